This is an optimization exercise on Yosys and OpenROAD, whose aim is small area, a short achievable clock period and few clock cycles, not a production implementation.
At most, simulation tests tie the RTL to the original design; equivalence was not proved.
The runs stand in the order in which they began. Some may have run side by side, so a run need not build on the results above it, and the first need not be the original design.
Not every run is shown, and edits may drop behaviour that the tests do not exercise.
Only the layout flow was run in run 1; the RTL was not checked for function there.

## flow/config.mk

```make
export PLATFORM = sky130hd
export DESIGN_NAME = sun
export DESIGN_NICKNAME = sun
export VERILOG_FILES = /design/flow/design.v
export SDC_FILE = /design/flow/constraint.sdc
export NUM_CORES = 4
export LEC_CHECK = 0
export CAP_MARGIN = 20
export CORE_MARGIN = 2
export CORE_UTILIZATION = 40
export PLACE_DENSITY = 0.6
export SLEW_MARGIN = 20
```

## flow/constraint.sdc

```tcl
create_clock -name core_clock -period 80.0 [get_ports {pclk}]
set_input_delay 16.0000 -clock core_clock [delete_from_list [all_inputs] [get_ports {pclk}]]
set_output_delay 16.0000 -clock core_clock [all_outputs]
set_load 0.01 [all_outputs]
```

## flow/design.v

```verilog
module sun(
    pclk,
    presetn,
    psels,
    penables,
    pwrites,
    paddrs,
    pwdatas,
    prdatas,
    preadys
);
input pclk;
input presetn;
input psels;
input penables;
input pwrites;
input [31:0] paddrs;
input [31:0] pwdatas;
output [31:0] prdatas;
output preadys;
reg pready_temp;
reg [7:0] control;
reg [7:0] status;
reg [7:0] threshold;
reg [15:0] xmax;
reg [15:0] ymax;
reg [15:0] xcount;
reg [15:0] ycount;
reg [7:0] access_state;
reg [7:0] calc_state;
reg [31:0] op_temp;
reg[31:0] sum_accum_x;
reg[31:0] sum_accum_y;
reg[31:0] I_Data;
reg[31:0] I_Data_temp;
reg[31:0] I_total;
reg[31:0] ans;
reg[31:0] h;
reg[31:0] k;
always @(posedge pclk) begin
    if(psels == 1'b1) begin
        if(penables == 1'b1) begin
            if(access_state == 8'h02) begin
                if(paddrs[7:0] == 8'h00) begin
                    control <= pwdatas[7:0];
                    access_state <= 8'h61;
                    calc_state <= 8'h01;
                end
                else if(paddrs[7:0] == 8'h01) begin
                    threshold <= pwdatas[7:0];
                    access_state <= 8'h61;
                end
                else if(paddrs[7:0] == 8'h02) begin
                    xmax <= pwdatas[7:0];
                    access_state <= 8'h61;
                end
                else if(paddrs[7:0] == 8'h03) begin
                    ymax <= pwdatas[7:0];
                    access_state <= 8'h61;
                end
                else if(paddrs[7:0] == 8'h04) begin
                    I_Data_temp <= pwdatas[7:0];
                    access_state <= 8'h61;
                    calc_state <= 8'h04;
                    status <= 8'h03;
                end 
                else begin
                    access_state <= 8'h01;
                end
            end
            else if(access_state == 8'h03) begin
                if(paddrs[7:0] == 8'h05) begin
                    op_temp[7:0] <= status;
                end
                else if(paddrs[7:0] == 8'h06) begin
                    op_temp <= sum_accum_x;
                end
                else if(paddrs[7:0] == 8'h07) begin
                    op_temp <= sum_accum_y;
                end
                else if(paddrs[7:0] == 8'h08) begin
                    op_temp <= h;
                end
                else if(paddrs[7:0] == 8'h09) begin
                    op_temp <= k;
                end
                else if(paddrs[7:0] == 8'h01) begin
                    op_temp[7:0] <= threshold;
                end
                access_state <= 8'h01;
            end
        end
        else begin
            if(access_state == 8'h02)
                access_state <= 8'h01;
            else if(access_state == 8'h03)
                access_state <= 8'h01;
        end
        if(access_state == 8'h01) begin 
            if(psels == 1'b1) begin
                if(pwrites == 1'b1) begin
                    access_state <= 8'h02;
                end
                else begin
                    access_state <= 8'h03;
                end
            end
        end
    end
        if(access_state == 8'h61) begin
            pready_temp <= 1'b1;
            access_state <= 8'h62;
        end
        else if(access_state == 8'h62) begin
            pready_temp <= 1'b0;
            access_state <= 8'h01;
        end
        if(calc_state == 8'h01) begin
            if(control == 8'h01) begin
                sum_accum_x <= 32'h00000000;
                sum_accum_y <= 32'h00000000;
                xcount <= 16'h0000;
                ycount <= 16'h0000;
                status <= 8'h01;
                I_total <= 32'h00000000;
                calc_state <= 8'h00;
            end
        end
        else if(calc_state == 8'h04) begin
            I_Data <= (I_Data_temp > threshold) ? I_Data_temp: 8'h00;
            calc_state <= 8'h05;
        end
        else if(calc_state == 8'h05) begin
            sum_accum_x <= sum_accum_x + I_Data * (xcount+1);
            sum_accum_y <= sum_accum_y + I_Data * (ycount+1);
            I_total <= I_total + I_Data;
            calc_state <= 8'h06;
        end
        else if(calc_state == 8'h06) begin
            xcount <= xcount + 16'h0001;
            calc_state <= 8'h07;
        end
        else if(calc_state == 8'h07) begin
            if(xcount == xmax) begin
                calc_state <= 8'h03;
            end
            else begin
                status <= 8'h02;
                calc_state <= 8'h00;
            end
        end
        else if(calc_state == 8'h03) begin
            ycount <= ycount + 1;
            xcount <= 0;
            calc_state <= 8'h09;
        end
        else if(calc_state == 8'h09) begin
            if(ycount == ymax) begin
                calc_state <= 8'h08;
            end
            else begin
                status <= 8'h02;
                calc_state <= 8'h00;
            end
        end
        else if(calc_state == 8'h08) begin
            h <= (I_total == 32'h00000000) ? 32'h00000000 : sum_accum_x / I_total;
            k <= (I_total == 32'h00000000) ? 32'h00000000 : sum_accum_y / I_total;
            status <= 8'h48;
            calc_state <= 8'h00;
        end
        if(presetn == 1'b0) begin
            pready_temp <= 1'b0;
            control <= 8'h00;
            access_state <= 8'h01;
            calc_state <= 8'h00;
        end
end
assign prdatas = op_temp;
assign preadys = pready_temp;
endmodule
```

## flow/run.sh

```bash
#!/bin/bash
# synth_recipe.tcl (not shown) runs the flow's synth.tcl, then flattens the netlist and writes it again
# the make line also repeats each setting of config.mk as NAME=value (left out here)
make -C /OpenROAD-flow-scripts/flow DESIGN_CONFIG=/design/flow/config.mk WORK_HOME=/design/flow/orfs CLKGATE_MAP_FILE= SYNTH_SCRIPT=/design/flow/synth_recipe.tcl finish
```

==> results of run 1 <==
-- repair_timing --
item                                    CTS  global route
endpoints found under the setup margin    0             4
resized for setup                         0           140
setup buffers                             0            10
hold endpoints to repair                  0             0
-- critical path: cells and delay by family (launching register included) --
kind                     cells  cell delay, ns
flip-flops                   1            0.45
AND/OR/NAND/NOR             81           16.13
multiplexers                 8            2.70
buffers and inverters       52            8.99
AO/OA/AOI/OAI              166           38.02
adder cells (fa/ha/maj)     31            9.48
-- worst max path at each step --
stage,from,endpoint,cells past startpoint
final,I_total[27],k[0],338
after global routing,I_total[21],k[0],340
after CTS,I_total[24],h[0],326
after detailed placement,I_total[24],h[0],325
after global placement,I_total[24],h[0],325
after floorplan,I_total[0],h[0],328
-- per-stage QoR --
step	utilization	area [sq um]	setup slack, ns
3_3_place_gp	0.511	99800	1.47
5_1_grt	0.521	102000	-0.0794
3_5_place_dp	0.511	99800	1.13
6_report	0.521	102000	3.73
4_1_cts	0.518	101000	0.657
2_1_floorplan	-	78700	7.37
-- cell type report --
type	instances	area [sq um]
tap	2624	3280
clock buffer	48	1030
antenna	2	5.00
fill	18800	93400
inverter	576	2170
sequential	297	8590
timing repair buffer	2484	19000
multi-input combinational	9218	67500
clock inverter	20	221
-- logic make-up (layout without fill, tap and decap cells) --
| group | after synthesis | in the layout |
|---|---|---|
| other | 0 | 2 |
| AO/OA/AOI/OAI | 3010 | 3010 |
| multiplexers | 228 | 228 |
| adder cells (fa/ha/maj) | 1403 | 1403 |
| buffers and inverters | 918 | 3128 |
| flip-flops | 297 | 297 |
| XOR/XNOR | 765 | 765 |
| AND/OR/NAND/NOR | 3812 | 3812 |
-- layer usage --
| metal | GRT usage | vias to the layer above | routed length [um] |
|---|---|---|---|
| met2 | 0.510 | 2818 | 144000 |
| li1 | - | 42600 | - |
| met5 | 0 | - | 27 |
| met1 | 0.413 | 42900 | 142000 |
| met3 | 0.0326 | 548 | 20800 |
| met4 | 0.0954 | 4 | 10900 |
-- Yosys cell counts, types with 264 or more instances --
library cell	count	area [sq um]
clkbuf_1	309	1160
edfxtp_1	264	7930
a21o_1	320	2400
a21oi_1	732	3660
nand3_1	284	1420
nor3_1	302	1510
nand2_1	1068	4010
o21ai_0	527	2640
xnor2_1	503	4410
inv_1	576	2160
ha_1	1176	14700
nor2_1	1043	3920
-- state kept, by name, summed over array words and instances (netlist names), 16 cells and up --
signal,count
I_total,32
h,32
sum_accum_y,32
k,32
ycount,16
xcount,16
sum_accum_x,32
op_temp,32
-- cell usage in the layout, fill, tap and decap left out, drive strengths merged, types with 264 or more instances in the layout --
cell type,netlist,layout
nand3,284,284
inv,576,573
ha,1176,1176
buf,33,2432
a21oi,732,732
edfxtp,264,264
nand2,1068,1068
xnor2,503,503
nor3,306,306
nor2,1043,1043
o21ai,558,558
a21o,320,320
==> summary.txt, run 1 <==
Outcome:
- The run finished with no timing, DRC or antenna violations.

STA:
- Based on the critical path, the design can be clocked at up to between 0.01 and 0.015 GHz.
- The final critical path time including I/O delays and setup is 76.27 ns.
- The number of pins exceeding their max-slew limit in the final report came to 0.
- Hold timing on the final database bottoms out at a slack of roughly 0.44 ns.
- The final-report hold violation count came to 0.
- The clock skew after layout is 0.0179 ns.
- The setup TNS is 0 ns.
- The worst pin sits at a relative slew slack of 0.257.
- For the pin with the worst max-slew slack, the measured transition is roughly 1.1 ns.
- Setup violations remaining at the end of the flow were counted as 0.
- The part of the cycle the worst path needs is 0.953.

Clock network:
- For the worst-skew pair, the clock arrives at the later sink with an insertion delay of approximately 0.60 ns.
- In this run, post-CTS hold repair placed 0 buffers.
- CTS built an H-tree with a depth of 2.
- The clock transition time at the flip-flop clock pins of the worst setup and hold paths is ~0.060 ns.
- The clock passes through at most 3 buffers.
- In this run, CTS created clock tree buffers numbering 38.
- The cell sitting at the root of the clock tree is a clkbuf_16.
- The TritonCTS clock tree is yes.
- Clock tree synthesis found a total of between 200 and 300 sinks.

GRT:
- The number of antenna violations at the first check in global routing is 15.
- The global router's overall resource usage is 0.306.
- Entering global routing, the biggest net connects 73 pins.
- Summed over all layers, the global routing overflow is 0.
- The number of global-route vias before repair is 86600.
- The first global-routing pass estimated around 480000 um of wire.

Cells and area:
- Of the cells placed in the final design, the portion with a size suffix greater than 1 is 0.236.
- The final cell count without fillers is ~15000.
- The total number of nets in the final design is about 14000.
- From synthesis to final layout, the design area changed by 29.4%.

Worst setup path:
- The critical path in this run is classified as reg -> reg.
- The worst register-to-register path ends at k[0].
- The required time reported for the critical path endpoint is 80.33 ns.
- In this run the worst path has a maximum fanout of 23.
- The nature of the critical path startpoint is a flip-flop.
- The slack of the worst reg-to-reg path is around 3.7 ns.
- At the worst endpoint, the arrival time is around 77 ns.
- Among the stages of the critical path, the cell type that occurs most often is buf_4.
- On the critical path, the stage with the largest delay is an instance of or4_1.
- The maximum cell stage delay along the critical path is around 0.55 ns.
- The depth of the worst register-to-register path is around 340.
- The launch point of the worst reg-to-reg path is I_total[27].
- STA classifies the critical path endpoint as a flip-flop.

Synth:
- The count of warnings emitted by yosys is 1.
- Each instance of the synthesized netlist takes up on average 7.54 sq um.
- Of the post-synthesis cell area, the part taken by muxes is 0.0321.
- The count of different cell masters after synthesis is between 90 and 100.
- The register bit total from synthesis is 297.
- The post-synthesis share of cell area spent on full adders, half adders and majority gates is 0.245.
- The most used flip-flop cell after synthesis is edfxtp_1.
- After synthesis, the largest family of logic cells by area is compound AO/OA/AOI/OAI gates.
- The post-synthesis net count is ~12000.
- The compound-cell area share of the yosys netlist is 0.254.
- The simple-gate portion of the synthesized area is 0.230.
- The synthesized design contains 264 enable-type register cells.
- The cell area after synthesis is ~79000 sq um.
- The area share of xor/xnor cells in the synthesized design is 0.0852.
- For this run, the register share of the synthesized area comes to 0.109.
- The share of synthesized registers carrying an async set or reset is 0.
- Synthesis handed over a netlist of between 10000 and 15000 instances.

Floorplanning:
- The chip width is approximately 450 um.
- For this configuration, the core starts out at a cell density of 0.403.
- The overall die area is approximately 200000 sq um.
- The area inside the core boundary is around 200000 sq um.
- The initialized floorplan defines between 150 and 200 standard-cell rows.
- approximately 100 I/O pins were placed.
- The vertical extent of the die is 447 um.

Hold path:
- The worst hold path begins at calc_state[7].
- The worst hold path passes through 2 cells.
- The worst hold-check path type is reg -> reg.
- The sink of the worst hold path is calc_state[7].

Placement:
- The placed cell count is ~15000.
- Input and output buffers added on the ports amount to 53.
- The weighted congestion reported at the end of routability-driven placement is between 0.9 and 1.
- The HPWL after detailed placement is 260000 um.

Drt:
- The starting DRC count in detailed routing is 7044.
- The number of DRC violations after detailed routing is 0.
- The total routed wirelength is between 300000 and 400000 um.
- The count of TritonRoute iterations in the first routing pass is 6.
- The average wire per cell in the routed design is between 20 and 25 um.
- Dividing the detail-routed via count by the number of cells gives roughly 5.8.
- The routed layout has between 80000 and 90000 vias.
- The count of nets left with antenna violations once routing finished came out at 0.

Flow run:
- The number of maximum-capacitance violations is 0.
Power of run 1 is not shown: the default activity estimate is doubtful for this run.
==> run 2: changes to the inputs <==
==> flow/design.v (replaced) <==
module sun(
    pclk,
    presetn,
    psels,
    penables,
    pwrites,
    paddrs,
    pwdatas,
    prdatas,
    preadys
);
input pclk;
input presetn;
input psels;
input penables;
input pwrites;
input [31:0] paddrs;
input [31:0] pwdatas;
output [31:0] prdatas;
output preadys;
reg        pr0;           
reg        prd;           
reg  [7:0] thr;
reg  [7:0] xmax;
reg  [7:0] ymax;
reg  [7:0] x;
reg  [7:0] y;
reg  [7:0] p;             
reg [30:0] sx;            
reg [30:0] sy;            
reg [23:0] it;            
reg [23:0] rem;           
reg  [1:0] st;            
reg        go;            
reg        dv;            
reg  [3:0] dc;            
reg [30:0] rd;            
wire       acc  = psels & penables;
wire [7:0] a    = paddrs[7:0];
wire       wacc = acc & pwrites;
wire       racc = acc & ~pwrites;
wire [7:0] I    = (p > thr) ? p : 8'd0;
wire       xend = (x == xmax);
wire       yend = (y == ymax);
wire        dk    = dc[3];
wire        first = (dc[2:0] == 3'd0);
wire [23:0] ps    = first ? (dk ? {1'b0, sy[30:8]} : {1'b0, sx[30:8]}) : rem;
wire  [7:0] qs    = first ? (dk ? sy[7:0] : sx[7:0]) : (dk ? y : x);
wire [24:0] t     = {ps, qs[7]} - {1'b0, it};
wire        qb    = ~t[24] & (it != 24'd0);
wire [23:0] rn    = qb ? t[23:0] : {ps[22:0], qs[7]};
wire  [7:0] qn    = {qs[6:0], qb};
wire  [7:0] stb   = {1'b0, st == 2'b00, 2'b00, st == 2'b00, 1'b0, st};
always @(posedge pclk) begin
    go <= 1'b0;
    if (wacc) begin
        case (a)
            8'h00: if (pwdatas[7:0] == 8'h01) begin
                sx <= 31'd0;
                sy <= 31'd0;
                it <= 24'd0;
                x  <= 8'd1;
                y  <= 8'd1;
                st <= 2'b01;
            end
            8'h01: thr  <= pwdatas[7:0];
            8'h02: xmax <= pwdatas[7:0];
            8'h03: ymax <= pwdatas[7:0];
            8'h04: begin
                p  <= pwdatas[7:0];
                go <= 1'b1;
                st <= 2'b11;
            end
            default: ;
        endcase
    end
    if (racc) begin
        case (a)
            8'h01: rd[7:0] <= thr;
            8'h05: rd[7:0] <= stb;
            8'h06: rd <= sx;
            8'h07: rd <= sy;
            8'h08: rd <= {23'd0, x};
            8'h09: rd <= {23'd0, y};
            default: ;
        endcase
    end
    if (go) begin
        sx <= sx + I * x;
        sy <= sy + I * y;
        it <= it + I;
        if (xend) begin
            x <= 8'd1;
            if (yend) begin
                dv <= 1'b1;
                dc <= 4'd0;
            end else begin
                y  <= y + 8'd1;
                st <= 2'b10;
            end
        end else begin
            x  <= x + 8'd1;
            st <= 2'b10;
        end
    end
    if (dv) begin
        rem <= rn;
        if (dk) y <= qn; else x <= qn;
        dc <= dc + 4'd1;
        if (dc == 4'd15) begin
            dv <= 1'b0;
            st <= 2'b00;
        end
    end
    pr0 <= wacc & (a <= 8'h04);
    prd <= pr0;
    if (!presetn) begin
        pr0 <= 1'b0;
        prd <= 1'b0;
        go  <= 1'b0;
        dv  <= 1'b0;
    end
end
assign prdatas = {1'b0, rd};
assign preadys = prd;
endmodule
==> run 2 against run 1 <==
  * Still clean
  * Maximum frequency rose to 4.0 times the previous value
  * Clock skew fell by 0.0066 ns
  * Non-clock buffer count fell by 2418
  * Worst setup slack improved by 57 ns
  * Synthesized cell count fell by 83%
  * Register-to-register slack improved by 68 ns
==> summary.txt, run 2 <==
Outcome:
- Status: no timing/DRC/antenna violations (unchanged).

Cells and area:
- The final cell area excluding filler cells is 18400 sq um (was 102000 sq um).
- In the final layout, the registers with the most flip-flops are rd: 31 flops, sx: 31 flops, sy: 31 flops.
- The antenna cell count was 0 (was 2).
- The total number of nets in the final design is 2044 (was 14100).
- The number of fill cells was 4055 (was 18800).
- Commonest cells after routing, fill and taps aside: inv_1, edfxtp_1, nand2_1 (was buf_4, ha_1, nand2_1).
- The ratio of cells with drive above 1 in the final layout is 0.0466 (was 0.236).
- The area overhead of the layout relative to synthesis is 9.65% (was 29.4%).
- The most frequent standard cell in the layout excluding fill and tap cells was inv_1 (was buf_4).

GRT:
- The routing usage on met2 was 0.353 (was 0.510).
- The met1 track demand over resource in global routing was 0.270 (was 0.413).
- The met3 demand-to-capacity share in global routing is 0.0353 (was 0.0326).
- The overall overflow remaining after global route was 0 (unchanged).
- The global router's overall resource usage was 0.207 (was 0.306).
- The pin count of the biggest net entering global routing came to 78 (was 73).
- The global routing's busiest layer was met2 (unchanged).
- The number of global-route vias before repair is 12900 (was 86600).
- The global-route wire length before repair came to 70700 um (was 485000 um).
- The number of antenna violations at the first check in global routing was 1 (was 15).

Synth:
- The area share of xor/xnor cells in the synthesized design is 0.0527 (was 0.0852).
- The sequential element share of the synthesized area was 0.343 (was 0.109).
- The most common cell in the synthesized netlist is inv_1 (was ha_1).
- The compound-cell area share of the yosys netlist is 0.120 (was 0.254).
- The register bit total from synthesis is 199 (was 297).
- The library cell with the largest summed area after synthesis is edfxtp_1 (was ha_1).
- The cell count after synthesis came to 1743 (was 10400).
- The fraction of synthesized cell area taken by the top area cell type was 0.317 (was 0.187).
- The post-synthesis share of cell area spent on full adders, half adders and majority gates came to 0.216 (was 0.245).
- The combinational family with the most area after synthesis is adder cells (was compound AO/OA/AOI/OAI gates).
- The post-synthesis net count is 2040 (was 11900).
- The count of warnings emitted by yosys is 1 (unchanged).
- The portion of netlist area occupied by mux cells came to 0.0375 (was 0.0321).
- Leading cell types by count after synthesis: inv_1, edfxtp_1, nand2_1 (was ha_1, nand2_1, nor2_1).
- The post-synthesis area per instance is 9.62 sq um (was 7.54 sq um).
- The simple-gate portion of the synthesized area was 0.155 (was 0.230).
- The count of different cell masters after synthesis is 69 (was 96).
- The flip-flop cell with the highest count after synthesis was edfxtp_1 (unchanged).
- The number of enable-type register cells in the synthesized netlist is 177 (was 264).
- The cell area after synthesis is 16800 sq um (was 78700 sq um).
- The share of synthesized registers carrying an async set or reset is 0 (unchanged).
- Leading cell types by total area after synthesis: edfxtp_1, fa_1, ha_1 (was ha_1, edfxtp_1, fa_1).

Worst setup path:
- The category of the critical setup timing path was in -> reg (was reg -> reg).
- The dominant delay contributor by cell family on the critical path is simple AND/OR/NAND/NOR gates (was compound AO/OA/AOI/OAI gates).
- The maximum fanout along the worst path is 77 (was 23).
- The number of buffers and inverters on the critical path is 2 (was 52).
- The data arrival time of the critical path was 19.43 ns (was 76.60 ns).
- The nature of the critical path startpoint is an input port (was flip-flop).
- The element type at the critical path end is a flip-flop (unchanged).
- The required time reported for the critical path endpoint came to 80.41 ns (was 80.33 ns).
- Walking the worst path, the cells encountered are clkdlybuf4s50_1, or4_1, or4_1, or2_1, nand2_4, buf_6, nor2_1, a21oi_1, nor2_1, a21oi_1.
- The cell with the biggest individual delay on the critical path is buf_6 (was or4_1).
- The maximum cell stage delay along the critical path is 0.65 ns (was 0.55 ns).

STA:
- The count of endpoints failing setup in the final report is 0 (unchanged).
- The final critical path time including I/O delays and setup is 19.02 ns (was 76.27 ns).
- The maximum clock rate is 0.0526 GHz (was 0.0131 GHz).
- The setup TNS is 0 ns (unchanged).
- The actual slew at the worst max-slew pin is 1.06 ns (was 1.11 ns).
- The tightest slew margin relative to the limit came to 0.294 (was 0.257).
- The clock skew after layout is 0.0113 ns (was 0.0179 ns).
- The part of the cycle the worst path needs is 0.238 (was 0.953).
- The final-report hold violation count is 0 (unchanged).
- Setup repair after global routing left no endpoint under its margin.
- The tightest hold margin was 0.436 ns (was 0.441 ns).
- The number of pins exceeding their max-slew limit in the final report is 0 (unchanged).

Clock network:
- The maximum buffer depth of the clock tree is 2 (was 3).
- The TritonCTS clock tree is yes (unchanged).
- The number of cells upsized or downsized after cts is 0 (unchanged).
- The root cell of the clock tree is clkbuf_16 (unchanged).
- The number of sinks on the clock net is 199 (was 297).
- The count of hold-fix buffers inserted at cts is 0 (unchanged).
- The number of buffers added by the clock tree synthesis step is 17 (was 38).
- The H-tree depth came to 4 (was 2).
- The post-CTS setup buffer count is 0 (unchanged).
- The clock latency at the later pin of the worst-skew pair is 0.47 ns (was 0.60 ns).
- The clock transition time at the flip-flop clock pins of the worst setup and hold paths is 0.08 ns (was 0.06 ns).

Placement:
- The placed cell area is 17800 sq um (was 99800 sq um).
- The HPWL after detailed placement is 31000 um (was 260000 um).
- The weighted congestion reported at the end of routability-driven placement is 0.867 (was 0.979).
- The quantity of I/O buffers inserted on ports is 52 (was 53).

Drt:
- The number of DRC violations after detailed routing is 0 (unchanged).
- The total routed wirelength is 43000 um (was 317000 um).
- The starting DRC count in detailed routing is 1043 (was 7044).
- The average vias per placed instance is 5.49 (was 5.82).
- The average wire per cell in the routed design is 18.7 um (was 20.8 um).
- The remaining antenna violation count after routing is 0 (unchanged).
- The via total after detailed routing came to 12600 (was 88800).
- The count of TritonRoute iterations in the first routing pass came to 5 (was 6).

Floorplanning:
- The overall die area came to 43600 sq um (was 200000 sq um).
- The area inside the core boundary is 41700 sq um (was 195000 sq um).
- The number of placement rows is 75 (was 162).
- The I/O pin total is 102 (unchanged).
- The vertical extent of the die came to 209 um (was 447 um).
- The chip width is 209 um (was 447 um).
- The starting density of the core is 0.402 (was 0.403).

Flow run:
- The number of maximum-capacitance violations came to 0 (unchanged).

Hold path:
- The worst hold-check path type was reg -> reg (unchanged).
[run 2: cell families (layout without fill, tap and decap cells)]
logic type | Yosys count | after routing
simple gates | 533 | 533
buf+inv | 331 | 348
compound gates | 299 | 299
fa+ha+maj | 228 | 228
flops | 199 | 199
xor+xnor | 100 | 100
mux | 52 | 52
other cells | 1 | 1
[run 2: per-layer routing]
metal	wire length (um)	vias to the layer above
met2	20900	323
met5	0	-
met4	1010	0
met3	2050	56
met1	19100	6238
li1	-	6014
[run 2: worst reg2reg max path: cells and delay by family (launching register included)]
family | cells | cell delay (ns)
buffers and inverters | 4 | 0.62
AND/OR/NAND/NOR | 7 | 1.42
adder cells (fa/ha/maj) | 6 | 2.91
XOR/XNOR | 1 | 0.18
AO/OA/AOI/OAI | 8 | 1.79
flip-flops | 1 | 0.66
[run 2: path summary, 6_finish.rpt]
kind | cells past startpoint | endpoint | slack (ns) | start
setup / recovery | 10 | x[0] | 60.98 | paddrs[4]
hold / removal | 1 | prd | 0.44 | pr0
setup reg to reg | 26 | sy[24] | 72.13 | p[1]
hold reg to reg | 1 | prd | 0.44 | pr0
[run 2: area by class of cell]
| cell class | instances | area (sq um) | area share |
|---|---|---|---|
| Clock buffer | 19 | 433 | 0.0235 |
| Clock inverter | 13 | 148 | 0.00803 |
| Inverter | 250 | 938 | 0.0510 |
| Multi-Input combinational cell | 1213 | 9790 | 0.532 |
| Sequential cell | 199 | 5760 | 0.313 |
| Tap cell | 539 | 674 | 0.0367 |
| Timing Repair Buffer | 66 | 649 | 0.0353 |
[run 2: per-stage QoR]
stage           util  cells  worst slack, ns
2_1_floorplan      -   1743            59.73
5_1_grt        0.441   2299            60.73
6_report       0.441   2299            60.98
3_5_place_dp   0.427   2267            60.17
3_3_place_gp   0.426   2266            60.21
4_1_cts        0.441   2299            60.67
Testbench counts for the RTL of run 2, summed over its fixed seeds: cycles 19,824.
Power of run 2 is not shown: the default activity estimate is doubtful for this run.
==> run 3: changes to the inputs <==
==> flow/design.v (replaced) <==
module sun(
    pclk,
    presetn,
    psels,
    penables,
    pwrites,
    paddrs,
    pwdatas,
    prdatas,
    preadys
);
input pclk;
input presetn;
input psels;
input penables;
input pwrites;
input [31:0] paddrs;
input [31:0] pwdatas;
output [31:0] prdatas;
output preadys;
reg        sq;            
reg        wq;            
reg        zq;            
reg  [3:0] aq;            
reg        pr0;           
reg        prd;           
reg  [7:0] thr;
reg  [7:0] xmax;
reg  [7:0] ymax;
reg  [7:0] x;             
reg  [7:0] y;             
reg  [7:0] p;             
reg [30:0] r0;            
reg [30:0] r1;            
reg [23:0] it;            
reg [15:0] hk;            
reg  [1:0] st;            
reg        ac;            
reg        dv;            
reg        cl;            
reg  [3:0] c;             
reg [30:0] rd;            
wire       acc  = sq & zq;            
wire       wa   = acc & wq;
wire       ra   = acc & ~wq;
wire       a0   = (aq == 4'd0);
wire       a1   = (aq == 4'd1);
wire       a2   = (aq == 4'd2);
wire       a3   = (aq == 4'd3);
wire       a4   = (aq == 4'd4);
wire       pix  = wa & a4;
wire       ctl  = wa & a0 & (p == 8'h01);
wire       busy = ac | dv;
wire [8:0] gb;
assign gb[0] = 1'b0;
genvar i;
generate for (i = 0; i < 8; i = i + 1) begin : g_cmp
    assign gb[i+1] = (p[i] & ~thr[i]) | (~(p[i] ^ thr[i]) & gb[i]);
end endgenerate
wire [7:0] I    = p & {8{gb[8]}};
wire       xend = (x == xmax);
wire       yend = (y == ymax);
reg  [3:0] dig;
always @(*) begin
    case (c[1:0])
        2'd0: dig = y[3:0];
        2'd1: dig = x[3:0];
        2'd2: dig = y[7:4];
        default: dig = x[7:4];
    endcase
end
wire [7:0] pp0 = I & {8{dig[0]}};
wire [7:0] pp1 = I & {8{dig[1]}};
wire [7:0] pp2 = I & {8{dig[2]}};
wire [7:0] pp3 = I & {8{dig[3]}};
wire [8:0] m1c, m2c, m3c;
wire [7:0] m1s, m2s, m3s;
assign m1c[0] = 1'b0;
assign m2c[0] = 1'b0;
assign m3c[0] = 1'b0;
generate for (i = 0; i < 8; i = i + 1) begin : g_mul
    wire a1b = (i < 7) ? pp0[i+1] : 1'b0;
    assign m1s[i]   = a1b ^ pp1[i] ^ m1c[i];
    assign m1c[i+1] = (a1b & pp1[i]) | (m1c[i] & (a1b ^ pp1[i]));
    wire a2b = (i < 7) ? m1s[i+1] : m1c[8];
    assign m2s[i]   = a2b ^ pp2[i] ^ m2c[i];
    assign m2c[i+1] = (a2b & pp2[i]) | (m2c[i] & (a2b ^ pp2[i]));
    wire a3b = (i < 7) ? m2s[i+1] : m2c[8];
    assign m3s[i]   = a3b ^ pp3[i] ^ m3c[i];
    assign m3c[i+1] = (a3b & pp3[i]) | (m3c[i] & (a3b ^ pp3[i]));
end endgenerate
wire [11:0] pr   = {m3c[8], m3s, m2s[0], m1s[0], pp0[0]};
wire        stp  = pix | ac;
wire [15:0] addv = stp ? (c[1] ? {pr, 4'd0} : {4'd0, pr}) : 16'd0;
wire        ren  = ctl | cl | stp | (dv & (c[2:0] == 3'd7));
wire [30:0] ra_in = (ctl | cl) ? 31'd0 : r1;
wire [31:0] rc;
wire [30:0] rsum;
assign rc[0] = 1'b0;
generate for (i = 0; i < 31; i = i + 1) begin : g_ring
    wire b = (i < 16) ? addv[i] : 1'b0;
    assign rsum[i] = ra_in[i] ^ b ^ rc[i];
    assign rc[i+1] = (ra_in[i] & b) | (rc[i] & (ra_in[i] ^ b));
end endgenerate
wire [24:0] tc;
wire [23:0] itn;
assign tc[0] = 1'b0;
generate for (i = 0; i < 24; i = i + 1) begin : g_it
    wire b = (i < 8) ? I[i] : 1'b0;
    assign itn[i]  = it[i] ^ b ^ tc[i];
    assign tc[i+1] = (it[i] & b) | (tc[i] & (it[i] ^ b));
end endgenerate
wire [8:0] xc, yc;
wire [7:0] xn, yn;
assign xc[0] = 1'b1;
assign yc[0] = 1'b1;
generate for (i = 0; i < 8; i = i + 1) begin : g_inc
    assign xn[i]   = x[i] ^ xc[i];
    assign xc[i+1] = x[i] & xc[i];
    assign yn[i]   = y[i] ^ yc[i];
    assign yc[i+1] = y[i] & yc[i];
end endgenerate
wire [23:0] rem   = {x, y, p};
wire        first = (c[2:0] == 3'd0);
wire [23:0] ps    = first ? {1'b0, r0[30:8]} : rem;
wire        nb    = r0[~c[2:0]];
wire [24:0] da    = {ps, nb};
wire [24:0] db    = {1'b1, ~it};
wire [25:0] dcy;
wire [24:0] t;
assign dcy[0] = 1'b1;
generate for (i = 0; i < 25; i = i + 1) begin : g_div
    assign t[i]     = da[i] ^ db[i] ^ dcy[i];
    assign dcy[i+1] = (da[i] & db[i]) | (dcy[i] & (da[i] ^ db[i]));
end endgenerate
wire        qb    = dcy[25] & (it != 24'd0);
wire [23:0] rn    = qb ? t[23:0] : {ps[22:0], nb};
wire  [7:0] stb   = {1'b0, st == 2'b00, 2'b00, st == 2'b00, 1'b0, st};
always @(posedge pclk) begin
    sq <= psels & ~penables;
    wq <= pwrites;
    zq <= (paddrs[7:4] == 4'd0);
    aq <= paddrs[3:0];
    if (!busy)
        p <= pwdatas[7:0];
    if (wa & a1) thr  <= pwdatas[7:0];
    if (wa & a2) xmax <= pwdatas[7:0];
    if (wa & a3) ymax <= pwdatas[7:0];
    if (ctl) begin
        it <= 24'd0;
        x  <= 8'd1;
        y  <= 8'd1;
        st <= 2'b01;
        cl <= 1'b1;
    end
    if (ren) begin
        r0 <= rsum;
        r1 <= r0;
    end
    if (cl)
        cl <= 1'b0;
    if (ra) begin
        case (aq)
            4'h1: rd[7:0] <= thr;
            4'h5: rd[7:0] <= stb;
            4'h6: rd <= r0;
            4'h7: rd <= r1;
            4'h8: rd <= {23'd0, hk[15:8]};
            4'h9: rd <= {23'd0, hk[7:0]};
            default: ;
        endcase
    end
    if (stp) begin
        ac <= 1'b1;
        c  <= c + 4'd1;
        if (c[1:0] == 2'd0)
            it <= itn;
        if (c[1:0] == 2'd3) begin
            ac <= 1'b0;
            c  <= 4'd0;
            if (xend) begin
                x <= 8'd1;
                if (yend) begin
                    st <= 2'b11;
                    dv <= 1'b1;
                end else begin
                    y  <= yn;
                    st <= 2'b10;
                end
            end else begin
                x  <= xn;
                st <= 2'b10;
            end
        end
    end
    if (dv) begin
        {x, y, p} <= rn;
        hk <= {hk[14:0], qb};
        c  <= c + 4'd1;
        if (c == 4'd15) begin
            dv <= 1'b0;
            st <= 2'b00;
        end
    end
    pr0 <= wa & (aq <= 4'd4);
    prd <= pr0;
    if (!presetn) begin
        pr0 <= 1'b0;
        prd <= 1'b0;
        ac  <= 1'b0;
        dv  <= 1'b0;
        cl  <= 1'b0;
        c   <= 4'd0;
    end
end
assign prdatas = {1'b0, rd};
assign preadys = prd;
endmodule
==> run 3 against run 2 <==
  * Routed wire length down 42%
  * Hold slack better by 0.00072 ns
  * Non-clock buffer count fell by 4
  * Maximum frequency is 9.8% higher
  * Synthesized area down 35%
  * Largest cell class is now flip-flops and latches
  * Highest routed layer unchanged
==> summary.txt, run 3 <==
Drt:
- The remaining antenna violation count after routing was 0 (unchanged).
- The count of TritonRoute iterations in the first routing pass came to 5 (unchanged).
- The number of DRC violations after detailed routing is 0 (unchanged).
- The average wire per cell in the routed design is 19.3 um (was 18.7 um).
- The total routed wirelength is 25000 um (was 43000 um).
- The starting DRC count in detailed routing is 677 (was 1043).
- The via total after detailed routing is 6961 (was 12600).
- The average vias per placed instance is 5.36 (was 5.49).

GRT:
- The number of antenna violations at the first check in global routing was 0 (was 1).
- The overall overflow remaining after global route is 0 (unchanged).
- The met1 track demand over resource in global routing came to 0.271 (was 0.270).
- The met3 demand-to-capacity share in global routing was 0.0296 (was 0.0353).
- The global-route wire length before repair is 39500 um (was 70700 um).
- The global router's overall resource usage came to 0.180 (was 0.207).
- The pin count of the biggest net entering global routing came to 52 (was 78).
- The global routing's busiest layer is met2 (unchanged).
- The routing usage on met2 is 0.272 (was 0.353).
- The number of global-route vias before repair was 6880 (was 12900).

Worst setup path:
- The nature of the critical path startpoint is a flip-flop (was input port).
- The dominant delay contributor by cell family on the critical path is buffers and inverters (was simple AND/OR/NAND/NOR gates).
- The data arrival time of the critical path is 1.32 ns (was 19.43 ns).
- Cell-by-cell trace of the critical path: clkdlybuf4s50_1 (was clkdlybuf4s50_1, or4_1, or4_1, or2_1, nand2_4, buf_6, nor2_1, a21oi_1, nor2_1, a21oi_1).
- The launch point of the worst reg-to-reg path was c[1] (was p[1]).
- The maximum fanout along the worst path is 1 (was 77).
- The required time reported for the critical path endpoint is 64.00 ns (was 80.41 ns).
- The category of the critical setup timing path is reg -> out (was in -> reg).
- The element type at the critical path end is a primary output (was flip-flop).
- The cell with the biggest individual delay on the critical path is clkdlybuf4s50_1 (was buf_6).
- The maximum cell stage delay along the critical path is 0.55 ns (was 0.65 ns).
- The launching element of the worst setup path is rd[22] (was paddrs[4]).
- The number of buffers and inverters on the critical path was 1 (was 2).

Cells and area:
- The total number of nets in the final design is 1139 (was 2044).
- Registers with the most flip-flops: r0: 31 flops, r1: 31 flops, rd: 31 flops (was rd: 31 flops, sx: 31 flops, sy: 31 flops).
- The final cell area excluding filler cells is 12400 sq um (was 18400 sq um).
- The most frequent standard cell in the layout excluding fill and tap cells is edfxtp_1 (was inv_1).
- The ratio of cells with drive above 1 in the final layout is 0.0920 (was 0.0466).
- The antenna cell count was 0 (unchanged).
- The area overhead of the layout relative to synthesis is 13.6% (was 9.65%).
- Commonest cells after routing, fill and taps aside: edfxtp_1, nand2_1, fa_1 (was inv_1, edfxtp_1, nand2_1).
- The number of fill cells is 2420 (was 4055).

Clock network:
- The H-tree depth is 4 (unchanged).
- The number of sinks on the clock net is 199 (unchanged).
- The clock latency at the later pin of the worst-skew pair is 0.44 ns (was 0.47 ns).
- The number of buffers added by the clock tree synthesis step is 17 (unchanged).
- The root cell of the clock tree is clkbuf_16 (unchanged).
- The count of hold-fix buffers inserted at cts is 0 (unchanged).
- The post-CTS setup buffer count came to 0 (unchanged).
- The clock transition time at the flip-flop clock pins of the worst setup and hold paths is 0.08 ns (about the same).
- The TritonCTS clock tree is yes (unchanged).
- The maximum buffer depth of the clock tree is 2 (unchanged).
- The number of cells upsized or downsized after cts was 0 (unchanged).

Synth:
- The number of enable-type register cells in the synthesized netlist is 141 (was 177).
- The register bit total from synthesis was 199 (unchanged).
- The post-synthesis area per instance is 12.1 sq um (was 9.62 sq um).
- Leading cell types by count after synthesis: edfxtp_1, nand2_1, fa_1 (was inv_1, edfxtp_1, nand2_1).
- Leading cell types by total area after synthesis: edfxtp_1, fa_1, dfxtp_1 (was edfxtp_1, fa_1, ha_1).
- The library cell with the largest summed area after synthesis is edfxtp_1 (unchanged).
- The compound-cell area share of the yosys netlist is 0.0782 (was 0.120).
- The portion of netlist area occupied by mux cells came to 0.0743 (was 0.0375).
- The fraction of synthesized cell area taken by the top area cell type is 0.388 (was 0.317).
- The cell count after synthesis came to 901 (was 1743).
- The share of synthesized registers carrying an async set or reset is 0 (unchanged).
- The post-synthesis share of cell area spent on full adders, half adders and majority gates is 0.189 (was 0.216).
- The post-synthesis net count came to 1096 (was 2040).
- The area share of xor/xnor cells in the synthesized design is 0.0160 (was 0.0527).
- The count of warnings emitted by yosys is 1 (unchanged).
- The simple-gate portion of the synthesized area is 0.115 (was 0.155).
- The count of different cell masters after synthesis is 59 (was 69).
- The most common cell in the synthesized netlist is edfxtp_1 (was inv_1).
- The combinational family with the most area after synthesis is adder cells (unchanged).
- The flip-flop cell with the highest count after synthesis is edfxtp_1 (unchanged).
- The sequential element share of the synthesized area is 0.494 (was 0.343).
- The cell area after synthesis was 10900 sq um (was 16800 sq um).

STA:
- The tightest hold margin came to 0.437 ns (was 0.436 ns).
- The maximum clock rate was 0.0577 GHz (was 0.0526 GHz).
- The number of pins exceeding their max-slew limit in the final report was 0 (unchanged).
- The actual slew at the worst max-slew pin is 0.975 ns (was 1.06 ns).
- The setup slack after layout is 62.68 ns (was 60.98 ns).
- The part of the cycle the worst path needs came to 0.217 (was 0.238).
- The clock skew after layout is 0.0171 ns (was 0.0113 ns).
- Unrepaired setup endpoints after global routing: false (unchanged).
- The final critical path time including I/O delays and setup came to 17.32 ns (was 19.02 ns).
- The count of endpoints failing setup in the final report was 0 (unchanged).
- The setup TNS is 0 ns (unchanged).
- The tightest slew margin relative to the limit is 0.349 (was 0.294).
- The final-report hold violation count was 0 (unchanged).

Floorplanning:
- The overall die area is 28600 sq um (was 43600 sq um).
- The number of placement rows is 60 (was 75).
- The vertical extent of the die was 169 um (was 209 um).
- The area inside the core boundary is 26900 sq um (was 41700 sq um).
- The I/O pin total is 102 (unchanged).
- The chip width came to 169 um (was 209 um).
- The starting density of the core came to 0.406 (was 0.402).

Placement:
- The worst slack at placement is 62.87 ns (was 60.17 ns).
- The quantity of I/O buffers inserted on ports is 52 (unchanged).
- The HPWL after detailed placement is 18800 um (was 31000 um).
- The weighted congestion reported at the end of routability-driven placement is 0.852 (was 0.867).
- The placed cell area is 11800 sq um (was 17800 sq um).

Hold path:
- The worst hold path startpoint was pr0 (unchanged).
- The worst hold-check path type is reg -> reg (unchanged).

Flow run:
- The number of maximum-capacitance violations was 0 (unchanged).

Outcome:
- Status: no timing/DRC/antenna violations (unchanged).
## run 3: final timing paths
| path | to | slack [ns] | cells after the start |
|---|---|---|---|
| worst max-delay path | prdatas[22] | 62.68 | 1 |
| worst max register to register | r0[30] | 67.13 | 44 |
| worst min register to register | prd | 0.44 | 1 |
| worst min-delay path | prd | 0.44 | 1 |
## run 3: kinds of logic (layout without fill, tap and decap cells)
logic type                 count (synthesis)  count (layout)
other                                      1               1
xor gates and xnor gates                  20              20
buffers and inverters                     83             139
and+or+nand+nor                          274             274
AOI/OAI and AO/OA                        123             123
adders and majority gates                126             126
muxes                                     75              75
DFF                                      199             199
## run 3: final cells by class
class / count / area [sq um] / share of cell area
Clock buffer: 17 / 425 / 0.0343
Clock inverter: 15 / 170 / 0.0137
Inverter: 45 / 169 / 0.0136
Multi-Input combinational cell: 619 / 5190 / 0.419
Sequential cell: 199 / 5400 / 0.435
Tap cell: 341 / 427 / 0.0344
Timing Repair Buffer: 62 / 616 / 0.0496
## run 3: stage by stage
step / cells / utilization
floorplan: 901 / -
global placement: 1265 / 0.438
detailed placement: 1265 / 0.438
CTS: 1297 / 0.460
global route: 1298 / 0.461
finish: 1298 / 0.461
## run 3: routing by layer
metal,up-vias,wire (um)
met1,3450,12400
met4,0,380
met3,21,1290
li1,3294,-
met2,196,10900
met5,-,0
Testbench counts for the RTL of run 3, summed over its fixed seeds: cycles 19,920.
Power of run 3 is not shown: the default activity estimate is doubtful for this run.
==> run 4: changes to the inputs <==
--- a/flow/config.mk
+++ b/flow/config.mk
@@ -5,6 +5,7 @@
 export SDC_FILE = /design/flow/constraint.sdc
 export NUM_CORES = 4
 export LEC_CHECK = 0
+export ABC_AREA = 1
 export CAP_MARGIN = 20
 export CORE_MARGIN = 2
 export CORE_UTILIZATION = 40
==> run 4 against run 3 <==
  * Still clean on timing, DRC and antenna
  * Die area about the same
  * Cell count increased by 11%
  * Sequential share of layout area increased by 0.31 points
  * Sequential cell count unchanged
  * Clock-buffer cell count unchanged
  * Critical endpoint is now prdatas[14]
  * Largest cell class unchanged
==> summary.txt, run 4 <==
Outcome:
- Status: no timing/DRC/antenna violations (unchanged).

Placement:
- The weighted congestion reported at the end of routability-driven placement was 0.876 (was 0.852).
- The placed cell area is 11700 sq um (was 11800 sq um).
- The HPWL after detailed placement is 19800 um (was 18800 um).
- The worst slack at placement was 62.69 ns (was 62.87 ns).
- The quantity of I/O buffers inserted on ports is 52 (unchanged).

Worst setup path:
- The dominant delay contributor by cell family on the critical path is buffers and inverters (unchanged).
- The number of buffers and inverters on the critical path is 1 (unchanged).
- The maximum cell stage delay along the critical path is 0.55 ns (about the same).
- Cell-by-cell trace of the critical path: clkdlybuf4s50_1 (unchanged).
- The data arrival time of the critical path is 1.32 ns (about the same).
- The launch point of the worst reg-to-reg path is c[0] (was c[1]).
- The nature of the critical path startpoint is a flip-flop (unchanged).
- The element type at the critical path end is a primary output (unchanged).
- The cell with the biggest individual delay on the critical path was clkdlybuf4s50_1 (unchanged).
- The depth of the worst register-to-register path is 36 (was 44).
- The required time reported for the critical path endpoint was 64.00 ns (about the same).
- The maximum fanout along the worst path is 1 (unchanged).
- The category of the critical setup timing path was reg -> out (unchanged).
- The endpoint of the worst-slack reg-to-reg timing path is p[6] (was r0[30]).
- The slack of the worst reg-to-reg path is 66.47 ns (was 67.13 ns).

Synth:
- The cell count after synthesis is 1038 (was 901).
- Leading cell types by total area after synthesis: edfxtp_1, fa_1, dfxtp_1 (unchanged).
- The sequential element share of the synthesized area came to 0.494 (about the same).
- The share of synthesized registers carrying an async set or reset is 0 (unchanged).
- The register bit total from synthesis is 199 (unchanged).
- The post-synthesis area per instance was 10.5 sq um (was 12.1 sq um).
- The library cell with the largest summed area after synthesis is edfxtp_1 (unchanged).
- The post-synthesis net count is 1233 (was 1096).
- The cell area after synthesis is 10900 sq um (about the same).
- The fraction of synthesized cell area taken by the top area cell type is 0.388 (about the same).
- The most common cell in the synthesized netlist is nand2_1 (was edfxtp_1).
- The count of different cell masters after synthesis is 46 (was 59).
- The count of warnings emitted by yosys is 1 (unchanged).
- Leading cell types by count after synthesis: nand2_1, edfxtp_1, inv_1 (was edfxtp_1, nand2_1, fa_1).
- The number of enable-type register cells in the synthesized netlist is 141 (unchanged).
- The flip-flop cell with the highest count after synthesis is edfxtp_1 (unchanged).

Floorplanning:
- The area inside the core boundary is 26900 sq um (unchanged).
- The overall die area is 28600 sq um (about the same).
- The starting density of the core was 0.406 (about the same).
- The chip width came to 169 um (about the same).
- The number of placement rows was 60 (unchanged).
- The vertical extent of the die is 169 um (about the same).
- The I/O pin total is 102 (unchanged).

Drt:
- The via total after detailed routing is 7594 (was 6961).
- The number of DRC violations after detailed routing is 0 (unchanged).
- The total routed wirelength is 26300 um (was 25000 um).
- The remaining antenna violation count after routing is 0 (unchanged).
- The starting DRC count in detailed routing is 551 (was 677).
- The count of TritonRoute iterations in the first routing pass is 5 (unchanged).
- The average vias per placed instance is 5.29 (was 5.36).
- The average wire per cell in the routed design is 18.4 um (was 19.3 um).

Clock network:
- The clock latency at the later pin of the worst-skew pair is 0.44 ns (about the same).
- The number of buffers added by the clock tree synthesis step was 17 (unchanged).
- The TritonCTS clock tree is yes (unchanged).
- The H-tree depth is 4 (unchanged).
- The post-CTS setup buffer count is 0 (unchanged).
- The root cell of the clock tree is clkbuf_16 (unchanged).
- The number of sinks on the clock net is 199 (unchanged).
- The clock transition time at the flip-flop clock pins of the worst setup and hold paths is 0.08 ns (about the same).
- The count of hold-fix buffers inserted at cts came to 0 (unchanged).
- The maximum buffer depth of the clock tree was 2 (unchanged).
- The number of cells upsized or downsized after cts is 0 (unchanged).

STA:
- The final critical path time including I/O delays and setup was 17.32 ns (about the same).
- The final-report hold violation count is 0 (unchanged).
- The clock skew after layout is 0.0147 ns (was 0.0171 ns).
- The part of the cycle the worst path needs is 0.216 (was 0.217).
- The count of endpoints failing setup in the final report is 0 (unchanged).
- Unrepaired setup endpoints after global routing: false (unchanged).
- The number of pins exceeding their max-slew limit in the final report is 0 (unchanged).
- The tightest slew margin relative to the limit is 0.400 (was 0.349).
- The maximum clock rate came to 0.0577 GHz (about the same).
- The setup slack after layout is 62.68 ns (about the same).
- The actual slew at the worst max-slew pin came to 0.899 ns (was 0.975 ns).
- The setup TNS is 0 ns (unchanged).

Cells and area:
- Registers with the most flip-flops: r0: 31 flops, r1: 31 flops, rd: 31 flops (unchanged).
- The share of the core filled with cells is 0.458 (was 0.461).
- Commonest cells after routing, fill and taps aside: nand2_1, edfxtp_1, inv_1 (was edfxtp_1, nand2_1, fa_1).
- The area overhead of the layout relative to synthesis is 12.7% (was 13.6%).
- The number of fill cells is 2527 (was 2420).
- The most frequent standard cell in the layout excluding fill and tap cells is nand2_1 (was edfxtp_1).
- The ratio of cells with drive above 1 in the final layout is 0.0622 (was 0.0920).
- The antenna cell count is 0 (unchanged).
- The total number of nets in the final design was 1277 (was 1139).
- The final cell area excluding filler cells is 12300 sq um (was 12400 sq um).

Hold path:
- The worst hold-check path type is reg -> reg (unchanged).
- The worst hold path startpoint is pr0 (unchanged).
- The sink of the worst hold path was prd (unchanged).
- The count of cells along the worst hold path is 2 (was 1).

GRT:
- The number of global-route vias before repair is 7256 (was 6880).
- The global router's overall resource usage is 0.189 (was 0.180).
- The global-route wire length before repair is 40800 um (was 39500 um).
- The pin count of the biggest net entering global routing came to 63 (was 52).
- The overall overflow remaining after global route is 0 (unchanged).
- The number of antenna violations at the first check in global routing came to 0 (unchanged).

Flow run:
- The number of maximum-capacitance violations was 0 (unchanged).
run 4: cell types whose count changed in the layout (fill, tap and decap cells not counted), sizes merged, moves of 22 or more:
cell / delta
inv: +91
nor2: +53
mux2i: -40
nand3: +35
a21oi: +29
mux2: -28
o21ai: +27
nand2: +22
run 4: metrics by stage:
step / hold WS, ns / std cells
floorplan: 0.390 / 1038
global placement: 0.409 / 1404
detailed placement: 0.409 / 1404
CTS: 0.426 / 1435
global route: 0.440 / 1435
finish: 0.423 / 1435
run 4: layout make-up:
class | instances | area, sq um | area share
clock buffer | 17 | 425 | 0.0346
tap | 341 | 427 | 0.0347
sequential | 199 | 5400 | 0.438
inverter | 137 | 519 | 0.0422
timing repair buffer | 55 | 543 | 0.0441
clock inverter | 14 | 140 | 0.0114
multi-input combinational | 672 | 4860 | 0.395
run 4: cells by family (layout without fill, tap and decap cells):
kind of cell    count (synthesis)  after routing  share of synthesized area
mux                             5              5                    0.00458
buf+inv                       167            223                     0.0617
flops                         199            199                      0.494
xor+xnor                       13             13                     0.0104
simple gates                  348            348                      0.140
compound gates                179            179                      0.100
fa+ha+maj                     126            126                      0.189
other cells                     1              1                   0.000343
run 4: worst max-delay path by stage:
stage / from / to / slack, ns / depth (start not counted)
after global placement: presetn / pr0 / 62.72 / 3
after detailed placement: presetn / pr0 / 62.69 / 3
after global routing: rd[14] / prdatas[14] / 62.63 / 1
final: rd[14] / prdatas[14] / 62.68 / 1
after CTS: rd[14] / prdatas[14] / 62.66 / 1
after floorplan: pwdatas[0] / p[0] / 63.58 / 1
run 4: metal layers:
| metal | wire [um] | vias to the layer above | GRT usage | part of all wire |
|---|---|---|---|---|
| met2 | 11800 | 237 | 0.291 | 0.45 |
| li1 | - | 3614 | - | - |
| met4 | 354 | 0 | 0.0442 | 0.013 |
| met1 | 12800 | 3719 | 0.273 | 0.49 |
| met3 | 1380 | 24 | 0.0406 | 0.052 |
| met5 | 0 | - | 0 | 0 |
Power of run 4 is not shown: the default activity estimate is doubtful for this run.
==> run 5: changes to the inputs <==
--- a/flow/config.mk
+++ b/flow/config.mk
@@ -9,5 +9,6 @@
 export CAP_MARGIN = 20
 export CORE_MARGIN = 2
 export CORE_UTILIZATION = 40
+export CTS_BUF_LIST = sky130_fd_sc_hd__clkbuf_8
 export PLACE_DENSITY = 0.6
 export SLEW_MARGIN = 20
==> run 5 against run 4 <==
  * Still clean on timing, DRC and antenna
  * Utilization decreased by 0.71 points
  * Die area did not move
  * Clock-buffer cell count did not move
  * Via count up 0.37%
  * Maximum frequency fell by 0.37%
  * Register-to-register slack gained 0.05 ns
  * Synthesized area unchanged
  * Sequential share of layout area grew 0.69 points
  * Clock skew is 0.0056 ns higher
  * Synthesized cell count is the same
  * Routed wire length decreased by 0.72%
==> summary.txt, run 5 <==
Synth:
- The post-synthesis share of cell area spent on full adders, half adders and majority gates is 0.189 (unchanged).
- The most common cell in the synthesized netlist is nand2_1 (unchanged).
- The post-synthesis area per instance is 10.5 sq um (unchanged).
- The sequential element share of the synthesized area is 0.494 (unchanged).
- The count of different cell masters after synthesis came to 46 (unchanged).
- The flip-flop cell with the highest count after synthesis was edfxtp_1 (unchanged).
- The share of synthesized registers carrying an async set or reset is 0 (unchanged).
- The cell area after synthesis came to 10900 sq um (unchanged).
- The post-synthesis net count came to 1233 (unchanged).
- The fraction of synthesized cell area taken by the top area cell type is 0.388 (unchanged).
- The compound-cell area share of the yosys netlist was 0.100 (unchanged).
- The portion of netlist area occupied by mux cells was 0.00458 (unchanged).
- The simple-gate portion of the synthesized area is 0.140 (unchanged).
- The cell count after synthesis is 1038 (unchanged).
- The area share of xor/xnor cells in the synthesized design was 0.0104 (unchanged).
- Leading cell types by count after synthesis: nand2_1, edfxtp_1, inv_1 (unchanged).
- The combinational family with the most area after synthesis is adder cells (unchanged).
- The count of warnings emitted by yosys is 1 (unchanged).
- The library cell with the largest summed area after synthesis is edfxtp_1 (unchanged).
- Leading cell types by total area after synthesis: edfxtp_1, fa_1, dfxtp_1 (unchanged).
- The number of enable-type register cells in the synthesized netlist came to 141 (unchanged).
- The register bit total from synthesis is 199 (unchanged).

Placement:
- The quantity of I/O buffers inserted on ports was 52 (unchanged).
- The HPWL after detailed placement came to 19800 um (unchanged).
- The weighted congestion reported at the end of routability-driven placement is 0.876 (unchanged).
- The placed cell count came to 1404 (unchanged).
- The placed cell area is 11700 sq um (unchanged).

Worst setup path:
- Cell-by-cell trace of the critical path: clkdlybuf4s50_1 (unchanged).
- The element type at the critical path end is a primary output (unchanged).
- The slack of the worst reg-to-reg path is 66.52 ns (was 66.47 ns).
- The maximum cell stage delay along the critical path is 0.54 ns (was 0.55 ns).
- The maximum fanout along the worst path is 1 (unchanged).
- The depth of the worst register-to-register path came to 36 (unchanged).
- The required time reported for the critical path endpoint is 64.00 ns (about the same).
- The number of buffers and inverters on the critical path came to 1 (unchanged).
- The nature of the critical path startpoint is a flip-flop (unchanged).
- The dominant delay contributor by cell family on the critical path was buffers and inverters (unchanged).
- The data arrival time of the critical path is 1.38 ns (was 1.32 ns).
- The cell depth of the worst setup path is 1 (unchanged).
- The category of the critical setup timing path is reg -> out (unchanged).
- The cell with the biggest individual delay on the critical path is clkdlybuf4s50_1 (unchanged).

STA:
- Unrepaired setup endpoints after global routing: false (unchanged).
- The final-report hold violation count was 0 (unchanged).
- The actual slew at the worst max-slew pin is 0.901 ns (was 0.899 ns).
- The number of pins exceeding their max-slew limit in the final report came to 0 (unchanged).
- The count of endpoints failing setup in the final report is 0 (unchanged).
- The setup TNS is 0 ns (unchanged).
- The final critical path time including I/O delays and setup was 17.38 ns (was 17.32 ns).
- The tightest slew margin relative to the limit is 0.399 (was 0.400).
- The maximum clock rate was 0.0575 GHz (was 0.0577 GHz).
- The clock skew after layout was 0.0202 ns (was 0.0147 ns).
- The part of the cycle the worst path needs is 0.217 (was 0.216).

Drt:
- The via total after detailed routing is 7622 (was 7594).
- The count of TritonRoute iterations in the first routing pass is 5 (unchanged).
- The total routed wirelength is 26200 um (was 26300 um).
- The starting DRC count in detailed routing is 561 (was 551).
- The remaining antenna violation count after routing is 0 (unchanged).
- The average wire per cell in the routed design is 18.2 um (was 18.4 um).
- The average vias per placed instance came to 5.31 (was 5.29).
- The number of DRC violations after detailed routing is 0 (unchanged).

Clock network:
- The post-CTS setup buffer count is 0 (unchanged).
- The maximum buffer depth of the clock tree is 2 (unchanged).
- The number of sinks on the clock net was 199 (unchanged).
- The root cell of the clock tree is clkbuf_8 (was clkbuf_16).
- The clock latency at the later pin of the worst-skew pair is 0.49 ns (was 0.44 ns).
- The TritonCTS clock tree is yes (unchanged).
- The number of cells upsized or downsized after cts is 0 (unchanged).
- The H-tree depth was 4 (unchanged).
- The number of buffers added by the clock tree synthesis step is 17 (unchanged).
- The clock transition time at the flip-flop clock pins of the worst setup and hold paths came to 0.12 ns (was 0.08 ns).
- The count of hold-fix buffers inserted at cts is 0 (unchanged).

Floorplanning:
- The vertical extent of the die came to 169 um (unchanged).
- The I/O pin total came to 102 (unchanged).
- The chip width is 169 um (unchanged).
- The starting density of the core came to 0.406 (unchanged).
- The overall die area is 28600 sq um (unchanged).
- The number of placement rows was 60 (unchanged).
- The area inside the core boundary is 26900 sq um (unchanged).

Cells and area:
- The antenna cell count is 0 (unchanged).
- The final cell area excluding filler cells is 12100 sq um (was 12300 sq um).
- The ratio of cells with drive above 1 in the final layout came to 0.0622 (unchanged).
- The number of fill cells came to 2549 (was 2527).
- The total number of nets in the final design is 1277 (unchanged).
- The most frequent standard cell in the layout excluding fill and tap cells is nand2_1 (unchanged).
- Commonest cells after routing, fill and taps aside: nand2_1, edfxtp_1, inv_1 (unchanged).
- Registers with the most flip-flops: r0: 31 flops, r1: 31 flops, rd: 31 flops (unchanged).
- The final cell count without fillers is 1435 (unchanged).
- The area overhead of the layout relative to synthesis is 10.9% (was 12.7%).

GRT:
- The global router's overall resource usage is 0.189 (about the same).
- The number of global-route vias before repair came to 7244 (was 7256).
- The overall overflow remaining after global route is 0 (unchanged).
- The global-route wire length before repair is 40800 um (about the same).
- The pin count of the biggest net entering global routing is 63 (unchanged).
- The number of antenna violations at the first check in global routing is 0 (unchanged).

Flow run:
- The number of maximum-capacitance violations is 0 (unchanged).

Hold path:
- The worst hold-check path type was reg -> reg (unchanged).
- The count of cells along the worst hold path is 2 (unchanged).

Outcome:
- Status: no timing/DRC/antenna violations (unchanged).
run 5: final cells by class:
cell class                      instances  area, sq um  share of cell area
Clock inverter                         14          140              0.0116
Tap cell                              341          427              0.0352
Multi-Input combinational cell        672         4860               0.401
Inverter                              137          519              0.0429
Sequential cell                       199         5400               0.445
Clock buffer                           17          234              0.0193
Timing Repair Buffer                   55          543              0.0448
run 5: path summary, 6_finish.rpt:
check | endpoint | startpoint
hold reg to reg | prd | pr0
setup reg to reg | p[6] | c[0]
setup / recovery | prdatas[20] | rd[20]
hold / removal | prd | pr0
run 5: kinds of logic after synthesis:
family,after synthesis
DFF,199
other,1
xor gates and xnor gates,13
and+or+nand+nor,348
muxes,5
AOI/OAI and AO/OA,179
adders and majority gates,126
buffers and inverters,167
run 5: worst register-to-register path, delay by kind of cell, from the launching register on:
| family | cells | cell delay, ns |
|---|---|---|
| compound gates | 3 | 0.47 |
| simple gates | 4 | 1.08 |
| buf+inv | 5 | 1.29 |
| fa+ha+maj | 24 | 9.99 |
| flops | 1 | 0.44 |
run 5: layer usage:
metal / up-vias / wire length, um / share of wire / global-route usage
met3: 31 / 1610 / 0.062 / 0.0420
li1: 3615 / - / - / -
met4: 0 / 322 / 0.012 / 0.0431
met2: 260 / 11700 / 0.45 / 0.290
met1: 3716 / 12500 / 0.48 / 0.274
met5: - / 0 / 0 / 0
run 5: stage by stage:
stage               utilization  worst slack (ns)  hold slack, ns
floorplan                     -             63.58           0.390
global placement          0.437             62.72           0.409
detailed placement        0.437             62.69           0.409
CTS                       0.451             62.60           0.431
global route              0.451             62.56           0.445
finish                    0.451             62.62           0.427
Power of run 5 is not shown: the default activity estimate is doubtful for this run.
==> run 6: changes to the inputs <==
==> flow/flow/run.sh (new file) <==
#!/bin/bash
# Own layout flow: the standard flow (standard.sh) with two changes in how the
# layout is made:
#  - synthesis maps the logic with an area-oriented ABC script (flow/abc_area.script)
#    instead of ORFS's delay-oriented one; everything else in synthesis is unchanged,
#    so the registers (names, count, cells) are the standard synthesis's;
#  - the port buffers are sky130_fd_sc_hd__buf_2 cells.
# Each make run writes its full output to a log file in the work folder.
set -euo pipefail
W=$(pwd)
S="$W/scripts_area"
rm -rf "$S"
cp -r "$FLOW_HOME/scripts" "$S"
cp "$W/flow/abc_area.script" "$S/abc_speed.script"
bash standard.sh SCRIPTS_DIR="$S" synth > "$W/make_synth.log" 2>&1
bash standard.sh BUFFER_PORTS_ARGS="-buffer_cell sky130_fd_sc_hd__buf_2" finish > "$W/make_finish.log" 2>&1
==> flow/flow/abc_area.script (new file) <==
strash
dch -f
map -a
==> flow/standard.sh (new file) <==
#!/bin/bash
# synth_recipe.tcl (not shown) runs the flow's synth.tcl, then flattens the netlist and writes it again
# the make line also repeats each setting of config.mk as NAME=value (left out here)
make -C /OpenROAD-flow-scripts/flow DESIGN_CONFIG=/design/flow/config.mk WORK_HOME=/design/flow/orfs CLKGATE_MAP_FILE= SYNTH_SCRIPT=/design/flow/synth_recipe.tcl "${@:-finish}"
==> flow/config.mk (replaced) <==
export PLATFORM = sky130hd
export DESIGN_NAME = sun
export DESIGN_NICKNAME = sun
export VERILOG_FILES = /design/flow/design.v
export SDC_FILE = /design/flow/constraint.sdc
export NUM_CORES = 4
export LEC_CHECK = 0
export CAP_MARGIN = 20
export CORE_MARGIN = 2
export CORE_UTILIZATION = 40
export CTS_CLUSTER_DIAMETER = 100
export CTS_CLUSTER_SIZE = 50
export PLACE_DENSITY = 0.6
export SLEW_MARGIN = 20
removed: flow/run.sh
==> run 6 against run 5 <==
  * Routed wire length down 2.8%
  * Critical path depth is the same
  * Synthesized area decreased by 3.3%
  * Non-clock buffer count increased by 10
  * Largest cell class unchanged
  * Still clean
==> summary.txt, run 6 <==
Drt:
- The number of DRC violations after detailed routing is 0 (unchanged).
- The remaining antenna violation count after routing came to 0 (unchanged).
- The starting DRC count in detailed routing is 712 (was 561).
- The count of TritonRoute iterations in the first routing pass is 5 (unchanged).
- The via total after detailed routing came to 7416 (was 7622).
- The total routed wirelength is 25400 um (was 26200 um).
- The average wire per cell in the routed design came to 18.1 um (was 18.2 um).
- The average vias per placed instance is 5.29 (was 5.31).

Cells and area:
- The most frequent standard cell in the layout excluding fill and tap cells is nand2_1 (unchanged).
- The register area came to 5400 sq um (about the same).
- The ratio of cells with drive above 1 in the final layout is 0.108 (was 0.0622).
- The multi-input gate area in the final layout was 4670 sq um (was 4860 sq um).
- The number of fill cells is 2435 (was 2549).
- The area overhead of the layout relative to synthesis is 13.2% (was 10.9%).
- Commonest cells after routing, fill and taps aside: nand2_1, edfxtp_1, clkinv_1 (was nand2_1, edfxtp_1, inv_1).
- The total number of nets in the final design is 1249 (was 1277).
- Registers with the most flip-flops: r0: 31 flops, r1: 31 flops, rd: 31 flops (unchanged).

Hold path:
- The worst hold-check path type is reg -> reg (unchanged).
- The worst hold path startpoint is cl (was pr0).
- The sink of the worst hold path was cl (was prd).
- The count of cells along the worst hold path was 1 (was 2).

Clock network:
- The root cell of the clock tree is clkbuf_16 (was clkbuf_8).
- The maximum buffer depth of the clock tree is 2 (unchanged).
- The clock latency at the later pin of the worst-skew pair was 0.45 ns (was 0.49 ns).
- The count of hold-fix buffers inserted at cts is 0 (unchanged).
- The number of sinks on the clock net is 199 (unchanged).
- The H-tree depth is 4 (unchanged).
- The clock transition time at the flip-flop clock pins of the worst setup and hold paths came to 0.07 ns (was 0.12 ns).
- The number of cells upsized or downsized after cts was 0 (unchanged).
- The TritonCTS clock tree is yes (unchanged).
- The number of buffers added by the clock tree synthesis step is 17 (unchanged).
- The post-CTS setup buffer count was 0 (unchanged).

GRT:
- The number of global-route vias before repair is 7243 (was 7244).
- The number of antenna violations at the first check in global routing is 0 (unchanged).
- The pin count of the biggest net entering global routing is 63 (unchanged).
- The overall overflow remaining after global route is 0 (unchanged).
- The global-route wire length before repair is 40800 um (about the same).
- The global router's overall resource usage is 0.191 (was 0.189).

STA:
- The maximum clock rate is 0.0587 GHz (was 0.0575 GHz).
- The setup TNS is 0 ns (unchanged).
- The tightest slew margin relative to the limit is 0.238 (was 0.399).
- The final-report hold violation count is 0 (unchanged).
- Unrepaired setup endpoints after global routing: false (unchanged).
- The final critical path time including I/O delays and setup is 17.04 ns (was 17.38 ns).
- The count of endpoints failing setup in the final report came to 0 (unchanged).
- The number of pins exceeding their max-slew limit in the final report came to 0 (unchanged).
- The part of the cycle the worst path needs is 0.213 (was 0.217).
- The clock skew after layout came to 0.0142 ns (was 0.0202 ns).
- The actual slew at the worst max-slew pin is 1.14 ns (was 0.901 ns).

Synth:
- The post-synthesis area per instance was 10.9 sq um (was 10.5 sq um).
- The library cell with the largest summed area after synthesis is edfxtp_1 (unchanged).
- Leading cell types by count after synthesis: nand2_1, edfxtp_1, clkinv_1 (was nand2_1, edfxtp_1, inv_1).
- The fraction of synthesized cell area taken by the top area cell type is 0.401 (was 0.388).
- The number of enable-type register cells in the synthesized netlist came to 141 (unchanged).
- The cell area after synthesis is 10600 sq um (was 10900 sq um).
- The sequential element share of the synthesized area is 0.511 (was 0.494).
- The most common cell in the synthesized netlist is nand2_1 (unchanged).
- Leading cell types by total area after synthesis: edfxtp_1, fa_1, dfxtp_1 (unchanged).
- The count of warnings emitted by yosys is 1 (unchanged).
- The flip-flop cell with the highest count after synthesis is edfxtp_1 (unchanged).
- The cell count after synthesis was 971 (was 1038).
- The post-synthesis net count is 1166 (was 1233).
- The register bit total from synthesis is 199 (unchanged).
- The share of synthesized registers carrying an async set or reset came to 0 (unchanged).
- The count of different cell masters after synthesis came to 34 (was 46).

Worst setup path:
- The number of buffers and inverters on the critical path is 1 (unchanged).
- The nature of the critical path startpoint is a flip-flop (unchanged).
- The maximum cell stage delay along the critical path is 0.43 ns (was 0.54 ns).
- The dominant delay contributor by cell family on the critical path is flip-flops (was buffers and inverters).
- The slack of the worst reg-to-reg path was 66.45 ns (was 66.52 ns).
- The element type at the critical path end is a primary output (unchanged).
- The launch point of the worst reg-to-reg path is c[0] (unchanged).
- The required time reported for the critical path endpoint is 64.00 ns (about the same).
- The data arrival time of the critical path is 1.04 ns (was 1.38 ns).
- The endpoint of the worst-slack reg-to-reg timing path is p[1] (was p[6]).
- Cell-by-cell trace of the critical path: buf_2 (was clkdlybuf4s50_1).
- The cell with the biggest individual delay on the critical path is edfxtp_1 (was clkdlybuf4s50_1).
- The cell depth of the worst setup path was 1 (unchanged).
- The category of the critical setup timing path is reg -> out (unchanged).
- The depth of the worst register-to-register path is 37 (was 36).
- The maximum fanout along the worst path came to 1 (unchanged).

Floorplanning:
- The I/O pin total is 102 (unchanged).
- The starting density of the core is 0.406 (about the same).
- The area inside the core boundary is 26000 sq um (was 26900 sq um).
- The number of placement rows was 59 (was 60).
- The overall die area came to 27700 sq um (was 28600 sq um).
- The chip width is 166 um (was 169 um).
- The vertical extent of the die is 166 um (was 169 um).

Placement:
- The weighted congestion reported at the end of routability-driven placement is 0.873 (was 0.876).
- The HPWL after detailed placement is 19000 um (was 19800 um).
- The quantity of I/O buffers inserted on ports is 52 (unchanged).

Outcome:
- Status: no timing/DRC/antenna violations (unchanged).

Flow run:
- The number of maximum-capacitance violations is 0 (unchanged).
## run 6: cell count changes after synthesis, moves of 8 or more
cell / delta
o21ai_0: +9
inv_1: -128
nand3_1: -36
a21oi_1: +8
o22a_1: -8
clkinv_1: +131
buf_2: -16
a32oi_1: +10
nor2_1: -17
clkbuf_1: -10
a22o_2: +10
a22oi_1: +15
## run 6: cell families (layout without fill, tap and decap cells)
group | Yosys count | count (layout) | share of synthesized area
XOR/XNOR | 16 | 16 | 0.0133
adder cells (fa/ha/maj) | 126 | 126 | 0.196
AO/OA/AOI/OAI | 214 | 214 | 0.125
other | 1 | 2 | 0.000355
AND/OR/NAND/NOR | 282 | 282 | 0.108
flip-flops | 199 | 199 | 0.511
buffers and inverters | 133 | 229 | 0.0476
## run 6: per-stage QoR
stage	utilization	setup slack [ns]	instances	hold WS (ns)	area (sq um)
2_1_floorplan	-	63.52	971	0.383	10600
3_3_place_gp	0.436	63.19	1370	0.409	11300
3_5_place_dp	0.436	63.20	1370	0.420	11300
4_1_cts	0.460	62.96	1402	0.430	11900
5_1_grt	0.460	62.95	1402	0.462	11900
6_report	0.460	62.96	1403	0.429	12000
## run 6: layout make-up
cell class                 instances  share of cell area
antenna                            1            0.000209
clock buffer                      17              0.0356
timing repair buffer              65              0.0299
inverter                         132              0.0415
clock inverter                    15              0.0152
tap                              335              0.0351
multi-input combinational        639               0.391
sequential                       199               0.451
## run 6: worst max-delay path by stage
stage	to	slack [ns]	startpoint
4_1_cts	prdatas[0]	62.96	rd[0]
6_report	prdatas[0]	62.96	rd[0]
2_1_floorplan	p[0]	63.52	pwdatas[0]
5_1_grt	prdatas[0]	62.95	rd[0]
3_3_place_gp	pr0	63.19	presetn
3_5_place_dp	pr0	63.20	presetn
## run 6: per-layer routing
layer	share of wire	up-vias	GRT usage
li1	-	3570	-
met1	0.47	3618	0.283
met2	0.45	199	0.291
met3	0.058	29	0.0304
met4	0.018	0	0.0588
met5	0	-	0
Power of run 6 is not shown: the default activity estimate is doubtful for this run.
==> run 7: changes to the inputs <==
--- a/flow/config.mk
+++ b/flow/config.mk
@@ -7,8 +7,6 @@
 export LEC_CHECK = 0
 export CAP_MARGIN = 20
 export CORE_MARGIN = 2
-export CORE_UTILIZATION = 40
-export CTS_CLUSTER_DIAMETER = 100
-export CTS_CLUSTER_SIZE = 50
-export PLACE_DENSITY = 0.6
+export CORE_UTILIZATION = 65
+export PLACE_DENSITY = 0.8
 export SLEW_MARGIN = 20
==> run 7 against run 6 <==
  * Maximum frequency rose by 0.39%
  * Hold slack got worse by 0.031 ns
  * Sequential cell count did not move
  * Worst setup slack improved by 0.066 ns
  * Via count rose by 5.7%
  * Clock-buffer cell count rose by 3
  * Critical endpoint is now prdatas[1]
  * Highest routed layer unchanged
==> summary.txt, run 7 <==
GRT:
- The overall overflow remaining after global route is 0 (unchanged).
- The number of global-route vias before repair is 7516 (was 7243).
- The pin count of the biggest net entering global routing is 63 (unchanged).
- The number of antenna violations at the first check in global routing was 0 (unchanged).
- The global router's overall resource usage came to 0.300 (was 0.191).
- The global-route wire length before repair is 39900 um (was 40800 um).

Worst setup path:
- The category of the critical setup timing path is reg -> out (unchanged).
- The cell with the biggest individual delay on the critical path is edfxtp_1 (unchanged).
- The element type at the critical path end is a primary output (unchanged).
- The number of buffers and inverters on the critical path is 1 (unchanged).
- The maximum cell stage delay along the critical path came to 0.38 ns (was 0.43 ns).
- The launch point of the worst reg-to-reg path is p[1] (was c[0]).
- The slack of the worst reg-to-reg path is 66.90 ns (was 66.45 ns).
- The cell depth of the worst setup path is 1 (unchanged).
- The dominant delay contributor by cell family on the critical path is flip-flops (unchanged).
- Cell-by-cell trace of the critical path: buf_2 (unchanged).
- The data arrival time of the critical path was 0.97 ns (was 1.04 ns).
- The required time reported for the critical path endpoint is 64.00 ns (about the same).
- The nature of the critical path startpoint is a flip-flop (unchanged).
- The depth of the worst register-to-register path is 50 (was 37).
- The maximum fanout along the worst path came to 1 (unchanged).
- The endpoint of the worst-slack reg-to-reg timing path is r0[29] (was p[1]).

Synth:
- The flip-flop cell with the highest count after synthesis is edfxtp_1 (unchanged).
- The post-synthesis area per instance is 10.9 sq um (unchanged).
- The cell count after synthesis is 971 (unchanged).
- The number of enable-type register cells in the synthesized netlist is 141 (unchanged).
- The most common cell in the synthesized netlist is nand2_1 (unchanged).
- The fraction of synthesized cell area taken by the top area cell type was 0.401 (unchanged).
- The post-synthesis net count is 1166 (unchanged).
- The register bit total from synthesis is 199 (unchanged).
- The count of different cell masters after synthesis is 34 (unchanged).
- The count of warnings emitted by yosys is 1 (unchanged).
- The library cell with the largest summed area after synthesis was edfxtp_1 (unchanged).
- The cell area after synthesis was 10600 sq um (unchanged).
- The sequential element share of the synthesized area is 0.511 (unchanged).
- Leading cell types by count after synthesis: nand2_1, edfxtp_1, clkinv_1 (unchanged).
- Leading cell types by total area after synthesis: edfxtp_1, fa_1, dfxtp_1 (unchanged).
- The share of synthesized registers carrying an async set or reset is 0 (unchanged).

Clock network:
- The number of buffers added by the clock tree synthesis step was 17 (unchanged).
- The post-CTS setup buffer count is 0 (unchanged).
- The number of sinks on the clock net is 199 (unchanged).
- The TritonCTS clock tree was yes (unchanged).
- The maximum buffer depth of the clock tree came to 2 (unchanged).
- The root cell of the clock tree is clkbuf_16 (unchanged).
- The number of cells upsized or downsized after cts was 0 (unchanged).
- The clock latency at the later pin of the worst-skew pair is 0.44 ns (was 0.45 ns).
- The clock transition time at the flip-flop clock pins of the worst setup and hold paths is 0.07 ns (about the same).
- The H-tree depth is 4 (unchanged).
- The count of hold-fix buffers inserted at cts came to 0 (unchanged).

Drt:
- The average vias per placed instance was 6.11 (was 5.29).
- The starting DRC count in detailed routing is 937 (was 712).
- The count of TritonRoute iterations in the first routing pass came to 5 (unchanged).
- The total routed wirelength is 24800 um (was 25400 um).
- The number of DRC violations after detailed routing is 0 (unchanged).
- The average wire per cell in the routed design is 19.4 um (was 18.1 um).
- The via total after detailed routing came to 7838 (was 7416).
- The remaining antenna violation count after routing was 0 (unchanged).

Outcome:
- Status: no timing/DRC/antenna violations (unchanged).

STA:
- Unrepaired setup endpoints after global routing: false (unchanged).
- The final critical path time including I/O delays and setup came to 16.97 ns (was 17.04 ns).
- The clock skew after layout is 0.00753 ns (was 0.0142 ns).
- The number of pins exceeding their max-slew limit in the final report is 0 (unchanged).
- The actual slew at the worst max-slew pin came to 1.14 ns (about the same).
- The part of the cycle the worst path needs came to 0.212 (was 0.213).
- The tightest slew margin relative to the limit is 0.238 (about the same).
- The tightest hold margin is 0.399 ns (was 0.429 ns).
- The final-report hold violation count came to 0 (unchanged).
- The setup TNS is 0 ns (unchanged).
- The maximum clock rate is 0.0589 GHz (was 0.0587 GHz).
- The count of endpoints failing setup in the final report is 0 (unchanged).

Cells and area:
- The area overhead of the layout relative to synthesis is 12.0% (was 13.2%).
- Registers with the most flip-flops: r0: 31 flops, r1: 31 flops, rd: 31 flops (unchanged).
- The total number of nets in the final design is 1249 (unchanged).
- The antenna cell count is 0 (was 1).
- Commonest cells after routing, fill and taps aside: nand2_1, edfxtp_1, clkinv_1 (unchanged).
- The share of the core filled with cells was 0.745 (was 0.460).
- The final cell area excluding filler cells came to 11800 sq um (was 12000 sq um).
- The ratio of cells with drive above 1 in the final layout is 0.107 (was 0.108).
- The most frequent standard cell in the layout excluding fill and tap cells was nand2_1 (unchanged).

Placement:
- The weighted congestion reported at the end of routability-driven placement is 0.941 (was 0.873).
- The quantity of I/O buffers inserted on ports came to 52 (unchanged).
- The HPWL after detailed placement is 17900 um (was 19000 um).
- The placed cell area came to 11200 sq um (was 11300 sq um).

Hold path:
- The worst hold path startpoint is pr0 (was cl).
- The worst hold-check path type is reg -> reg (unchanged).
- The sink of the worst hold path is prd (was cl).
- The count of cells along the worst hold path came to 2 (was 1).

Floorplanning:
- The area inside the core boundary came to 15900 sq um (was 26000 sq um).
- The overall die area is 17300 sq um (was 27700 sq um).
- The chip width is 131 um (was 166 um).
- The I/O pin total is 102 (unchanged).
- The vertical extent of the die is 131 um (was 166 um).
- The number of placement rows came to 46 (was 59).
- The starting density of the core was 0.665 (was 0.406).

Flow run:
- The number of maximum-capacitance violations was 0 (unchanged).
-- run 7: cell counts after synthesis --
No cell type changed its count.
-- run 7: worst max-delay path by stage --
stage | startpoint | to | slack (ns)
after floorplan | pwdatas[0] | p[0] | 63.52
after global placement | presetn | pr0 | 63.26
after detailed placement | presetn | pr0 | 63.26
after CTS | rd[1] | prdatas[1] | 63.02
after global routing | rd[1] | prdatas[1] | 63.00
final | rd[1] | prdatas[1] | 63.03
-- run 7: cells by family (layout without fill, tap and decap cells) --
family / count (synthesis) / count (layout) / share of synthesized area
simple gates: 282 / 282 / 0.108
compound gates: 214 / 214 / 0.125
flops: 199 / 199 / 0.511
buf+inv: 133 / 229 / 0.0476
fa+ha+maj: 126 / 126 / 0.196
xor+xnor: 16 / 16 / 0.0133
other cells: 1 / 1 / 0.000355
-- run 7: area by class of cell --
| type | instances | area (sq um) |
|---|---|---|
| Sequential cell | 199 | 5400 |
| Multi-Input combinational cell | 639 | 4670 |
| Fill cell | 1094 | 4060 |
| Inverter | 132 | 495 |
| Clock buffer | 20 | 447 |
| Timing Repair Buffer | 65 | 358 |
| Tap cell | 216 | 270 |
| Clock inverter | 12 | 189 |
-- run 7: per-stage QoR --
step,setup slack [ns],std cells
after global routing,63.00,1283
after floorplan,63.52,971
after CTS,63.02,1283
final,63.03,1283
after detailed placement,63.26,1251
after global placement,63.26,1251
-- run 7: metal layers --
metal | vias to the layer above | GRT usage | part of all wire
met5 | - | 0 | 0
met4 | 0 | 0.102 | 0.024
met3 | 48 | 0.0694 | 0.11
met2 | 446 | 0.457 | 0.45
met1 | 3777 | 0.430 | 0.42
li1 | 3567 | - | -
Power of run 7 is not shown: the default activity estimate is doubtful for this run.
==> run 8: changes to the inputs <==
--- a/flow/config.mk
+++ b/flow/config.mk
@@ -7,6 +7,6 @@
 export LEC_CHECK = 0
 export CAP_MARGIN = 20
 export CORE_MARGIN = 2
-export CORE_UTILIZATION = 65
-export PLACE_DENSITY = 0.8
+export CORE_UTILIZATION = 40
+export PLACE_DENSITY = 0.6
 export SLEW_MARGIN = 20
==> run 8 against run 7 <==
  * Cell area is 1.0% higher
  * Synthesized cell count is the same
  * Still clean on timing, DRC and antenna
  * Highest routed layer unchanged
  * Global-route usage down 11 points
  * Critical endpoint is now prdatas[0]
  * Clock skew increased by 0.0067 ns
  * Non-clock buffer count stayed put
==> summary.txt, run 8 <==
Clock network:
- The maximum buffer depth of the clock tree came to 2 (unchanged).
- The clock latency at the later pin of the worst-skew pair came to 0.45 ns (was 0.44 ns).
- The number of cells upsized or downsized after cts is 0 (unchanged).
- The H-tree depth is 4 (unchanged).
- The TritonCTS clock tree is yes (unchanged).
- The clock transition time at the flip-flop clock pins of the worst setup and hold paths is 0.07 ns (about the same).
- The number of buffers added by the clock tree synthesis step is 17 (unchanged).
- The number of sinks on the clock net is 199 (unchanged).
- The count of hold-fix buffers inserted at cts was 0 (unchanged).
- The root cell of the clock tree is clkbuf_16 (unchanged).
- The post-CTS setup buffer count is 0 (unchanged).

Synth:
- The share of synthesized registers carrying an async set or reset is 0 (unchanged).
- The most common cell in the synthesized netlist is nand2_1 (unchanged).
- The post-synthesis net count is 1166 (unchanged).
- Leading cell types by count after synthesis: nand2_1, edfxtp_1, clkinv_1 (unchanged).
- The count of warnings emitted by yosys is 1 (unchanged).
- The fraction of synthesized cell area taken by the top area cell type is 0.401 (unchanged).
- The sequential element share of the synthesized area was 0.511 (unchanged).
- The flip-flop cell with the highest count after synthesis is edfxtp_1 (unchanged).
- The post-synthesis area per instance is 10.9 sq um (unchanged).
- The library cell with the largest summed area after synthesis is edfxtp_1 (unchanged).
- The count of different cell masters after synthesis was 34 (unchanged).
- Leading cell types by total area after synthesis: edfxtp_1, fa_1, dfxtp_1 (unchanged).
- The number of enable-type register cells in the synthesized netlist was 141 (unchanged).
- The cell area after synthesis is 10600 sq um (unchanged).
- The register bit total from synthesis is 199 (unchanged).
- The cell count after synthesis is 971 (unchanged).

Worst setup path:
- The maximum cell stage delay along the critical path was 0.43 ns (was 0.38 ns).
- The element type at the critical path end is a primary output (unchanged).
- The category of the critical setup timing path is reg -> out (unchanged).
- The slack of the worst reg-to-reg path came to 66.45 ns (was 66.90 ns).
- The data arrival time of the critical path is 1.04 ns (was 0.97 ns).
- The cell with the biggest individual delay on the critical path is edfxtp_1 (unchanged).
- Cell-by-cell trace of the critical path: buf_2 (unchanged).
- The maximum fanout along the worst path is 1 (unchanged).
- The dominant delay contributor by cell family on the critical path is flip-flops (unchanged).
- The nature of the critical path startpoint is a flip-flop (unchanged).
- The number of buffers and inverters on the critical path is 1 (unchanged).
- The required time reported for the critical path endpoint is 64.00 ns (about the same).

STA:
- Unrepaired setup endpoints after global routing: false (unchanged).
- The setup TNS was 0 ns (unchanged).
- The clock skew after layout came to 0.0142 ns (was 0.00753 ns).
- The tightest slew margin relative to the limit came to 0.238 (about the same).
- The number of pins exceeding their max-slew limit in the final report is 0 (unchanged).
- The count of endpoints failing setup in the final report came to 0 (unchanged).
- The actual slew at the worst max-slew pin is 1.14 ns (about the same).
- The final critical path time including I/O delays and setup is 17.04 ns (was 16.97 ns).
- The final-report hold violation count is 0 (unchanged).
- The part of the cycle the worst path needs was 0.213 (was 0.212).
- The maximum clock rate is 0.0587 GHz (was 0.0589 GHz).

Placement:
- The HPWL after detailed placement came to 19000 um (was 17900 um).
- The quantity of I/O buffers inserted on ports came to 52 (unchanged).
- The weighted congestion reported at the end of routability-driven placement is 0.873 (was 0.941).

Cells and area:
- Commonest cells after routing, fill and taps aside: nand2_1, edfxtp_1, clkinv_1 (unchanged).
- The number of fill cells is 2435 (was 1094).
- The most frequent standard cell in the layout excluding fill and tap cells is nand2_1 (unchanged).
- The ratio of cells with drive above 1 in the final layout is 0.108 (was 0.107).
- Registers with the most flip-flops: r0: 31 flops, r1: 31 flops, rd: 31 flops (unchanged).
- The total number of nets in the final design is 1249 (unchanged).
- The share of the core filled with cells is 0.460 (was 0.745).
- The area overhead of the layout relative to synthesis is 13.2% (was 12.0%).

Drt:
- The remaining antenna violation count after routing is 0 (unchanged).
- The average vias per placed instance is 5.29 (was 6.11).
- The total routed wirelength is 25400 um (was 24800 um).
- The via total after detailed routing is 7416 (was 7838).
- The number of DRC violations after detailed routing was 0 (unchanged).
- The starting DRC count in detailed routing is 712 (was 937).
- The average wire per cell in the routed design is 18.1 um (was 19.4 um).
- The count of TritonRoute iterations in the first routing pass came to 5 (unchanged).

GRT:
- The pin count of the biggest net entering global routing was 63 (unchanged).
- The number of global-route vias before repair is 7243 (was 7516).
- The global-route wire length before repair is 40800 um (was 39900 um).
- The number of antenna violations at the first check in global routing is 0 (unchanged).
- The global router's overall resource usage was 0.191 (was 0.300).
- The overall overflow remaining after global route was 0 (unchanged).

Floorplanning:
- The area inside the core boundary is 26000 sq um (was 15900 sq um).
- The I/O pin total is 102 (unchanged).
- The number of placement rows is 59 (was 46).
- The overall die area came to 27700 sq um (was 17300 sq um).
- The chip width is 166 um (was 131 um).
- The starting density of the core is 0.406 (was 0.665).
- The vertical extent of the die is 166 um (was 131 um).

Outcome:
- Status: no timing/DRC/antenna violations (unchanged).

Flow run:
- The number of maximum-capacitance violations is 0 (unchanged).

Hold path:
- The worst hold-check path type was reg -> reg (unchanged).
==> run 8: kinds of logic after synthesis <==
family | synth area share
compound gates | 0.125
simple gates | 0.108
other cells | 0.000355
fa+ha+maj | 0.196
buf+inv | 0.0476
flops | 0.511
xor+xnor | 0.0133
==> run 8: stage by stage <==
| stage | hold WS, ns | cell area, sq um | instances | setup slack (ns) |
|---|---|---|---|---|
| after CTS | 0.430 | 11900 | 1402 | 62.96 |
| final | 0.429 | 12000 | 1403 | 62.96 |
| after global placement | 0.409 | 11300 | 1370 | 63.19 |
| after global routing | 0.462 | 11900 | 1402 | 62.95 |
| after floorplan | 0.383 | 10600 | 971 | 63.52 |
| after detailed placement | 0.420 | 11300 | 1370 | 63.20 |
==> run 8: final timing paths <==
path | depth (start not counted) | to | start
worst max-delay path | 1 | prdatas[0] | rd[0]
worst min-delay path | 1 | cl | cl
worst max register to register | 37 | p[1] | c[0]
worst min register to register | 1 | cl | cl
==> run 8: layout make-up <==
class / count / area [sq um] / share of cell area
diodes: 1 / 2.50 / 0.000209
inverters: 132 / 495 / 0.0415
repair buffers: 65 / 358 / 0.0299
multi-input cells: 639 / 4670 / 0.391
well taps: 335 / 419 / 0.0351
clock inverters: 15 / 181 / 0.0152
flip-flops and latches: 199 / 5400 / 0.451
clock buffers: 17 / 425 / 0.0356
==> run 8: layer usage <==
layer,up-vias,GRT usage,share of wire
li1,3570,-,-
met1,3618,0.283,0.47
met2,199,0.291,0.45
met3,29,0.0304,0.058
met4,0,0.0588,0.018
met5,-,0,0
Power of run 8 is not shown: the default activity estimate is doubtful for this run.
==> run 9: changes to the inputs <==
==> flow/design.v (replaced) <==
module sun(
    pclk,
    presetn,
    psels,
    penables,
    pwrites,
    paddrs,
    pwdatas,
    prdatas,
    preadys
);
input pclk;
input presetn;
input psels;
input penables;
input pwrites;
input [31:0] paddrs;
input [31:0] pwdatas;
output [31:0] prdatas;
output preadys;
reg        ws;            
reg        rs;            
reg  [3:0] aq;            
reg        pr0;           
reg        prd;           
reg  [7:0] thr;
reg  [7:0] xmax;
reg  [7:0] ymax;
reg  [7:0] x;             
reg  [7:0] y;             
reg  [7:0] p;             
reg [30:0] r0;            
reg [30:0] r1;
reg        ph;            
reg [23:0] nit;           
reg  [7:0] hq;            
reg  [7:0] kq;            
reg  [1:0] st;            
reg        ac;            
reg        dv;            
reg        cl;            
reg  [4:0] c;             
reg [30:0] rd;            
wire       wa   = ws;                 
wire       ra   = rs;                 
wire       a0   = (aq == 4'd0);
wire       a1   = (aq == 4'd1);
wire       a2   = (aq == 4'd2);
wire       a3   = (aq == 4'd3);
wire       a4   = (aq == 4'd4);
wire       pix  = wa & a4;
wire       ctl  = wa & a0 & (p == 8'h01);
wire       busy = ac | dv;
wire [8:0] gb;
assign gb[0] = 1'b0;
genvar i;
generate for (i = 0; i < 8; i = i + 1) begin : g_cmp
    assign gb[i+1] = (p[i] & ~thr[i]) | (~(p[i] ^ thr[i]) & gb[i]);
end endgenerate
wire [7:0] I    = p & {8{gb[8]}};
wire       xend = (x == xmax);
wire       yend = (y == ymax);
reg  [3:0] dig;
always @(*) begin
    case ({ph, c[1]})
        2'b00: dig = y[3:0];
        2'b01: dig = y[7:4];
        2'b10: dig = x[3:0];
        default: dig = x[7:4];
    endcase
end
wire [7:0] pp0 = I & {8{dig[0]}};
wire [7:0] pp1 = I & {8{dig[1]}};
wire [7:0] pp2 = I & {8{dig[2]}};
wire [7:0] pp3 = I & {8{dig[3]}};
wire [8:0] m1c, m2c, m3c;
wire [7:0] m1s, m2s, m3s;
assign m1c[0] = 1'b0;
assign m2c[0] = 1'b0;
assign m3c[0] = 1'b0;
generate for (i = 0; i < 8; i = i + 1) begin : g_mul
    wire a1b = (i < 7) ? pp0[i+1] : 1'b0;
    assign m1s[i]   = a1b ^ pp1[i] ^ m1c[i];
    assign m1c[i+1] = (a1b & pp1[i]) | (m1c[i] & (a1b ^ pp1[i]));
    wire a2b = (i < 7) ? m1s[i+1] : m1c[8];
    assign m2s[i]   = a2b ^ pp2[i] ^ m2c[i];
    assign m2c[i+1] = (a2b & pp2[i]) | (m2c[i] & (a2b ^ pp2[i]));
    wire a3b = (i < 7) ? m2s[i+1] : m2c[8];
    assign m3s[i]   = a3b ^ pp3[i] ^ m3c[i];
    assign m3c[i+1] = (a3b & pp3[i]) | (m3c[i] & (a3b ^ pp3[i]));
end endgenerate
wire [11:0] pr   = {m3c[8], m3s, m2s[0], m1s[0], pp0[0]};
wire        stp  = pix | ac;
wire [15:0] addv = stp ? (c[1] ? {pr, 4'd0} : {4'd0, pr}) : 16'd0;
wire [30:0] ra_in = (ctl | cl) ? 31'd0 : r1;
wire [31:0] rc;
wire [30:0] rsum;
assign rc[0] = 1'b0;
generate for (i = 0; i < 31; i = i + 1) begin : g_ring
    wire b = (i < 16) ? addv[i] : 1'b0;
    assign rsum[i] = ra_in[i] ^ b ^ rc[i];
    assign rc[i+1] = (ra_in[i] & b) | (rc[i] & (ra_in[i] ^ b));
end endgenerate
wire [23:0] rem   = {x, y, p};
wire        first = dv & ((c == 5'd0) | (c == 5'd9));
wire [23:0] ps    = first ? {1'b0, r0[30:8]} : rem;
wire        nb    = first ? r0[7] : kq[7];
wire [24:0] da    = dv ? {ps, nb} : {17'h1ffff, ~I};
wire [24:0] db    = {1'b1, nit};
wire [25:0] dcy;
wire [24:0] t;
assign dcy[0] = 1'b1;
generate for (i = 0; i < 25; i = i + 1) begin : g_div
    assign t[i]     = da[i] ^ db[i] ^ dcy[i];
    assign dcy[i+1] = (da[i] & db[i]) | (dcy[i] & (da[i] ^ db[i]));
end endgenerate
wire        qb    = dcy[25] & ~(&nit);
wire [23:0] rn    = qb ? t[23:0] : {ps[22:0], nb};
wire        dstep = dv & (c != 5'd8) & ((c != 5'd0) | ~ph);
wire  [7:0] stb   = {1'b0, st == 2'b00, 2'b00, st == 2'b00, 1'b0, st};
always @(posedge pclk) begin
    ws <= psels & ~penables & pwrites & (paddrs[7:4] == 4'd0);
    rs <= psels & ~penables & ~pwrites & (paddrs[7:4] == 4'd0);
    aq <= paddrs[3:0];
    if (!busy)
        p <= pwdatas[7:0];
    if (wa & a1) thr  <= pwdatas[7:0];
    if (wa & a2) xmax <= pwdatas[7:0];
    if (wa & a3) ymax <= pwdatas[7:0];
    r0 <= rsum;
    r1 <= r0;
    ph <= ~ph;
    if (ctl) begin
        nit <= 24'hffffff;
        x   <= 8'd1;
        y   <= 8'd1;
        st  <= 2'b01;
        cl  <= 1'b1;
    end
    if (cl)
        cl <= 1'b0;
    if (ra) begin
        case (aq)
            4'h1: rd[7:0] <= thr;
            4'h5: rd[7:0] <= stb;
            4'h6, 4'h7: rd <= (r0 & {31{aq[0] ^ ~ph}}) | (r1 & {31{aq[0] ^ ph}});
            4'h8: rd <= {23'd0, hq};
            4'h9: rd <= {23'd0, kq};
            default: ;
        endcase
    end
    if (stp) begin
        ac <= 1'b1;
        c  <= c + 5'd1;
        if (c[1:0] == 2'd0)
            nit <= t[23:0];
        if (c[1:0] == 2'd3) begin
            ac <= 1'b0;
            c  <= 5'd0;
            if (xend) begin
                x <= 8'd1;
                if (yend) begin
                    st <= 2'b11;
                    dv <= 1'b1;
                end else begin
                    y  <= y + 8'd1;
                    st <= 2'b10;
                end
            end else begin
                x  <= x + 8'd1;
                st <= 2'b10;
            end
        end
    end
    if (dv) begin
        if ((c != 5'd0) | ~ph)
            c <= c + 5'd1;
        if (dstep) begin
            {x, y, p} <= rn;
            kq <= first ? {r0[6:0], qb} : {kq[6:0], qb};
        end
        if (c == 5'd8)
            hq <= kq;
        if (c == 5'd16) begin
            dv <= 1'b0;
            c  <= 5'd0;
            st <= 2'b00;
        end
    end
    pr0 <= wa & (aq <= 4'd4);
    prd <= pr0;
    if (!presetn) begin
        pr0 <= 1'b0;
        prd <= 1'b0;
        ac  <= 1'b0;
        dv  <= 1'b0;
        cl  <= 1'b0;
        c   <= 5'd0;
        ph  <= 1'b0;
    end
end
assign prdatas = {1'b0, rd};
assign preadys = prd;
endmodule
==> flow/flow/abc_area.script (replaced) <==
strash
dch -f
amap
--- a/flow/config.mk
+++ b/flow/config.mk
@@ -5,8 +5,8 @@
 export SDC_FILE = /design/flow/constraint.sdc
 export NUM_CORES = 4
 export LEC_CHECK = 0
-export CAP_MARGIN = 20
+export CAP_MARGIN = 0
 export CORE_MARGIN = 2
 export CORE_UTILIZATION = 40
 export PLACE_DENSITY = 0.6
-export SLEW_MARGIN = 20
+export SLEW_MARGIN = 0
==> run 9 against run 8 <==
  * Clock-buffer cell count unchanged
  * Register-to-register slack worse by 0.29 ns
  * Worst setup slack better by 0.072 ns
  * Non-clock buffer count up 5
  * Global-route usage up 1.2 points
==> summary.txt, run 9 <==
Outcome:
- Status: no timing/DRC/antenna violations (unchanged).

STA:
- The final critical path time including I/O delays and setup came to 16.96 ns (was 17.04 ns).
- The actual slew at the worst max-slew pin is 1.03 ns (was 1.14 ns).
- The number of pins exceeding their max-slew limit in the final report is 0 (unchanged).
- The part of the cycle the worst path needs came to 0.212 (was 0.213).
- The maximum clock rate is 0.0589 GHz (was 0.0587 GHz).
- The final-report hold violation count is 0 (unchanged).
- The tightest slew margin relative to the limit is 0.305 (was 0.238).
- The clock skew after layout is 0.0138 ns (was 0.0142 ns).
- Unrepaired setup endpoints after global routing: false (unchanged).
- The count of endpoints failing setup in the final report came to 0 (unchanged).
- The setup TNS came to 0 ns (unchanged).

Worst setup path:
- The element type at the critical path end was a primary output (unchanged).
- The required time reported for the critical path endpoint came to 64.00 ns (about the same).
- The depth of the worst register-to-register path was 46 (was 37).
- The maximum fanout along the worst path is 1 (unchanged).
- The cell with the biggest individual delay on the critical path is edfxtp_1 (unchanged).
- The nature of the critical path startpoint was a flip-flop (unchanged).
- The dominant delay contributor by cell family on the critical path is flip-flops (unchanged).
- Cell-by-cell trace of the critical path: buf_2 (unchanged).
- The data arrival time of the critical path is 0.96 ns (was 1.04 ns).
- The maximum cell stage delay along the critical path is 0.38 ns (was 0.43 ns).
- The number of buffers and inverters on the critical path is 1 (unchanged).
- The slack of the worst reg-to-reg path was 66.16 ns (was 66.45 ns).
- The cell depth of the worst setup path is 1 (unchanged).
- The category of the critical setup timing path is reg -> out (unchanged).

Synth:
- The count of different cell masters after synthesis is 46 (was 34).
- The fraction of synthesized cell area taken by the top area cell type is 0.261 (was 0.401).
- The post-synthesis net count is 1118 (was 1166).
- The cell area after synthesis was 9900 sq um (was 10600 sq um).
- The library cell with the largest summed area after synthesis is dfxtp_1 (was edfxtp_1).
- The most common cell in the synthesized netlist is dfxtp_1 (was nand2_1).
- Leading cell types by count after synthesis: dfxtp_1, clkinv_1, nor2_1 (was nand2_1, edfxtp_1, clkinv_1).
- The cell count after synthesis is 958 (was 971).
- Leading cell types by total area after synthesis: dfxtp_1, edfxtp_1, fa_1 (was edfxtp_1, fa_1, dfxtp_1).
- The sequential element share of the synthesized area came to 0.476 (was 0.511).
- The register bit total from synthesis came to 200 (was 199).
- The flip-flop cell with the highest count after synthesis is dfxtp_1 (was edfxtp_1).
- The post-synthesis area per instance came to 10.3 sq um (was 10.9 sq um).
- The share of synthesized registers carrying an async set or reset was 0 (unchanged).
- The number of enable-type register cells in the synthesized netlist is 71 (was 141).
- The count of warnings emitted by yosys came to 1 (unchanged).

GRT:
- The global-route wire length before repair is 41100 um (was 40800 um).
- The overall overflow remaining after global route is 0 (unchanged).
- The number of antenna violations at the first check in global routing is 0 (unchanged).
- The pin count of the biggest net entering global routing is 35 (was 63).
- The number of global-route vias before repair is 7419 (was 7243).
- The global router's overall resource usage is 0.203 (was 0.191).

Clock network:
- The clock transition time at the flip-flop clock pins of the worst setup and hold paths was 0.08 ns (was 0.07 ns).
- The count of hold-fix buffers inserted at cts is 0 (unchanged).
- The post-CTS setup buffer count is 0 (unchanged).
- The TritonCTS clock tree is yes (unchanged).
- The clock latency at the later pin of the worst-skew pair is 0.44 ns (was 0.45 ns).
- The number of buffers added by the clock tree synthesis step is 17 (unchanged).
- The number of cells upsized or downsized after cts was 0 (unchanged).
- The H-tree depth was 4 (unchanged).
- The number of sinks on the clock net is 200 (was 199).
- The root cell of the clock tree is clkbuf_16 (unchanged).
- The maximum buffer depth of the clock tree came to 2 (unchanged).

Cells and area:
- Commonest cells after routing, fill and taps aside: dfxtp_1, clkinv_1, nor2_1 (was nand2_1, edfxtp_1, clkinv_1).
- The most frequent standard cell in the layout excluding fill and tap cells is dfxtp_1 (was nand2_1).
- The antenna cell count was 0 (was 1).
- Registers with the most flip-flops: r0: 31 flops, r1: 31 flops, rd: 31 flops (unchanged).
- The area overhead of the layout relative to synthesis came to 13.9% (was 13.2%).
- The total number of nets in the final design is 1206 (was 1249).
- The ratio of cells with drive above 1 in the final layout is 0.100 (was 0.108).

Floorplanning:
- The vertical extent of the die came to 161 um (was 166 um).
- The I/O pin total is 102 (unchanged).
- The overall die area is 26000 sq um (was 27700 sq um).
- The starting density of the core is 0.407 (was 0.406).
- The number of placement rows came to 57 (was 59).
- The chip width is 161 um (was 166 um).
- The area inside the core boundary is 24300 sq um (was 26000 sq um).

Drt:
- The average vias per placed instance was 5.49 (was 5.29).
- The average wire per cell in the routed design is 18.4 um (was 18.1 um).
- The number of DRC violations after detailed routing is 0 (unchanged).
- The via total after detailed routing is 7595 (was 7416).
- The remaining antenna violation count after routing was 0 (unchanged).
- The total routed wirelength is 25400 um (about the same).
- The count of TritonRoute iterations in the first routing pass was 5 (unchanged).
- The starting DRC count in detailed routing is 672 (was 712).

Placement:
- The weighted congestion reported at the end of routability-driven placement came to 0.880 (was 0.873).
- The quantity of I/O buffers inserted on ports is 52 (unchanged).
- The HPWL after detailed placement is 18800 um (was 19000 um).

Hold path:
- The count of cells along the worst hold path is 0 (was 1).
- The worst hold-check path type is reg -> reg (unchanged).

Flow run:
- The number of maximum-capacitance violations is 0 (unchanged).
==> run 9: metrics by stage <==
| step | utilization | setup WS (ns) | hold slack (ns) | instance area [sq um] | std cells |
|---|---|---|---|---|---|
| 2_1_floorplan | - | 63.22 | 0.338 | 9900 | 958 |
| 4_1_cts | 0.463 | 63.02 | 0.359 | 11300 | 1383 |
| 5_1_grt | 0.463 | 62.99 | 0.366 | 11300 | 1383 |
| 3_3_place_gp | 0.441 | 63.08 | 0.342 | 10700 | 1351 |
| 6_report | 0.463 | 63.04 | 0.359 | 11300 | 1383 |
| 3_5_place_dp | 0.441 | 63.10 | 0.347 | 10700 | 1351 |
==> run 9: final timing paths <==
kind              startpoint           to
setup / recovery      rd[10]  prdatas[10]
hold / removal         r0[2]        r1[2]
setup reg to reg        c[1]         p[6]
hold reg to reg        r0[2]        r1[2]
==> run 9: kinds of logic (layout without fill, tap and decap cells) <==
family	after synthesis	after routing	share of synthesized area
xor gates and xnor gates	1	1	0.000885
AOI/OAI and AO/OA	254	254	0.182
DFF	200	200	0.476
other	1	1	0.000379
and+or+nand+nor	286	286	0.134
adders and majority gates	91	91	0.159
buffers and inverters	125	226	0.0478
==> run 9: cell type report <==
cell class | instances | area, sq um
clock buffers | 17 | 425
clock inverters | 15 | 131
fillers | 2273 | 13000
inverters | 124 | 465
multi-input cells | 633 | 4730
flip-flops and latches | 200 | 4710
well taps | 324 | 405
repair buffers | 70 | 395
==> run 9: per-layer routing <==
metal | track usage | vias to the layer above | share of wire
li1 | - | 3645 | -
met1 | 0.302 | 3702 | 0.49
met2 | 0.309 | 228 | 0.45
met3 | 0.0293 | 20 | 0.048
met4 | 0.0556 | 0 | 0.015
met5 | 0 | - | 0
Testbench counts for the RTL of run 9, summed over its fixed seeds: cycles 20,016.
Power of run 9 is not shown: the default activity estimate is doubtful for this run.
==> run 10: changes to the inputs <==
--- a/flow/config.mk
+++ b/flow/config.mk
@@ -5,8 +5,8 @@
 export SDC_FILE = /design/flow/constraint.sdc
 export NUM_CORES = 4
 export LEC_CHECK = 0
-export CAP_MARGIN = 0
+export CAP_MARGIN = 20
 export CORE_MARGIN = 2
 export CORE_UTILIZATION = 40
 export PLACE_DENSITY = 0.6
-export SLEW_MARGIN = 0
+export SLEW_MARGIN = 20
==> run 10 against run 9 <==
  * Still clean
  * Cell count unchanged
  * First-iteration DRC count is 6.1% lower
  * Sequential share of layout area about the same
  * Via count up 0.39%
  * Largest cell class unchanged
  * Highest routed layer unchanged
==> summary.txt, run 10 <==
Cells and area:
- The ratio of cells with drive above 1 in the final layout is 0.101 (was 0.100).
- The total number of nets in the final design is 1206 (unchanged).
- The antenna cell count was 0 (unchanged).
- The most frequent standard cell in the layout excluding fill and tap cells was dfxtp_1 (unchanged).
- The number of fill cells was 2272 (was 2273).
- The area overhead of the layout relative to synthesis is 13.9% (about the same).
- The final cell count without fillers is 1383 (unchanged).
- The final cell area excluding filler cells is 11300 sq um (about the same).
- Commonest cells after routing, fill and taps aside: dfxtp_1, clkinv_1, nor2_1 (unchanged).
- Registers with the most flip-flops: r0: 31 flops, r1: 31 flops, rd: 31 flops (unchanged).

Floorplanning:
- The vertical extent of the die came to 161 um (unchanged).
- The area inside the core boundary is 24300 sq um (unchanged).
- The I/O pin total is 102 (unchanged).
- The starting density of the core is 0.407 (unchanged).
- The chip width came to 161 um (unchanged).
- The number of placement rows was 57 (unchanged).
- The overall die area is 26000 sq um (unchanged).

Flow run:
- The number of maximum-capacitance violations is 0 (unchanged).

Synth:
- The most common cell in the synthesized netlist was dfxtp_1 (unchanged).
- The number of enable-type register cells in the synthesized netlist is 71 (unchanged).
- The share of synthesized registers carrying an async set or reset was 0 (unchanged).
- The count of different cell masters after synthesis is 46 (unchanged).
- The post-synthesis net count is 1118 (unchanged).
- The post-synthesis area per instance is 10.3 sq um (unchanged).
- Leading cell types by total area after synthesis: dfxtp_1, edfxtp_1, fa_1 (unchanged).
- The cell area after synthesis is 9900 sq um (unchanged).
- The flip-flop cell with the highest count after synthesis is dfxtp_1 (unchanged).
- The register bit total from synthesis is 200 (unchanged).
- The fraction of synthesized cell area taken by the top area cell type is 0.261 (unchanged).
- The library cell with the largest summed area after synthesis is dfxtp_1 (unchanged).
- The sequential element share of the synthesized area came to 0.476 (unchanged).
- The cell count after synthesis was 958 (unchanged).
- The count of warnings emitted by yosys is 1 (unchanged).
- Leading cell types by count after synthesis: dfxtp_1, clkinv_1, nor2_1 (unchanged).

Clock network:
- The number of sinks on the clock net came to 200 (unchanged).
- The clock latency at the later pin of the worst-skew pair was 0.44 ns (about the same).
- The H-tree depth is 4 (unchanged).
- The clock transition time at the flip-flop clock pins of the worst setup and hold paths is 0.08 ns (about the same).
- The number of cells upsized or downsized after cts is 0 (unchanged).
- The maximum buffer depth of the clock tree is 2 (unchanged).
- The post-CTS setup buffer count is 0 (unchanged).
- The number of buffers added by the clock tree synthesis step was 17 (unchanged).
- The count of hold-fix buffers inserted at cts is 0 (unchanged).
- The TritonCTS clock tree is yes (unchanged).
- The root cell of the clock tree is clkbuf_16 (unchanged).

Drt:
- The total routed wirelength is 25400 um (about the same).
- The average wire per cell in the routed design is 18.4 um (about the same).
- The average vias per placed instance came to 5.51 (was 5.49).
- The starting DRC count in detailed routing is 631 (was 672).
- The remaining antenna violation count after routing came to 0 (unchanged).
- The number of DRC violations after detailed routing is 0 (unchanged).
- The count of TritonRoute iterations in the first routing pass came to 6 (was 5).
- The via total after detailed routing is 7625 (was 7595).

Worst setup path:
- The element type at the critical path end is a primary output (unchanged).
- The number of buffers and inverters on the critical path came to 1 (unchanged).
- The nature of the critical path startpoint was a flip-flop (unchanged).
- Cell-by-cell trace of the critical path: buf_2 (unchanged).
- The required time reported for the critical path endpoint is 64.00 ns (about the same).
- The category of the critical setup timing path is reg -> out (unchanged).
- The cell with the biggest individual delay on the critical path is edfxtp_1 (unchanged).
- The maximum cell stage delay along the critical path is 0.38 ns (about the same).
- The maximum fanout along the worst path is 1 (unchanged).
- The dominant delay contributor by cell family on the critical path is flip-flops (unchanged).
- The data arrival time of the critical path is 0.96 ns (about the same).

GRT:
- The pin count of the biggest net entering global routing is 35 (unchanged).
- The number of antenna violations at the first check in global routing is 0 (unchanged).
- The number of global-route vias before repair is 7419 (unchanged).
- The global router's overall resource usage is 0.203 (unchanged).
- The global-route wire length before repair is 41100 um (unchanged).
- The overall overflow remaining after global route was 0 (unchanged).

STA:
- The number of pins exceeding their max-slew limit in the final report is 0 (unchanged).
- The actual slew at the worst max-slew pin is 0.977 ns (was 1.03 ns).
- The count of endpoints failing setup in the final report is 0 (unchanged).
- The part of the cycle the worst path needs came to 0.212 (about the same).
- The setup TNS came to 0 ns (unchanged).
- The maximum clock rate is 0.0589 GHz (about the same).
- The final-report hold violation count was 0 (unchanged).
- The tightest slew margin relative to the limit came to 0.345 (was 0.305).
- The final critical path time including I/O delays and setup came to 16.96 ns (about the same).
- Unrepaired setup endpoints after global routing: false (unchanged).
- The clock skew after layout was 0.0139 ns (was 0.0138 ns).

Placement:
- The placed cell area is 10700 sq um (unchanged).
- The quantity of I/O buffers inserted on ports is 52 (unchanged).
- The placed cell count is 1351 (unchanged).
- The HPWL after detailed placement is 18800 um (unchanged).
- The weighted congestion reported at the end of routability-driven placement came to 0.880 (unchanged).

Hold path:
- The worst hold-check path type is reg -> reg (unchanged).

Outcome:
- Status: no timing/DRC/antenna violations (unchanged).
run 10: cell counts after synthesis:
Identical to the previous run, type by type.
run 10: layer usage:
layer / part of all wire / GRT usage / routed length, um
met1: 0.48 / 0.302 / 12300
met2: 0.45 / 0.309 / 11300
met4: 0.016 / 0.0556 / 398
met3: 0.055 / 0.0293 / 1400
met5: 0 / 0 / 0
run 10: layout make-up:
type,count,area [sq um],share of cell area
timing repair buffer,70,395,0.0351
multi-input combinational,633,4740,0.420
inverter,124,465,0.0413
clock inverter,15,131,0.0117
clock buffer,17,425,0.0377
tap,324,405,0.0360
sequential,200,4710,0.418
run 10: metrics by stage:
step	utilization	worst slack (ns)	hold slack [ns]
4_1_cts	0.463	63.02	0.359
3_3_place_gp	0.441	63.08	0.342
3_5_place_dp	0.441	63.10	0.347
5_1_grt	0.464	62.99	0.366
6_report	0.464	63.04	0.358
2_1_floorplan	-	63.22	0.338
run 10: cells by family (layout without fill, tap and decap cells):
| logic type | Yosys count | in the layout | share of synthesized area |
|---|---|---|---|
| compound gates | 254 | 254 | 0.182 |
| buf+inv | 125 | 226 | 0.0478 |
| other cells | 1 | 1 | 0.000379 |
| simple gates | 286 | 286 | 0.134 |
| fa+ha+maj | 91 | 91 | 0.159 |
| xor+xnor | 1 | 1 | 0.000885 |
| flops | 200 | 200 | 0.476 |
run 10: final timing paths:
kind | startpoint | depth (start not counted) | slack [ns] | end
setup / recovery | rd[10] | 1 | 63.04 | prdatas[10]
hold / removal | r0[2] | 0 | 0.36 | r1[2]
setup reg to reg | c[1] | 46 | 66.13 | p[6]
hold reg to reg | r0[2] | 0 | 0.36 | r1[2]
Power of run 10 is not shown: the default activity estimate is doubtful for this run.
==> run 11: changes to the inputs <==
==> flow/flow/run.sh (replaced) <==
#!/bin/bash
# Own layout flow: the standard flow (standard.sh) with two changes in how the
# layout is made:
#  - synthesis maps the logic with an area-oriented ABC script (flow/abc_area.script)
#    instead of ORFS's delay-oriented one; everything else in synthesis is unchanged,
#    so the registers (names, count, cells) are the standard synthesis's;
#  - the port buffers are sky130_fd_sc_hd__buf_2 cells;
#  - clock tree synthesis adds no dummy loads (same tree otherwise).
# Each make run writes its full output to a log file in the work folder.
set -euo pipefail
W=$(pwd)
S="$W/scripts_area"
rm -rf "$S"
cp -r "$FLOW_HOME/scripts" "$S"
cp "$W/flow/abc_area.script" "$S/abc_speed.script"
bash standard.sh SCRIPTS_DIR="$S" synth > "$W/make_synth.log" 2>&1
bash standard.sh BUFFER_PORTS_ARGS="-buffer_cell sky130_fd_sc_hd__buf_2" \
    CTS_ARGS="-sink_clustering_enable -repair_clock_nets -dont_use_dummy_load" finish > "$W/make_finish.log" 2>&1
==> run 11 against run 10 <==
  * Maximum frequency hardly changed
  * Routed wire length is 0.20% lower
  * Synthesized area stayed put
  * Critical path depth stayed put
  * Critical endpoint is now prdatas[5]
==> summary.txt, run 11 <==
Outcome:
- Status: no timing/DRC/antenna violations (unchanged).

Worst setup path:
- Cell-by-cell trace of the critical path: buf_2 (unchanged).
- The launch point of the worst reg-to-reg path is c[1] (unchanged).
- The required time reported for the critical path endpoint is 64.00 ns (about the same).
- The data arrival time of the critical path is 0.95 ns (was 0.96 ns).
- The element type at the critical path end is a primary output (unchanged).
- The category of the critical setup timing path is reg -> out (unchanged).
- The number of buffers and inverters on the critical path is 1 (unchanged).
- The dominant delay contributor by cell family on the critical path is flip-flops (unchanged).
- The nature of the critical path startpoint is a flip-flop (unchanged).
- The endpoint of the worst-slack reg-to-reg timing path is p[6] (unchanged).
- The depth of the worst register-to-register path came to 46 (unchanged).
- The cell with the biggest individual delay on the critical path is edfxtp_1 (unchanged).
- The maximum cell stage delay along the critical path was 0.36 ns (was 0.38 ns).
- The maximum fanout along the worst path was 1 (unchanged).
- The slack of the worst reg-to-reg path is 66.14 ns (was 66.13 ns).

Cells and area:
- Registers with the most flip-flops: r0: 31 flops, r1: 31 flops, rd: 31 flops (unchanged).
- The most frequent standard cell in the layout excluding fill and tap cells is dfxtp_1 (unchanged).
- The share of the core filled with cells is 0.458 (was 0.464).
- The ratio of cells with drive above 1 in the final layout is 0.0881 (was 0.101).
- The final cell count without fillers is 1368 (was 1383).
- The total number of nets in the final design was 1206 (unchanged).
- The area overhead of the layout relative to synthesis is 12.6% (was 13.9%).
- The antenna cell count was 0 (unchanged).
- Commonest cells after routing, fill and taps aside: dfxtp_1, clkinv_1, nor2_1 (unchanged).
- The final cell area excluding filler cells is 11100 sq um (was 11300 sq um).

Clock network:
- The number of buffers added by the clock tree synthesis step is 17 (unchanged).
- The clock latency at the later pin of the worst-skew pair is 0.45 ns (was 0.44 ns).
- The H-tree depth was 4 (unchanged).
- The maximum buffer depth of the clock tree is 2 (unchanged).
- The root cell of the clock tree is clkbuf_16 (unchanged).
- The clock transition time at the flip-flop clock pins of the worst setup and hold paths is 0.07 ns (was 0.08 ns).
- The count of hold-fix buffers inserted at cts is 0 (unchanged).
- The post-CTS setup buffer count is 0 (unchanged).
- The number of sinks on the clock net is 200 (unchanged).
- The TritonCTS clock tree is yes (unchanged).
- The number of cells upsized or downsized after cts is 0 (unchanged).

Synth:
- The cell count after synthesis is 958 (unchanged).
- The cell area after synthesis is 9900 sq um (unchanged).
- The share of synthesized registers carrying an async set or reset is 0 (unchanged).
- The flip-flop cell with the highest count after synthesis is dfxtp_1 (unchanged).
- The number of enable-type register cells in the synthesized netlist came to 71 (unchanged).
- Leading cell types by count after synthesis: dfxtp_1, clkinv_1, nor2_1 (unchanged).
- The register bit total from synthesis was 200 (unchanged).
- The count of different cell masters after synthesis is 46 (unchanged).
- The library cell with the largest summed area after synthesis was dfxtp_1 (unchanged).
- The most common cell in the synthesized netlist is dfxtp_1 (unchanged).
- The post-synthesis area per instance was 10.3 sq um (unchanged).
- Leading cell types by total area after synthesis: dfxtp_1, edfxtp_1, fa_1 (unchanged).
- The sequential element share of the synthesized area is 0.476 (unchanged).
- The fraction of synthesized cell area taken by the top area cell type is 0.261 (unchanged).
- The post-synthesis net count is 1118 (unchanged).
- The count of warnings emitted by yosys is 1 (unchanged).

Drt:
- The starting DRC count in detailed routing is 585 (was 631).
- The via total after detailed routing is 7555 (was 7625).
- The average vias per placed instance came to 5.52 (was 5.51).
- The total routed wirelength is 25400 um (about the same).
- The number of DRC violations after detailed routing is 0 (unchanged).
- The remaining antenna violation count after routing is 0 (unchanged).
- The average wire per cell in the routed design is 18.6 um (was 18.4 um).
- The count of TritonRoute iterations in the first routing pass was 5 (was 6).

Floorplanning:
- The number of placement rows was 57 (unchanged).
- The vertical extent of the die is 161 um (unchanged).
- The area inside the core boundary is 24300 sq um (unchanged).
- The I/O pin total is 102 (unchanged).
- The overall die area came to 26000 sq um (unchanged).
- The starting density of the core came to 0.407 (unchanged).
- The chip width was 161 um (unchanged).

Placement:
- The quantity of I/O buffers inserted on ports is 52 (unchanged).
- The placed cell count is 1351 (unchanged).
- The placed cell area was 10700 sq um (unchanged).
- The weighted congestion reported at the end of routability-driven placement was 0.880 (unchanged).
- The HPWL after detailed placement is 18800 um (unchanged).

Hold path:
- The worst hold-check path type is reg -> reg (unchanged).
- The count of cells along the worst hold path is 0 (unchanged).
- The worst hold path startpoint is r0[2] (unchanged).
- The sink of the worst hold path is r1[2] (unchanged).

GRT:
- The overall overflow remaining after global route is 0 (unchanged).
- The routing usage on met2 is 0.307 (was 0.309).
- The number of antenna violations at the first check in global routing came to 0 (unchanged).
- The global routing's busiest layer is met2 (unchanged).
- The pin count of the biggest net entering global routing was 35 (unchanged).
- The global-route wire length before repair came to 40900 um (was 41100 um).
- The global router's overall resource usage is 0.202 (was 0.203).
- The met1 track demand over resource in global routing was 0.301 (was 0.302).
- The met3 demand-to-capacity share in global routing is 0.0272 (was 0.0293).
- The number of global-route vias before repair is 7382 (was 7419).

STA:
- The final-report hold violation count is 0 (unchanged).
- The maximum clock rate is 0.0590 GHz (was 0.0589 GHz).
- The number of pins exceeding their max-slew limit in the final report is 0 (unchanged).
- The tightest slew margin relative to the limit is 0.340 (was 0.345).
- The count of endpoints failing setup in the final report is 0 (unchanged).
- The actual slew at the worst max-slew pin is 0.984 ns (was 0.977 ns).
- The clock skew after layout is 0.0302 ns (was 0.0139 ns).
- The final critical path time including I/O delays and setup came to 16.95 ns (was 16.96 ns).
- The part of the cycle the worst path needs is 0.212 (about the same).
- Unrepaired setup endpoints after global routing: false (unchanged).
- The setup TNS is 0 ns (unchanged).

Flow run:
- The number of maximum-capacitance violations is 0 (unchanged).
-- run 11: how the worst max path moves through the flow --
| stage | start | to | slack, ns | cells past startpoint |
|---|---|---|---|---|
| floorplan | paddrs[4] | ws | 63.22 | 2 |
| global placement | paddrs[4] | ws | 63.08 | 3 |
| detailed placement | paddrs[4] | ws | 63.10 | 3 |
| CTS | rd[10] | prdatas[10] | 63.04 | 1 |
| global route | rd[29] | prdatas[29] | 62.99 | 1 |
| finish | rd[5] | prdatas[5] | 63.05 | 1 |
-- run 11: final cells by class --
type | count | area [sq um]
flip-flops and latches | 200 | 4710
inverters | 124 | 465
repair buffers | 70 | 395
multi-input cells | 633 | 4740
well taps | 324 | 405
clock buffers | 17 | 425
fillers | 2282 | 13200
-- run 11: per-layer routing --
metal / routed length, um / share of wire
met1: 12400 / 0.49
met2: 11300 / 0.44
met3: 1290 / 0.051
met4: 423 / 0.017
met5: 0 / 0
-- run 11: cells by family after synthesis --
logic type / count (synthesis) / share of synthesized area
AO/OA/AOI/OAI: 254 / 0.182
XOR/XNOR: 1 / 0.000885
adder cells (fa/ha/maj): 91 / 0.159
buffers and inverters: 125 / 0.0478
flip-flops: 200 / 0.476
other: 1 / 0.000379
AND/OR/NAND/NOR: 286 / 0.134
-- run 11: through the flow --
step	hold slack, ns	setup slack [ns]
6_report	0.357	63.05
5_1_grt	0.365	62.99
4_1_cts	0.358	63.04
3_5_place_dp	0.347	63.10
3_3_place_gp	0.342	63.08
2_1_floorplan	0.338	63.22
Power of run 11 is not shown: the default activity estimate is doubtful for this run.
==> run 12: changes to the inputs <==
==> flow/flow/run.sh (replaced) <==
#!/bin/bash
# Own layout flow: the standard flow (standard.sh) with two changes in how the
# layout is made:
#  - synthesis maps the logic with an area-oriented ABC script (flow/abc_area.script)
#    instead of ORFS's delay-oriented one; everything else in synthesis is unchanged,
#    so the registers (names, count, cells) are the standard synthesis's;
#  - the port buffers are sky130_fd_sc_hd__buf_1 cells;
#  - clock tree synthesis adds no dummy loads (same tree otherwise).
# Each make run writes its full output to a log file in the work folder.
set -euo pipefail
W=$(pwd)
S="$W/scripts_area"
rm -rf "$S"
cp -r "$FLOW_HOME/scripts" "$S"
cp "$W/flow/abc_area.script" "$S/abc_speed.script"
bash standard.sh SCRIPTS_DIR="$S" synth > "$W/make_synth.log" 2>&1
bash standard.sh BUFFER_PORTS_ARGS="-buffer_cell sky130_fd_sc_hd__buf_1" \
    CTS_ARGS="-sink_clustering_enable -repair_clock_nets -dont_use_dummy_load" finish > "$W/make_finish.log" 2>&1
==> run 12 against run 11 <==
  * Global-route usage is essentially flat
  * Sequential share of layout area grew 0.25 points
  * First-iteration DRC count is the same
  * Routed wire length shrank 0.61%
  * Critical path depth is the same
  * Non-clock buffer count is the same
  * Clock skew shrank 0.0033 ns
==> summary.txt, run 12 <==
Outcome:
- Status: no timing/DRC/antenna violations (unchanged).

Placement:
- The HPWL after detailed placement was 18800 um (about the same).
- The weighted congestion reported at the end of routability-driven placement is 0.878 (was 0.880).
- The quantity of I/O buffers inserted on ports came to 52 (unchanged).

Worst setup path:
- The element type at the critical path end is a primary output (unchanged).
- The nature of the critical path startpoint is a flip-flop (unchanged).
- The required time reported for the critical path endpoint is 64.00 ns (about the same).
- The maximum fanout along the worst path is 1 (unchanged).
- Cell-by-cell trace of the critical path: buf_1 (was buf_2).
- The cell with the biggest individual delay on the critical path is edfxtp_1 (unchanged).
- The number of buffers and inverters on the critical path came to 1 (unchanged).
- The maximum cell stage delay along the critical path is 0.38 ns (was 0.36 ns).
- The dominant delay contributor by cell family on the critical path is flip-flops (unchanged).
- The category of the critical setup timing path is reg -> out (unchanged).
- The data arrival time of the critical path is 0.95 ns (about the same).

Clock network:
- The number of sinks on the clock net is 200 (unchanged).
- The TritonCTS clock tree is yes (unchanged).
- The H-tree depth is 4 (unchanged).
- The number of cells upsized or downsized after cts is 0 (unchanged).
- The post-CTS setup buffer count is 0 (unchanged).
- The clock latency at the later pin of the worst-skew pair came to 0.44 ns (was 0.45 ns).
- The clock transition time at the flip-flop clock pins of the worst setup and hold paths is 0.07 ns (about the same).
- The count of hold-fix buffers inserted at cts is 0 (unchanged).
- The maximum buffer depth of the clock tree is 2 (unchanged).
- The number of buffers added by the clock tree synthesis step is 17 (unchanged).
- The root cell of the clock tree was clkbuf_16 (unchanged).

Synth:
- The post-synthesis net count is 1118 (unchanged).
- The sequential element share of the synthesized area is 0.476 (unchanged).
- The fraction of synthesized cell area taken by the top area cell type is 0.261 (unchanged).
- The count of different cell masters after synthesis is 46 (unchanged).
- The register bit total from synthesis is 200 (unchanged).
- The area share of xor/xnor cells in the synthesized design is 0.000885 (unchanged).
- The library cell with the largest summed area after synthesis is dfxtp_1 (unchanged).
- The number of enable-type register cells in the synthesized netlist was 71 (unchanged).
- The most common cell in the synthesized netlist is dfxtp_1 (unchanged).
- The post-synthesis share of cell area spent on full adders, half adders and majority gates is 0.159 (unchanged).
- The portion of netlist area occupied by mux cells is 0 (unchanged).
- The simple-gate portion of the synthesized area is 0.134 (unchanged).
- The cell count after synthesis is 958 (unchanged).
- Leading cell types by total area after synthesis: dfxtp_1, edfxtp_1, fa_1 (unchanged).
- The compound-cell area share of the yosys netlist was 0.182 (unchanged).
- The count of warnings emitted by yosys came to 1 (unchanged).
- The combinational family with the most area after synthesis is compound AO/OA/AOI/OAI gates (unchanged).
- The cell area after synthesis was 9900 sq um (unchanged).
- The flip-flop cell with the highest count after synthesis is dfxtp_1 (unchanged).
- The share of synthesized registers carrying an async set or reset is 0 (unchanged).
- The post-synthesis area per instance is 10.3 sq um (unchanged).
- Leading cell types by count after synthesis: dfxtp_1, clkinv_1, nor2_1 (unchanged).

STA:
- The number of pins exceeding their max-slew limit in the final report is 0 (unchanged).
- The final critical path time including I/O delays and setup is 16.95 ns (about the same).
- Unrepaired setup endpoints after global routing: false (unchanged).
- The part of the cycle the worst path needs is 0.212 (about the same).
- The actual slew at the worst max-slew pin came to 0.943 ns (was 0.984 ns).
- The setup TNS came to 0 ns (unchanged).
- The maximum clock rate was 0.0590 GHz (about the same).
- The clock skew after layout is 0.0269 ns (was 0.0302 ns).
- The final-report hold violation count came to 0 (unchanged).
- The tightest slew margin relative to the limit is 0.368 (was 0.340).
- The count of endpoints failing setup in the final report was 0 (unchanged).

Floorplanning:
- The vertical extent of the die is 161 um (unchanged).
- The I/O pin total is 102 (unchanged).
- The number of placement rows is 57 (unchanged).
- The starting density of the core is 0.407 (unchanged).
- The area inside the core boundary is 24300 sq um (unchanged).
- The overall die area is 26000 sq um (unchanged).
- The chip width is 161 um (unchanged).

Cells and area:
- The register area is 4710 sq um (unchanged).
- The total number of nets in the final design is 1206 (unchanged).
- The number of fill cells is 2321 (was 2282).
- Registers with the most flip-flops: r0: 31 flops, r1: 31 flops, rd: 31 flops (unchanged).
- The area overhead of the layout relative to synthesis was 11.9% (was 12.6%).
- The antenna cell count is 0 (unchanged).
- The share of the core filled with cells is 0.456 (was 0.458).
- The multi-input gate area in the final layout is 4740 sq um (unchanged).
- The ratio of cells with drive above 1 in the final layout is 0.0383 (was 0.0881).
- Commonest cells after routing, fill and taps aside: dfxtp_1, clkinv_1, nor2_1 (unchanged).
- The most frequent standard cell in the layout excluding fill and tap cells is dfxtp_1 (unchanged).

GRT:
- The number of antenna violations at the first check in global routing is 0 (unchanged).
- The number of global-route vias before repair came to 7317 (was 7382).
- The overall overflow remaining after global route was 0 (unchanged).
- The global-route wire length before repair came to 40500 um (was 40900 um).
- The global router's overall resource usage is 0.202 (about the same).
- The pin count of the biggest net entering global routing is 35 (unchanged).

Drt:
- The starting DRC count in detailed routing is 585 (unchanged).
- The average vias per placed instance is 5.53 (was 5.52).
- The remaining antenna violation count after routing came to 0 (unchanged).
- The average wire per cell in the routed design is 18.4 um (was 18.6 um).
- The via total after detailed routing came to 7562 (was 7555).
- The count of TritonRoute iterations in the first routing pass is 5 (unchanged).
- The total routed wirelength came to 25200 um (was 25400 um).
- The number of DRC violations after detailed routing came to 0 (unchanged).

Hold path:
- The worst hold-check path type is reg -> reg (unchanged).

Flow run:
- The number of maximum-capacitance violations is 0 (unchanged).
run 12: changes by cell type in the layout (fill, tap and decap cells not counted):
| cell | change |
|---|---|
| buf_1 | +52 |
| buf_2 | -52 |
run 12: path summary, 6_finish.rpt:
path                      to  depth (start not counted)  slack (ns)   from
hold reg to reg        r1[2]                          0        0.36  r0[2]
hold / removal         r1[2]                          0        0.36  r0[2]
setup / recovery  prdatas[7]                          1       63.05  rd[7]
setup reg to reg        p[5]                         46       66.17   c[1]
run 12: routing by layer:
metal  global-route usage  part of all wire  routed length [um]  vias up
met5                    0                 0                   0        -
met4               0.0552             0.017                 422        0
met3               0.0308             0.057                1430       20
met2                0.316              0.44               11200      221
met1                0.294              0.48               12200     3699
li1                     -                 -                   -     3622
run 12: logic make-up after synthesis:
group / Yosys count
AND/OR/NAND/NOR: 286
AO/OA/AOI/OAI: 254
flip-flops: 200
buffers and inverters: 125
adder cells (fa/ha/maj): 91
XOR/XNOR: 1
other: 1
run 12: cell type report:
type	count	area share
Timing Repair Buffer	70	0.0298
Sequential cell	200	0.426
Inverter	124	0.0420
Multi-Input combinational cell	633	0.428
Tap cell	324	0.0366
Clock buffer	17	0.0384
run 12: per-stage QoR:
| step | instance area, sq um | cells | worst slack (ns) | hold slack (ns) |
|---|---|---|---|---|
| floorplan | 9900 | 958 | 63.22 | 0.338 |
| global placement | 10600 | 1351 | 63.06 | 0.344 |
| detailed placement | 10600 | 1351 | 63.07 | 0.350 |
| CTS | 11100 | 1368 | 63.02 | 0.360 |
| global route | 11100 | 1368 | 63.00 | 0.368 |
| finish | 11100 | 1368 | 63.05 | 0.358 |
Power of run 12 is not shown: the default activity estimate is doubtful for this run.
==> run 13: changes to the inputs <==
--- a/flow/flow/run.sh
+++ b/flow/flow/run.sh
@@ -1,5 +1,5 @@
 #!/bin/bash
-# Own layout flow: the standard flow (standard.sh) with two changes in how the
+# Own layout flow: the standard flow (standard.sh) with these changes in how the
 # layout is made:
 #  - synthesis maps the logic with an area-oriented ABC script (flow/abc_area.script)
 #    instead of ORFS's delay-oriented one; everything else in synthesis is unchanged,
==> run 13 against run 12 <==
  * First-iteration DRC count unchanged
  * Sequential cell count stayed put
  * Non-clock buffer count did not move
  * Synthesized area stayed put
  * Maximum frequency stayed put
  * Synthesized cell count unchanged
  * Still clean
  * Utilization is the same
==> summary.txt, run 13 <==
Outcome:
- Status: no timing/DRC/antenna violations (unchanged).

STA:
- The part of the cycle the worst path needs was 0.212 (unchanged).
- The final-report hold violation count is 0 (unchanged).
- The count of endpoints failing setup in the final report is 0 (unchanged).
- The actual slew at the worst max-slew pin is 0.943 ns (unchanged).
- The maximum clock rate is 0.0590 GHz (unchanged).
- The setup TNS is 0 ns (unchanged).
- Unrepaired setup endpoints after global routing: false (unchanged).
- The clock skew after layout is 0.0269 ns (unchanged).
- The tightest slew margin relative to the limit was 0.368 (unchanged).
- The final critical path time including I/O delays and setup came to 16.95 ns (unchanged).
- The number of pins exceeding their max-slew limit in the final report was 0 (unchanged).

Synth:
- Leading cell types by count after synthesis: dfxtp_1, clkinv_1, nor2_1 (unchanged).
- The fraction of synthesized cell area taken by the top area cell type is 0.261 (unchanged).
- The cell area after synthesis came to 9900 sq um (unchanged).
- The count of different cell masters after synthesis is 46 (unchanged).
- The post-synthesis area per instance was 10.3 sq um (unchanged).
- The register bit total from synthesis was 200 (unchanged).
- The most common cell in the synthesized netlist was dfxtp_1 (unchanged).
- The cell count after synthesis came to 958 (unchanged).
- The count of warnings emitted by yosys is 1 (unchanged).
- The number of enable-type register cells in the synthesized netlist came to 71 (unchanged).
- The library cell with the largest summed area after synthesis is dfxtp_1 (unchanged).
- The post-synthesis net count is 1118 (unchanged).
- Leading cell types by total area after synthesis: dfxtp_1, edfxtp_1, fa_1 (unchanged).
- The flip-flop cell with the highest count after synthesis was dfxtp_1 (unchanged).
- The sequential element share of the synthesized area is 0.476 (unchanged).
- The share of synthesized registers carrying an async set or reset is 0 (unchanged).

Worst setup path:
- Cell-by-cell trace of the critical path: buf_1 (unchanged).
- The maximum fanout along the worst path is 1 (unchanged).
- The element type at the critical path end was a primary output (unchanged).
- The number of buffers and inverters on the critical path is 1 (unchanged).
- The maximum cell stage delay along the critical path is 0.38 ns (about the same).
- The dominant delay contributor by cell family on the critical path is flip-flops (unchanged).
- The cell with the biggest individual delay on the critical path is edfxtp_1 (unchanged).
- The nature of the critical path startpoint is a flip-flop (unchanged).
- The category of the critical setup timing path is reg -> out (unchanged).
- The data arrival time of the critical path was 0.95 ns (about the same).
- The required time reported for the critical path endpoint is 64.00 ns (about the same).
- The depth of the worst register-to-register path is 46 (unchanged).
- The cell depth of the worst setup path is 1 (unchanged).

Drt:
- The number of DRC violations after detailed routing is 0 (unchanged).
- The wire length on met3 is 1430 um (unchanged).
- The total routed wirelength came to 25200 um (unchanged).
- The uppermost signal routing layer after detailed routing is met4 (unchanged).
- The count of TritonRoute iterations in the first routing pass is 5 (unchanged).
- The wire length on met1 was 12200 um (unchanged).
- The remaining antenna violation count after routing is 0 (unchanged).
- The starting DRC count in detailed routing is 585 (unchanged).
- The via total after detailed routing is 7562 (unchanged).
- The average vias per placed instance is 5.53 (unchanged).
- The wire length on met2 came to 11200 um (unchanged).
- The average wire per cell in the routed design is 18.4 um (unchanged).

Floorplanning:
- The number of placement rows is 57 (unchanged).
- The overall die area is 26000 sq um (unchanged).
- The chip width is 161 um (unchanged).
- The I/O pin total came to 102 (unchanged).
- The starting density of the core is 0.407 (unchanged).
- The area inside the core boundary is 24300 sq um (unchanged).
- The vertical extent of the die is 161 um (unchanged).

Placement:
- The weighted congestion reported at the end of routability-driven placement was 0.878 (unchanged).
- The quantity of I/O buffers inserted on ports is 52 (unchanged).
- The HPWL after detailed placement is 18800 um (unchanged).

Clock network:
- The number of cells upsized or downsized after cts is 0 (unchanged).
- The maximum buffer depth of the clock tree is 2 (unchanged).
- The root cell of the clock tree is clkbuf_16 (unchanged).
- The post-CTS setup buffer count is 0 (unchanged).
- The count of hold-fix buffers inserted at cts came to 0 (unchanged).
- The number of buffers added by the clock tree synthesis step is 17 (unchanged).
- The clock latency at the later pin of the worst-skew pair is 0.44 ns (about the same).
- The clock transition time at the flip-flop clock pins of the worst setup and hold paths is 0.07 ns (about the same).
- The H-tree depth came to 4 (unchanged).
- The TritonCTS clock tree is yes (unchanged).
- The number of sinks on the clock net is 200 (unchanged).

Cells and area:
- The number of fill cells came to 2321 (unchanged).
- The antenna cell count was 0 (unchanged).
- The total number of nets in the final design is 1206 (unchanged).
- The area overhead of the layout relative to synthesis is 11.9% (unchanged).
- Registers with the most flip-flops: r0: 31 flops, r1: 31 flops, rd: 31 flops (unchanged).
- The ratio of cells with drive above 1 in the final layout is 0.0383 (unchanged).
- The most frequent standard cell in the layout excluding fill and tap cells is dfxtp_1 (unchanged).
- Commonest cells after routing, fill and taps aside: dfxtp_1, clkinv_1, nor2_1 (unchanged).

GRT:
- The overall overflow remaining after global route was 0 (unchanged).
- The number of antenna violations at the first check in global routing was 0 (unchanged).
- The global router's overall resource usage was 0.202 (unchanged).
- The global-route wire length before repair was 40500 um (unchanged).
- The number of global-route vias before repair is 7317 (unchanged).
- The pin count of the biggest net entering global routing is 35 (unchanged).

Hold path:
- The count of cells along the worst hold path came to 0 (unchanged).
- The worst hold-check path type was reg -> reg (unchanged).

Flow run:
- The number of maximum-capacitance violations is 0 (unchanged).
[run 13: metrics by stage]
step / cell area [sq um] / util / setup slack, ns / hold WS, ns / std cells
after CTS: 11100 / 0.455 / 63.02 / 0.360 / 1368
after global routing: 11100 / 0.456 / 63.00 / 0.368 / 1368
after global placement: 10600 / 0.438 / 63.06 / 0.344 / 1351
after detailed placement: 10600 / 0.438 / 63.07 / 0.350 / 1351
after floorplan: 9900 / - / 63.22 / 0.338 / 958
final: 11100 / 0.456 / 63.05 / 0.358 / 1368
[run 13: cells by family after synthesis]
group,synth area share
other,0.000379
AND/OR/NAND/NOR,0.134
adder cells (fa/ha/maj),0.159
XOR/XNOR,0.000885
flip-flops,0.476
buffers and inverters,0.0478
AO/OA/AOI/OAI,0.182
[run 13: cell type report]
type                            instances  area (sq um)  share of cell area
Multi-Input combinational cell        633          4740               0.428
Tap cell                              324           405              0.0366
Timing Repair Buffer                   70           330              0.0298
Clock buffer                           17           425              0.0384
Sequential cell                       200          4710               0.426
Inverter                              124           465              0.0420
[run 13: metal layers]
metal / global-route usage / vias up
li1: - / 3622
met1: 0.294 / 3699
met2: 0.316 / 221
met3: 0.0308 / 20
met4: 0.0552 / 0
met5: 0 / -
[run 13: path summary, 6_finish.rpt]
path	slack, ns	start	endpoint
worst max-delay path	63.05	rd[7]	prdatas[7]
worst min-delay path	0.36	r0[2]	r1[2]
worst max register to register	66.17	c[1]	p[5]
worst min register to register	0.36	r0[2]	r1[2]
Power of run 13 is not shown: the default activity estimate is doubtful for this run.
==> run 14: changes to the inputs <==
==> flow/flow/run.sh (replaced) <==
#!/bin/bash
# Own layout flow: the standard flow (standard.sh) with these changes in how the
# layout is made:
#  - synthesis maps the logic with an area-oriented ABC script (flow/abc_area.script)
#    instead of ORFS's delay-oriented one, and skips the quick generic ABC pass inside
#    Yosys's synth (synth -noabc for the fine stage), so the full adders written in
#    the RTL reach Yosys's full-adder extraction as written. Everything else in
#    synthesis is unchanged, so the registers (names, count, cells) are the standard
#    synthesis's;
#  - the port buffers are sky130_fd_sc_hd__buf_1 cells;
#  - clock tree synthesis adds no dummy loads (same tree otherwise).
# Each make run writes its full output to a log file in the work folder.
set -euo pipefail
W=$(pwd)
S="$W/scripts_area"
rm -rf "$S"
cp -r "$FLOW_HOME/scripts" "$S"
cp "$W/flow/abc_area.script" "$S/abc_speed.script"
sed -i 's/-run fine: {\*}\$synth_full_args/-run fine: -noabc {*}$synth_full_args/' "$S/synth.tcl"
grep -q -- '-run fine: -noabc' "$S/synth.tcl"
bash standard.sh SCRIPTS_DIR="$S" synth > "$W/make_synth.log" 2>&1
bash standard.sh BUFFER_PORTS_ARGS="-buffer_cell sky130_fd_sc_hd__buf_1" \
    CTS_ARGS="-sink_clustering_enable -repair_clock_nets -dont_use_dummy_load" \
    finish > "$W/make_finish.log" 2>&1
--- a/flow/config.mk
+++ b/flow/config.mk
@@ -8,5 +8,6 @@
 export CAP_MARGIN = 20
 export CORE_MARGIN = 2
 export CORE_UTILIZATION = 40
+export GPL_TIMING_DRIVEN = 0
 export PLACE_DENSITY = 0.6
 export SLEW_MARGIN = 20
==> run 14 against run 13 <==
  * Sequential cell count unchanged
  * Die area shrank 1.8%
  * Highest routed layer unchanged
  * Global-route usage is essentially flat
  * Still clean on timing, DRC and antenna
  * Register-to-register slack got worse by 0.95 ns
  * Cell area decreased by 1.5%
  * Non-clock buffer count fell by 13
  * Critical path type unchanged
==> summary.txt, run 14 <==
Outcome:
- Status: no timing/DRC/antenna violations (unchanged).

Cells and area:
- The final cell count without fillers is 1307 (was 1368).
- Commonest cells after routing, fill and taps aside: dfxtp_1, nor2_1, clkinv_1 (was dfxtp_1, clkinv_1, nor2_1).
- The area overhead of the layout relative to synthesis is 12.3% (was 11.9%).
- The most frequent standard cell in the layout excluding fill and tap cells is dfxtp_1 (unchanged).
- The total number of nets in the final design is 1148 (was 1206).
- The number of fill cells was 2291 (was 2321).
- The multi-input gate area in the final layout is 4660 sq um (was 4740 sq um).
- The register area was 4710 sq um (unchanged).
- The ratio of cells with drive above 1 in the final layout is 0.0356 (was 0.0383).
- Registers with the most flip-flops: r0: 31 flops, r1: 31 flops, rd: 31 flops (unchanged).

Hold path:
- The worst hold-check path type is reg -> reg (unchanged).
- The worst hold path startpoint is r0[27] (was r0[2]).

GRT:
- The global-route wire length before repair is 40200 um (was 40500 um).
- The global router's overall resource usage is 0.202 (about the same).
- The pin count of the biggest net entering global routing is 35 (unchanged).
- The number of global-route vias before repair was 7027 (was 7317).
- The number of antenna violations at the first check in global routing was 1 (was 0).
- The overall overflow remaining after global route is 0 (unchanged).

STA:
- The part of the cycle the worst path needs is 0.212 (about the same).
- The final-report hold violation count is 0 (unchanged).
- The tightest hold margin is 0.373 ns (was 0.358 ns).
- The number of pins exceeding their max-slew limit in the final report is 0 (unchanged).
- The tightest slew margin relative to the limit is 0.251 (was 0.368).
- The maximum clock rate was 0.0590 GHz (about the same).
- The actual slew at the worst max-slew pin was 1.12 ns (was 0.943 ns).
- The clock skew after layout came to 0.0179 ns (was 0.0269 ns).
- Unrepaired setup endpoints after global routing: false (unchanged).
- The setup TNS is 0 ns (unchanged).
- The count of endpoints failing setup in the final report is 0 (unchanged).
- The final critical path time including I/O delays and setup is 16.95 ns (about the same).

Clock network:
- The H-tree depth is 4 (unchanged).
- The number of sinks on the clock net is 200 (unchanged).
- The number of cells upsized or downsized after cts was 0 (unchanged).
- The clock transition time at the flip-flop clock pins of the worst setup and hold paths came to 0.07 ns (about the same).
- The post-CTS setup buffer count is 0 (unchanged).
- The number of buffers added by the clock tree synthesis step is 17 (unchanged).
- The clock latency at the later pin of the worst-skew pair is 0.44 ns (about the same).
- The root cell of the clock tree is clkbuf_16 (unchanged).
- The TritonCTS clock tree is yes (unchanged).
- The count of hold-fix buffers inserted at cts was 0 (unchanged).
- The maximum buffer depth of the clock tree is 2 (unchanged).

Placement:
- The HPWL after detailed placement came to 18100 um (was 18800 um).
- The weighted congestion reported at the end of routability-driven placement is 0.881 (was 0.878).
- The placed cell count is 1289 (was 1351).
- The quantity of I/O buffers inserted on ports came to 52 (unchanged).

Worst setup path:
- The timing endpoint of the critical path is prdatas[24] (was prdatas[7]).
- The maximum cell stage delay along the critical path is 0.38 ns (about the same).
- The cell with the biggest individual delay on the critical path was edfxtp_1 (unchanged).
- The launching element of the worst setup path is rd[24] (was rd[7]).
- The depth of the worst register-to-register path is 39 (was 46).
- The data arrival time of the critical path is 0.95 ns (about the same).
- The slack of the worst reg-to-reg path is 65.22 ns (was 66.17 ns).
- The number of buffers and inverters on the critical path was 1 (unchanged).
- The launch point of the worst reg-to-reg path is dv (was c[1]).
- The cell depth of the worst setup path was 1 (unchanged).
- The category of the critical setup timing path is reg -> out (unchanged).
- The endpoint of the worst-slack reg-to-reg timing path is y[3] (was p[5]).
- The element type at the critical path end is a primary output (unchanged).
- Cell-by-cell trace of the critical path: buf_1 (unchanged).
- The dominant delay contributor by cell family on the critical path is flip-flops (unchanged).
- The nature of the critical path startpoint is a flip-flop (unchanged).
- The required time reported for the critical path endpoint is 64.00 ns (about the same).
- The maximum fanout along the worst path is 1 (unchanged).

Drt:
- The average wire per cell in the routed design is 19.0 um (was 18.4 um).
- The count of TritonRoute iterations in the first routing pass is 5 (unchanged).
- The average vias per placed instance is 5.54 (was 5.53).
- The number of DRC violations after detailed routing is 0 (unchanged).
- The total routed wirelength is 24800 um (was 25200 um).
- The starting DRC count in detailed routing is 636 (was 585).
- The via total after detailed routing is 7236 (was 7562).
- The remaining antenna violation count after routing is 0 (unchanged).

Synth:
- The post-synthesis net count is 1073 (was 1118).
- The most common cell in the synthesized netlist is dfxtp_1 (unchanged).
- The library cell with the largest summed area after synthesis is dfxtp_1 (unchanged).
- The cell count after synthesis was 909 (was 958).
- The register bit total from synthesis is 200 (unchanged).
- The fraction of synthesized cell area taken by the top area cell type is 0.266 (was 0.261).
- The count of warnings emitted by yosys came to 1 (unchanged).
- The cell area after synthesis is 9720 sq um (was 9900 sq um).
- The post-synthesis area per instance is 10.7 sq um (was 10.3 sq um).
- The share of synthesized registers carrying an async set or reset is 0 (unchanged).
- The count of different cell masters after synthesis is 40 (was 46).
- The number of enable-type register cells in the synthesized netlist is 71 (unchanged).
- The sequential element share of the synthesized area was 0.485 (was 0.476).
- Leading cell types by count after synthesis: dfxtp_1, nor2_1, clkinv_1 (was dfxtp_1, clkinv_1, nor2_1).
- The flip-flop cell with the highest count after synthesis is dfxtp_1 (unchanged).
- Leading cell types by total area after synthesis: dfxtp_1, edfxtp_1, fa_1 (unchanged).

Floorplanning:
- The chip width is 160 um (was 161 um).
- The starting density of the core is 0.403 (was 0.407).
- The overall die area is 25600 sq um (was 26000 sq um).
- The area inside the core boundary is 24100 sq um (was 24300 sq um).
- The number of placement rows came to 57 (unchanged).
- The vertical extent of the die is 160 um (was 161 um).
- The I/O pin total is 102 (unchanged).

Flow run:
- The number of maximum-capacitance violations was 0 (unchanged).
run 14: cell count changes in the layout (fill, tap and decap cells not counted), sizes merged, moves of 9 or more:
| cell | previous run | this run |
|---|---|---|
| o22ai | 34 | 53 |
| buf | 70 | 57 |
| or2 | 14 | 5 |
| clkinv | 124 | 106 |
| a21oi | 56 | 39 |
| o21ai | 40 | 15 |
| a22oi | 3 | 16 |
| nand2b | 13 | 2 |
run 14: worst min-delay path by stage:
stage | end | slack (ns) | depth (start not counted)
finish | r1[27] | 0.37 | 0
floorplan | r1[30] | 0.35 | 0
global placement | r1[7] | 0.36 | 0
global route | r1[27] | 0.38 | 0
detailed placement | r1[0] | 0.36 | 0
CTS | r1[6] | 0.37 | 0
run 14: area by class of cell:
cell class | count | share of cell area
antenna | 1 | 0.000229
buffer | 1 | 0.000688
clock buffer | 17 | 0.0390
inverter | 107 | 0.0369
multi-input combinational | 601 | 0.427
sequential | 200 | 0.432
tap | 324 | 0.0371
timing repair buffer | 56 | 0.0268
run 14: kinds of logic (layout without fill, tap and decap cells):
| logic type | Yosys count | after routing | synth area share |
|---|---|---|---|
| simple gates | 268 | 268 | 0.124 |
| compound gates | 237 | 237 | 0.181 |
| flops | 200 | 200 | 0.485 |
| buf+inv | 108 | 181 | 0.0421 |
| fa+ha+maj | 95 | 95 | 0.167 |
| other cells | 1 | 2 | 0.000386 |
run 14: through the flow:
| step | setup slack (ns) | util | cell area, sq um |
|---|---|---|---|
| global route | 63.00 | 0.453 | 10900 |
| floorplan | 63.16 | - | 9720 |
| detailed placement | 62.76 | 0.435 | 10500 |
| global placement | 62.00 | 0.428 | 10300 |
| finish | 63.05 | 0.453 | 10900 |
| CTS | 63.03 | 0.452 | 10900 |
run 14: per-layer routing:
| layer | GRT usage | routed length, um |
|---|---|---|
| met5 | 0 | 0 |
| met4 | 0.0504 | 281 |
| met3 | 0.0325 | 1360 |
| met2 | 0.303 | 11100 |
| met1 | 0.304 | 12100 |
Power of run 14 is not shown: the default activity estimate is doubtful for this run.
==> run 15: changes to the inputs <==
--- a/flow/flow/run.sh
+++ b/flow/flow/run.sh
@@ -20,5 +20,5 @@
 grep -q -- '-run fine: -noabc' "$S/synth.tcl"
 bash standard.sh SCRIPTS_DIR="$S" synth > "$W/make_synth.log" 2>&1
 bash standard.sh BUFFER_PORTS_ARGS="-buffer_cell sky130_fd_sc_hd__buf_1" \
-    CTS_ARGS="-sink_clustering_enable -repair_clock_nets -dont_use_dummy_load" \
+    CTS_ARGS="-sink_clustering_enable -repair_clock_nets -dont_use_dummy_load -root_buf sky130_fd_sc_hd__clkbuf_16 -buf_list sky130_fd_sc_hd__clkbuf_8" \
     finish > "$W/make_finish.log" 2>&1
==> run 15 against run 14 <==
  * Still clean
  * Via count is essentially flat
  * Worst setup slack improved by 0.028 ns
  * Maximum frequency up 0.17%
  * Sequential cell count did not move
  * Die area stayed put
  * Synthesized cell count is the same
  * Critical path type unchanged
  * Critical endpoint unchanged
  * Largest cell class unchanged
==> summary.txt, run 15 <==
Synth:
- The cell count after synthesis came to 909 (unchanged).
- The most common cell in the synthesized netlist is dfxtp_1 (unchanged).
- Leading cell types by total area after synthesis: dfxtp_1, edfxtp_1, fa_1 (unchanged).
- The register bit total from synthesis is 200 (unchanged).
- The number of enable-type register cells in the synthesized netlist is 71 (unchanged).
- The count of warnings emitted by yosys is 1 (unchanged).
- The flip-flop cell with the highest count after synthesis is dfxtp_1 (unchanged).
- The post-synthesis net count was 1073 (unchanged).
- The cell area after synthesis is 9720 sq um (unchanged).
- The library cell with the largest summed area after synthesis is dfxtp_1 (unchanged).
- Leading cell types by count after synthesis: dfxtp_1, nor2_1, clkinv_1 (unchanged).
- The post-synthesis area per instance came to 10.7 sq um (unchanged).
- The count of different cell masters after synthesis is 40 (unchanged).
- The fraction of synthesized cell area taken by the top area cell type was 0.266 (unchanged).
- The sequential element share of the synthesized area came to 0.485 (unchanged).
- The share of synthesized registers carrying an async set or reset is 0 (unchanged).

Drt:
- The via total after detailed routing is 7238 (was 7236).
- The total routed wirelength is 24700 um (was 24800 um).
- The starting DRC count in detailed routing came to 589 (was 636).
- The count of TritonRoute iterations in the first routing pass came to 6 (was 5).
- The average vias per placed instance is 5.54 (about the same).
- The wire length on met3 is 1380 um (was 1360 um).
- The wire length on met1 is 12100 um (about the same).
- The uppermost signal routing layer after detailed routing is met4 (unchanged).
- The wire length on met2 came to 10900 um (was 11100 um).
- The remaining antenna violation count after routing came to 0 (unchanged).
- The average wire per cell in the routed design is 18.9 um (was 19.0 um).
- The number of DRC violations after detailed routing is 0 (unchanged).

GRT:
- The number of global-route vias before repair is 6962 (was 7027).
- The number of antenna violations at the first check in global routing is 1 (unchanged).
- The pin count of the biggest net entering global routing is 35 (unchanged).
- The global-route wire length before repair was 40000 um (was 40200 um).
- The overall overflow remaining after global route came to 0 (unchanged).
- The global router's overall resource usage is 0.201 (was 0.202).

Worst setup path:
- The category of the critical setup timing path is reg -> out (unchanged).
- The maximum cell stage delay along the critical path came to 0.39 ns (was 0.38 ns).
- The data arrival time of the critical path came to 0.93 ns (was 0.95 ns).
- The required time reported for the critical path endpoint is 64.00 ns (about the same).
- The cell with the biggest individual delay on the critical path is edfxtp_1 (unchanged).
- The dominant delay contributor by cell family on the critical path is flip-flops (unchanged).
- The number of buffers and inverters on the critical path is 1 (unchanged).
- The maximum fanout along the worst path came to 1 (unchanged).
- The slack of the worst reg-to-reg path is 65.27 ns (was 65.22 ns).
- The element type at the critical path end is a primary output (unchanged).
- Cell-by-cell trace of the critical path: buf_1 (unchanged).
- The nature of the critical path startpoint was a flip-flop (unchanged).

Clock network:
- The count of hold-fix buffers inserted at cts is 0 (unchanged).
- The post-CTS setup buffer count was 0 (unchanged).
- The clock transition time at the flip-flop clock pins of the worst setup and hold paths is 0.10 ns (was 0.07 ns).
- The maximum buffer depth of the clock tree is 2 (unchanged).
- The number of cells upsized or downsized after cts came to 0 (unchanged).
- The clock latency at the later pin of the worst-skew pair is 0.40 ns (was 0.44 ns).
- The number of buffers added by the clock tree synthesis step is 17 (unchanged).
- The root cell of the clock tree is clkbuf_16 (unchanged).
- The H-tree depth came to 4 (unchanged).
- The TritonCTS clock tree was yes (unchanged).
- The number of sinks on the clock net was 200 (unchanged).

STA:
- Unrepaired setup endpoints after global routing: false (unchanged).
- The final critical path time including I/O delays and setup is 16.93 ns (was 16.95 ns).
- The part of the cycle the worst path needs came to 0.212 (about the same).
- The tightest hold margin is 0.364 ns (was 0.373 ns).
- The final-report hold violation count is 0 (unchanged).
- The setup TNS is 0 ns (unchanged).
- The clock skew after layout is 0.0319 ns (was 0.0179 ns).
- The count of endpoints failing setup in the final report is 0 (unchanged).
- The actual slew at the worst max-slew pin came to 1.12 ns (about the same).
- The number of pins exceeding their max-slew limit in the final report is 0 (unchanged).
- The tightest slew margin relative to the limit was 0.250 (was 0.251).
- The maximum clock rate is 0.0591 GHz (was 0.0590 GHz).

Cells and area:
- Registers with the most flip-flops: r0: 31 flops, r1: 31 flops, rd: 31 flops (unchanged).
- The most frequent standard cell in the layout excluding fill and tap cells is dfxtp_1 (unchanged).
- The total number of nets in the final design is 1148 (unchanged).
- The final cell area excluding filler cells was 10700 sq um (was 10900 sq um).
- The area overhead of the layout relative to synthesis was 10.5% (was 12.3%).
- The ratio of cells with drive above 1 in the final layout was 0.0356 (unchanged).
- Commonest cells after routing, fill and taps aside: dfxtp_1, nor2_1, clkinv_1 (unchanged).
- The antenna cell count was 0 (was 1).

Floorplanning:
- The number of placement rows was 57 (unchanged).
- The starting density of the core is 0.403 (unchanged).
- The chip width is 160 um (unchanged).
- The overall die area is 25600 sq um (unchanged).
- The vertical extent of the die is 160 um (unchanged).
- The area inside the core boundary is 24100 sq um (unchanged).
- The I/O pin total came to 102 (unchanged).

Placement:
- The weighted congestion reported at the end of routability-driven placement is 0.881 (unchanged).
- The quantity of I/O buffers inserted on ports was 52 (unchanged).
- The placed cell area came to 10500 sq um (unchanged).
- The HPWL after detailed placement is 18100 um (unchanged).

Hold path:
- The worst hold-check path type is reg -> reg (unchanged).

Flow run:
- The number of maximum-capacitance violations is 0 (unchanged).

Outcome:
- Status: no timing/DRC/antenna violations (unchanged).
run 15: cell counts after synthesis:
No cell type changed its count.
run 15: final cells by class:
| class | count | area [sq um] |
|---|---|---|
| multi-input combinational | 601 | 4660 |
| fill | 2316 | 13400 |
| timing repair buffer | 56 | 293 |
| inverter | 107 | 403 |
| tap | 324 | 405 |
| sequential | 200 | 4710 |
| clock buffer | 17 | 245 |
| buffer | 1 | 7.51 |
run 15: cells by family after synthesis:
group,count (synthesis),share of synthesized area
AOI/OAI and AO/OA,237,0.181
buffers and inverters,108,0.0421
DFF,200,0.485
and+or+nand+nor,268,0.124
adders and majority gates,95,0.167
other,1,0.000386
run 15: layer usage:
layer	vias to the layer above	track usage
met5	-	0
met4	0	0.0471
met3	25	0.0314
met2	216	0.302
met1	3538	0.304
li1	3459	-
run 15: path summary, 6_finish.rpt:
path                  to  startpoint  cells after the start
max reg2reg         y[3]          dv                     39
max          prdatas[24]      rd[24]                      1
min reg2reg       r1[27]      r0[27]                      0
min               r1[27]      r0[27]                      0
run 15: stage by stage:
| step | utilization | instances | worst slack, ns |
|---|---|---|---|
| after CTS | 0.445 | 1306 | 63.06 |
| after detailed placement | 0.435 | 1289 | 62.76 |
| final | 0.445 | 1306 | 63.07 |
| after floorplan | - | 909 | 63.16 |
| after global placement | 0.428 | 1285 | 62.00 |
| after global routing | 0.445 | 1306 | 63.00 |
Power of run 15 is not shown: the default activity estimate is doubtful for this run.
==> run 16: changes to the inputs <==
--- a/flow/flow/run.sh
+++ b/flow/flow/run.sh
@@ -8,7 +8,7 @@
 #    synthesis is unchanged, so the registers (names, count, cells) are the standard
 #    synthesis's;
 #  - the port buffers are sky130_fd_sc_hd__buf_1 cells;
-#  - clock tree synthesis adds no dummy loads (same tree otherwise).
+#  - clock tree synthesis adds no dummy loads and uses clkbuf_8 below a clkbuf_16 root.
 # Each make run writes its full output to a log file in the work folder.
 set -euo pipefail
 W=$(pwd)
==> run 16 against run 15 <==
  * Critical path type unchanged
  * Non-clock buffer count unchanged
  * Sequential share of layout area unchanged
  * Still clean
  * Utilization is the same
  * Via count is the same
  * Critical endpoint unchanged
==> summary.txt, run 16 <==
Outcome:
- Status: no timing/DRC/antenna violations (unchanged).

Clock network:
- The clock transition time at the flip-flop clock pins of the worst setup and hold paths is 0.10 ns (about the same).
- The TritonCTS clock tree is yes (unchanged).
- The count of hold-fix buffers inserted at cts is 0 (unchanged).
- The maximum buffer depth of the clock tree was 2 (unchanged).
- The number of sinks on the clock net came to 200 (unchanged).
- The number of buffers added by the clock tree synthesis step is 17 (unchanged).
- The number of cells upsized or downsized after cts is 0 (unchanged).
- The root cell of the clock tree was clkbuf_16 (unchanged).
- The post-CTS setup buffer count is 0 (unchanged).
- The clock latency at the later pin of the worst-skew pair is 0.40 ns (about the same).
- The H-tree depth is 4 (unchanged).

Worst setup path:
- The endpoint of the worst-slack reg-to-reg timing path was y[3] (unchanged).
- The nature of the critical path startpoint is a flip-flop (unchanged).
- The depth of the worst register-to-register path is 39 (unchanged).
- The data arrival time of the critical path was 0.93 ns (about the same).
- The required time reported for the critical path endpoint is 64.00 ns (about the same).
- The dominant delay contributor by cell family on the critical path is flip-flops (unchanged).
- The element type at the critical path end was a primary output (unchanged).
- The maximum cell stage delay along the critical path was 0.39 ns (about the same).
- The timing endpoint of the critical path is prdatas[24] (unchanged).
- The category of the critical setup timing path is reg -> out (unchanged).
- The maximum fanout along the worst path is 1 (unchanged).
- The number of buffers and inverters on the critical path came to 1 (unchanged).
- The slack of the worst reg-to-reg path is 65.27 ns (about the same).
- The launching element of the worst setup path was rd[24] (unchanged).
- Cell-by-cell trace of the critical path: buf_1 (unchanged).
- The cell with the biggest individual delay on the critical path was edfxtp_1 (unchanged).
- The cell depth of the worst setup path came to 1 (unchanged).
- The launch point of the worst reg-to-reg path is dv (unchanged).

STA:
- The final critical path time including I/O delays and setup was 16.93 ns (unchanged).
- The actual slew at the worst max-slew pin is 1.12 ns (unchanged).
- The maximum clock rate is 0.0591 GHz (unchanged).
- The final-report hold violation count was 0 (unchanged).
- The setup TNS was 0 ns (unchanged).
- Unrepaired setup endpoints after global routing: false (unchanged).
- The tightest slew margin relative to the limit was 0.250 (unchanged).
- The part of the cycle the worst path needs is 0.212 (unchanged).
- The setup slack after layout is 63.07 ns (unchanged).
- The clock skew after layout is 0.0319 ns (unchanged).
- The number of pins exceeding their max-slew limit in the final report is 0 (unchanged).
- The count of endpoints failing setup in the final report is 0 (unchanged).

Drt:
- The average wire per cell in the routed design is 18.9 um (unchanged).
- The via total after detailed routing is 7238 (unchanged).
- The total routed wirelength is 24700 um (unchanged).
- The average vias per placed instance is 5.54 (unchanged).
- The remaining antenna violation count after routing is 0 (unchanged).
- The number of DRC violations after detailed routing is 0 (unchanged).
- The starting DRC count in detailed routing is 589 (unchanged).
- The count of TritonRoute iterations in the first routing pass was 6 (unchanged).

Floorplanning:
- The starting density of the core is 0.403 (unchanged).
- The overall die area is 25600 sq um (unchanged).
- The vertical extent of the die came to 160 um (unchanged).
- The number of placement rows is 57 (unchanged).
- The area inside the core boundary was 24100 sq um (unchanged).
- The chip width is 160 um (unchanged).
- The I/O pin total came to 102 (unchanged).

Cells and area:
- Commonest cells after routing, fill and taps aside: dfxtp_1, nor2_1, clkinv_1 (unchanged).
- The share of the core filled with cells is 0.445 (unchanged).
- The most frequent standard cell in the layout excluding fill and tap cells is dfxtp_1 (unchanged).
- The ratio of cells with drive above 1 in the final layout is 0.0356 (unchanged).
- The area overhead of the layout relative to synthesis is 10.5% (unchanged).
- The number of fill cells is 2316 (unchanged).
- Registers with the most flip-flops: r0: 31 flops, r1: 31 flops, rd: 31 flops (unchanged).
- The total number of nets in the final design was 1148 (unchanged).
- The antenna cell count is 0 (unchanged).

Flow run:
- The number of maximum-capacitance violations is 0 (unchanged).

Placement:
- The worst slack at placement came to 62.76 ns (unchanged).
- The weighted congestion reported at the end of routability-driven placement is 0.881 (unchanged).
- The HPWL after detailed placement came to 18100 um (unchanged).
- The quantity of I/O buffers inserted on ports is 52 (unchanged).

GRT:
- The overall overflow remaining after global route is 0 (unchanged).
- The number of antenna violations at the first check in global routing is 1 (unchanged).
- The pin count of the biggest net entering global routing came to 35 (unchanged).
- The number of global-route vias before repair is 6962 (unchanged).
- The global-route wire length before repair is 40000 um (unchanged).
- The global router's overall resource usage is 0.201 (unchanged).

Synth:
- The number of enable-type register cells in the synthesized netlist is 71 (unchanged).
- The count of different cell masters after synthesis was 40 (unchanged).
- The post-synthesis net count is 1073 (unchanged).
- The cell count after synthesis is 909 (unchanged).
- The count of warnings emitted by yosys came to 1 (unchanged).
- The post-synthesis area per instance was 10.7 sq um (unchanged).
- The register bit total from synthesis is 200 (unchanged).
- Leading cell types by total area after synthesis: dfxtp_1, edfxtp_1, fa_1 (unchanged).
- The library cell with the largest summed area after synthesis was dfxtp_1 (unchanged).
- The share of synthesized registers carrying an async set or reset is 0 (unchanged).
- Leading cell types by count after synthesis: dfxtp_1, nor2_1, clkinv_1 (unchanged).
- The sequential element share of the synthesized area is 0.485 (unchanged).
- The flip-flop cell with the highest count after synthesis is dfxtp_1 (unchanged).
- The fraction of synthesized cell area taken by the top area cell type is 0.266 (unchanged).
- The most common cell in the synthesized netlist is dfxtp_1 (unchanged).
- The cell area after synthesis is 9720 sq um (unchanged).

Hold path:
- The worst hold-check path type was reg -> reg (unchanged).
run 16: worst min path at each step:
stage | from | end | slack (ns) | cells past startpoint
floorplan | r0[30] | r1[30] | 0.35 | 0
global placement | r0[7] | r1[7] | 0.36 | 0
detailed placement | r0[0] | r1[0] | 0.36 | 0
CTS | r0[6] | r1[6] | 0.37 | 0
global route | r0[27] | r1[27] | 0.37 | 0
finish | r0[27] | r1[27] | 0.36 | 0
run 16: layout make-up:
| class | count | area (sq um) | share of cell area |
|---|---|---|---|
| sequential | 200 | 4710 | 0.439 |
| multi-input combinational | 601 | 4660 | 0.435 |
| tap | 324 | 405 | 0.0378 |
| inverter | 107 | 403 | 0.0375 |
| timing repair buffer | 56 | 293 | 0.0273 |
| clock buffer | 17 | 245 | 0.0229 |
| buffer | 1 | 7.51 | 0.000700 |
run 16: per-layer routing:
metal | track usage | part of all wire | wire length, um | up-vias
met4 | 0.0471 | 0.012 | 307 | 0
li1 | - | - | - | 3459
met2 | 0.302 | 0.44 | 10900 | 216
met5 | 0 | 0 | 0 | -
met1 | 0.304 | 0.49 | 12100 | 3538
met3 | 0.0314 | 0.056 | 1380 | 25
run 16: per-stage QoR:
stage / hold slack, ns / area (sq um) / std cells
6_report: 0.364 / 10700 / 1306
5_1_grt: 0.368 / 10700 / 1306
4_1_cts: 0.368 / 10700 / 1306
3_5_place_dp: 0.364 / 10500 / 1289
3_3_place_gp: 0.360 / 10300 / 1285
2_1_floorplan: 0.347 / 9720 / 909
run 16: logic make-up after synthesis:
kind of cell / count (synthesis) / synth area share
buffers and inverters: 108 / 0.0421
adder cells (fa/ha/maj): 95 / 0.167
AND/OR/NAND/NOR: 268 / 0.124
other: 1 / 0.000386
AO/OA/AOI/OAI: 237 / 0.181
flip-flops: 200 / 0.485
Power of run 16 is not shown: the default activity estimate is doubtful for this run.
==> run 17: changes to the inputs <==
--- a/flow/design.v
+++ b/flow/design.v
@@ -35,6 +35,7 @@
 reg [23:0] nit;           
 reg  [7:0] hq;            
 reg  [7:0] kq;            
+reg        od;            
 reg  [1:0] st;            
 reg        ac;            
 reg        dv;            
@@ -101,11 +102,12 @@
     assign rsum[i] = ra_in[i] ^ b ^ rc[i];
     assign rc[i+1] = (ra_in[i] & b) | (rc[i] & (ra_in[i] ^ b));
 end endgenerate
+wire        last  = ac & (c[1:0] == 2'd3) & xend & yend;
 wire [23:0] rem   = {x, y, p};
-wire        first = dv & ((c == 5'd0) | (c == 5'd9));
+wire        first = last | (dv & (c == 5'd9));
 wire [23:0] ps    = first ? {1'b0, r0[30:8]} : rem;
 wire        nb    = first ? r0[7] : kq[7];
-wire [24:0] da    = dv ? {ps, nb} : {17'h1ffff, ~I};
+wire [24:0] da    = (dv | last) ? {ps, nb} : {17'h1ffff, ~I};
 wire [24:0] db    = {1'b1, nit};
 wire [25:0] dcy;
 wire [24:0] t;
@@ -116,7 +118,7 @@
 end endgenerate
 wire        qb    = dcy[25] & ~(&nit);
 wire [23:0] rn    = qb ? t[23:0] : {ps[22:0], nb};
-wire        dstep = dv & (c != 5'd8) & ((c != 5'd0) | ~ph);
+wire        dstep = last | (dv & (c != 5'd8));
 wire  [7:0] stb   = {1'b0, st == 2'b00, 2'b00, st == 2'b00, 1'b0, st};
 always @(posedge pclk) begin
     ws <= psels & ~penables & pwrites & (paddrs[7:4] == 4'd0);
@@ -144,8 +146,7 @@
             4'h1: rd[7:0] <= thr;
             4'h5: rd[7:0] <= stb;
             4'h6, 4'h7: rd <= (r0 & {31{aq[0] ^ ~ph}}) | (r1 & {31{aq[0] ^ ph}});
-            4'h8: rd <= {23'd0, hq};
-            4'h9: rd <= {23'd0, kq};
+            4'h8, 4'h9: rd <= {23'd0, (hq & {8{aq[0] ^ ~od}}) | (kq & {8{aq[0] ^ od}})};
             default: ;
         endcase
     end
@@ -162,6 +163,8 @@
                 if (yend) begin
                     st <= 2'b11;
                     dv <= 1'b1;
+                    od <= ph;
+                    c  <= 5'd1;
                 end else begin
                     y  <= y + 8'd1;
                     st <= 2'b10;
@@ -172,20 +175,18 @@
             end
         end
     end
-    if (dv) begin
-        if ((c != 5'd0) | ~ph)
-            c <= c + 5'd1;
-        if (dstep) begin
-            {x, y, p} <= rn;
-            kq <= first ? {r0[6:0], qb} : {kq[6:0], qb};
-        end
-        if (c == 5'd8)
-            hq <= kq;
-        if (c == 5'd16) begin
-            dv <= 1'b0;
-            c  <= 5'd0;
-            st <= 2'b00;
-        end
+    if (dv)
+        c <= c + 5'd1;
+    if (dstep) begin
+        {x, y, p} <= rn;
+        kq <= first ? {r0[6:0], qb} : {kq[6:0], qb};
+    end
+    if (dv & (c == 5'd8))
+        hq <= kq;
+    if (dv & (c == 5'd16)) begin
+        dv <= 1'b0;
+        c  <= 5'd0;
+        st <= 2'b00;
     end
     pr0 <= wa & (aq <= 4'd4);
     prd <= pr0;
==> run 17 against run 16 <==
  * Still clean
  * Die area is 0.38% higher
  * Maximum frequency is 0.33% lower
  * Critical path depth stayed put
  * Global-route usage hardly changed
  * Cell count is 0.15% lower
  * Clock-buffer cell count is 19 higher
  * Register-to-register slack better by 0.62 ns
  * Sequential share of layout area is 0.97 points lower
  * Cell area is 4.7% higher
  * Worst setup slack worse by 0.056 ns
  * First-iteration DRC count is 35% lower
  * Non-clock buffer count is 9 higher
  * Critical path type unchanged
  * Highest routed layer unchanged
==> summary.txt, run 17 <==
Outcome:
- Status: no timing/DRC/antenna violations (unchanged).

Drt:
- The total routed wirelength is 25200 um (was 24700 um).
- The starting DRC count in detailed routing was 384 (was 589).
- The wire length on met1 was 11100 um (was 12100 um).
- The uppermost signal routing layer after detailed routing is met4 (unchanged).
- The number of DRC violations after detailed routing is 0 (unchanged).
- The via total after detailed routing is 7207 (was 7238).
- The count of TritonRoute iterations in the first routing pass is 5 (was 6).
- The remaining antenna violation count after routing was 0 (unchanged).
- The average vias per placed instance was 5.53 (was 5.54).
- The wire length on met3 came to 1470 um (was 1380 um).
- The average wire per cell in the routed design came to 19.3 um (was 18.9 um).
- The wire length on met2 is 12000 um (was 10900 um).

Floorplanning:
- The area inside the core boundary is 24100 sq um (unchanged).
- The overall die area is 25600 sq um (about the same).
- The number of placement rows is 57 (unchanged).
- The chip width is 160 um (about the same).
- The starting density of the core is 0.405 (was 0.403).
- The I/O pin total was 102 (unchanged).
- The vertical extent of the die came to 160 um (about the same).

GRT:
- The number of antenna violations at the first check in global routing is 0 (was 1).
- The global-route wire length before repair was 40200 um (was 40000 um).
- The number of global-route vias before repair is 7282 (was 6962).
- The pin count of the biggest net entering global routing is 42 (was 35).
- The overall overflow remaining after global route is 0 (unchanged).
- The global router's overall resource usage is 0.201 (about the same).

Synth:
- The library cell with the largest summed area after synthesis is dfxtp_1 (unchanged).
- The count of different cell masters after synthesis is 42 (was 40).
- The sequential element share of the synthesized area was 0.495 (was 0.485).
- The post-synthesis net count came to 1043 (was 1073).
- The fraction of synthesized cell area taken by the top area cell type was 0.248 (was 0.266).
- The register bit total from synthesis came to 201 (was 200).
- The share of synthesized registers carrying an async set or reset is 0 (unchanged).
- The flip-flop cell with the highest count after synthesis is dfxtp_1 (unchanged).
- The post-synthesis area per instance is 11.1 sq um (was 10.7 sq um).
- The most common cell in the synthesized netlist is dfxtp_1 (unchanged).
- The count of warnings emitted by yosys came to 1 (unchanged).
- The number of enable-type register cells in the synthesized netlist was 80 (was 71).
- The cell count after synthesis was 879 (was 909).
- The cell area after synthesis is 9750 sq um (was 9720 sq um).
- Leading cell types by total area after synthesis: dfxtp_1, edfxtp_1, fa_1 (unchanged).
- Leading cell types by count after synthesis: dfxtp_1, nor2_1, clkinv_1 (unchanged).

Worst setup path:
- The number of buffers and inverters on the critical path came to 1 (unchanged).
- The maximum cell stage delay along the critical path is 0.38 ns (was 0.39 ns).
- The element type at the critical path end is a primary output (unchanged).
- The cell with the biggest individual delay on the critical path is edfxtp_1 (unchanged).
- The data arrival time of the critical path is 0.98 ns (was 0.93 ns).
- The nature of the critical path startpoint is a flip-flop (unchanged).
- The category of the critical setup timing path is reg -> out (unchanged).
- The maximum fanout along the worst path came to 1 (unchanged).
- The dominant delay contributor by cell family on the critical path is flip-flops (unchanged).
- The required time reported for the critical path endpoint was 64.00 ns (about the same).
- Cell-by-cell trace of the critical path: buf_1 (unchanged).

Clock network:
- The count of hold-fix buffers inserted at cts came to 0 (unchanged).
- The post-CTS setup buffer count is 0 (unchanged).
- The clock transition time at the flip-flop clock pins of the worst setup and hold paths is 0.06 ns (was 0.10 ns).
- The H-tree depth was 2 (was 4).
- The number of sinks on the clock net came to 201 (was 200).
- The root cell of the clock tree was clkbuf_16 (unchanged).
- The maximum buffer depth of the clock tree is 3 (was 2).
- The number of buffers added by the clock tree synthesis step was 36 (was 17).
- The number of cells upsized or downsized after cts was 0 (unchanged).
- The TritonCTS clock tree is yes (unchanged).
- The clock latency at the later pin of the worst-skew pair is 0.47 ns (was 0.40 ns).

Cells and area:
- The register area is 4820 sq um (was 4710 sq um).
- The antenna cell count was 0 (unchanged).
- The total number of nets in the final design came to 1146 (was 1148).
- Registers with the most flip-flops: r0: 31 flops, r1: 31 flops, rd: 31 flops (unchanged).
- The multi-input gate area in the final layout is 4690 sq um (was 4660 sq um).
- The number of fill cells is 2309 (was 2316).
- The area overhead of the layout relative to synthesis is 15.2% (was 10.5%).
- Commonest cells after routing, fill and taps aside: dfxtp_1, nor2_1, clkinv_1 (unchanged).
- The ratio of cells with drive above 1 in the final layout is 0.0653 (was 0.0356).
- The most frequent standard cell in the layout excluding fill and tap cells was dfxtp_1 (unchanged).

STA:
- Unrepaired setup endpoints after global routing: false (unchanged).
- The count of endpoints failing setup in the final report is 0 (unchanged).
- The final-report hold violation count is 0 (unchanged).
- The actual slew at the worst max-slew pin is 1.03 ns (was 1.12 ns).
- The part of the cycle the worst path needs is 0.212 (about the same).
- The clock skew after layout is 0.0237 ns (was 0.0319 ns).
- The number of pins exceeding their max-slew limit in the final report came to 0 (unchanged).
- The tightest slew margin relative to the limit was 0.310 (was 0.250).
- The maximum clock rate came to 0.0589 GHz (was 0.0591 GHz).
- The final critical path time including I/O delays and setup was 16.98 ns (was 16.93 ns).
- The tightest hold margin is 0.368 ns (was 0.364 ns).
- The setup TNS came to 0 ns (unchanged).

Placement:
- The quantity of I/O buffers inserted on ports is 52 (unchanged).
- The weighted congestion reported at the end of routability-driven placement is 0.858 (was 0.881).
- The HPWL after detailed placement is 18300 um (was 18100 um).

Hold path:
- The worst hold-check path type is reg -> reg (unchanged).

Flow run:
- The number of maximum-capacitance violations came to 0 (unchanged).
## run 17: cell type report
type	count	share of cell area
flip-flops and latches	201	0.430
well taps	324	0.0361
clock buffers	36	0.0491
plain buffers	1	0.000668
inverters	85	0.0286
multi-input cells	592	0.418
repair buffers	65	0.0380
## run 17: logic make-up after synthesis
kind of cell             after synthesis  synth area share
AO/OA/AOI/OAI                        256             0.192
buffers and inverters                 86            0.0335
flip-flops                           201             0.495
other                                  1          0.000384
adder cells (fa/ha/maj)               95             0.167
AND/OR/NAND/NOR                      240             0.113
## run 17: layer usage
| layer | track usage | vias up |
|---|---|---|
| met1 | 0.263 | 3500 |
| met2 | 0.334 | 195 |
| met3 | 0.0431 | 43 |
| met4 | 0.0622 | 0 |
| met5 | 0 | - |
| li1 | - | 3469 |
## run 17: path summary, 6_finish.rpt
path          start     endpoint  slack [ns]  cells past startpoint
max          rd[21]  prdatas[21]       63.02                      1
min          r0[27]       r1[27]        0.37                      0
max reg2reg    y[6]         p[6]       65.89                     43
min reg2reg  r0[27]       r1[27]        0.37                      0
## run 17: stage by stage
stage | setup WS, ns | instance area [sq um] | utilization | std cells
after CTS | 63.00 | 11200 | 0.465 | 1304
after detailed placement | 62.89 | 10700 | 0.442 | 1268
after floorplan | 63.21 | 9750 | - | 879
final | 63.02 | 11200 | 0.466 | 1304
after global placement | 60.80 | 10400 | 0.430 | 1255
after global routing | 62.98 | 11200 | 0.466 | 1304
Testbench counts for the RTL of run 17, summed over its fixed seeds: cycles 19,920.
Power of run 17 is not shown: the default activity estimate is doubtful for this run.
==> run 18: changes to the inputs <==
--- a/flow/design.v
+++ b/flow/design.v
@@ -56,9 +56,10 @@
 assign gb[0] = 1'b0;
 genvar i;
 generate for (i = 0; i < 8; i = i + 1) begin : g_cmp
-    assign gb[i+1] = (p[i] & ~thr[i]) | (~(p[i] ^ thr[i]) & gb[i]);
-end endgenerate
-wire [7:0] I    = p & {8{gb[8]}};
+    assign gb[i+1] = (p[i] & ~thr[i]) | (gb[i] & (p[i] | ~thr[i]));
+end endgenerate
+wire       stp  = pix | ac;
+wire [7:0] I    = p & {8{gb[8] & stp}};
 wire       xend = (x == xmax);
 wire       yend = (y == ymax);
 reg  [3:0] dig;
@@ -91,8 +92,7 @@
     assign m3c[i+1] = (a3b & pp3[i]) | (m3c[i] & (a3b ^ pp3[i]));
 end endgenerate
 wire [11:0] pr   = {m3c[8], m3s, m2s[0], m1s[0], pp0[0]};
-wire        stp  = pix | ac;
-wire [15:0] addv = stp ? (c[1] ? {pr, 4'd0} : {4'd0, pr}) : 16'd0;
+wire [15:0] addv = c[1] ? {pr, 4'd0} : {4'd0, pr};
 wire [30:0] ra_in = (ctl | cl) ? 31'd0 : r1;
 wire [31:0] rc;
 wire [30:0] rsum;
--- a/flow/flow/run.sh
+++ b/flow/flow/run.sh
@@ -8,7 +8,8 @@
 #    synthesis is unchanged, so the registers (names, count, cells) are the standard
 #    synthesis's;
 #  - the port buffers are sky130_fd_sc_hd__buf_1 cells;
-#  - clock tree synthesis adds no dummy loads and uses clkbuf_8 below a clkbuf_16 root.
+#  - clock tree synthesis builds a plain H-tree (no sink clustering) of clkbuf_8 below a
+#    clkbuf_16 root and adds no dummy loads.
 # Each make run writes its full output to a log file in the work folder.
 set -euo pipefail
 W=$(pwd)
@@ -20,5 +21,5 @@
 grep -q -- '-run fine: -noabc' "$S/synth.tcl"
 bash standard.sh SCRIPTS_DIR="$S" synth > "$W/make_synth.log" 2>&1
 bash standard.sh BUFFER_PORTS_ARGS="-buffer_cell sky130_fd_sc_hd__buf_1" \
-    CTS_ARGS="-sink_clustering_enable -repair_clock_nets -dont_use_dummy_load -root_buf sky130_fd_sc_hd__clkbuf_16 -buf_list sky130_fd_sc_hd__clkbuf_8" \
+    CTS_ARGS="-repair_clock_nets -dont_use_dummy_load -root_buf sky130_fd_sc_hd__clkbuf_16 -buf_list sky130_fd_sc_hd__clkbuf_8" \
     finish > "$W/make_finish.log" 2>&1
==> run 18 against run 17 <==
  * Still clean on timing, DRC and antenna
  * Sequential share of layout area rose by 1.8 points
  * Synthesized cell count fell by 0.91%
  * Register-to-register slack worse by 1.3 ns
  * Utilization decreased by 0.83 points
  * Hold slack improved by 0.0088 ns
  * Critical path depth unchanged
  * Synthesized area down 1.1%
  * Global-route usage fell by 0.15 points
  * Non-clock buffer count shrank 3
==> summary.txt, run 18 <==
Clock network:
- The clock transition time at the flip-flop clock pins of the worst setup and hold paths was 0.11 ns (was 0.06 ns).
- The TritonCTS clock tree is yes (unchanged).
- The number of cells upsized or downsized after cts came to 0 (unchanged).
- The H-tree depth is 4 (was 2).
- The number of buffers added by the clock tree synthesis step is 17 (was 36).
- The maximum buffer depth of the clock tree is 2 (was 3).
- The count of hold-fix buffers inserted at cts is 0 (unchanged).
- The number of sinks on the clock net is 201 (unchanged).
- The post-CTS setup buffer count is 0 (unchanged).
- The clock latency at the later pin of the worst-skew pair is 0.40 ns (was 0.47 ns).
- The root cell of the clock tree was clkbuf_16 (unchanged).

Synth:
- The number of enable-type register cells in the synthesized netlist is 80 (unchanged).
- The flip-flop cell with the highest count after synthesis is dfxtp_1 (unchanged).
- The sequential element share of the synthesized area is 0.500 (was 0.495).
- The fraction of synthesized cell area taken by the top area cell type is 0.251 (was 0.248).
- The cell area after synthesis is 9640 sq um (was 9750 sq um).
- The share of synthesized registers carrying an async set or reset is 0 (unchanged).
- The register bit total from synthesis is 201 (unchanged).
- The count of warnings emitted by yosys is 1 (unchanged).
- Leading cell types by count after synthesis: nor2_1, dfxtp_1, edfxtp_1 (was dfxtp_1, nor2_1, clkinv_1).
- Leading cell types by total area after synthesis: dfxtp_1, edfxtp_1, fa_1 (unchanged).
- The most common cell in the synthesized netlist is nor2_1 (was dfxtp_1).
- The cell count after synthesis is 871 (was 879).
- The library cell with the largest summed area after synthesis is dfxtp_1 (unchanged).
- The count of different cell masters after synthesis is 40 (was 42).
- The post-synthesis net count came to 1028 (was 1043).
- The post-synthesis area per instance was 11.1 sq um (about the same).

Cells and area:
- The ratio of cells with drive above 1 in the final layout was 0.0442 (was 0.0653).
- The total number of nets in the final design is 1109 (was 1146).
- Registers with the most flip-flops: r0: 31 flops, r1: 31 flops, rd: 31 flops (unchanged).
- The area overhead of the layout relative to synthesis is 11.7% (was 15.2%).
- The antenna cell count is 0 (unchanged).
- Commonest cells after routing, fill and taps aside: nor2_1, dfxtp_1, edfxtp_1 (was dfxtp_1, nor2_1, clkinv_1).
- The most frequent standard cell in the layout excluding fill and tap cells is nor2_1 (was dfxtp_1).

GRT:
- The number of antenna violations at the first check in global routing is 0 (unchanged).
- The pin count of the biggest net entering global routing is 40 (was 42).
- The global router's overall resource usage came to 0.199 (was 0.201).
- The global-route wire length before repair is 39400 um (was 40200 um).
- The number of global-route vias before repair came to 6924 (was 7282).
- The overall overflow remaining after global route was 0 (unchanged).

Outcome:
- Status: no timing/DRC/antenna violations (unchanged).

Drt:
- The average wire per cell in the routed design is 19.4 um (was 19.3 um).
- The starting DRC count in detailed routing is 632 (was 384).
- The remaining antenna violation count after routing is 0 (unchanged).
- The number of DRC violations after detailed routing is 0 (unchanged).
- The count of TritonRoute iterations in the first routing pass is 5 (unchanged).
- The total routed wirelength is 24600 um (was 25200 um).
- The via total after detailed routing is 7171 (was 7207).
- The average vias per placed instance is 5.65 (was 5.53).

Worst setup path:
- The element type at the critical path end is a primary output (unchanged).
- The category of the critical setup timing path was reg -> out (unchanged).
- The maximum fanout along the worst path is 1 (unchanged).
- The dominant delay contributor by cell family on the critical path was flip-flops (unchanged).
- The maximum cell stage delay along the critical path was 0.37 ns (was 0.38 ns).
- The required time reported for the critical path endpoint was 64.00 ns (about the same).
- The number of buffers and inverters on the critical path is 1 (unchanged).
- The data arrival time of the critical path was 0.91 ns (was 0.98 ns).
- The cell with the biggest individual delay on the critical path is edfxtp_1 (unchanged).
- The nature of the critical path startpoint is a flip-flop (unchanged).
- Cell-by-cell trace of the critical path: buf_1 (unchanged).

STA:
- The setup TNS is 0 ns (unchanged).
- The number of pins exceeding their max-slew limit in the final report is 0 (unchanged).
- The clock skew after layout is 0.0331 ns (was 0.0237 ns).
- The final critical path time including I/O delays and setup is 16.91 ns (was 16.98 ns).
- The part of the cycle the worst path needs is 0.211 (was 0.212).
- Unrepaired setup endpoints after global routing: false (unchanged).
- The final-report hold violation count is 0 (unchanged).
- The maximum clock rate came to 0.0591 GHz (was 0.0589 GHz).
- The actual slew at the worst max-slew pin is 1.04 ns (was 1.03 ns).
- The count of endpoints failing setup in the final report was 0 (unchanged).
- The tightest slew margin relative to the limit was 0.302 (was 0.310).

Floorplanning:
- The I/O pin total came to 102 (unchanged).
- The number of placement rows came to 56 (was 57).
- The vertical extent of the die is 159 um (was 160 um).
- The starting density of the core is 0.410 (was 0.405).
- The area inside the core boundary was 23500 sq um (was 24100 sq um).
- The chip width is 159 um (was 160 um).
- The overall die area came to 25400 sq um (was 25600 sq um).

Hold path:
- The worst hold-check path type is reg -> reg (unchanged).

Placement:
- The quantity of I/O buffers inserted on ports is 52 (unchanged).
- The HPWL after detailed placement came to 17900 um (was 18300 um).
- The weighted congestion reported at the end of routability-driven placement is 0.841 (was 0.858).

Flow run:
- The number of maximum-capacitance violations is 0 (unchanged).
run 18: kinds of logic (layout without fill, tap and decap cells):
| kind of cell | count (synthesis) | after routing | share of synthesized area |
|---|---|---|---|
| buffers and inverters | 76 | 155 | 0.0300 |
| AND/OR/NAND/NOR | 248 | 248 | 0.117 |
| flip-flops | 201 | 201 | 0.500 |
| adder cells (fa/ha/maj) | 88 | 88 | 0.159 |
| AO/OA/AOI/OAI | 257 | 257 | 0.193 |
| other | 1 | 1 | 0.000389 |
run 18: through the flow:
step	util	hold slack (ns)	instances	setup WS, ns	cell area, sq um
floorplan	-	0.346	871	63.21	9640
global placement	0.435	0.365	1242	59.63	10200
detailed placement	0.446	0.366	1251	62.94	10500
CTS	0.456	0.372	1268	63.07	10700
global route	0.458	0.379	1269	63.04	10800
finish	0.458	0.377	1269	63.09	10800
run 18: routing by layer:
layer | part of all wire | GRT usage | wire length, um | vias up
met3 | 0.057 | 0.0294 | 1410 | 25
met4 | 0.015 | 0.0562 | 364 | 0
met1 | 0.49 | 0.302 | 12100 | 3492
met2 | 0.44 | 0.296 | 10700 | 243
met5 | 0 | 0 | 0 | -
li1 | - | - | - | 3411
run 18: final cells by class:
cell class	count	area (sq um)
sequential	201	4820
buffer	1	7.51
clock buffer	17	245
fill	2280	12800
tap	319	399
timing repair buffer	62	387
multi-input combinational	594	4630
inverter	75	283
run 18: path summary, 6_finish.rpt:
path / start / endpoint / slack (ns) / cells after the start
setup / recovery: rd[1] / prdatas[1] / 63.09 / 1
hold / removal: r0[4] / r1[4] / 0.38 / 0
setup reg to reg: c[1] / p[4] / 64.61 / 38
hold reg to reg: r0[4] / r1[4] / 0.38 / 0
Testbench counts for the RTL of run 18, summed over its fixed seeds: cycles 19,920.
Power of run 18 is not shown: the default activity estimate is doubtful for this run.
==> run 19: changes to the inputs <==
--- a/flow/flow/run.sh
+++ b/flow/flow/run.sh
@@ -21,5 +21,5 @@
 grep -q -- '-run fine: -noabc' "$S/synth.tcl"
 bash standard.sh SCRIPTS_DIR="$S" synth > "$W/make_synth.log" 2>&1
 bash standard.sh BUFFER_PORTS_ARGS="-buffer_cell sky130_fd_sc_hd__buf_1" \
-    CTS_ARGS="-repair_clock_nets -dont_use_dummy_load -root_buf sky130_fd_sc_hd__clkbuf_16 -buf_list sky130_fd_sc_hd__clkbuf_8" \
+    CTS_ARGS="-repair_clock_nets -dont_use_dummy_load" \
     finish > "$W/make_finish.log" 2>&1
==> run 19 against run 18 <==
  * Still clean
  * Non-clock buffer count stayed put
  * Maximum frequency is 0.18% lower
  * Via count is 0.89% higher
==> summary.txt, run 19 <==
STA:
- Unrepaired setup endpoints after global routing: false (unchanged).
- The final critical path time including I/O delays and setup came to 16.94 ns (was 16.91 ns).
- The final-report hold violation count is 0 (unchanged).
- The clock skew after layout is 0.0193 ns (was 0.0331 ns).
- The actual slew at the worst max-slew pin is 1.03 ns (was 1.04 ns).
- The part of the cycle the worst path needs is 0.212 (was 0.211).
- The maximum clock rate is 0.0590 GHz (was 0.0591 GHz).
- The number of pins exceeding their max-slew limit in the final report came to 0 (unchanged).
- The tightest slew margin relative to the limit is 0.312 (was 0.302).
- The setup slack after layout came to 63.06 ns (was 63.09 ns).
- The setup TNS came to 0 ns (unchanged).
- The count of endpoints failing setup in the final report is 0 (unchanged).

Drt:
- The average vias per placed instance came to 5.70 (was 5.65).
- The starting DRC count in detailed routing is 674 (was 632).
- The wire length on met3 came to 1580 um (was 1410 um).
- The count of TritonRoute iterations in the first routing pass came to 5 (unchanged).
- The number of DRC violations after detailed routing was 0 (unchanged).
- The wire length on met2 is 10900 um (was 10700 um).
- The uppermost signal routing layer after detailed routing was met4 (unchanged).
- The average wire per cell in the routed design came to 19.6 um (was 19.4 um).
- The wire length on met1 is 12000 um (was 12100 um).
- The remaining antenna violation count after routing is 0 (unchanged).
- The via total after detailed routing was 7235 (was 7171).
- The total routed wirelength is 24800 um (was 24600 um).

Synth:
- The count of different cell masters after synthesis came to 40 (unchanged).
- The post-synthesis net count came to 1028 (unchanged).
- The flip-flop cell with the highest count after synthesis is dfxtp_1 (unchanged).
- The post-synthesis area per instance is 11.1 sq um (unchanged).
- The count of warnings emitted by yosys is 1 (unchanged).
- Leading cell types by count after synthesis: nor2_1, dfxtp_1, edfxtp_1 (unchanged).
- The library cell with the largest summed area after synthesis is dfxtp_1 (unchanged).
- The sequential element share of the synthesized area was 0.500 (unchanged).
- The cell count after synthesis is 871 (unchanged).
- The most common cell in the synthesized netlist is nor2_1 (unchanged).
- The cell area after synthesis came to 9640 sq um (unchanged).
- The number of enable-type register cells in the synthesized netlist is 80 (unchanged).
- The share of synthesized registers carrying an async set or reset came to 0 (unchanged).
- The fraction of synthesized cell area taken by the top area cell type is 0.251 (unchanged).
- Leading cell types by total area after synthesis: dfxtp_1, edfxtp_1, fa_1 (unchanged).
- The register bit total from synthesis is 201 (unchanged).

Clock network:
- The maximum buffer depth of the clock tree came to 2 (unchanged).
- The number of buffers added by the clock tree synthesis step is 17 (unchanged).
- The TritonCTS clock tree was yes (unchanged).
- The number of sinks on the clock net was 201 (unchanged).
- The root cell of the clock tree is clkbuf_16 (unchanged).
- The count of hold-fix buffers inserted at cts is 0 (unchanged).
- The H-tree depth is 4 (unchanged).
- The post-CTS setup buffer count is 0 (unchanged).
- The clock latency at the later pin of the worst-skew pair was 0.44 ns (was 0.40 ns).
- The clock transition time at the flip-flop clock pins of the worst setup and hold paths is 0.07 ns (was 0.11 ns).
- The number of cells upsized or downsized after cts was 0 (unchanged).

Worst setup path:
- The element type at the critical path end is a primary output (unchanged).
- The category of the critical setup timing path is reg -> out (unchanged).
- The depth of the worst register-to-register path is 38 (unchanged).
- The number of buffers and inverters on the critical path is 1 (unchanged).
- The dominant delay contributor by cell family on the critical path was flip-flops (unchanged).
- Cell-by-cell trace of the critical path: buf_1 (unchanged).
- The nature of the critical path startpoint is a flip-flop (unchanged).
- The cell depth of the worst setup path came to 1 (unchanged).
- The data arrival time of the critical path is 0.94 ns (was 0.91 ns).
- The maximum cell stage delay along the critical path was 0.37 ns (about the same).
- The required time reported for the critical path endpoint is 64.00 ns (about the same).
- The cell with the biggest individual delay on the critical path is edfxtp_1 (unchanged).
- The maximum fanout along the worst path is 1 (unchanged).

Placement:
- The weighted congestion reported at the end of routability-driven placement was 0.841 (unchanged).
- The placed cell count is 1251 (unchanged).
- The HPWL after detailed placement is 17900 um (unchanged).
- The worst slack at placement is 62.94 ns (unchanged).
- The quantity of I/O buffers inserted on ports is 52 (unchanged).

Floorplanning:
- The vertical extent of the die is 159 um (unchanged).
- The area inside the core boundary is 23500 sq um (unchanged).
- The starting density of the core was 0.410 (unchanged).
- The chip width is 159 um (unchanged).
- The I/O pin total is 102 (unchanged).
- The number of placement rows was 56 (unchanged).
- The overall die area is 25400 sq um (unchanged).

GRT:
- The global-route wire length before repair is 39400 um (about the same).
- The number of global-route vias before repair was 6903 (was 6924).
- The global router's overall resource usage came to 0.200 (was 0.199).
- The overall overflow remaining after global route was 0 (unchanged).
- The pin count of the biggest net entering global routing is 40 (unchanged).
- The number of antenna violations at the first check in global routing is 0 (unchanged).

Cells and area:
- The ratio of cells with drive above 1 in the final layout is 0.0442 (unchanged).
- The total number of nets in the final design is 1109 (unchanged).
- Registers with the most flip-flops: r0: 31 flops, r1: 31 flops, rd: 31 flops (unchanged).
- The most frequent standard cell in the layout excluding fill and tap cells was nor2_1 (unchanged).
- The area overhead of the layout relative to synthesis is 13.6% (was 11.7%).
- Commonest cells after routing, fill and taps aside: nor2_1, dfxtp_1, edfxtp_1 (unchanged).
- The antenna cell count is 0 (unchanged).
- The final cell count without fillers is 1269 (unchanged).

Flow run:
- The number of maximum-capacitance violations is 0 (unchanged).

Hold path:
- The worst hold-check path type is reg -> reg (unchanged).
- The count of cells along the worst hold path is 0 (unchanged).

Outcome:
- Status: no timing/DRC/antenna violations (unchanged).
==> run 19: cell count changes in the layout (fill, tap and decap cells not counted) <==
cell       delta
clkbuf_16    +16
clkbuf_8     -16
==> run 19: path summary, 6_finish.rpt <==
check / start / endpoint / slack, ns
max: rd[21] / prdatas[21] / 63.06
min: r0[4] / r1[4] / 0.37
max reg2reg: c[1] / p[4] / 64.59
min reg2reg: r0[4] / r1[4] / 0.37
==> run 19: cell families after synthesis <==
family | share of synthesized area
simple gates | 0.117
flops | 0.500
fa+ha+maj | 0.159
compound gates | 0.193
buf+inv | 0.0300
other cells | 0.000389
==> run 19: cell type report <==
cell class | count | area [sq um]
inverters | 75 | 283
clock buffers | 17 | 425
flip-flops and latches | 201 | 4820
well taps | 319 | 399
multi-input cells | 594 | 4630
plain buffers | 1 | 7.51
repair buffers | 62 | 387
fillers | 2248 | 12600
==> run 19: per-stage QoR <==
step | cell area [sq um] | hold WS, ns | util
final | 11000 | 0.373 | 0.465
after global routing | 11000 | 0.381 | 0.465
after CTS | 10900 | 0.374 | 0.464
after detailed placement | 10500 | 0.366 | 0.446
after global placement | 10200 | 0.365 | 0.435
after floorplan | 9640 | 0.346 | -
==> run 19: metal layers <==
| layer | GRT usage | up-vias |
|---|---|---|
| met5 | 0 | - |
| met4 | 0.0545 | 0 |
| met3 | 0.0289 | 24 |
| met2 | 0.298 | 271 |
| met1 | 0.303 | 3536 |
| li1 | - | 3404 |
Power of run 19 is not shown: the default activity estimate is doubtful for this run.
==> run 20: changes to the inputs <==
--- a/flow/flow/run.sh
+++ b/flow/flow/run.sh
@@ -20,6 +20,7 @@
 sed -i 's/-run fine: {\*}\$synth_full_args/-run fine: -noabc {*}$synth_full_args/' "$S/synth.tcl"
 grep -q -- '-run fine: -noabc' "$S/synth.tcl"
 bash standard.sh SCRIPTS_DIR="$S" synth > "$W/make_synth.log" 2>&1
+DONT_USE_CELLS="sky130_fd_sc_hd__buf_8 sky130_fd_sc_hd__buf_12 sky130_fd_sc_hd__buf_16 sky130_fd_sc_hd__bufinv_8 sky130_fd_sc_hd__bufinv_16 sky130_fd_sc_hd__inv_8 sky130_fd_sc_hd__inv_12 sky130_fd_sc_hd__inv_16" \
 bash standard.sh BUFFER_PORTS_ARGS="-buffer_cell sky130_fd_sc_hd__buf_1" \
-    CTS_ARGS="-repair_clock_nets -dont_use_dummy_load" \
+    CTS_ARGS="-repair_clock_nets -dont_use_dummy_load -root_buf sky130_fd_sc_hd__clkbuf_16 -buf_list sky130_fd_sc_hd__clkbuf_8" \
     finish > "$W/make_finish.log" 2>&1
==> run 20 against run 19 <==
  * Critical path depth unchanged
  * Global-route usage barely moved
  * Highest routed layer unchanged
  * Sequential share of layout area up 0.74 points
  * Critical path type unchanged
  * Register-to-register slack improved by 0.02 ns
  * Routed wire length fell by 0.85%
  * Cell count unchanged
  * Hold slack better by 0.0041 ns
  * Maximum frequency grew 0.18%
  * Synthesized area unchanged
==> summary.txt, run 20 <==
STA:
- The clock skew after layout is 0.0331 ns (was 0.0193 ns).
- Unrepaired setup endpoints after global routing: false (unchanged).
- The number of pins exceeding their max-slew limit in the final report is 0 (unchanged).
- The actual slew at the worst max-slew pin is 1.04 ns (was 1.03 ns).
- The part of the cycle the worst path needs was 0.211 (was 0.212).
- The final critical path time including I/O delays and setup is 16.91 ns (was 16.94 ns).
- The tightest slew margin relative to the limit is 0.302 (was 0.312).
- The setup TNS is 0 ns (unchanged).
- The final-report hold violation count was 0 (unchanged).
- The count of endpoints failing setup in the final report was 0 (unchanged).
- The maximum clock rate was 0.0591 GHz (was 0.0590 GHz).

Hold path:
- The worst hold-check path type is reg -> reg (unchanged).
- The worst hold path startpoint is r0[4] (unchanged).

Clock network:
- The TritonCTS clock tree was yes (unchanged).
- The post-CTS setup buffer count is 0 (unchanged).
- The maximum buffer depth of the clock tree was 2 (unchanged).
- The count of hold-fix buffers inserted at cts is 0 (unchanged).
- The H-tree depth is 4 (unchanged).
- The root cell of the clock tree is clkbuf_16 (unchanged).
- The clock transition time at the flip-flop clock pins of the worst setup and hold paths was 0.11 ns (was 0.07 ns).
- The clock latency at the later pin of the worst-skew pair came to 0.40 ns (was 0.44 ns).
- The number of sinks on the clock net was 201 (unchanged).
- The number of cells upsized or downsized after cts is 0 (unchanged).
- The number of buffers added by the clock tree synthesis step was 17 (unchanged).

Synth:
- The post-synthesis net count is 1028 (unchanged).
- The most common cell in the synthesized netlist is nor2_1 (unchanged).
- The library cell with the largest summed area after synthesis was dfxtp_1 (unchanged).
- The register bit total from synthesis came to 201 (unchanged).
- The count of different cell masters after synthesis is 40 (unchanged).
- The post-synthesis area per instance was 11.1 sq um (unchanged).
- The fraction of synthesized cell area taken by the top area cell type is 0.251 (unchanged).
- The cell area after synthesis is 9640 sq um (unchanged).
- The share of synthesized registers carrying an async set or reset is 0 (unchanged).
- The sequential element share of the synthesized area is 0.500 (unchanged).
- The flip-flop cell with the highest count after synthesis was dfxtp_1 (unchanged).
- Leading cell types by count after synthesis: nor2_1, dfxtp_1, edfxtp_1 (unchanged).
- The cell count after synthesis is 871 (unchanged).
- Leading cell types by total area after synthesis: dfxtp_1, edfxtp_1, fa_1 (unchanged).
- The number of enable-type register cells in the synthesized netlist is 80 (unchanged).
- The count of warnings emitted by yosys is 1 (unchanged).

Drt:
- The via total after detailed routing is 7171 (was 7235).
- The total routed wirelength is 24600 um (was 24800 um).
- The starting DRC count in detailed routing is 632 (was 674).
- The count of TritonRoute iterations in the first routing pass is 5 (unchanged).
- The average wire per cell in the routed design came to 19.4 um (was 19.6 um).
- The remaining antenna violation count after routing is 0 (unchanged).
- The average vias per placed instance was 5.65 (was 5.70).
- The number of DRC violations after detailed routing is 0 (unchanged).

Placement:
- The weighted congestion reported at the end of routability-driven placement is 0.841 (unchanged).
- The HPWL after detailed placement is 17900 um (unchanged).
- The quantity of I/O buffers inserted on ports came to 52 (unchanged).
- The placed cell count is 1251 (unchanged).

GRT:
- The overall overflow remaining after global route was 0 (unchanged).
- The global-route wire length before repair is 39400 um (about the same).
- The pin count of the biggest net entering global routing is 40 (unchanged).
- The global router's overall resource usage is 0.199 (was 0.200).
- The number of antenna violations at the first check in global routing came to 0 (unchanged).
- The number of global-route vias before repair is 6924 (was 6903).

Floorplanning:
- The starting density of the core came to 0.410 (unchanged).
- The vertical extent of the die is 159 um (unchanged).
- The chip width came to 159 um (unchanged).
- The I/O pin total is 102 (unchanged).
- The overall die area is 25400 sq um (unchanged).
- The number of placement rows is 56 (unchanged).
- The area inside the core boundary is 23500 sq um (unchanged).

Worst setup path:
- The depth of the worst register-to-register path is 38 (unchanged).
- The endpoint of the worst-slack reg-to-reg timing path is p[4] (unchanged).
- The launch point of the worst reg-to-reg path is c[1] (unchanged).
- The category of the critical setup timing path is reg -> out (unchanged).
- The required time reported for the critical path endpoint was 64.00 ns (about the same).
- The cell with the biggest individual delay on the critical path was edfxtp_1 (unchanged).
- The cell depth of the worst setup path is 1 (unchanged).
- The nature of the critical path startpoint is a flip-flop (unchanged).
- The dominant delay contributor by cell family on the critical path is flip-flops (unchanged).
- The launching element of the worst setup path is rd[1] (was rd[21]).
- The timing endpoint of the critical path is prdatas[1] (was prdatas[21]).
- The data arrival time of the critical path is 0.91 ns (was 0.94 ns).
- Cell-by-cell trace of the critical path: buf_1 (unchanged).
- The maximum cell stage delay along the critical path is 0.37 ns (about the same).
- The maximum fanout along the worst path is 1 (unchanged).
- The number of buffers and inverters on the critical path was 1 (unchanged).
- The element type at the critical path end is a primary output (unchanged).
- The slack of the worst reg-to-reg path is 64.61 ns (was 64.59 ns).

Cells and area:
- The number of fill cells is 2280 (was 2248).
- Registers with the most flip-flops: r0: 31 flops, r1: 31 flops, rd: 31 flops (unchanged).
- The area overhead of the layout relative to synthesis is 11.7% (was 13.6%).
- The antenna cell count is 0 (unchanged).
- The ratio of cells with drive above 1 in the final layout was 0.0442 (unchanged).
- The most frequent standard cell in the layout excluding fill and tap cells is nor2_1 (unchanged).
- Commonest cells after routing, fill and taps aside: nor2_1, dfxtp_1, edfxtp_1 (unchanged).
- The share of the core filled with cells was 0.458 (was 0.465).
- The final cell count without fillers is 1269 (unchanged).
- The total number of nets in the final design is 1109 (unchanged).

Flow run:
- The number of maximum-capacitance violations is 0 (unchanged).

Outcome:
- Status: no timing/DRC/antenna violations (unchanged).
## run 20: changes by cell type in the layout (fill, tap and decap cells not counted)
| cell | previous run | this run |
|---|---|---|
| clkbuf_8 | 0 | 16 |
| clkbuf_16 | 18 | 2 |
## run 20: final cells by class
class	instances	area, sq um	area share
Timing Repair Buffer	62	387	0.0359
Buffer	1	7.51	0.000697
Clock buffer	17	245	0.0228
Sequential cell	201	4820	0.448
Inverter	75	283	0.0262
Multi-Input combinational cell	594	4630	0.430
Tap cell	319	399	0.0371
## run 20: metal layers
layer	wire [um]	GRT usage	vias up	part of all wire
met5	0	0	-	0
met1	12100	0.302	3492	0.49
met4	364	0.0562	0	0.015
met2	10700	0.296	243	0.44
li1	-	-	3411	-
met3	1410	0.0294	25	0.057
## run 20: cells by family after synthesis
group | synth area share
compound gates | 0.193
fa+ha+maj | 0.159
buf+inv | 0.0300
flops | 0.500
other cells | 0.000389
simple gates | 0.117
## run 20: stage by stage
step | setup WS, ns | instance area, sq um | hold slack [ns]
final | 63.09 | 10800 | 0.377
after detailed placement | 62.94 | 10500 | 0.366
after global routing | 63.04 | 10800 | 0.379
after global placement | 59.63 | 10200 | 0.365
after CTS | 63.07 | 10700 | 0.372
after floorplan | 63.21 | 9640 | 0.346
## run 20: how the worst min path moves through the flow
| stage | to | cells past startpoint |
|---|---|---|
| finish | r1[4] | 0 |
| global route | r1[12] | 0 |
| CTS | r1[4] | 0 |
| detailed placement | r1[20] | 0 |
| global placement | r1[14] | 0 |
| floorplan | r1[30] | 0 |
Power of run 20 is not shown: the default activity estimate is doubtful for this run.
==> run 21: changes to the inputs <==
--- a/flow/flow/run.sh
+++ b/flow/flow/run.sh
@@ -20,7 +20,6 @@
 sed -i 's/-run fine: {\*}\$synth_full_args/-run fine: -noabc {*}$synth_full_args/' "$S/synth.tcl"
 grep -q -- '-run fine: -noabc' "$S/synth.tcl"
 bash standard.sh SCRIPTS_DIR="$S" synth > "$W/make_synth.log" 2>&1
-DONT_USE_CELLS="sky130_fd_sc_hd__buf_8 sky130_fd_sc_hd__buf_12 sky130_fd_sc_hd__buf_16 sky130_fd_sc_hd__bufinv_8 sky130_fd_sc_hd__bufinv_16 sky130_fd_sc_hd__inv_8 sky130_fd_sc_hd__inv_12 sky130_fd_sc_hd__inv_16" \
 bash standard.sh BUFFER_PORTS_ARGS="-buffer_cell sky130_fd_sc_hd__buf_1" \
     CTS_ARGS="-repair_clock_nets -dont_use_dummy_load -root_buf sky130_fd_sc_hd__clkbuf_16 -buf_list sky130_fd_sc_hd__clkbuf_8" \
     finish > "$W/make_finish.log" 2>&1
--- a/flow/config.mk
+++ b/flow/config.mk
@@ -7,7 +7,8 @@
 export LEC_CHECK = 0
 export CAP_MARGIN = 20
 export CORE_MARGIN = 2
-export CORE_UTILIZATION = 40
+export CORE_UTILIZATION = 55
+export GPL_ROUTABILITY_DRIVEN = 0
 export GPL_TIMING_DRIVEN = 0
-export PLACE_DENSITY = 0.6
+export PLACE_DENSITY = 0.75
 export SLEW_MARGIN = 20
==> run 21 against run 20 <==
  * Critical path depth unchanged
  * Worst setup slack got worse by 0.021 ns
  * Global-route usage increased by 7.0 points
  * Synthesized cell count unchanged
  * Clock skew decreased by 0.0073 ns
  * Die area decreased by 27%
==> summary.txt, run 21 <==
Clock network:
- The clock latency at the later pin of the worst-skew pair is 0.39 ns (was 0.40 ns).
- The number of cells upsized or downsized after cts is 0 (unchanged).
- The post-CTS setup buffer count came to 0 (unchanged).
- The clock transition time at the flip-flop clock pins of the worst setup and hold paths is 0.09 ns (was 0.11 ns).
- The count of hold-fix buffers inserted at cts was 0 (unchanged).
- The number of sinks on the clock net is 201 (unchanged).
- The number of buffers added by the clock tree synthesis step is 17 (unchanged).
- The TritonCTS clock tree is yes (unchanged).
- The root cell of the clock tree was clkbuf_16 (unchanged).
- The maximum buffer depth of the clock tree is 2 (unchanged).
- The H-tree depth is 4 (unchanged).

Synth:
- The post-synthesis area per instance came to 11.1 sq um (unchanged).
- The share of synthesized registers carrying an async set or reset is 0 (unchanged).
- Leading cell types by total area after synthesis: dfxtp_1, edfxtp_1, fa_1 (unchanged).
- The most common cell in the synthesized netlist is nor2_1 (unchanged).
- The flip-flop cell with the highest count after synthesis is dfxtp_1 (unchanged).
- The register bit total from synthesis came to 201 (unchanged).
- The post-synthesis net count is 1028 (unchanged).
- The library cell with the largest summed area after synthesis is dfxtp_1 (unchanged).
- The count of warnings emitted by yosys was 1 (unchanged).
- The sequential element share of the synthesized area was 0.500 (unchanged).
- The count of different cell masters after synthesis is 40 (unchanged).
- The number of enable-type register cells in the synthesized netlist is 80 (unchanged).
- The fraction of synthesized cell area taken by the top area cell type is 0.251 (unchanged).
- The cell count after synthesis is 871 (unchanged).
- The cell area after synthesis is 9640 sq um (unchanged).
- Leading cell types by count after synthesis: nor2_1, dfxtp_1, edfxtp_1 (unchanged).

STA:
- The tightest slew margin relative to the limit is 0.270 (was 0.302).
- The number of pins exceeding their max-slew limit in the final report is 0 (unchanged).
- The final critical path time including I/O delays and setup came to 16.93 ns (was 16.91 ns).
- The final-report hold violation count is 0 (unchanged).
- The setup TNS is 0 ns (unchanged).
- The count of endpoints failing setup in the final report came to 0 (unchanged).
- The actual slew at the worst max-slew pin is 1.09 ns (was 1.04 ns).
- The part of the cycle the worst path needs is 0.212 (was 0.211).
- The maximum clock rate was 0.0591 GHz (about the same).
- The clock skew after layout is 0.0257 ns (was 0.0331 ns).
- Unrepaired setup endpoints after global routing: false (unchanged).

Worst setup path:
- The required time reported for the critical path endpoint is 64.00 ns (about the same).
- The category of the critical setup timing path is reg -> out (unchanged).
- The nature of the critical path startpoint is a flip-flop (unchanged).
- The cell with the biggest individual delay on the critical path is edfxtp_1 (unchanged).
- The data arrival time of the critical path was 0.93 ns (was 0.91 ns).
- Cell-by-cell trace of the critical path: buf_1 (unchanged).
- The number of buffers and inverters on the critical path is 1 (unchanged).
- The dominant delay contributor by cell family on the critical path is flip-flops (unchanged).
- The maximum fanout along the worst path came to 1 (unchanged).
- The element type at the critical path end is a primary output (unchanged).
- The maximum cell stage delay along the critical path is 0.40 ns (was 0.37 ns).

Outcome:
- Status: no timing/DRC/antenna violations (unchanged).

Drt:
- The total routed wirelength came to 23600 um (was 24600 um).
- The number of DRC violations after detailed routing is 0 (unchanged).
- The count of TritonRoute iterations in the first routing pass is 5 (unchanged).
- The via total after detailed routing came to 7351 (was 7171).
- The remaining antenna violation count after routing was 0 (unchanged).
- The average vias per placed instance is 6.25 (was 5.65).
- The starting DRC count in detailed routing is 783 (was 632).
- The average wire per cell in the routed design came to 20.1 um (was 19.4 um).

GRT:
- The global router's overall resource usage is 0.270 (was 0.199).
- The number of antenna violations at the first check in global routing is 0 (unchanged).
- The number of global-route vias before repair is 7091 (was 6924).
- The pin count of the biggest net entering global routing is 40 (unchanged).
- The overall overflow remaining after global route is 0 (unchanged).
- The global-route wire length before repair is 37700 um (was 39400 um).

Placement:
- The HPWL after detailed placement is 16900 um (was 17900 um).
- The quantity of I/O buffers inserted on ports is 52 (unchanged).

Floorplanning:
- The number of placement rows was 48 (was 56).
- The I/O pin total is 102 (unchanged).
- The starting density of the core is 0.560 (was 0.410).
- The chip width came to 136 um (was 159 um).
- The area inside the core boundary is 17200 sq um (was 23500 sq um).
- The overall die area is 18600 sq um (was 25400 sq um).
- The vertical extent of the die is 136 um (was 159 um).

Cells and area:
- The ratio of cells with drive above 1 in the final layout came to 0.0442 (about the same).
- Registers with the most flip-flops: r0: 31 flops, r1: 31 flops, rd: 31 flops (unchanged).
- The antenna cell count came to 0 (unchanged).
- The most frequent standard cell in the layout excluding fill and tap cells is nor2_1 (unchanged).
- The total number of nets in the final design is 1110 (was 1109).
- The area overhead of the layout relative to synthesis is 10.4% (was 11.7%).
- Commonest cells after routing, fill and taps aside: nor2_1, dfxtp_1, edfxtp_1 (unchanged).

Flow run:
- The number of maximum-capacitance violations is 0 (unchanged).

Hold path:
- The worst hold-check path type was reg -> reg (unchanged).
run 21: cell counts after synthesis:
No cell type changed its count.
run 21: per-layer routing:
metal | track usage | up-vias | part of all wire
met5 | 0 | - | 0
li1 | - | 3404 | -
met4 | 0.0845 | 0 | 0.019
met2 | 0.403 | 375 | 0.44
met3 | 0.0649 | 27 | 0.096
met1 | 0.390 | 3545 | 0.44
run 21: layout make-up:
| type | count | area, sq um |
|---|---|---|
| timing repair buffer | 63 | 382 |
| sequential | 201 | 4820 |
| tap | 225 | 282 |
| fill | 1335 | 6590 |
| multi-input combinational | 594 | 4620 |
| inverter | 75 | 283 |
| clock buffer | 17 | 245 |
| buffer | 1 | 7.51 |
run 21: logic make-up (layout without fill, tap and decap cells):
logic type	Yosys count	in the layout	synth area share
AOI/OAI and AO/OA	257	257	0.193
other	1	1	0.000389
DFF	201	201	0.500
buffers and inverters	76	156	0.0300
and+or+nand+nor	248	248	0.117
adders and majority gates	88	88	0.159
run 21: final timing paths:
path | from | end | slack, ns | depth (start not counted)
worst max-delay path | rd[2] | prdatas[2] | 63.07 | 1
worst min-delay path | r0[12] | r1[12] | 0.37 | 0
worst max register to register | c[1] | p[2] | 64.51 | 39
worst min register to register | r0[12] | r1[12] | 0.37 | 0
run 21: metrics by stage:
stage	hold slack, ns	instance area (sq um)	cells	util	setup WS [ns]
after floorplan	0.346	9640	871	-	63.21
after global placement	0.362	10100	1148	0.587	60.18
after detailed placement	0.360	10300	1157	0.599	63.01
after CTS	0.363	10600	1174	0.613	63.05
after global routing	0.369	10600	1176	0.618	63.03
final	0.367	10600	1176	0.618	63.07
Power of run 21 is not shown: the default activity estimate is doubtful for this run.
==> run 22: changes to the inputs <==
--- a/flow/config.mk
+++ b/flow/config.mk
@@ -7,8 +7,7 @@
 export LEC_CHECK = 0
 export CAP_MARGIN = 20
 export CORE_MARGIN = 2
-export CORE_UTILIZATION = 55
-export GPL_ROUTABILITY_DRIVEN = 0
+export CORE_UTILIZATION = 65
 export GPL_TIMING_DRIVEN = 0
-export PLACE_DENSITY = 0.75
+export PLACE_DENSITY = 0.85
 export SLEW_MARGIN = 20
==> run 22 against run 21 <==
  * Routed wire length increased by 2.1%
  * Die area decreased by 15%
  * Non-clock buffer count fell by 2
  * Synthesized cell count unchanged
  * Via count increased by 2.7%
  * Maximum frequency fell by 0.18%
  * Utilization increased by 11 points
  * Sequential cell count did not move
  * Sequential share of layout area increased by 0.35 points
  * First-iteration DRC count is 37% higher
  * Critical endpoint is now prdatas[6]
==> summary.txt, run 22 <==
Drt:
- The total routed wirelength came to 24100 um (was 23600 um).
- The average vias per placed instance came to 6.67 (was 6.25).
- The starting DRC count in detailed routing was 1071 (was 783).
- The remaining antenna violation count after routing is 0 (unchanged).
- The via total after detailed routing is 7553 (was 7351).
- The number of DRC violations after detailed routing was 0 (unchanged).
- The count of TritonRoute iterations in the first routing pass is 7 (was 5).
- The average wire per cell in the routed design was 21.3 um (was 20.1 um).

GRT:
- The overall overflow remaining after global route is 0 (unchanged).
- The pin count of the biggest net entering global routing came to 40 (unchanged).
- The number of global-route vias before repair is 7371 (was 7091).
- The global-route wire length before repair was 38200 um (was 37700 um).
- The global router's overall resource usage was 0.307 (was 0.270).
- The number of antenna violations at the first check in global routing is 0 (unchanged).

Placement:
- The placed cell area came to 10300 sq um (about the same).
- The HPWL after detailed placement is 17100 um (was 16900 um).
- The quantity of I/O buffers inserted on ports is 52 (unchanged).
- The placed cell count is 1115 (was 1157).
- The weighted congestion reported at the end of routability-driven placement is 0.905.

Clock network:
- The TritonCTS clock tree is yes (unchanged).
- The clock transition time at the flip-flop clock pins of the worst setup and hold paths is 0.09 ns (about the same).
- The H-tree depth came to 4 (unchanged).
- The root cell of the clock tree is clkbuf_16 (unchanged).
- The number of sinks on the clock net came to 201 (unchanged).
- The number of cells upsized or downsized after cts was 0 (unchanged).
- The clock latency at the later pin of the worst-skew pair was 0.40 ns (was 0.39 ns).
- The maximum buffer depth of the clock tree was 2 (unchanged).
- The post-CTS setup buffer count is 0 (unchanged).
- The count of hold-fix buffers inserted at cts is 0 (unchanged).
- The number of buffers added by the clock tree synthesis step is 17 (unchanged).

Synth:
- The flip-flop cell with the highest count after synthesis was dfxtp_1 (unchanged).
- The most common cell in the synthesized netlist is nor2_1 (unchanged).
- The sequential element share of the synthesized area was 0.500 (unchanged).
- The cell count after synthesis was 871 (unchanged).
- The compound-cell area share of the yosys netlist came to 0.193 (unchanged).
- The count of different cell masters after synthesis is 40 (unchanged).
- The post-synthesis net count was 1028 (unchanged).
- The share of synthesized registers carrying an async set or reset is 0 (unchanged).
- The area share of xor/xnor cells in the synthesized design is 0 (unchanged).
- The combinational family with the most area after synthesis is compound AO/OA/AOI/OAI gates (unchanged).
- The library cell with the largest summed area after synthesis is dfxtp_1 (unchanged).
- The post-synthesis share of cell area spent on full adders, half adders and majority gates was 0.159 (unchanged).
- Leading cell types by count after synthesis: nor2_1, dfxtp_1, edfxtp_1 (unchanged).
- The number of enable-type register cells in the synthesized netlist is 80 (unchanged).
- The count of warnings emitted by yosys is 1 (unchanged).
- The post-synthesis area per instance was 11.1 sq um (unchanged).
- The simple-gate portion of the synthesized area is 0.117 (unchanged).
- The cell area after synthesis is 9640 sq um (unchanged).
- Leading cell types by total area after synthesis: dfxtp_1, edfxtp_1, fa_1 (unchanged).
- The portion of netlist area occupied by mux cells is 0 (unchanged).
- The register bit total from synthesis is 201 (unchanged).
- The fraction of synthesized cell area taken by the top area cell type is 0.251 (unchanged).

Cells and area:
- The most frequent standard cell in the layout excluding fill and tap cells is nor2_1 (unchanged).
- The total number of nets in the final design was 1108 (was 1110).
- The antenna cell count is 0 (unchanged).
- The multi-input gate area in the final layout is 4630 sq um (was 4620 sq um).
- The final cell area excluding filler cells is 10600 sq um (about the same).
- Registers with the most flip-flops: r0: 31 flops, r1: 31 flops, rd: 31 flops (unchanged).
- The area overhead of the layout relative to synthesis is 9.52% (was 10.4%).
- The register area is 4820 sq um (unchanged).
- The ratio of cells with drive above 1 in the final layout is 0.0421 (was 0.0442).
- The number of fill cells is 1027 (was 1335).
- Commonest cells after routing, fill and taps aside: nor2_1, dfxtp_1, edfxtp_1 (unchanged).
- The final cell count without fillers is 1133 (was 1176).

Worst setup path:
- The maximum fanout along the worst path is 1 (unchanged).
- The cell depth of the worst setup path is 1 (unchanged).
- The data arrival time of the critical path is 0.96 ns (was 0.93 ns).
- The number of buffers and inverters on the critical path is 1 (unchanged).
- The element type at the critical path end is a primary output (unchanged).
- The cell with the biggest individual delay on the critical path is edfxtp_1 (unchanged).
- Cell-by-cell trace of the critical path: buf_1 (unchanged).
- The launch point of the worst reg-to-reg path was c[1] (unchanged).
- The depth of the worst register-to-register path is 38 (was 39).
- The endpoint of the worst-slack reg-to-reg timing path is p[2] (unchanged).
- The category of the critical setup timing path is reg -> out (unchanged).
- The dominant delay contributor by cell family on the critical path was flip-flops (unchanged).
- The maximum cell stage delay along the critical path came to 0.42 ns (was 0.40 ns).
- The slack of the worst reg-to-reg path is 64.49 ns (was 64.51 ns).
- The required time reported for the critical path endpoint is 64.00 ns (about the same).
- The nature of the critical path startpoint is a flip-flop (unchanged).

STA:
- The clock skew after layout came to 0.0301 ns (was 0.0257 ns).
- The setup TNS is 0 ns (unchanged).
- Unrepaired setup endpoints after global routing: false (unchanged).
- The part of the cycle the worst path needs is 0.212 (about the same).
- The number of pins exceeding their max-slew limit in the final report is 0 (unchanged).
- The tightest slew margin relative to the limit came to 0.258 (was 0.270).
- The actual slew at the worst max-slew pin is 1.11 ns (was 1.09 ns).
- The maximum clock rate is 0.0590 GHz (was 0.0591 GHz).
- The final critical path time including I/O delays and setup is 16.96 ns (was 16.93 ns).
- The final-report hold violation count was 0 (unchanged).
- The tightest hold margin is 0.380 ns (was 0.367 ns).
- The count of endpoints failing setup in the final report is 0 (unchanged).

Hold path:
- The count of cells along the worst hold path was 0 (unchanged).
- The worst hold-check path type is reg -> reg (unchanged).
- The worst hold path startpoint is r0[10] (was r0[12]).
- The sink of the worst hold path is r1[10] (was r1[12]).

Outcome:
- Status: no timing/DRC/antenna violations (unchanged).

Floorplanning:
- The area inside the core boundary is 14500 sq um (was 17200 sq um).
- The starting density of the core is 0.664 (was 0.560).
- The vertical extent of the die is 126 um (was 136 um).
- The I/O pin total is 102 (unchanged).
- The chip width is 126 um (was 136 um).
- The number of placement rows is 44 (was 48).
- The overall die area came to 15800 sq um (was 18600 sq um).

Flow run:
- The number of maximum-capacitance violations is 0 (unchanged).
-- run 22: cell counts after synthesis --
Identical to the previous run, type by type.
-- run 22: worst max path at each step --
stage | from | endpoint | slack (ns)
final | rd[6] | prdatas[6] | 63.04
after global routing | rd[19] | prdatas[19] | 63.04
after CTS | rd[6] | prdatas[6] | 63.06
after detailed placement | presetn | c[3] | 63.01
after global placement | c[1] | p[2] | 60.45
after floorplan | paddrs[7] | ws | 63.21
-- run 22: final cells by class --
class                           instances  area share
Buffer                                  1    0.000711
Clock buffer                           17      0.0232
Multi-Input combinational cell        594       0.438
Inverter                               75      0.0268
Sequential cell                       201       0.457
Tap cell                              184      0.0218
Timing Repair Buffer                   61      0.0328
-- run 22: cell families after synthesis --
kind of cell,count (synthesis)
AO/OA/AOI/OAI,257
adder cells (fa/ha/maj),88
buffers and inverters,76
flip-flops,201
other,1
AND/OR/NAND/NOR,248
-- run 22: layer usage --
layer | track usage | up-vias | share of wire
li1 | - | 3390 | -
met1 | 0.430 | 3604 | 0.40
met2 | 0.479 | 494 | 0.46
met3 | 0.0786 | 65 | 0.11
met4 | 0.0989 | 0 | 0.025
met5 | 0 | - | 0
-- run 22: metrics by stage --
stage	setup WS, ns	utilization
floorplan	63.21	-
global placement	60.45	0.693
detailed placement	63.01	0.706
CTS	63.06	0.722
global route	63.04	0.727
finish	63.04	0.727
Power of run 22 is not shown: the default activity estimate is doubtful for this run.
==> run 23: changes to the inputs <==
--- a/flow/flow/run.sh
+++ b/flow/flow/run.sh
@@ -9,7 +9,10 @@
 #    synthesis's;
 #  - the port buffers are sky130_fd_sc_hd__buf_1 cells;
 #  - clock tree synthesis builds a plain H-tree (no sink clustering) of clkbuf_8 below a
-#    clkbuf_16 root and adds no dummy loads.
+#    clkbuf_16 root and adds no dummy loads;
+#  - the repair steps after placement and global routing do not use buffers or
+#    inverters of drive 8 and up (flow/no_big_buffers.tcl, sourced before each step's
+#    resizer starts).
 # Each make run writes its full output to a log file in the work folder.
 set -euo pipefail
 W=$(pwd)
@@ -20,6 +23,7 @@
 sed -i 's/-run fine: {\*}\$synth_full_args/-run fine: -noabc {*}$synth_full_args/' "$S/synth.tcl"
 grep -q -- '-run fine: -noabc' "$S/synth.tcl"
 bash standard.sh SCRIPTS_DIR="$S" synth > "$W/make_synth.log" 2>&1
+PRE_RESIZE_TCL="$W/flow/no_big_buffers.tcl" PRE_GLOBAL_ROUTE_TCL="$W/flow/no_big_buffers.tcl" \
 bash standard.sh BUFFER_PORTS_ARGS="-buffer_cell sky130_fd_sc_hd__buf_1" \
     CTS_ARGS="-repair_clock_nets -dont_use_dummy_load -root_buf sky130_fd_sc_hd__clkbuf_16 -buf_list sky130_fd_sc_hd__clkbuf_8" \
     finish > "$W/make_finish.log" 2>&1
==> flow/flow/no_big_buffers.tcl (new file) <==
set_dont_use {sky130_fd_sc_hd__buf_8 sky130_fd_sc_hd__buf_12 sky130_fd_sc_hd__buf_16 sky130_fd_sc_hd__bufinv_8 sky130_fd_sc_hd__bufinv_16 sky130_fd_sc_hd__inv_8 sky130_fd_sc_hd__inv_12 sky130_fd_sc_hd__inv_16}
--- a/flow/config.mk
+++ b/flow/config.mk
@@ -7,7 +7,7 @@
 export LEC_CHECK = 0
 export CAP_MARGIN = 20
 export CORE_MARGIN = 2
-export CORE_UTILIZATION = 65
+export CORE_UTILIZATION = 40
 export GPL_TIMING_DRIVEN = 0
-export PLACE_DENSITY = 0.85
+export PLACE_DENSITY = 0.6
 export SLEW_MARGIN = 20
==> run 23 against run 22 <==
  * Die area rose by 60%
  * Highest routed layer unchanged
  * Clock-buffer cell count unchanged
  * Register-to-register slack improved by 0.09 ns
  * First-iteration DRC count shrank 32%
  * Still clean on timing, DRC and antenna
  * Maximum frequency is 0.28% higher
  * Sequential share of layout area is 0.54 points lower
  * Worst setup slack improved by 0.048 ns
  * Hold slack worse by 0.0058 ns
  * Synthesized area stayed put
==> summary.txt, run 23 <==
Hold path:
- The worst hold-check path type is reg -> reg (unchanged).
- The count of cells along the worst hold path was 0 (unchanged).

Flow run:
- The number of maximum-capacitance violations came to 0 (unchanged).

Worst setup path:
- The timing endpoint of the critical path is prdatas[21] (was prdatas[6]).
- The maximum cell stage delay along the critical path was 0.38 ns (was 0.42 ns).
- The number of buffers and inverters on the critical path is 1 (unchanged).
- The cell depth of the worst setup path came to 1 (unchanged).
- The maximum fanout along the worst path is 1 (unchanged).
- The element type at the critical path end is a primary output (unchanged).
- The category of the critical setup timing path is reg -> out (unchanged).
- The launching element of the worst setup path is rd[21] (was rd[6]).
- The endpoint of the worst-slack reg-to-reg timing path is p[2] (unchanged).
- The depth of the worst register-to-register path is 37 (was 38).
- Cell-by-cell trace of the critical path: buf_1 (unchanged).
- The launch point of the worst reg-to-reg path was c[1] (unchanged).
- The required time reported for the critical path endpoint was 64.00 ns (about the same).
- The slack of the worst reg-to-reg path is 64.58 ns (was 64.49 ns).
- The dominant delay contributor by cell family on the critical path was flip-flops (unchanged).
- The cell with the biggest individual delay on the critical path is edfxtp_1 (unchanged).
- The nature of the critical path startpoint is a flip-flop (unchanged).
- The data arrival time of the critical path came to 0.91 ns (was 0.96 ns).

Placement:
- The weighted congestion reported at the end of routability-driven placement came to 0.841 (was 0.905).
- The worst slack at placement is 62.95 ns (was 63.01 ns).
- The placed cell area is 10400 sq um (was 10300 sq um).
- The HPWL after detailed placement came to 18000 um (was 17100 um).
- The quantity of I/O buffers inserted on ports was 52 (unchanged).

GRT:
- The overall overflow remaining after global route is 0 (unchanged).
- The number of global-route vias before repair was 6944 (was 7371).
- The pin count of the biggest net entering global routing is 40 (unchanged).
- The number of antenna violations at the first check in global routing is 0 (unchanged).
- The global router's overall resource usage is 0.201 (was 0.307).
- The global-route wire length before repair is 39800 um (was 38200 um).

Clock network:
- The number of buffers added by the clock tree synthesis step came to 17 (unchanged).
- The TritonCTS clock tree was yes (unchanged).
- The maximum buffer depth of the clock tree was 2 (unchanged).
- The count of hold-fix buffers inserted at cts is 0 (unchanged).
- The H-tree depth is 4 (unchanged).
- The number of cells upsized or downsized after cts is 0 (unchanged).
- The post-CTS setup buffer count was 0 (unchanged).
- The clock transition time at the flip-flop clock pins of the worst setup and hold paths is 0.10 ns (was 0.09 ns).
- The clock latency at the later pin of the worst-skew pair came to 0.40 ns (about the same).
- The root cell of the clock tree is clkbuf_16 (unchanged).
- The number of sinks on the clock net is 201 (unchanged).

Cells and area:
- The multi-input gate area in the final layout is 4630 sq um (about the same).
- The most frequent standard cell in the layout excluding fill and tap cells is nor2_1 (unchanged).
- The number of fill cells is 2285 (was 1027).
- The ratio of cells with drive above 1 in the final layout is 0.0442 (was 0.0421).
- The total number of nets in the final design is 1109 (was 1108).
- The register area is 4820 sq um (unchanged).
- The final cell area excluding filler cells is 10700 sq um (was 10600 sq um).
- Commonest cells after routing, fill and taps aside: nor2_1, dfxtp_1, edfxtp_1 (unchanged).
- Registers with the most flip-flops: r0: 31 flops, r1: 31 flops, rd: 31 flops (unchanged).
- The antenna cell count is 0 (unchanged).
- The area overhead of the layout relative to synthesis was 10.8% (was 9.52%).

Drt:
- The average vias per placed instance is 5.65 (was 6.67).
- The remaining antenna violation count after routing is 0 (unchanged).
- The starting DRC count in detailed routing came to 733 (was 1071).
- The via total after detailed routing came to 7167 (was 7553).
- The average wire per cell in the routed design is 19.6 um (was 21.3 um).
- The number of DRC violations after detailed routing is 0 (unchanged).
- The count of TritonRoute iterations in the first routing pass came to 5 (was 7).
- The total routed wirelength is 24900 um (was 24100 um).

STA:
- The count of endpoints failing setup in the final report was 0 (unchanged).
- The tightest hold margin came to 0.375 ns (was 0.380 ns).
- The setup slack after layout is 63.09 ns (was 63.04 ns).
- The part of the cycle the worst path needs is 0.211 (was 0.212).
- Unrepaired setup endpoints after global routing: false (unchanged).
- The clock skew after layout was 0.0291 ns (was 0.0301 ns).
- The maximum clock rate was 0.0591 GHz (was 0.0590 GHz).
- The final-report hold violation count is 0 (unchanged).
- The final critical path time including I/O delays and setup is 16.91 ns (was 16.96 ns).
- The number of pins exceeding their max-slew limit in the final report was 0 (unchanged).
- The setup TNS came to 0 ns (unchanged).
- The tightest slew margin relative to the limit is 0.337 (was 0.258).
- The actual slew at the worst max-slew pin is 0.992 ns (was 1.11 ns).

Synth:
- The post-synthesis net count is 1028 (unchanged).
- The count of warnings emitted by yosys is 1 (unchanged).
- The number of enable-type register cells in the synthesized netlist is 80 (unchanged).
- The count of different cell masters after synthesis was 40 (unchanged).
- The flip-flop cell with the highest count after synthesis is dfxtp_1 (unchanged).
- The simple-gate portion of the synthesized area came to 0.117 (unchanged).
- The share of synthesized registers carrying an async set or reset is 0 (unchanged).
- The area share of xor/xnor cells in the synthesized design came to 0 (unchanged).
- The post-synthesis share of cell area spent on full adders, half adders and majority gates is 0.159 (unchanged).
- Leading cell types by count after synthesis: nor2_1, dfxtp_1, edfxtp_1 (unchanged).
- The register bit total from synthesis is 201 (unchanged).
- The most common cell in the synthesized netlist is nor2_1 (unchanged).
- Leading cell types by total area after synthesis: dfxtp_1, edfxtp_1, fa_1 (unchanged).
- The cell count after synthesis is 871 (unchanged).
- The cell area after synthesis is 9640 sq um (unchanged).
- The compound-cell area share of the yosys netlist came to 0.193 (unchanged).
- The fraction of synthesized cell area taken by the top area cell type is 0.251 (unchanged).
- The library cell with the largest summed area after synthesis is dfxtp_1 (unchanged).
- The portion of netlist area occupied by mux cells is 0 (unchanged).
- The combinational family with the most area after synthesis was compound AO/OA/AOI/OAI gates (unchanged).
- The sequential element share of the synthesized area came to 0.500 (unchanged).
- The post-synthesis area per instance came to 11.1 sq um (unchanged).

Floorplanning:
- The chip width is 159 um (was 126 um).
- The overall die area came to 25400 sq um (was 15800 sq um).
- The I/O pin total is 102 (unchanged).
- The area inside the core boundary is 23500 sq um (was 14500 sq um).
- The number of placement rows was 56 (was 44).
- The vertical extent of the die is 159 um (was 126 um).
- The starting density of the core is 0.410 (was 0.664).

Outcome:
- Status: no timing/DRC/antenna violations (unchanged).
[run 23: kinds of logic after synthesis]
kind of cell | count (synthesis)
buf+inv | 76
compound gates | 257
other cells | 1
fa+ha+maj | 88
flops | 201
simple gates | 248
[run 23: worst min path at each step]
stage,from,to,slack [ns]
after floorplan,r0[30],r1[30],0.35
after global placement,r0[14],r1[14],0.36
after detailed placement,r0[7],r1[7],0.36
after CTS,r0[11],r1[11],0.38
after global routing,r0[11],r1[11],0.38
final,r0[11],r1[11],0.37
[run 23: layer usage]
metal / vias up / global-route usage / share of wire
met4: 0 / 0.0508 / 0.013
met2: 259 / 0.297 / 0.44
met1: 3498 / 0.303 / 0.48
met5: - / 0 / 0
met3: 20 / 0.0386 / 0.071
li1: 3390 / - / -
[run 23: per-stage QoR]
stage,cells,utilization
floorplan,871,-
global placement,1242,0.435
detailed placement,1251,0.442
CTS,1268,0.453
global route,1269,0.454
finish,1269,0.454
[run 23: cell type report]
| type | instances | area share |
|---|---|---|
| inverter | 75 | 0.0265 |
| buffer | 1 | 0.000702 |
| clock buffer | 17 | 0.0229 |
| multi-input combinational | 594 | 0.433 |
| tap | 319 | 0.0373 |
| sequential | 201 | 0.451 |
| timing repair buffer | 62 | 0.0282 |
Power of run 23 is not shown: the default activity estimate is doubtful for this run.
==> run 24: changes to the inputs <==
--- a/flow/design.v
+++ b/flow/design.v
@@ -49,7 +49,13 @@
 wire       a2   = (aq == 4'd2);
 wire       a3   = (aq == 4'd3);
 wire       a4   = (aq == 4'd4);
+wire       a5   = (aq == 4'd5);
 wire       pix  = wa & a4;
+wire       rhi  = ra & (aq[3:1] == 3'b011 | aq[3:1] == 3'b100);
+wire       s0   = ra & (aq[3:1] == 3'b011) & (aq[0] ^ ~ph);
+wire       s1   = ra & (aq[3:1] == 3'b011) & (aq[0] ^ ph);
+wire       sh   = ra & (aq[3:1] == 3'b100) & (aq[0] ^ ~od);
+wire       sk   = ra & (aq[3:1] == 3'b100) & (aq[0] ^ od);
 wire       ctl  = wa & a0 & (p == 8'h01);
 wire       busy = ac | dv;
 wire [8:0] gb;
@@ -141,15 +147,12 @@
     end
     if (cl)
         cl <= 1'b0;
-    if (ra) begin
-        case (aq)
-            4'h1: rd[7:0] <= thr;
-            4'h5: rd[7:0] <= stb;
-            4'h6, 4'h7: rd <= (r0 & {31{aq[0] ^ ~ph}}) | (r1 & {31{aq[0] ^ ph}});
-            4'h8, 4'h9: rd <= {23'd0, (hq & {8{aq[0] ^ ~od}}) | (kq & {8{aq[0] ^ od}})};
-            default: ;
-        endcase
-    end
+    if (rhi)
+        rd[30:8] <= (r0[30:8] & {23{s0}}) | (r1[30:8] & {23{s1}});
+    if (rhi | (ra & (a1 | a5)))
+        rd[7:0] <= (r0[7:0] & {8{s0}}) | (r1[7:0] & {8{s1}}) |
+                   (hq & {8{sh}}) | (kq & {8{sk}}) |
+                   (thr & {8{ra & a1}}) | (stb & {8{ra & a5}});
     if (stp) begin
         ac <= 1'b1;
         c  <= c + 5'd1;
==> run 24 against run 23 <==
  * Cell area down 0.62%
  * Maximum frequency down 0.11%
  * Register-to-register slack better by 0.10 ns
  * Routed wire length down 6.3%
  * Via count shrank 1.7%
  * First-iteration DRC count decreased by 29%
  * Critical endpoint is now prdatas[17]
==> summary.txt, run 24 <==
Synth:
- The count of warnings emitted by yosys is 1 (unchanged).
- The fraction of synthesized cell area taken by the top area cell type is 0.252 (was 0.251).
- The count of different cell masters after synthesis is 41 (was 40).
- The most common cell in the synthesized netlist is nor2_1 (unchanged).
- Leading cell types by count after synthesis: nor2_1, clkinv_1, dfxtp_1 (was nor2_1, dfxtp_1, edfxtp_1).
- The cell area after synthesis was 9610 sq um (was 9640 sq um).
- The post-synthesis net count was 1079 (was 1028).
- The sequential element share of the synthesized area is 0.502 (was 0.500).
- The library cell with the largest summed area after synthesis was dfxtp_1 (unchanged).
- The register bit total from synthesis is 201 (unchanged).
- The number of enable-type register cells in the synthesized netlist was 80 (unchanged).
- Leading cell types by total area after synthesis: dfxtp_1, edfxtp_1, fa_1 (unchanged).
- The cell count after synthesis is 922 (was 871).
- The post-synthesis area per instance was 10.4 sq um (was 11.1 sq um).
- The share of synthesized registers carrying an async set or reset is 0 (unchanged).
- The flip-flop cell with the highest count after synthesis is dfxtp_1 (unchanged).

Worst setup path:
- The maximum cell stage delay along the critical path came to 0.39 ns (was 0.38 ns).
- The category of the critical setup timing path is reg -> out (unchanged).
- The number of buffers and inverters on the critical path is 1 (unchanged).
- The maximum fanout along the worst path is 1 (unchanged).
- The nature of the critical path startpoint is a flip-flop (unchanged).
- The dominant delay contributor by cell family on the critical path is flip-flops (unchanged).
- The cell with the biggest individual delay on the critical path is edfxtp_1 (unchanged).
- The data arrival time of the critical path came to 0.93 ns (was 0.91 ns).
- The element type at the critical path end was a primary output (unchanged).
- The required time reported for the critical path endpoint is 64.00 ns (about the same).
- Cell-by-cell trace of the critical path: buf_1 (unchanged).

Drt:
- The count of TritonRoute iterations in the first routing pass is 5 (unchanged).
- The average vias per placed instance was 5.34 (was 5.65).
- The total routed wirelength is 23300 um (was 24900 um).
- The via total after detailed routing is 7043 (was 7167).
- The number of DRC violations after detailed routing is 0 (unchanged).
- The starting DRC count in detailed routing is 520 (was 733).
- The average wire per cell in the routed design came to 17.7 um (was 19.6 um).
- The remaining antenna violation count after routing is 0 (unchanged).

Clock network:
- The post-CTS setup buffer count came to 0 (unchanged).
- The clock transition time at the flip-flop clock pins of the worst setup and hold paths is 0.11 ns (was 0.10 ns).
- The number of sinks on the clock net is 201 (unchanged).
- The root cell of the clock tree is clkbuf_16 (unchanged).
- The count of hold-fix buffers inserted at cts is 0 (unchanged).
- The number of cells upsized or downsized after cts was 0 (unchanged).
- The maximum buffer depth of the clock tree is 2 (unchanged).
- The TritonCTS clock tree is yes (unchanged).
- The number of buffers added by the clock tree synthesis step is 17 (unchanged).
- The clock latency at the later pin of the worst-skew pair is 0.40 ns (about the same).
- The H-tree depth came to 4 (unchanged).

Floorplanning:
- The number of placement rows came to 56 (unchanged).
- The I/O pin total is 102 (unchanged).
- The area inside the core boundary is 23500 sq um (unchanged).
- The chip width came to 159 um (about the same).
- The vertical extent of the die is 159 um (about the same).
- The overall die area came to 25300 sq um (was 25400 sq um).
- The starting density of the core came to 0.408 (was 0.410).

Cells and area:
- Registers with the most flip-flops: r0: 31 flops, r1: 31 flops, rd: 31 flops (unchanged).
- The ratio of cells with drive above 1 in the final layout was 0.0420 (was 0.0442).
- The most frequent standard cell in the layout excluding fill and tap cells was nor2_1 (unchanged).
- The share of the core filled with cells is 0.451 (was 0.454).
- The final cell area excluding filler cells is 10600 sq um (was 10700 sq um).
- The total number of nets in the final design came to 1159 (was 1109).
- Commonest cells after routing, fill and taps aside: nor2_1, clkinv_1, dfxtp_1 (was nor2_1, dfxtp_1, edfxtp_1).
- The area overhead of the layout relative to synthesis is 10.5% (was 10.8%).

GRT:
- The global router's overall resource usage is 0.187 (was 0.201).
- The pin count of the biggest net entering global routing is 42 (was 40).
- The global-route wire length before repair is 37200 um (was 39800 um).
- The routing usage on met2 is 0.289 (was 0.297).
- The overall overflow remaining after global route is 0 (unchanged).
- The global routing's busiest layer is met2 (was met1).
- The number of global-route vias before repair was 6814 (was 6944).
- The met1 track demand over resource in global routing was 0.268 (was 0.303).
- The met3 demand-to-capacity share in global routing is 0.0401 (was 0.0386).
- The number of antenna violations at the first check in global routing is 1 (was 0).

Outcome:
- Status: no timing/DRC/antenna violations (unchanged).

Hold path:
- The worst hold-check path type is reg -> reg (unchanged).

STA:
- The setup TNS is 0 ns (unchanged).
- The count of endpoints failing setup in the final report is 0 (unchanged).
- The part of the cycle the worst path needs is 0.212 (was 0.211).
- The actual slew at the worst max-slew pin is 0.975 ns (was 0.992 ns).
- Unrepaired setup endpoints after global routing: false (unchanged).
- The tightest slew margin relative to the limit is 0.346 (was 0.337).
- The final critical path time including I/O delays and setup is 16.93 ns (was 16.91 ns).
- The final-report hold violation count is 0 (unchanged).
- The clock skew after layout is 0.0390 ns (was 0.0291 ns).
- The maximum clock rate is 0.0591 GHz (about the same).
- The number of pins exceeding their max-slew limit in the final report is 0 (unchanged).
- The setup slack after layout is 63.07 ns (was 63.09 ns).

Placement:
- The quantity of I/O buffers inserted on ports is 52 (unchanged).
- The weighted congestion reported at the end of routability-driven placement is 0.849 (was 0.841).
- The HPWL after detailed placement is 17300 um (was 18000 um).
- The placed cell area is 10400 sq um (about the same).
- The worst slack at placement is 62.95 ns (about the same).

Flow run:
- The number of maximum-capacitance violations came to 0 (unchanged).
==> run 24: cell count changes after synthesis, moves of 18 or more <==
cell      delta
nor2b_1     -29
o221a_1     -22
o32a_1      -24
clkinv_1    +64
nor2_1      +18
o22ai_1     +49
==> run 24: logic make-up after synthesis <==
family | count (synthesis) | share of synthesized area
adder cells (fa/ha/maj) | 88 | 0.160
buffers and inverters | 140 | 0.0551
AND/OR/NAND/NOR | 249 | 0.113
other | 1 | 0.000390
flip-flops | 201 | 0.502
AO/OA/AOI/OAI | 243 | 0.170
==> run 24: through the flow <==
stage                     hold WS (ns)  cells
after floorplan                  0.338    922
after global placement           0.339   1293
after detailed placement         0.343   1301
after CTS                        0.332   1318
after global routing             0.333   1319
final                            0.333   1320
==> run 24: worst paths after layout <==
kind	start	slack [ns]	cells after the start	endpoint
worst max-delay path	rd[17]	63.07	1	prdatas[17]
worst min-delay path	r0[3]	0.33	0	r1[3]
worst max register to register	x[5]	64.68	44	p[0]
worst min register to register	r0[3]	0.33	0	r1[3]
==> run 24: routing by layer <==
layer,up-vias,share of wire
met2,220,0.44
met4,0,0.020
met5,-,0
met1,3327,0.48
met3,32,0.058
li1,3464,-
==> run 24: cell type report <==
class                           count  area (sq um)
Antenna cell                        1          2.50
Inverter                          139           523
Sequential cell                   201          4820
Fill cell                        2277         12900
Timing Repair Buffer               61           284
Clock buffer                       17           245
Tap cell                          319           399
Multi-Input combinational cell    581          4340
Buffer                              1          7.51
Testbench counts for the RTL of run 24, summed over its fixed seeds: cycles 19,920.
Power of run 24 is not shown: the default activity estimate is doubtful for this run.
==> run 25: changes to the inputs <==
--- a/flow/design.v
+++ b/flow/design.v
@@ -130,8 +130,6 @@
     ws <= psels & ~penables & pwrites & (paddrs[7:4] == 4'd0);
     rs <= psels & ~penables & ~pwrites & (paddrs[7:4] == 4'd0);
     aq <= paddrs[3:0];
-    if (!busy)
-        p <= pwdatas[7:0];
     if (wa & a1) thr  <= pwdatas[7:0];
     if (wa & a2) xmax <= pwdatas[7:0];
     if (wa & a3) ymax <= pwdatas[7:0];
@@ -147,12 +145,12 @@
     end
     if (cl)
         cl <= 1'b0;
-    if (rhi)
-        rd[30:8] <= (r0[30:8] & {23{s0}}) | (r1[30:8] & {23{s1}});
-    if (rhi | (ra & (a1 | a5)))
-        rd[7:0] <= (r0[7:0] & {8{s0}}) | (r1[7:0] & {8{s1}}) |
-                   (hq & {8{sh}}) | (kq & {8{sk}}) |
-                   (thr & {8{ra & a1}}) | (stb & {8{ra & a5}});
+    rd[30:8] <= (rd[30:8] & {23{~rhi}}) |
+                (r0[30:8] & {23{s0}}) | (r1[30:8] & {23{s1}});
+    rd[7:0]  <= (rd[7:0] & {8{~(rhi | (ra & (a1 | a5)))}}) |
+                (r0[7:0] & {8{s0}}) | (r1[7:0] & {8{s1}}) |
+                (hq & {8{sh}}) | (kq & {8{sk}}) |
+                (thr & {8{ra & a1}}) | (stb & {8{ra & a5}});
     if (stp) begin
         ac <= 1'b1;
         c  <= c + 5'd1;
@@ -180,10 +178,12 @@
     end
     if (dv)
         c <= c + 5'd1;
-    if (dstep) begin
-        {x, y, p} <= rn;
-        kq <= first ? {r0[6:0], qb} : {kq[6:0], qb};
-    end
+    if (dstep)
+        {x, y} <= rn[23:8];
+    p  <= (pwdatas[7:0] & {8{~busy}}) | (rn[7:0] & {8{dstep}}) |
+          (p & {8{busy & ~dstep}});
+    kq <= ({r0[6:0], qb} & {8{first}}) | ({kq[6:0], qb} & {8{dstep & ~first}}) |
+          (kq & {8{~dstep}});
     if (dv & (c == 5'd8))
         hq <= kq;
     if (dv & (c == 5'd16)) begin
==> run 25 against run 24 <==
  * Critical path type unchanged
  * Cell area fell by 2.6%
  * Routed wire length grew 5.4%
  * Register-to-register slack better by 0.81 ns
  * Sequential share of layout area fell by 3.3 points
  * Clock-buffer cell count unchanged
  * Critical path depth did not move
  * Critical endpoint is now prdatas[0]
  * Hold slack better by 0.037 ns
  * Still clean
  * Maximum frequency decreased by 0.12%
  * Global-route usage grew 1.7 points
==> summary.txt, run 25 <==
Worst setup path:
- The maximum fanout along the worst path was 2 (was 1).
- The dominant delay contributor by cell family on the critical path is flip-flops (unchanged).
- The element type at the critical path end is a primary output (unchanged).
- Cell-by-cell trace of the critical path: buf_1 (unchanged).
- The nature of the critical path startpoint was a flip-flop (unchanged).
- The data arrival time of the critical path is 0.95 ns (was 0.93 ns).
- The category of the critical setup timing path is reg -> out (unchanged).
- The maximum cell stage delay along the critical path was 0.40 ns (was 0.39 ns).
- The required time reported for the critical path endpoint is 64.00 ns (about the same).
- The number of buffers and inverters on the critical path came to 1 (unchanged).
- The cell with the biggest individual delay on the critical path is dfxtp_1 (was edfxtp_1).

Synth:
- The library cell with the largest summed area after synthesis is dfxtp_1 (unchanged).
- Leading cell types by count after synthesis: dfxtp_1, nor2_1, clkinv_1 (was nor2_1, clkinv_1, dfxtp_1).
- The share of synthesized registers carrying an async set or reset is 0 (unchanged).
- The post-synthesis area per instance is 9.88 sq um (was 10.4 sq um).
- Leading cell types by total area after synthesis: dfxtp_1, fa_1, edfxtp_1 (was dfxtp_1, edfxtp_1, fa_1).
- The fraction of synthesized cell area taken by the top area cell type came to 0.359 (was 0.252).
- The count of different cell masters after synthesis is 39 (was 41).
- The cell area after synthesis is 9360 sq um (was 9610 sq um).
- The register bit total from synthesis is 201 (unchanged).
- The count of warnings emitted by yosys was 1 (unchanged).
- The sequential element share of the synthesized area was 0.465 (was 0.502).
- The most common cell in the synthesized netlist was dfxtp_1 (was nor2_1).
- The flip-flop cell with the highest count after synthesis was dfxtp_1 (unchanged).
- The cell count after synthesis is 947 (was 922).
- The number of enable-type register cells in the synthesized netlist is 33 (was 80).
- The post-synthesis net count is 1104 (was 1079).

STA:
- The number of pins exceeding their max-slew limit in the final report is 0 (unchanged).
- The tightest slew margin relative to the limit is 0.262 (was 0.346).
- The actual slew at the worst max-slew pin is 1.10 ns (was 0.975 ns).
- The setup TNS was 0 ns (unchanged).
- The part of the cycle the worst path needs is 0.212 (about the same).
- The count of endpoints failing setup in the final report is 0 (unchanged).
- The final critical path time including I/O delays and setup is 16.95 ns (was 16.93 ns).
- The maximum clock rate is 0.0590 GHz (was 0.0591 GHz).
- Unrepaired setup endpoints after global routing: false (unchanged).
- The final-report hold violation count is 0 (unchanged).
- The clock skew after layout came to 0.0390 ns (about the same).

GRT:
- The global routing's busiest layer is met2 (unchanged).
- The met1 track demand over resource in global routing came to 0.302 (was 0.268).
- The number of global-route vias before repair is 6911 (was 6814).
- The number of antenna violations at the first check in global routing is 0 (was 1).
- The met3 demand-to-capacity share in global routing is 0.0322 (was 0.0401).
- The global router's overall resource usage came to 0.204 (was 0.187).
- The overall overflow remaining after global route was 0 (unchanged).
- The pin count of the biggest net entering global routing is 33 (was 42).
- The routing usage on met2 is 0.310 (was 0.289).
- The global-route wire length before repair was 38600 um (was 37200 um).

Cells and area:
- The total number of nets in the final design is 1180 (was 1159).
- The share of the core filled with cells came to 0.454 (was 0.451).
- The final cell area excluding filler cells is 10300 sq um (was 10600 sq um).
- The antenna cell count was 0 (was 1).
- The most frequent standard cell in the layout excluding fill and tap cells is dfxtp_1 (was nor2_1).
- The ratio of cells with drive above 1 in the final layout came to 0.0362 (was 0.0420).
- Registers with the most flip-flops: r0: 31 flops, r1: 31 flops, rd: 31 flops (unchanged).
- Commonest cells after routing, fill and taps aside: dfxtp_1, nor2_1, clkinv_1 (was nor2_1, clkinv_1, dfxtp_1).
- The area overhead of the layout relative to synthesis is 10.5% (about the same).

Flow run:
- The number of maximum-capacitance violations came to 0 (unchanged).

Clock network:
- The number of sinks on the clock net is 201 (unchanged).
- The number of buffers added by the clock tree synthesis step is 17 (unchanged).
- The TritonCTS clock tree was yes (unchanged).
- The clock transition time at the flip-flop clock pins of the worst setup and hold paths came to 0.09 ns (was 0.11 ns).
- The maximum buffer depth of the clock tree came to 2 (unchanged).
- The root cell of the clock tree was clkbuf_16 (unchanged).
- The number of cells upsized or downsized after cts is 0 (unchanged).
- The H-tree depth is 4 (unchanged).
- The post-CTS setup buffer count was 0 (unchanged).
- The count of hold-fix buffers inserted at cts is 0 (unchanged).
- The clock latency at the later pin of the worst-skew pair is 0.40 ns (about the same).

Drt:
- The starting DRC count in detailed routing was 702 (was 520).
- The remaining antenna violation count after routing came to 0 (unchanged).
- The via total after detailed routing is 7338 (was 7043).
- The average vias per placed instance came to 5.50 (was 5.34).
- The count of TritonRoute iterations in the first routing pass was 7 (was 5).
- The number of DRC violations after detailed routing came to 0 (unchanged).
- The total routed wirelength is 24600 um (was 23300 um).
- The average wire per cell in the routed design was 18.4 um (was 17.7 um).

Floorplanning:
- The I/O pin total is 102 (unchanged).
- The area inside the core boundary came to 22800 sq um (was 23500 sq um).
- The overall die area is 24600 sq um (was 25300 sq um).
- The vertical extent of the die is 157 um (was 159 um).
- The starting density of the core is 0.411 (was 0.408).
- The number of placement rows was 55 (was 56).
- The chip width was 157 um (was 159 um).

Outcome:
- Status: no timing/DRC/antenna violations (unchanged).

Placement:
- The quantity of I/O buffers inserted on ports is 52 (unchanged).
- The HPWL after detailed placement came to 18500 um (was 17300 um).
- The placed cell area came to 10100 sq um (was 10400 sq um).
- The weighted congestion reported at the end of routability-driven placement came to 0.842 (was 0.849).

Hold path:
- The worst hold-check path type is reg -> reg (unchanged).
run 25: layer usage:
layer / wire (um) / share of wire / vias up
met5: 0 / 0 / -
met4: 363 / 0.015 / 0
met3: 1490 / 0.061 / 22
met2: 11000 / 0.45 / 229
met1: 11700 / 0.48 / 3547
li1: - / - / 3540
run 25: final timing paths:
path / startpoint / to / slack, ns / cells past startpoint
setup / recovery: rd[0] / prdatas[0] / 63.05 / 1
setup reg to reg: x[5] / p[0] / 65.49 / 42
hold reg to reg: r0[15] / r1[15] / 0.37 / 0
hold / removal: r0[15] / r1[15] / 0.37 / 0
run 25: logic make-up after synthesis:
group,after synthesis,share of synthesized area
AO/OA/AOI/OAI,275,0.198
adder cells (fa/ha/maj),88,0.164
buffers and inverters,113,0.0457
other,1,0.000401
AND/OR/NAND/NOR,269,0.126
flip-flops,201,0.465
run 25: cell type report:
cell class / instances / area, sq um
flip-flops and latches: 201 / 4350
plain buffers: 1 / 7.51
inverters: 112 / 420
multi-input cells: 633 / 4680
well taps: 313 / 392
repair buffers: 57 / 251
clock buffers: 17 / 245
fillers: 2182 / 12400
run 25: through the flow:
step | setup slack [ns] | hold WS (ns) | std cells
finish | 63.05 | 0.370 | 1334
global route | 63.00 | 0.386 | 1334
CTS | 63.02 | 0.367 | 1334
detailed placement | 62.86 | 0.368 | 1317
global placement | 62.81 | 0.365 | 1312
floorplan | 63.21 | 0.350 | 947
Testbench counts for the RTL of run 25, summed over its fixed seeds: cycles 19,920.
Power of run 25 is not shown: the default activity estimate is doubtful for this run.
==> run 26: changes to the inputs <==
--- a/flow/flow/run.sh
+++ b/flow/flow/run.sh
@@ -8,8 +8,8 @@
 #    synthesis is unchanged, so the registers (names, count, cells) are the standard
 #    synthesis's;
 #  - the port buffers are sky130_fd_sc_hd__buf_1 cells;
-#  - clock tree synthesis builds a plain H-tree (no sink clustering) of clkbuf_8 below a
-#    clkbuf_16 root and adds no dummy loads;
+#  - clock tree synthesis builds a plain H-tree (no sink clustering) of the default
+#    clkbuf_16 buffers and adds no dummy loads;
 #  - the repair steps after placement and global routing do not use buffers or
 #    inverters of drive 8 and up (flow/no_big_buffers.tcl, sourced before each step's
 #    resizer starts).
@@ -25,5 +25,5 @@
 bash standard.sh SCRIPTS_DIR="$S" synth > "$W/make_synth.log" 2>&1
 PRE_RESIZE_TCL="$W/flow/no_big_buffers.tcl" PRE_GLOBAL_ROUTE_TCL="$W/flow/no_big_buffers.tcl" \
 bash standard.sh BUFFER_PORTS_ARGS="-buffer_cell sky130_fd_sc_hd__buf_1" \
-    CTS_ARGS="-repair_clock_nets -dont_use_dummy_load -root_buf sky130_fd_sc_hd__clkbuf_16 -buf_list sky130_fd_sc_hd__clkbuf_8" \
+    CTS_ARGS="-repair_clock_nets -dont_use_dummy_load" \
     finish > "$W/make_finish.log" 2>&1
==> run 26 against run 25 <==
  * Critical path depth unchanged
  * Register-to-register slack better by 0.11 ns
  * Critical path type unchanged
  * Largest cell class unchanged
  * Global-route usage up 0.059 points
  * Sequential cell count unchanged
  * Die area unchanged
==> summary.txt, run 26 <==
Outcome:
- Status: no timing/DRC/antenna violations (unchanged).

GRT:
- The global router's overall resource usage is 0.205 (was 0.204).
- The global-route wire length before repair is 38600 um (about the same).
- The number of global-route vias before repair was 6937 (was 6911).
- The pin count of the biggest net entering global routing is 33 (unchanged).
- The number of antenna violations at the first check in global routing is 0 (unchanged).
- The overall overflow remaining after global route is 0 (unchanged).

Synth:
- The fraction of synthesized cell area taken by the top area cell type is 0.359 (unchanged).
- The cell count after synthesis is 947 (unchanged).
- The flip-flop cell with the highest count after synthesis is dfxtp_1 (unchanged).
- Leading cell types by total area after synthesis: dfxtp_1, fa_1, edfxtp_1 (unchanged).
- The sequential element share of the synthesized area is 0.465 (unchanged).
- The most common cell in the synthesized netlist was dfxtp_1 (unchanged).
- The library cell with the largest summed area after synthesis is dfxtp_1 (unchanged).
- The cell area after synthesis is 9360 sq um (unchanged).
- The post-synthesis area per instance is 9.88 sq um (unchanged).
- The register bit total from synthesis was 201 (unchanged).
- Leading cell types by count after synthesis: dfxtp_1, nor2_1, clkinv_1 (unchanged).
- The share of synthesized registers carrying an async set or reset came to 0 (unchanged).
- The count of different cell masters after synthesis is 39 (unchanged).
- The post-synthesis net count was 1104 (unchanged).
- The number of enable-type register cells in the synthesized netlist came to 33 (unchanged).
- The count of warnings emitted by yosys is 1 (unchanged).

Drt:
- The average wire per cell in the routed design came to 18.3 um (was 18.4 um).
- The via total after detailed routing came to 7359 (was 7338).
- The starting DRC count in detailed routing is 792 (was 702).
- The remaining antenna violation count after routing was 0 (unchanged).
- The count of TritonRoute iterations in the first routing pass is 8 (was 7).
- The number of DRC violations after detailed routing came to 0 (unchanged).
- The average vias per placed instance came to 5.52 (was 5.50).
- The total routed wirelength is 24500 um (was 24600 um).

Floorplanning:
- The I/O pin total is 102 (unchanged).
- The starting density of the core is 0.411 (unchanged).
- The chip width was 157 um (unchanged).
- The area inside the core boundary came to 22800 sq um (unchanged).
- The overall die area is 24600 sq um (unchanged).
- The vertical extent of the die is 157 um (unchanged).
- The number of placement rows is 55 (unchanged).

Worst setup path:
- The launch point of the worst reg-to-reg path is x[5] (unchanged).
- The maximum fanout along the worst path is 2 (unchanged).
- The element type at the critical path end is a primary output (unchanged).
- The timing endpoint of the critical path is prdatas[0] (unchanged).
- The maximum cell stage delay along the critical path was 0.41 ns (was 0.40 ns).
- The slack of the worst reg-to-reg path is 65.60 ns (was 65.49 ns).
- The nature of the critical path startpoint is a flip-flop (unchanged).
- Cell-by-cell trace of the critical path: buf_1 (unchanged).
- The launching element of the worst setup path is rd[0] (unchanged).
- The cell depth of the worst setup path is 1 (unchanged).
- The cell with the biggest individual delay on the critical path was dfxtp_1 (unchanged).
- The required time reported for the critical path endpoint is 64.00 ns (about the same).
- The depth of the worst register-to-register path is 42 (unchanged).
- The number of buffers and inverters on the critical path is 1 (unchanged).
- The endpoint of the worst-slack reg-to-reg timing path is p[0] (unchanged).
- The dominant delay contributor by cell family on the critical path is flip-flops (unchanged).
- The category of the critical setup timing path is reg -> out (unchanged).
- The data arrival time of the critical path is 1.01 ns (was 0.95 ns).

Placement:
- The HPWL after detailed placement was 18500 um (unchanged).
- The quantity of I/O buffers inserted on ports came to 52 (unchanged).
- The weighted congestion reported at the end of routability-driven placement is 0.842 (unchanged).

Clock network:
- The count of hold-fix buffers inserted at cts is 0 (unchanged).
- The number of cells upsized or downsized after cts is 0 (unchanged).
- The number of buffers added by the clock tree synthesis step is 17 (unchanged).
- The TritonCTS clock tree is yes (unchanged).
- The clock latency at the later pin of the worst-skew pair is 0.43 ns (was 0.40 ns).
- The H-tree depth was 4 (unchanged).
- The post-CTS setup buffer count is 0 (unchanged).
- The clock transition time at the flip-flop clock pins of the worst setup and hold paths is 0.06 ns (was 0.09 ns).
- The maximum buffer depth of the clock tree was 2 (unchanged).
- The number of sinks on the clock net came to 201 (unchanged).
- The root cell of the clock tree is clkbuf_16 (unchanged).

Hold path:
- The worst hold-check path type was reg -> reg (unchanged).

STA:
- The setup TNS is 0 ns (unchanged).
- Unrepaired setup endpoints after global routing: false (unchanged).
- The maximum clock rate came to 0.0588 GHz (was 0.0590 GHz).
- The actual slew at the worst max-slew pin was 1.08 ns (was 1.10 ns).
- The number of pins exceeding their max-slew limit in the final report is 0 (unchanged).
- The count of endpoints failing setup in the final report was 0 (unchanged).
- The part of the cycle the worst path needs is 0.213 (was 0.212).
- The tightest slew margin relative to the limit was 0.276 (was 0.262).
- The final-report hold violation count is 0 (unchanged).
- The clock skew after layout is 0.0249 ns (was 0.0390 ns).
- The final critical path time including I/O delays and setup is 17.01 ns (was 16.95 ns).

Cells and area:
- The most frequent standard cell in the layout excluding fill and tap cells is dfxtp_1 (unchanged).
- The total number of nets in the final design is 1180 (unchanged).
- The antenna cell count was 0 (unchanged).
- The ratio of cells with drive above 1 in the final layout was 0.0362 (unchanged).
- The number of fill cells is 2166 (was 2182).
- The area overhead of the layout relative to synthesis is 12.5% (was 10.5%).
- Registers with the most flip-flops: r0: 31 flops, r1: 31 flops, rd: 31 flops (unchanged).
- Commonest cells after routing, fill and taps aside: dfxtp_1, nor2_1, clkinv_1 (unchanged).

Flow run:
- The number of maximum-capacitance violations came to 0 (unchanged).
## run 26: cells by family after synthesis
logic type	share of synthesized area
AO/OA/AOI/OAI	0.198
adder cells (fa/ha/maj)	0.164
buffers and inverters	0.0457
flip-flops	0.465
other	0.000401
AND/OR/NAND/NOR	0.126
## run 26: routing by layer
metal,up-vias,part of all wire,GRT usage
li1,3541,-,-
met1,3561,0.48,0.304
met2,234,0.45,0.313
met3,23,0.056,0.0292
met4,0,0.016,0.0529
met5,-,0,0
## run 26: metrics by stage
stage	area [sq um]	hold WS (ns)	setup WS, ns	util	instances
after floorplan	9360	0.350	63.21	-	947
after global placement	9950	0.365	62.81	0.437	1312
after detailed placement	10100	0.368	62.86	0.443	1317
after CTS	10500	0.372	62.98	0.462	1334
after global routing	10500	0.388	62.97	0.462	1334
final	10500	0.376	62.99	0.462	1334
## run 26: how the worst min path moves through the flow
| stage | from | endpoint | slack (ns) | cells past startpoint |
|---|---|---|---|---|
| finish | r0[0] | r1[0] | 0.38 | 0 |
| floorplan | r0[4] | r1[4] | 0.35 | 0 |
| CTS | r0[15] | r1[15] | 0.37 | 0 |
| detailed placement | r0[16] | r1[16] | 0.37 | 0 |
| global placement | r0[20] | r1[20] | 0.36 | 0 |
| global route | r0[0] | r1[0] | 0.39 | 0 |
## run 26: area by class of cell
cell class                 instances  area (sq um)  share of cell area
multi-input combinational        633          4680               0.444
timing repair buffer              57           251              0.0239
inverter                         112           420              0.0399
buffer                             1          7.51            0.000713
sequential                       201          4350               0.414
tap                              313           392              0.0372
clock buffer                      17           425              0.0404
Power of run 26 is not shown: the default activity estimate is doubtful for this run.
==> run 27: changes to the inputs <==
--- a/flow/design.v
+++ b/flow/design.v
@@ -40,7 +40,7 @@
 reg        ac;            
 reg        dv;            
 reg        cl;            
-reg  [4:0] c;             
+reg  [3:0] c;             
 reg [30:0] rd;            
 wire       wa   = ws;                 
 wire       ra   = rs;                 
@@ -110,7 +110,7 @@
 end endgenerate
 wire        last  = ac & (c[1:0] == 2'd3) & xend & yend;
 wire [23:0] rem   = {x, y, p};
-wire        first = last | (dv & (c == 5'd9));
+wire        first = last | (dv & (c == 4'd8));
 wire [23:0] ps    = first ? {1'b0, r0[30:8]} : rem;
 wire        nb    = first ? r0[7] : kq[7];
 wire [24:0] da    = (dv | last) ? {ps, nb} : {17'h1ffff, ~I};
@@ -124,7 +124,7 @@
 end endgenerate
 wire        qb    = dcy[25] & ~(&nit);
 wire [23:0] rn    = qb ? t[23:0] : {ps[22:0], nb};
-wire        dstep = last | (dv & (c != 5'd8));
+wire        dstep = last | (dv & (c != 4'd7));
 wire  [7:0] stb   = {1'b0, st == 2'b00, 2'b00, st == 2'b00, 1'b0, st};
 always @(posedge pclk) begin
     ws <= psels & ~penables & pwrites & (paddrs[7:4] == 4'd0);
@@ -153,19 +153,18 @@
                 (thr & {8{ra & a1}}) | (stb & {8{ra & a5}});
     if (stp) begin
         ac <= 1'b1;
-        c  <= c + 5'd1;
+        c  <= c + 4'd1;
         if (c[1:0] == 2'd0)
             nit <= t[23:0];
         if (c[1:0] == 2'd3) begin
             ac <= 1'b0;
-            c  <= 5'd0;
+            c  <= 4'd0;
             if (xend) begin
                 x <= 8'd1;
                 if (yend) begin
                     st <= 2'b11;
                     dv <= 1'b1;
                     od <= ph;
-                    c  <= 5'd1;
                 end else begin
                     y  <= y + 8'd1;
                     st <= 2'b10;
@@ -177,18 +176,17 @@
         end
     end
     if (dv)
-        c <= c + 5'd1;
+        c <= c + 4'd1;
     if (dstep)
         {x, y} <= rn[23:8];
     p  <= (pwdatas[7:0] & {8{~busy}}) | (rn[7:0] & {8{dstep}}) |
           (p & {8{busy & ~dstep}});
     kq <= ({r0[6:0], qb} & {8{first}}) | ({kq[6:0], qb} & {8{dstep & ~first}}) |
           (kq & {8{~dstep}});
-    if (dv & (c == 5'd8))
+    if (dv & (c == 4'd7))
         hq <= kq;
-    if (dv & (c == 5'd16)) begin
+    if (dv & (c == 4'd15)) begin
         dv <= 1'b0;
-        c  <= 5'd0;
         st <= 2'b00;
     end
     pr0 <= wa & (aq <= 4'd4);
@@ -199,7 +197,7 @@
         ac  <= 1'b0;
         dv  <= 1'b0;
         cl  <= 1'b0;
-        c   <= 5'd0;
+        c   <= 4'd0;
         ph  <= 1'b0;
     end
 end
--- a/flow/flow/run.sh
+++ b/flow/flow/run.sh
@@ -8,8 +8,8 @@
 #    synthesis is unchanged, so the registers (names, count, cells) are the standard
 #    synthesis's;
 #  - the port buffers are sky130_fd_sc_hd__buf_1 cells;
-#  - clock tree synthesis builds a plain H-tree (no sink clustering) of the default
-#    clkbuf_16 buffers and adds no dummy loads;
+#  - clock tree synthesis builds a plain H-tree (no sink clustering) of clkbuf_8 below a
+#    clkbuf_16 root and adds no dummy loads;
 #  - the repair steps after placement and global routing do not use buffers or
 #    inverters of drive 8 and up (flow/no_big_buffers.tcl, sourced before each step's
 #    resizer starts).
@@ -25,5 +25,5 @@
 bash standard.sh SCRIPTS_DIR="$S" synth > "$W/make_synth.log" 2>&1
 PRE_RESIZE_TCL="$W/flow/no_big_buffers.tcl" PRE_GLOBAL_ROUTE_TCL="$W/flow/no_big_buffers.tcl" \
 bash standard.sh BUFFER_PORTS_ARGS="-buffer_cell sky130_fd_sc_hd__buf_1" \
-    CTS_ARGS="-repair_clock_nets -dont_use_dummy_load" \
+    CTS_ARGS="-repair_clock_nets -dont_use_dummy_load -root_buf sky130_fd_sc_hd__clkbuf_16 -buf_list sky130_fd_sc_hd__clkbuf_8" \
     finish > "$W/make_finish.log" 2>&1
==> run 27 against run 26 <==
  * Routed wire length rose by 1.2%
  * Cell area down 2.1%
  * Via count is 0.75% higher
  * Synthesized cell count is the same
  * Critical endpoint unchanged
==> summary.txt, run 27 <==
Outcome:
- Status: no timing/DRC/antenna violations (unchanged).

Worst setup path:
- The element type at the critical path end was a primary output (unchanged).
- The launch point of the worst reg-to-reg path is c[1] (was x[5]).
- The depth of the worst register-to-register path came to 38 (was 42).
- The nature of the critical path startpoint is a flip-flop (unchanged).
- The number of buffers and inverters on the critical path is 1 (unchanged).
- The data arrival time of the critical path is 0.92 ns (was 1.01 ns).
- The dominant delay contributor by cell family on the critical path is flip-flops (unchanged).
- The category of the critical setup timing path is reg -> out (unchanged).
- The maximum cell stage delay along the critical path was 0.36 ns (was 0.41 ns).
- The endpoint of the worst-slack reg-to-reg timing path is p[0] (unchanged).
- The slack of the worst reg-to-reg path is 65.59 ns (was 65.60 ns).
- The required time reported for the critical path endpoint is 64.00 ns (about the same).
- The maximum fanout along the worst path is 2 (unchanged).
- The launching element of the worst setup path is rd[0] (unchanged).
- The cell with the biggest individual delay on the critical path is dfxtp_1 (unchanged).
- Cell-by-cell trace of the critical path: buf_1 (unchanged).

Cells and area:
- The number of fill cells came to 2248 (was 2166).
- The total number of nets in the final design is 1179 (was 1180).
- Commonest cells after routing, fill and taps aside: dfxtp_1, nor2_1, clkinv_1 (unchanged).
- The antenna cell count is 0 (unchanged).
- The share of the core filled with cells was 0.453 (was 0.462).
- Registers with the most flip-flops: r0: 31 flops, r1: 31 flops, rd: 31 flops (unchanged).
- The area overhead of the layout relative to synthesis is 10.6% (was 12.5%).
- The most frequent standard cell in the layout excluding fill and tap cells is dfxtp_1 (unchanged).
- The ratio of cells with drive above 1 in the final layout is 0.0372 (was 0.0362).

Synth:
- The flip-flop cell with the highest count after synthesis was dfxtp_1 (unchanged).
- The most common cell in the synthesized netlist is dfxtp_1 (unchanged).
- The cell area after synthesis is 9320 sq um (was 9360 sq um).
- Leading cell types by count after synthesis: dfxtp_1, nor2_1, clkinv_1 (unchanged).
- The number of enable-type register cells in the synthesized netlist is 33 (unchanged).
- The post-synthesis area per instance is 9.84 sq um (was 9.88 sq um).
- The sequential element share of the synthesized area was 0.465 (about the same).
- Leading cell types by total area after synthesis: dfxtp_1, fa_1, edfxtp_1 (unchanged).
- The register bit total from synthesis is 200 (was 201).
- The library cell with the largest summed area after synthesis is dfxtp_1 (unchanged).
- The count of different cell masters after synthesis is 36 (was 39).
- The count of warnings emitted by yosys is 1 (unchanged).
- The share of synthesized registers carrying an async set or reset is 0 (unchanged).
- The post-synthesis net count is 1103 (was 1104).
- The cell count after synthesis is 947 (unchanged).
- The fraction of synthesized cell area taken by the top area cell type is 0.359 (about the same).

Clock network:
- The TritonCTS clock tree is yes (unchanged).
- The number of cells upsized or downsized after cts is 0 (unchanged).
- The H-tree depth is 4 (unchanged).
- The number of buffers added by the clock tree synthesis step is 17 (unchanged).
- The root cell of the clock tree was clkbuf_16 (unchanged).
- The post-CTS setup buffer count is 0 (unchanged).
- The number of sinks on the clock net is 200 (was 201).
- The clock transition time at the flip-flop clock pins of the worst setup and hold paths is 0.11 ns (was 0.06 ns).
- The count of hold-fix buffers inserted at cts is 0 (unchanged).
- The maximum buffer depth of the clock tree was 2 (unchanged).
- The clock latency at the later pin of the worst-skew pair is 0.40 ns (was 0.43 ns).

Drt:
- The count of TritonRoute iterations in the first routing pass is 6 (was 8).
- The average wire per cell in the routed design is 18.6 um (was 18.3 um).
- The average vias per placed instance is 5.56 (was 5.52).
- The starting DRC count in detailed routing is 521 (was 792).
- The via total after detailed routing came to 7414 (was 7359).
- The total routed wirelength is 24800 um (was 24500 um).
- The remaining antenna violation count after routing is 0 (unchanged).
- The number of DRC violations after detailed routing was 0 (unchanged).

Hold path:
- The worst hold-check path type was reg -> reg (unchanged).
- The worst hold path startpoint is r0[3] (was r0[0]).
- The sink of the worst hold path is r1[3] (was r1[0]).
- The count of cells along the worst hold path was 0 (unchanged).

STA:
- The count of endpoints failing setup in the final report came to 0 (unchanged).
- The maximum clock rate came to 0.0591 GHz (was 0.0588 GHz).
- The final-report hold violation count came to 0 (unchanged).
- The final critical path time including I/O delays and setup is 16.92 ns (was 17.01 ns).
- Unrepaired setup endpoints after global routing: false (unchanged).
- The setup TNS is 0 ns (unchanged).
- The actual slew at the worst max-slew pin is 1.10 ns (was 1.08 ns).
- The number of pins exceeding their max-slew limit in the final report is 0 (unchanged).
- The clock skew after layout is 0.0379 ns (was 0.0249 ns).
- The part of the cycle the worst path needs came to 0.211 (was 0.213).
- The tightest slew margin relative to the limit is 0.260 (was 0.276).

Placement:
- The HPWL after detailed placement is 18300 um (was 18500 um).
- The quantity of I/O buffers inserted on ports is 52 (unchanged).
- The weighted congestion reported at the end of routability-driven placement is 0.887 (was 0.842).

Floorplanning:
- The overall die area is 24500 sq um (was 24600 sq um).
- The vertical extent of the die was 157 um (about the same).
- The I/O pin total is 102 (unchanged).
- The number of placement rows came to 55 (unchanged).
- The area inside the core boundary is 22800 sq um (unchanged).
- The starting density of the core is 0.409 (was 0.411).
- The chip width is 157 um (about the same).

GRT:
- The global router's overall resource usage is 0.210 (was 0.205).
- The number of antenna violations at the first check in global routing was 0 (unchanged).
- The global-route wire length before repair is 39700 um (was 38600 um).
- The number of global-route vias before repair is 7159 (was 6937).
- The overall overflow remaining after global route is 0 (unchanged).
- The pin count of the biggest net entering global routing is 33 (unchanged).

Flow run:
- The number of maximum-capacitance violations is 0 (unchanged).
## run 27: final cells by class
class | count | area (sq um) | share of cell area
sequential | 200 | 4330 | 0.420
tap | 313 | 392 | 0.0380
timing repair buffer | 57 | 251 | 0.0244
inverter | 109 | 409 | 0.0397
clock buffer | 17 | 245 | 0.0238
buffer | 1 | 7.51 | 0.000728
multi-input combinational | 637 | 4670 | 0.453
## run 27: worst max path at each step
stage	to	cells after the start	slack, ns
finish	prdatas[0]	1	63.08
detailed placement	rs	3	63.10
global placement	p[5]	37	62.67
global route	prdatas[6]	1	63.02
CTS	prdatas[3]	1	63.06
floorplan	rs	2	63.23
## run 27: routing by layer
metal / global-route usage / wire (um) / vias to the layer above
met5: 0 / 0 / -
met4: 0.0559 / 398 / 0
met3: 0.0390 / 1270 / 33
met2: 0.339 / 11600 / 236
met1: 0.291 / 11500 / 3611
li1: - / - / 3534
## run 27: metrics by stage
stage | cell area (sq um) | std cells | setup WS [ns] | hold slack, ns
4_1_cts | 10300 | 1334 | 63.06 | 0.368
3_3_place_gp | 9910 | 1312 | 62.67 | 0.348
3_5_place_dp | 10000 | 1317 | 63.10 | 0.355
5_1_grt | 10300 | 1334 | 63.02 | 0.375
2_1_floorplan | 9320 | 947 | 63.23 | 0.338
6_report | 10300 | 1334 | 63.08 | 0.365
## run 27: kinds of logic after synthesis
family,share of synthesized area
other cells,0.000402
flops,0.465
buf+inv,0.0447
simple gates,0.131
fa+ha+maj,0.163
compound gates,0.195
Testbench counts for the RTL of run 27, summed over its fixed seeds: cycles 19,920.
Power of run 27 is not shown: the default activity estimate is doubtful for this run.

-- port drivers added, routing unchanged --
No port has a modelled driver above. Below, the same layouts with a new extraction and two added sets of constraints.
Step 1, drivers: a clkbuf_16 drives pclk and a buf_2 each remaining input, both assumed.
Step 2 adds t to the input delays and takes it off the output delays; t is the mean of the earliest and latest rising clock arrival at the registers after step 1. Input paths then give back, and output paths get back, about the clock's delay inside the block.
Slacks: ideal ports / drivers / drivers and shift; pairs: ideal ports / drivers.
run | t, ns | slack for setup (ns) | hold slack, ns | worst setup path after step 2 | latest minus earliest clock arrival (ns)
run 1 | 0.665 | 3.732 / 3.732 / 3.732 | 0.441 / 0.441 / 0.441 | register to register | 0.018 / 0.018
run 2 | 0.521 | 60.983 / 61.008 / 60.487 | 0.436 / 0.436 / 0.436 | input to register | 0.012 / 0.012
run 3 | 0.480 | 62.675 / 62.631 / 62.882 | 0.437 / 0.437 / 0.437 | input to register | 0.017 / 0.017
run 4 | 0.485 | 62.684 / 62.635 / 62.653 | 0.423 / 0.423 / 0.423 | input to register | 0.014 / 0.014
run 5 | 0.518 | 62.619 / 62.576 / 62.695 | 0.427 / 0.427 / 0.427 | input to register | 0.020 / 0.020
run 6 | 0.486 | 62.964 / 62.918 / 63.171 | 0.429 / 0.429 / 0.429 | input to register | 0.015 / 0.015
run 7 | 0.485 | 63.030 / 62.984 / 63.253 | 0.399 / 0.399 / 0.399 | input to register | 0.008 / 0.008
run 8 | 0.486 | 62.964 / 62.918 / 63.171 | 0.429 / 0.429 / 0.429 | input to register | 0.015 / 0.015
run 9 | 0.481 | 63.036 / 62.993 / 63.064 | 0.359 / 0.359 / 0.359 | input to register | 0.014 / 0.014
run 10 | 0.479 | 63.036 / 62.993 / 63.064 | 0.358 / 0.358 / 0.358 | input to register | 0.014 / 0.014
run 11 | 0.475 | 63.052 / 63.009 / 63.060 | 0.357 / 0.357 / 0.357 | input to register | 0.031 / 0.031
run 12 | 0.476 | 63.050 / 63.003 / 63.069 | 0.358 / 0.358 / 0.358 | input to register | 0.027 / 0.027
run 13 | 0.476 | 63.050 / 63.003 / 63.069 | 0.358 / 0.358 / 0.358 | input to register | 0.027 / 0.027
run 14 | 0.476 | 63.046 / 62.997 / 62.749 | 0.373 / 0.373 / 0.373 | input to register | 0.018 / 0.018
run 15 | 0.426 | 63.074 / 63.031 / 62.756 | 0.364 / 0.364 / 0.364 | input to register | 0.032 / 0.032
run 16 | 0.426 | 63.074 / 63.031 / 62.756 | 0.364 / 0.364 / 0.364 | input to register | 0.032 / 0.032
run 17 | 0.508 | 63.018 / 62.970 / 62.872 | 0.368 / 0.368 / 0.368 | input to register | 0.024 / 0.024
run 18 | 0.425 | 63.091 / 63.048 / 62.962 | 0.377 / 0.377 / 0.377 | input to register | 0.033 / 0.033
run 19 | 0.470 | 63.061 / 63.018 / 62.946 | 0.373 / 0.373 / 0.373 | input to register | 0.019 / 0.019
run 20 | 0.425 | 63.091 / 63.048 / 62.962 | 0.377 / 0.377 / 0.377 | input to register | 0.033 / 0.033
run 21 | 0.424 | 63.069 / 63.023 / 62.997 | 0.367 / 0.367 / 0.367 | input to register | 0.026 / 0.026
run 22 | 0.425 | 63.039 / 63.002 / 62.970 | 0.380 / 0.380 / 0.380 | input to register | 0.030 / 0.030
run 23 | 0.428 | 63.087 / 63.045 / 62.938 | 0.375 / 0.375 / 0.375 | input to register | 0.029 / 0.029
run 24 | 0.427 | 63.069 / 63.021 / 62.928 | 0.333 / 0.333 / 0.333 | input to register | 0.040 / 0.039
run 25 | 0.425 | 63.049 / 63.005 / 62.823 | 0.370 / 0.370 / 0.370 | input to register | 0.039 / 0.039
run 26 | 0.465 | 62.989 / 62.946 / 62.826 | 0.376 / 0.376 / 0.376 | input to register | 0.025 / 0.025
run 27 | 0.432 | 63.085 / 63.037 / 63.099 | 0.365 / 0.365 / 0.365 | input to register | 0.038 / 0.038
After both steps every run listed still meets setup and hold. For run 2, which loses most, drivers alone change the setup slack by +0.025 ns; drivers and shift together by -0.496 ns.
